What follows belongs to an exercise in optimizing a design on an open flow for small area; a production flow would make more cautious choices. RTL that was checked went through simulation tests only; none was proved equivalent to the original. Order is by start time. A run may have started before the one above it ended, and the first run may already hold edits. Some runs may be left out. An edit can pass the tests and still lose a function that they never use. Function not checked in runs 3, 4 and 15: the RTL went through the layout flow alone. The flow treats the clock pin as an ideal source, which a real chip does not have.

## config.mk

```make
export PLATFORM = sky130hd
export DESIGN_NAME = simon
export DESIGN_NICKNAME = simon
export VERILOG_FILES = /design/flow/design.v
export SDC_FILE = /design/flow/constraint.sdc
export NUM_CORES = 4
export LEC_CHECK = 0
export CAP_MARGIN = 20
export CORE_MARGIN = 2
export CORE_UTILIZATION = 40
export PLACE_DENSITY = 0.6
export SLEW_MARGIN = 20
```

## design.v

```verilog
module simon(
    input wire clk,
    input wire rst,
    input wire [3:0] btn,     
    input wire start,
    input wire difficulty,  
    output reg [3:0] led,     
    output reg [11:0] rgb,    
    output reg hsync,         
    output reg vsync,         
    output reg [6:0] score,    
    output reg [3:0] an        
);
    parameter H_DISPLAY = 640;
    parameter H_FRONT = 16;
    parameter H_SYNC = 96;
    parameter H_BACK = 48;
    parameter V_DISPLAY = 480;
    parameter V_FRONT = 10;
    parameter V_SYNC = 2;
    parameter V_BACK = 33;
    parameter TOTAL_COLS = H_DISPLAY + H_FRONT + H_SYNC + H_BACK;
    parameter TOTAL_ROWS = V_DISPLAY + V_FRONT + V_SYNC + V_BACK;
    parameter SLOW_DELAY_ON = 27'd5000;
    parameter SLOW_DELAY_OFF = 27'd6000;
    parameter FAST_DELAY_ON = 27'd2000;
    parameter FAST_DELAY_OFF = 27'd2500;
    parameter BLINK_BIT = 10;  
    localparam IDLE = 3'b000;
    localparam SHOW = 3'b001;
    localparam WAIT = 3'b010;
    localparam INPUT = 3'b011;
    localparam WIN = 3'b100;
    localparam LOSE = 3'b101;
    reg [2:0] state;
    reg [3:0] seq_mem [15:0];
    reg [4:0] current_length;
    reg [4:0] current_pos;
    reg [26:0] counter;
    reg [9:0] h_count;
    reg [9:0] v_count;
    reg [3:0] btn_prev;
    reg [3:0] btn_valid;
    reg [1:0] clk_div;
    reg [26:0] delay_counter;  
    reg [16:0] refresh_counter;
    wire [1:0] display_select;
    reg [3:0] digit_value;   
    assign display_select = refresh_counter[16:15];
    always @(posedge clk or posedge rst) begin
        if (rst) begin
            clk_div <= 0;
            refresh_counter <= 0;
        end else begin
            clk_div <= clk_div + 1;
            refresh_counter <= refresh_counter + 1;
        end
    end
    always @(posedge clk or posedge rst) begin
        if (rst) begin
            btn_prev <= 0;
            btn_valid <= 0;
        end else begin
            btn_prev <= btn;
            btn_valid <= (btn & ~btn_prev);
        end
    end
    always @(posedge clk or posedge rst) begin
        if (rst) begin
            h_count <= 0;
            v_count <= 0;
        end else if (clk_div == 0) begin
            if (h_count == TOTAL_COLS - 1) begin
                h_count <= 0;
                if (v_count == TOTAL_ROWS - 1)
                    v_count <= 0;
                else
                    v_count <= v_count + 1;
            end else
                h_count <= h_count + 1;
        end
    end
    always @* begin
        hsync = ~((h_count >= (H_DISPLAY + H_FRONT)) && 
                  (h_count < (H_DISPLAY + H_FRONT + H_SYNC)));
        vsync = ~((v_count >= (V_DISPLAY + V_FRONT)) && 
                  (v_count < (V_DISPLAY + V_FRONT + V_SYNC)));
    end
    always @* begin
        case(display_select)
            2'b00: begin
                an = 4'b1110;   
                case(digit_value)
                    4'h0: score = 7'b1000000;  
                    4'h1: score = 7'b1111001;  
                    4'h2: score = 7'b0100100;  
                    4'h3: score = 7'b0110000;  
                    4'h4: score = 7'b0011001;  
                    4'h5: score = 7'b0010010;  
                    4'h6: score = 7'b0000010;  
                    4'h7: score = 7'b1111000;  
                    4'h8: score = 7'b0000000;  
                    4'h9: score = 7'b0010000;  
                    default: score = 7'b1111111;  
                endcase
            end
            default: begin
                an = 4'b1111;   
                score = 7'b1111111;  
            end
        endcase
    end
    reg [15:0] lfsr;
    always @(posedge clk) begin
        if (rst)
            lfsr <= 16'hFFFF;
        else
            lfsr <= {lfsr[14:0], lfsr[15] ^ lfsr[14] ^ lfsr[12] ^ lfsr[3]};
    end
    always @(posedge clk or posedge rst) begin
        if (rst) begin
            state <= IDLE;
            current_length <= 0;
            current_pos <= 0;
            digit_value <= 0;
            led <= 4'b0000;
            counter <= 0;
            delay_counter <= 0;
        end else begin
            case (state)
                IDLE: begin
                    led <= 4'b0000;
                    if (start) begin
                        state <= SHOW;
                        seq_mem[0] <= lfsr[1:0];
                        current_length <= 1;
                        current_pos <= 0;
                        counter <= 0;
                        digit_value <= 0;
                    end
                end
                SHOW: begin
                    if (difficulty) begin
                        if (delay_counter < SLOW_DELAY_ON) begin
                            led <= (4'b0001 << seq_mem[current_pos]);  
                            delay_counter <= delay_counter + 1;
                        end else if (delay_counter < SLOW_DELAY_OFF) begin
                            led <= 4'b0000;  
                            delay_counter <= delay_counter + 1;
                        end else begin
                            delay_counter <= 0;
                            if (current_pos == current_length - 1) begin
                                state <= INPUT;
                                current_pos <= 0;
                                led <= 4'b0000;
                            end else begin
                                current_pos <= current_pos + 1;
                            end
                        end
                    end else begin
                        if (delay_counter < FAST_DELAY_ON) begin
                            led <= (4'b0001 << seq_mem[current_pos]);  
                            delay_counter <= delay_counter + 1;
                        end else if (delay_counter < FAST_DELAY_OFF) begin
                            led <= 4'b0000;  
                            delay_counter <= delay_counter + 1;
                        end else begin
                            delay_counter <= 0;
                            if (current_pos == current_length - 1) begin
                                state <= INPUT;
                                current_pos <= 0;
                                led <= 4'b0000;
                            end else begin
                                current_pos <= current_pos + 1;
                            end
                        end
                    end
                end
                INPUT: begin
                    led <= btn;
                    if (|btn_valid) begin
                        if (btn_valid == (4'b0001 << seq_mem[current_pos])) begin
                            if (current_pos == current_length - 1) begin
                                if ((difficulty && current_length == 5) || (!difficulty && current_length == 4)) begin
                                    digit_value <= digit_value + 1;
                                    state <= WIN;
                                end else begin
                                    state <= SHOW;
                                    seq_mem[current_length] <= (lfsr[1:0] == 2'b11) ? 2'b10 : {1'b0, lfsr[0]};
                                    current_length <= current_length + 1;
                                    current_pos <= 0;
                                    if (digit_value < 9)  
                                        digit_value <= digit_value + 1;
                                    counter <= 0;
                                end
                            end else begin
                                current_pos <= current_pos + 1;
                            end
                        end else begin
                            state <= LOSE;
                        end
                    end
                end
                WIN: begin
                    led <= 4'b1111;
                    if (start) begin
                        state <= IDLE;
                    end
                end
                LOSE: begin
                    led <= 4'b0000;
                    counter <= counter + 1;
                    if (start) begin
                        state <= IDLE;
                    end
                end
            endcase
        end
    end
    always @* begin
        if (h_count < H_DISPLAY && v_count < V_DISPLAY) begin
            case (state)
                IDLE: rgb = 12'h333;
                SHOW, INPUT: begin
                    case (led)
                        4'b0001: rgb = 12'h00F; 
                        4'b0010: rgb = 12'hFF0; 
                        4'b0100: rgb = 12'hF0F; 
                        4'b1000: rgb = 12'h0F0; 
                        default: rgb = 12'h444;
                    endcase
                end
                WIN: rgb = 12'hF00;
                LOSE: rgb = (counter[BLINK_BIT]) ? 12'h00F : 12'h333;
                default: rgb = 12'h333;
            endcase
        end else
            rgb = 12'h000;
    end
endmodule
```

## run.sh

```bash
#!/bin/bash
# synth_recipe.tcl (not shown) runs the flow's synth.tcl, then flattens the netlist and writes it again
# the make line also repeats each setting of config.mk as NAME=value (left out here)
make -C /OpenROAD-flow-scripts/flow DESIGN_CONFIG=/design/flow/config.mk WORK_HOME=/design/flow/orfs CLKGATE_MAP_FILE= SYNTH_SCRIPT=/design/flow/synth_recipe.tcl finish
```

## constraint.sdc

```tcl
create_clock -name core_clock -period 10.0 [get_ports {clk}]
set_input_delay 2.0000 -clock core_clock [delete_from_list [all_inputs] [get_ports {clk}]]
set_output_delay 2.0000 -clock core_clock [all_outputs]
set_load 0.01 [all_outputs]
```

==> metrics.md, run 1 <==
| Metric | Value |
|---|---|
| Die ar. | 21500 sq um |
| Dpl hpwl | 13.2 mm |
| Synth area leaders | dfrtp_1, edfxtp_1, dfxtp_1 |
| WL final | 18.9 mm |
| Setup repair after global routing missed its margin | false |
| Fraction of layout cells with a size suffix above 1 | 7.98% |
| Global route overflow | 0 |
| Hold crit path type | register to register |
| Area share of the leading cell type in the synthesized netlist | 32.7% |
| Vias in the first global route | 5848 |
| Area Overhead vs Synth | 13.8% |
| Die height | 147 um |
| Critical path arrival | 2.93 ns |
| Post-synth ARST share | 68.8% |
| Global Route Usage Sum | 18.4% |
| Skew-Pair Late Insertion Delay | 0.43 ns |
| Type of element launching the critical path | register |
| PortBufs | 33 |
| Post-synth EDFFs | 32 |
| Crit Path Max Fanout | 23 |
| Final period utilization | 49.3% |
| Kind of critical path | register to output pin |
| DR WL/cell | 16.9 um |
| Multi-input logic area | 3880 sq um |
| Status | complete, no violations |
| Synth cell types | 77 |
| Detail Route Antenna Nets | 0 |
| Via Count | 6153 |
| Yosys reg bits | 154 |
| CTS root buffer | clkbuf_16 |
| Sequential element share of the synthesized area | 48.4% |
| Hold Path Depth | 1 |
| Fin. Hold Viols | 0 |
| Most common cell in the netlist | dfrtp_1 |
| Worst Skew | 0.0109 ns |
| F_max | 203 MHz |
| Slew @ Worst Pin | 0.932 ns |
| Largest net degree at the start of global routing | 69 |
| RD Place Congestion | 0.837 |
| Gate Count Post-Synth | 824 |
| Final setup viols | 0 |
| CTS Buf Count | 17 |
| Hold Path Sink | btn_valid[2]$_DFF_PP0_ |
| I/O pins | 37 |
| Crit end category | output pin |
| Synth area leader | dfrtp_1 |
| Synth warn | 2 |
| Top FF cell, synth | dfrtp_1 |
| Reg-to-reg endpoint | counter[8]$_DFFE_PP0P_ |
| Setup TNS | 0 ns |
| DIE WIDTH | 147 um |
| CTS tree | yes |
| Layout Nets | 869 |
| DRC viols | 0 |
| Min-delay src | btn_prev[2]$_DFF_PP0_ |
| Worst r2r src | state[1]$_DFFE_PP0P_ |
| Initial antenna violation count | 0 |
| Worst reg-to-reg path cell count | 7 |
| Reg area | 3930 sq um |
| Post-CTS Resized | 0 |
| Post-CTS setup buffers | 0 |
| Post-synth top cells | dfrtp_1, nand2_1, nor2_1 |
| Reg clk slew, reported paths | 0.07 ns |
| Headroom to the max-slew limit | 37.8% |
| Max Cap Viol | 0 |
| Synth Area per Inst | 9.86 sq um |
| # diodes | 0 |
| Vias per cell | 5.48 |
| Synth Cell Area | 8120 sq um |
| Initial Util | 40.4% |
| Clock net sink count | 154 |
| Drt first pass iters | 5 |
| R2R Setup Slk | 6.56 ns |
| Wire length of the first global-routing pass | 31.4 mm |
| Filler instances | 1908 |
| Row cnt | 52 |
| Initial drt markers | 404 |
| Max Root-Sink Buffers | 2 |
| Req. time, crit path | 8.00 ns |
| Tmin final | 4.93 ns |
| Hold Buf Count CTS | 0 |
| Final Max Tran Viols | 0 |
| H-tree lvl count | 4 |
| CORE AREA | 20100 sq um |
cell families (layout without fill, tap and decap cells):
logic type	after synthesis	in the layout	synth area share [%]
AOI/OAI and AO/OA	179	179	15.2
xor gates and xnor gates	56	56	6.04
adders and majority gates	22	22	3.39
buffers and inverters	75	101	3.91
DFF	154	154	48.4
muxes	13	13	1.65
other	1	3	0.0462
and+or+nand+nor	324	324	21.3
worst max path at each step:
stage          cells past startpoint                    endpoint  slack, ns                  from
2_1_floorplan                      4     seq_mem[4][0]$_DFFE_PP_       4.57                   rst
3_3_place_gp                       7  digit_value[2]$_DFFE_PP0P_       5.54            difficulty
6_report                           3                      rgb[0]       5.07  state[1]$_DFFE_PP0P_
5_1_grt                            5                      rgb[2]       4.93  state[1]$_DFFE_PP0P_
4_1_cts                            5                     rgb[10]       5.10  state[2]$_DFFE_PP0P_
3_5_place_dp                       7  digit_value[2]$_DFFE_PP0P_       5.49            difficulty
sequential cells by signal, summed over array words and instances, names as in the netlist:
signal / count
counter: 11
current_pos: 5
led: 4
btn_valid: 4
btn_prev: 4
clk_div: 2
refresh_counter: 17
digit_value: 4
delay_counter: 27
v_count: 10
current_length: 5
lfsr: 16
seq_mem: 32
state: 3
h_count: 10
metrics by stage:
stage               setup WS, ns  instances  utilization (%)  area [sq um]  hold WS [ns]
floorplan                   4.57        826                -          8130         0.378
global placement            5.54       1090             42.9          8630         0.378
detailed placement          5.49       1090             42.9          8630         0.384
CTS                         5.10       1122             46.0          9240         0.399
global route                4.93       1122             46.0          9240         0.409
finish                      5.07       1122             46.0          9240         0.399
critical path: stages, from the launching register on:
cell             delay (ns)
dfrtp_1                0.84
nor2b_1                0.28
a221oi_1               0.72
clkdlybuf4s50_1        0.67
metal layers:
metal  GRT usage, %  wire length (um)
met5              0                 0
met4           6.12               285
met1           26.2              8960
met2           28.2              8830
met3           3.91               827
cell type report:
type / count / share of cell area, %
multi-input cells: 597 / 42.0
well taps: 270 / 3.66
inverters: 34 / 1.41
clock inverters: 12 / 1.64
flip-flops and latches: 154 / 42.6
repair buffers: 35 / 3.74
clock buffers: 20 / 4.96
layout by cell type (no fill, tap or decap), types with 18 or more instances in the layout:
cell               n
xnor2_1           35
edfxtp_1          32
and2_1            18
clkbuf_16         18
a21oi_1           31
and3_1            26
xor2_1            21
clkdlybuf4s50_1   33
nand2_1           67
nor2_1            55
inv_1             31
nand3_1           36
nor3_1            19
dfrtp_1          106
ha_1              22
o21ai_0           44
Power of run 1 is not shown: the default activity estimate is doubtful for this run.
==> run 2, diff against run 1 <==
==> design.v (replaced) <==
module simon(
    input wire clk,
    input wire rst,
    input wire [3:0] btn,
    input wire start,
    input wire difficulty,  
    output reg [3:0] led,
    output reg [11:0] rgb,
    output reg hsync,
    output reg vsync,
    output reg [6:0] score,    
    output reg [3:0] an        
);
    localparam IDLE  = 3'b000;
    localparam SHOW  = 3'b001;
    localparam INPUT = 3'b011;
    localparam WIN   = 3'b100;
    localparam LOSE  = 3'b101;
    localparam L_OFF  = 2'd0;   
    localparam L_SEQ  = 2'd1;   
    localparam L_BTN  = 2'd2;   
    localparam L_ALL  = 2'd3;   
    reg [16:0] tb;
    reg [4:0]  h_hi;
    reg [9:0]  v_count;
    wire tb_wrap7 = &tb[6:0];
    always @(posedge clk or posedge rst) begin
        if (rst) begin
            tb <= 17'd3;
            h_hi <= 0;
            v_count <= 0;
        end else begin
            tb <= tb + 1'b1;
            if (tb_wrap7) begin
                if (h_hi == 5'd24) begin
                    h_hi <= 0;
                    if (v_count == 10'd524)
                        v_count <= 0;
                    else
                        v_count <= v_count + 1'b1;
                end else
                    h_hi <= h_hi + 1'b1;
            end
        end
    end
    wire h_vis = (h_hi < 5'd20);
    wire v_vis = (v_count < 10'd480);
    always @* begin
        hsync = ~((h_hi == 5'd20 && tb[6]) || h_hi == 5'd21 || h_hi == 5'd22 ||
                  (h_hi == 5'd23 && !tb[6]));
        vsync = ~(v_count[9:1] == 9'd245);
    end
    wire tb_low = (tb[14:2] == 13'd0) && (tb[1:0] != 2'b11);
    wire ds0 = ~tb[16] & (tb[15] ~^ tb_low);
    reg [15:0] lfsr;
    always @(posedge clk) begin
        if (rst)
            lfsr <= 16'hFFFF;
        else
            lfsr <= {lfsr[14:0], lfsr[15] ^ lfsr[14] ^ lfsr[12] ^ lfsr[3]};
    end
    reg [2:0]  state;
    reg [2:0]  digit;       
    reg [1:0]  lsrc;
    reg [2:0]  pos;
    reg [12:0] cnt;         
    reg [3:0]  btn_prev;
    reg [3:0]  btn_valid;
    reg [1:0]  seq0, seq1, seq2, seq3, seq4;
    reg [1:0] cur;
    always @* begin
        case (pos)
            3'd0: cur = seq0;
            3'd1: cur = seq1;
            3'd2: cur = seq2;
            3'd3: cur = seq3;
            default: cur = seq4;
        endcase
    end
    wire [3:0] cur_oh = 4'b0001 << cur;
    wire last  = (pos == digit);
    wire final_round = difficulty ? (digit == 3'd4) : (digit == 3'd3);
    wire led_on = difficulty ? (cnt < 13'd5000) : (cnt < 13'd2000);
    wire step   = difficulty ? (cnt == 13'd6000) : (cnt == 13'd2500);
    wire hit    = (btn_valid == cur_oh);
    wire [1:0] newval = {lfsr[1] & lfsr[0], ~lfsr[1] & lfsr[0]};
    wire s_idle  = (state == IDLE);
    wire s_show  = (state == SHOW);
    wire s_input = (state == INPUT);
    wire s_win   = (state == WIN);
    wire s_lose  = (state == LOSE);
    always @(posedge clk or posedge rst) begin
        if (rst) begin
            state <= IDLE;
            digit <= 0;
            lsrc <= L_OFF;
        end else begin
            lsrc <= L_OFF;
            case (state)
                IDLE: begin
                    if (start) begin
                        state <= SHOW;
                        digit <= 0;
                    end
                end
                SHOW: begin
                    if (!step) begin
                        if (led_on) lsrc <= L_SEQ;
                    end else if (last)
                        state <= INPUT;
                end
                INPUT: begin
                    lsrc <= L_BTN;
                    if (|btn_valid) begin
                        if (hit) begin
                            if (last) begin
                                digit <= digit + 1'b1;
                                state <= final_round ? WIN : SHOW;
                            end
                        end else
                            state <= LOSE;
                    end
                end
                WIN: begin
                    lsrc <= L_ALL;
                    if (start) state <= IDLE;
                end
                LOSE: begin
                    if (start) state <= IDLE;
                end
                default: state <= IDLE;
            endcase
        end
    end
    wire advance = (s_show & step) | (s_input & (|btn_valid) & hit);
    always @(posedge clk) begin
        btn_prev <= btn;
        btn_valid <= btn & ~btn_prev;
        if ((s_show & ~step) | s_lose)
            cnt <= cnt + 1'b1;
        else
            cnt <= 0;
        if (s_idle)
            pos <= 0;
        else if (advance)
            pos <= last ? 3'd0 : pos + 1'b1;
        if (s_idle & start)
            seq0 <= lfsr[1:0];
        if (s_input & (|btn_valid) & hit & last) begin
            case (digit)
                3'd0: seq1 <= newval;
                3'd1: seq2 <= newval;
                3'd2: seq3 <= newval;
                default: seq4 <= newval;
            endcase
        end
    end
    always @* begin
        case (lsrc)
            L_OFF: led = 4'b0000;
            L_SEQ: led = cur_oh;
            L_BTN: led = btn_prev;
            default: led = 4'b1111;
        endcase
    end
    always @* begin
        an = {3'b111, ~ds0};
        if (ds0) begin
            case (digit)
                3'd0: score = 7'b1000000;
                3'd1: score = 7'b1111001;
                3'd2: score = 7'b0100100;
                3'd3: score = 7'b0110000;
                3'd4: score = 7'b0011001;
                3'd5: score = 7'b0010010;
                3'd6: score = 7'b0000010;
                default: score = 7'b1111000;
            endcase
        end else
            score = 7'b1111111;
    end
    always @* begin
        if (h_vis && v_vis) begin
            case (state)
                SHOW, INPUT: begin
                    case (led)
                        4'b0001: rgb = 12'h00F;
                        4'b0010: rgb = 12'hFF0;
                        4'b0100: rgb = 12'hF0F;
                        4'b1000: rgb = 12'h0F0;
                        default: rgb = 12'h444;
                    endcase
                end
                WIN: rgb = 12'hF00;
                LOSE: rgb = cnt[10] ? 12'h00F : 12'h333;
                default: rgb = 12'h333;
            endcase
        end else
            rgb = 12'h000;
    end
endmodule
==> metrics.md, run 2 <==
| Metric | Value |
|---|---|
| Initial Util | 40.6% (+0.20 points) |
| Kind of critical path | register to output pin |
| Hold Buf Count CTS | 0 (unchanged) |
| Slew @ Worst Pin | 0.854 ns (-0.0777 ns) |
| Area Overhead vs Synth | 15.8% |
| Top FF cell, synth | dfxtp_1 |
| Wire length of the first global-routing pass | 16.0 mm (-49%) |
| Die height | 111 um (-24%) |
| Synth cell types | 56 (-27%) |
| Synth Area per Inst | 9.23 sq um (-6.4%) |
| Post-synth EDFFs | 10 (-69%) |
| Skew-Pair Late Insertion Delay | 0.34 ns (-0.09 ns) |
| DR WL/cell | 13.8 um (-18%) |
| Global route overflow | 0 (unchanged) |
| CORE AREA | 11300 sq um (-44%) |
| Global Route Usage Sum | 15.6% (-2.8 points) |
| F_max | 185 MHz (-8.7%) |
| CTS tree | yes |
| Clock net sink count | 90 (-42%) |
| Min-delay src | lfsr[7]$_SDFF_PP1_ |
| Dpl hpwl | 6.90 mm (-48%) |
| Top reg by flops | tb |
| Via Count | 3547 (-42%) |
| Sequential element share of the synthesized area | 45.8% (-2.6 points) |
| # diodes | 0 (unchanged) |
| Initial drt markers | 226 (-44%) |
| H-tree lvl count | 3 (-1) |
| Reg-to-reg endpoint | seq2[0]$_DFFE_PP_ |
| Layout Nets | 550 (-37%) |
| Vias in the first global route | 3379 (-42%) |
| R2R Setup Slk | 6.54 ns (-0.02 ns) |
| Post-CTS Resized | 0 (unchanged) |
| Crit end category | output pin |
| Setup repair after global routing missed its margin | false |
| Fraction of layout cells with a size suffix above 1 | 8.71% (+0.73 points) |
| Row cnt | 39 (-25%) |
| Biggest regs | tb x17, lfsr x16, cnt x13 |
| Reg clk slew, reported paths | 0.07 ns (about the same) |
| Max Cap Viol | 0 (unchanged) |
| Setup TNS | 0 ns (unchanged) |
| Hold Path Depth | 1 (unchanged) |
| Post-CTS setup buffers | 0 (unchanged) |
| Initial antenna violation count | 0 (unchanged) |
| Commonest cells after routing, fill and taps aside | nand2_1, nor2_1, dfxtp_1 |
| CTS root buffer | clkbuf_16 |
| Post-synth ARST share | 44.4% (-24 points) |
| Final period utilization | 54.0% (+4.7 points) |
| Fin. Hold Viols | 0 (unchanged) |
| Worst reg-to-reg path cell count | 9 (+2) |
| Type of element launching the critical path | register |
| Final setup viols | 0 (unchanged) |
| Reg area | 2100 sq um (-47%) |
| Multi-input logic area | 2310 sq um (-41%) |
| Max Root-Sink Buffers | 2 (unchanged) |
| RD Place Congestion | 0.809 (-3.4%) |
| DRC viols | 0 (unchanged) |
| Drt first pass iters | 5 (unchanged) |
| Synth area leaders | dfrtp_1, dfxtp_1, edfxtp_1 |
| Req. time, crit path | 8.00 ns (about the same) |
| Hold crit path type | register to register |
| Vias per cell | 5.29 (-3.6%) |
| Final Max Tran Viols | 0 (unchanged) |
| Hold Path Sink | lfsr[8]$_SDFF_PP1_ |
| Gate Count Post-Synth | 498 (-40%) |
| Yosys reg bits | 90 (-42%) |
| Synth area leader | dfrtp_1 |
| Detail Route Antenna Nets | 0 (unchanged) |
| Crit Path Max Fanout | 8 (-65%) |
| Tmin final | 5.40 ns (+0.469 ns) |
| Die ar. | 12400 sq um (-42%) |
| Filler instances | 1068 (-44%) |
| Headroom to the max-slew limit | 42.5% (+4.8 points) |
| Most common cell in the netlist | nand2_1 |
| Synth Cell Area | 4600 sq um (-43%) |
| Worst Skew | 0.00717 ns (-0.00368 ns) |
| DIE WIDTH | 111 um (-24%) |
| Area share of the leading cell type in the synthesized netlist | 20.7% (-12 points) |
| Status | complete, no violations |
| CTS Buf Count | 9 (-8) |
| Max reg flops | 17 (-47%) |
| Synth warn | 1 (-1) |
| Critical path arrival | 3.40 ns (+0.47 ns) |
| I/O pins | 37 (unchanged) |
| WL final | 9.29 mm (-51%) |
| Largest net degree at the start of global routing | 41 (-41%) |
| Most common cell after layout, fill and taps aside | nand2_1 |
| Worst r2r src | pos[0]$_SDFFE_PN0P_ |
| PortBufs | 33 (unchanged) |
| Post-synth top cells | nand2_1, nor2_1, dfxtp_1 |
[run 2: cell count changes after synthesis, sizes merged, moves of 9 or more]
cell    change
dfrtp      -68
and3       -24
dfxtp      +24
edfxtp     -22
a21oi      -19
nand2      -17
o21ai      -17
and2       -16
nand3      -16
nor3       -12
inv        -11
clkbuf     -10
buf         -9
[run 2: worst max-delay path, stage by stage, from the launching register on]
cell             delay [ns]
dfxtp_1                0.45
inv_1                  0.10
ha_1                   0.23
a222oi_1               0.32
o21ai_0                0.12
mux2i_1                0.52
xnor2_1                0.15
o22ai_1                0.28
o21ai_0                0.12
a21oi_1                0.20
clkdlybuf4s50_1        0.57
[run 2: how the worst max path moves through the flow]
stage,slack (ns),to,cells past startpoint,start
global route,4.22,rgb[8],10,pos[0]$_SDFFE_PN0P_
detailed placement,4.95,rgb[8],10,pos[0]$_SDFFE_PN0P_
CTS,4.57,rgb[8],10,pos[0]$_SDFFE_PN0P_
finish,4.60,rgb[8],10,pos[0]$_SDFFE_PN0P_
floorplan,5.61,rgb[5],9,pos[0]$_SDFFE_PN0P_
global placement,5.03,rgb[8],10,pos[0]$_SDFFE_PN0P_
[run 2: metal layers]
layer / up-vias / global-route usage [%] / part of all wire (%)
met5: - / 0 / 0
met4: 0 / 4.86 / 1.1
met3: 8 / 3.50 / 2.3
met2: 58 / 27.6 / 52
met1: 1704 / 19.0 / 45
li1: 1777 / - / -
[run 2: cell families (layout without fill, tap and decap cells)]
logic type | after synthesis | count (layout) | synth area share [%]
AO/OA/AOI/OAI | 79 | 79 | 10.8
XOR/XNOR | 42 | 42 | 8.00
adder cells (fa/ha/maj) | 19 | 19 | 5.17
buffers and inverters | 45 | 73 | 4.22
flip-flops | 90 | 90 | 45.8
multiplexers | 10 | 10 | 2.59
other | 1 | 3 | 0.0816
AND/OR/NAND/NOR | 212 | 212 | 23.4
[run 2: cell type report]
| cell class | instances | share of cell area (%) |
|---|---|---|
| clock buffer | 9 | 4.23 |
| inverter | 23 | 1.62 |
| tap | 143 | 3.36 |
| clock inverter | 7 | 1.55 |
| sequential | 90 | 39.5 |
| multi-input combinational | 365 | 43.3 |
| timing repair buffer | 34 | 6.35 |
[run 2: metrics by stage]
step           instances  worst slack (ns)  area, sq um  util [%]  hold WS [ns]
2_1_floorplan        500              5.61         4600         -         0.389
3_3_place_gp         655              5.03         5010      44.3         0.395
3_5_place_dp         655              4.95         5010      44.3         0.397
4_1_cts              671              4.57         5320      47.0         0.412
5_1_grt              671              4.22         5320      47.0         0.426
6_report             671              4.60         5320      47.0         0.405
Power of run 2 is not shown: the default activity estimate is doubtful for this run.
==> run 3, diff against run 2 <==
--- a/design.v
+++ b/design.v
@@ -53,10 +53,12 @@
     wire tb_low = (tb[14:2] == 13'd0) && (tb[1:0] != 2'b11);
     wire ds0 = ~tb[16] & (tb[15] ~^ tb_low);
-    reg [15:0] lfsr;
+    reg [15:0] lfsr_q;
+    wire [15:0] lfsr = lfsr_q ^ 16'hAAAA;
+    wire [15:0] lfsr_n = {lfsr[14:0], lfsr[15] ^ lfsr[14] ^ lfsr[12] ^ lfsr[3]};
     always @(posedge clk) begin
         if (rst)
-            lfsr <= 16'hFFFF;
+            lfsr_q <= 16'hFFFF ^ 16'hAAAA;
         else
-            lfsr <= {lfsr[14:0], lfsr[15] ^ lfsr[14] ^ lfsr[12] ^ lfsr[3]};
+            lfsr_q <= lfsr_n ^ 16'hAAAA;
     end
     reg [2:0]  state;
@@ -81,6 +83,9 @@
     wire last  = (pos == digit);
     wire final_round = difficulty ? (digit == 3'd4) : (digit == 3'd3);
-    wire led_on = difficulty ? (cnt < 13'd5000) : (cnt < 13'd2000);
-    wire step   = difficulty ? (cnt == 13'd6000) : (cnt == 13'd2500);
+    wire off_f = cnt[11] | (&cnt[10:6] & (cnt[5] | cnt[4]));
+    wire off_s = cnt[12] & (cnt[11] | cnt[10] | (&cnt[9:7] & (|cnt[6:3])));
+    wire led_on = ~(difficulty ? off_s : off_f);
+    wire step   = difficulty ? (cnt[12] & cnt[10] & cnt[9] & cnt[8] & cnt[6] & cnt[5] & cnt[4])
+                             : (cnt[11] & cnt[8] & cnt[7] & cnt[6] & cnt[2]);
     wire hit    = (btn_valid == cur_oh);
     wire [1:0] newval = {lfsr[1] & lfsr[0], ~lfsr[1] & lfsr[0]};
==> metrics.md, run 3 <==
| Metric | Value |
|---|---|
| Status | complete, no violations |
| Fraction of layout cells with a size suffix above 1 | 5.10% (-3.6 points) |
| Final period utilization | 51.9% (-2.2 points) |
| Detail Route Antenna Nets | 0 (unchanged) |
| Synth Cell Area | 4590 sq um (about the same) |
| Post-synth EDFFs | 10 (unchanged) |
| Vias per cell | 5.18 (-2.1%) |
| Initial drt markers | 122 (-46%) |
| Clock net sink count | 90 (unchanged) |
| Crit path cell chain | inv_1 -> ha_1 -> or3_1 -> a211o_1 -> o21ai_2 -> xnor2_1 -> nand3b_1 -> a31oi_1 -> clkdlybuf4s50_1 |
| F_max | 193 MHz (+4.2%) |
| Max Cap Viol | 0 (unchanged) |
| Synth cell types | 61 (+8.9%) |
| Critical path arrival | 3.19 ns (-0.21 ns) |
| Post-CTS Resized | 0 (unchanged) |
| H-tree lvl count | 3 (unchanged) |
| Die height | 111 um (about the same) |
| Worst Skew | 0.00940 ns (+0.00223 ns) |
| Req. time, crit path | 8.00 ns (about the same) |
| Drt first pass iters | 4 (-1) |
| Via Count | 3478 (-1.9%) |
| CORE AREA | 11300 sq um (unchanged) |
| Die ar. | 12400 sq um (about the same) |
| PortBufs | 33 (unchanged) |
| DR WL/cell | 13.7 um (-1.4%) |
| Setup repair after global routing missed its margin | false |
| Post-CTS setup buffers | 0 (unchanged) |
| Initial Util | 40.6% (about the same) |
| Commonest cells after routing, fill and taps aside | nand2_1, nor2_1, dfxtp_1 |
| Multi-input logic area | 2320 sq um (+0.49%) |
| Final Max Tran Viols | 0 (unchanged) |
| RD Place Congestion | 0.868 (+7.3%) |
| Reg clk slew, reported paths | 0.06 ns (about the same) |
| Crit Path Max Fanout | 8 (unchanged) |
| WL final | 9.18 mm (-1.2%) |
| Synth warn | 1 (unchanged) |
| Setup TNS | 0 ns (unchanged) |
| Biggest regs | tb x17, lfsr_q x16, cnt x13 |
| CTS tree | yes |
| Dpl hpwl | 6.64 mm (-3.8%) |
| Gate Count Post-Synth | 495 (-0.60%) |
| Largest net degree at the start of global routing | 44 (+7.3%) |
| Vias in the first global route | 3323 (-1.7%) |
| Top reg by flops | tb |
| Post-synth ARST share | 44.4% (unchanged) |
| Max Root-Sink Buffers | 2 (unchanged) |
| Row cnt | 39 (unchanged) |
| Final setup viols | 0 (unchanged) |
| Post-synth top cells | nand2_1, nor2_1, dfxtp_1 |
| Top FF cell, synth | dfxtp_1 |
| Kind of critical path | register to output pin |
| Reg area | 2100 sq um (unchanged) |
| Sequential element share of the synthesized area | 45.8% (about the same) |
| # diodes | 0 (unchanged) |
| Layout Nets | 550 (unchanged) |
| Global Route Usage Sum | 15.7% (+0.051 points) |
| Headroom to the max-slew limit | 47.7% (+5.2 points) |
| Most common cell after layout, fill and taps aside | nand2_1 |
| Critical Path Slowest Stage Cell | clkdlybuf4s50_1 |
| Hold Buf Count CTS | 0 (unchanged) |
| Filler instances | 1075 (+0.66%) |
| CTS root buffer | clkbuf_16 |
| Hold crit path type | register to register |
| Wire length of the first global-routing pass | 15.7 mm (-1.9%) |
| I/O pins | 37 (unchanged) |
| Tmin final | 5.19 ns (-0.215 ns) |
| Global route overflow | 0 (unchanged) |
| Skew-Pair Late Insertion Delay | 0.35 ns (about the same) |
| Area share of the leading cell type in the synthesized netlist | 20.7% (about the same) |
| Synth area leaders | dfrtp_1, dfxtp_1, edfxtp_1 |
| Synth area leader | dfrtp_1 |
| Type of element launching the critical path | register |
| Synth Area per Inst | 9.28 sq um (+0.52%) |
| Fin. Hold Viols | 0 (unchanged) |
| DRC viols | 0 (unchanged) |
| Most common cell in the netlist | nand2_1 |
| Crit end category | output pin |
| Slowest stage delay, CP | 0.58 ns (about the same) |
| Area Overhead vs Synth | 16.1% |
| Initial antenna violation count | 0 (unchanged) |
| DIE WIDTH | 111 um (about the same) |
| Slew @ Worst Pin | 0.777 ns (-0.0770 ns) |
| CTS Buf Count | 9 (unchanged) |
| Yosys reg bits | 90 (unchanged) |
| Max reg flops | 17 (unchanged) |
==> run 3: per-layer routing <==
metal  global-route usage, %  wire, um  part of all wire [%]  vias up
met1                    20.1      4400                    48     1645
met2                    25.1      4340                    47       44
li1                        -         -                     -     1775
met5                       0         0                     0        -
met3                    3.66       245                   2.7       14
met4                    7.24       192                   2.1        0
==> run 3: final cells by class <==
| type | count | share of cell area [%] |
|---|---|---|
| clock inverter | 3 | 0.868 |
| clock buffer | 13 | 4.88 |
| inverter | 23 | 1.62 |
| sequential | 90 | 39.5 |
| timing repair buffer | 34 | 6.34 |
| multi-input combinational | 366 | 43.5 |
| tap | 143 | 3.36 |
==> run 3: cells by family after synthesis <==
family	synth area share [%]
fa+ha+maj	4.90
simple gates	23.0
xor+xnor	8.01
flops	45.8
buf+inv	3.90
other cells	0.0816
compound gates	11.4
mux	2.81
==> run 3: per-stage QoR <==
| step | cells | hold slack, ns | utilization, % | setup WS, ns | area (sq um) |
|---|---|---|---|---|---|
| global route | 672 | 0.379 | 47.1 | 4.55 | 5330 |
| floorplan | 497 | 0.343 | - | 5.65 | 4600 |
| detailed placement | 656 | 0.348 | 44.4 | 5.17 | 5020 |
| CTS | 672 | 0.365 | 47.1 | 4.78 | 5330 |
| finish | 672 | 0.362 | 47.1 | 4.81 | 5330 |
| global placement | 656 | 0.345 | 44.4 | 5.26 | 5020 |
==> run 3: worst paths after layout <==
path	from	end	slack, ns	cells after the start
worst max-delay path	pos[0]$_SDFFE_PN0P_	rgb[9]	4.81	9
worst min-delay path	lfsr_q[7]$_SDFF_PP0_	lfsr_q[8]$_SDFF_PP1_	0.36	1
worst max register to register	pos[0]$_SDFFE_PN0P_	seq4[0]$_DFFE_PP_	7.19	8
worst min register to register	lfsr_q[7]$_SDFF_PP0_	lfsr_q[8]$_SDFF_PP1_	0.36	1
max in group asynchronous	rst	tb[0]$_DFF_PP1_	7.11	3
min in group asynchronous	rst	h_hi[1]$_DFFE_PP0P_	2.12	2
==> run 3: worst max-delay path, delay by kind of cell, from the launching register on <==
| family | cells | cell delay, ns |
|---|---|---|
| flops | 1 | 0.42 |
| fa+ha+maj | 1 | 0.24 |
| compound gates | 3 | 0.76 |
| xor+xnor | 1 | 0.17 |
| buf+inv | 2 | 0.69 |
| simple gates | 2 | 0.55 |
Power of run 3 is not shown: the default activity estimate is doubtful for this run.
==> run 4, diff against run 3 <==
--- a/config.mk
+++ b/config.mk
@@ -9,4 +9,5 @@
 export CORE_MARGIN = 2
 export CORE_UTILIZATION = 40
+export CTS_BUF_LIST = sky130_fd_sc_hd__clkbuf_8
 export PLACE_DENSITY = 0.6
 export SLEW_MARGIN = 20
==> metrics.md, run 4 <==
| Metric | Value |
|---|---|
| Status | complete, no violations |
| Global Route Usage Sum | 15.6% (-0.12 points) |
| Crit path cell chain | inv_1 -> ha_1 -> or3_1 -> a211o_1 -> o21ai_2 -> xnor2_1 -> nand3b_1 -> a31oi_1 -> clkdlybuf4s50_1 |
| Setup repair after global routing missed its margin | false |
| Post-synth EDFFs | 10 (unchanged) |
| Synth Area per Inst | 9.28 sq um (unchanged) |
| H-tree lvl count | 3 (unchanged) |
| CTS Buf Count | 9 (unchanged) |
| # diodes | 0 (unchanged) |
| Final Max Tran Viols | 0 (unchanged) |
| Vias in the first global route | 3310 (-0.39%) |
| DR WL/cell | 13.6 um (-0.56%) |
| Most common cell after layout, fill and taps aside | nand2_1 |
| Area Overhead vs Synth | 13.9% |
| Slew @ Worst Pin | 0.768 ns (-0.00936 ns) |
| Largest net degree at the start of global routing | 44 (unchanged) |
| Synth Cell Area | 4590 sq um (unchanged) |
| Skew-Pair Late Insertion Delay | 0.38 ns (+0.03 ns) |
| Synth area leader | dfrtp_1 |
| Final period utilization | 52.4% (+0.51 points) |
| Critical path arrival | 3.24 ns (+0.05 ns) |
| Top FF cell, synth | dfxtp_1 |
| Drt first pass iters | 4 (unchanged) |
| Hold Buf Count CTS | 0 (unchanged) |
| Filler instances | 1085 (+0.93%) |
| Critical Path Slowest Stage Cell | clkdlybuf4s50_1 |
| Area share of the leading cell type in the synthesized netlist | 20.7% (unchanged) |
| Global route overflow | 0 (unchanged) |
| Post-synth ARST share | 44.4% (unchanged) |
| Synth cell types | 61 (unchanged) |
| Final setup viols | 0 (unchanged) |
| Max Cap Viol | 0 (unchanged) |
| Detail Route Antenna Nets | 0 (unchanged) |
| Post-CTS Resized | 0 (unchanged) |
| Via Count | 3466 (-0.35%) |
| Multi-input logic area | 2320 sq um (unchanged) |
| Wire length of the first global-routing pass | 15.6 mm (-0.83%) |
| Most common cell in the netlist | nand2_1 |
| Initial Util | 40.6% (unchanged) |
| CTS root buffer | clkbuf_8 |
| Die height | 111 um (unchanged) |
| Crit end category | output pin |
| DRC viols | 0 (unchanged) |
| Clock net sink count | 90 (unchanged) |
| WL final | 9.13 mm (-0.56%) |
| Layout Nets | 550 (unchanged) |
| Synth area leaders | dfrtp_1, dfxtp_1, edfxtp_1 |
| I/O pins | 37 (unchanged) |
| Row cnt | 39 (unchanged) |
| Sequential element share of the synthesized area | 45.8% (unchanged) |
| Type of element launching the critical path | register |
| Initial antenna violation count | 0 (unchanged) |
| Worst Skew | 0.00982 ns (+0.000416 ns) |
| Gate Count Post-Synth | 495 (unchanged) |
| Fraction of layout cells with a size suffix above 1 | 5.10% (unchanged) |
| Headroom to the max-slew limit | 48.4% (+0.63 points) |
| Commonest cells after routing, fill and taps aside | nand2_1, nor2_1, dfxtp_1 |
| Hold crit path type | register to register |
| Synth warn | 1 (unchanged) |
| Crit Path Max Fanout | 8 (unchanged) |
| CORE AREA | 11300 sq um (unchanged) |
| Post-CTS setup buffers | 0 (unchanged) |
| Reg area | 2100 sq um (unchanged) |
| Yosys reg bits | 90 (unchanged) |
| Die ar. | 12400 sq um (unchanged) |
| Max Root-Sink Buffers | 2 (unchanged) |
| Post-synth top cells | nand2_1, nor2_1, dfxtp_1 |
| PortBufs | 33 (unchanged) |
| Top reg by flops | tb |
| Slowest stage delay, CP | 0.58 ns (about the same) |
| DIE WIDTH | 111 um (unchanged) |
| Tmin final | 5.24 ns (+0.0513 ns) |
| Max reg flops | 17 (unchanged) |
| Req. time, crit path | 8.00 ns (about the same) |
| Fin. Hold Viols | 0 (unchanged) |
| Reg clk slew, reported paths | 0.09 ns (+0.03 ns) |
| Biggest regs | tb x17, lfsr_q x16, cnt x13 |
| F_max | 191 MHz (-0.98%) |
| Initial drt markers | 114 (-6.6%) |
| RD Place Congestion | 0.868 (unchanged) |
| CTS tree | yes |
| Dpl hpwl | 6.64 mm (unchanged) |
| Vias per cell | 5.16 (-0.35%) |
| Setup TNS | 0 ns (unchanged) |
| Kind of critical path | register to output pin |
==> run 4: cells by family after synthesis <==
kind of cell    Yosys count  synth area share [%]
buf+inv                  41                  3.90
compound gates           74                  11.4
xor+xnor                 42                  8.01
simple gates            217                  23.0
mux                      12                  2.81
flops                    90                  45.8
other cells               1                0.0816
fa+ha+maj                18                  4.90
==> run 4: through the flow <==
stage | setup WS (ns) | cells | utilization [%] | cell area (sq um) | hold WS (ns)
after global placement | 5.26 | 656 | 44.4 | 5020 | 0.345
after CTS | 4.73 | 672 | 46.2 | 5230 | 0.369
after floorplan | 5.65 | 497 | - | 4600 | 0.343
final | 4.76 | 672 | 46.2 | 5230 | 0.365
after global routing | 4.51 | 672 | 46.2 | 5230 | 0.386
after detailed placement | 5.17 | 656 | 44.4 | 5020 | 0.348
==> run 4: path summary, 6_finish.rpt <==
kind,startpoint,cells past startpoint,slack (ns),to
max in group asynchronous,rst,3,7.15,tb[0]$_DFF_PP1_
worst min register to register,lfsr_q[9]$_SDFF_PP0_,1,0.37,lfsr_q[10]$_SDFF_PP1_
worst max-delay path,pos[0]$_SDFFE_PN0P_,9,4.76,rgb[9]
worst max register to register,pos[0]$_SDFFE_PN0P_,8,7.18,seq4[0]$_DFFE_PP_
min in group asynchronous,rst,2,2.08,h_hi[1]$_DFFE_PP0P_
worst min-delay path,lfsr_q[9]$_SDFF_PP0_,1,0.37,lfsr_q[10]$_SDFF_PP1_
==> run 4: area by class of cell <==
cell class	count	area share [%]
clock inverters	5	1.03
repair buffers	34	6.46
well taps	143	3.42
flip-flops and latches	90	40.2
multi-input cells	366	44.3
clock buffers	11	2.89
inverters	23	1.65
==> run 4: per-layer routing <==
layer,share of wire (%),global-route usage [%]
met1,47,19.9
met2,48,25.0
met3,2.9,3.17
met4,2.2,7.98
met5,0,0
==> run 4: worst max-delay path: cells and delay by family, from the launching register on <==
kind | cells | cell delay [ns]
adders and majority gates | 1 | 0.25
and+or+nand+nor | 2 | 0.55
buffers and inverters | 2 | 0.69
DFF | 1 | 0.43
AOI/OAI and AO/OA | 3 | 0.77
xor gates and xnor gates | 1 | 0.17
Power of run 4 is not shown: the default activity estimate is doubtful for this run.
==> run 5, diff against run 4 <==
==> design.v (replaced) <==
module simon(
    input wire clk,
    input wire rst,
    input wire [3:0] btn,
    input wire start,
    input wire difficulty,  
    output reg [3:0] led,
    output reg [11:0] rgb,
    output reg hsync,
    output reg vsync,
    output reg [6:0] score,    
    output reg [3:0] an        
);
    localparam IDLE  = 3'b000;
    localparam SHOW  = 3'b001;
    localparam INPUT = 3'b011;
    localparam WIN   = 3'b100;
    localparam LOSE  = 3'b101;
    localparam L_OFF = 2'd0;    
    localparam L_SEQ = 2'd1;    
    localparam L_BTN = 2'd2;    
    localparam L_ALL = 2'd3;    
    localparam J0 = 3'b000, J1 = 3'b001, J2 = 3'b011, J3 = 3'b111, J4 = 3'b110, J5 = 3'b100;
    reg [16:0] tb;
    reg [4:0]  h_hi;
    reg [9:0]  v_count;
    reg [17:0] tc;
    reg [16:0] tb_n;
    reg [5:0]  hc;
    reg [4:0]  h_n;
    reg [10:0] vc;
    reg [9:0]  v_n;
    integer i;
    wire h_end = h_hi[4] & h_hi[3];                  
    wire v_end = v_count[9] & v_count[3] & v_count[2];  
    always @* begin
        tc[0] = 1'b1;
        for (i = 0; i < 17; i = i + 1) begin
            tb_n[i] = tb[i] ^ tc[i];
            tc[i+1] = tc[i] & tb[i];
        end
        hc[0] = tc[7];
        for (i = 0; i < 5; i = i + 1) begin
            h_n[i] = (h_hi[i] ^ hc[i]) & ~(tc[7] & h_end);
            hc[i+1] = hc[i] & h_hi[i];
        end
        vc[0] = tc[7] & h_end;
        for (i = 0; i < 10; i = i + 1) begin
            v_n[i] = (v_count[i] ^ vc[i]) & ~(vc[0] & v_end);
            vc[i+1] = vc[i] & v_count[i];
        end
    end
    always @(posedge clk or posedge rst) begin
        if (rst) begin
            tb <= 17'd3;
            h_hi <= 0;
            v_count <= 0;
        end else begin
            tb <= tb_n;
            h_hi <= h_n;
            v_count <= v_n;
        end
    end
    wire h_vis = ~(h_hi[4] & (h_hi[3] | h_hi[2]));
    wire v_vis = ~(v_count[9] | (&v_count[8:5]));
    always @* begin
        hsync = ~(h_hi[4] & ~h_hi[3] & h_hi[2] &
                  ((h_hi[1] ^ h_hi[0]) | (~h_hi[1] & tb[6]) | (h_hi[1] & ~tb[6])));
        vsync = ~(v_count[9:1] == 9'd245);
    end
    wire tb_low = ~(|tb[14:2]) & ~(tb[1] & tb[0]);
    wire ds0 = ~tb[16] & (tb[15] ~^ tb_low);
    reg [15:0] lfsr_q;
    wire [15:0] lfsr = lfsr_q ^ 16'hAAAA;
    wire [15:0] lfsr_n = {lfsr[14:0], lfsr[15] ^ lfsr[14] ^ lfsr[12] ^ lfsr[3]};
    always @(posedge clk) begin
        if (rst)
            lfsr_q <= 16'hFFFF ^ 16'hAAAA;
        else
            lfsr_q <= lfsr_n ^ 16'hAAAA;
    end
    reg [2:0]  state;
    reg [2:0]  e;
    reg [1:0]  lsrc;
    reg [2:0]  q;
    reg [12:0] cnt;         
    reg [3:0]  btn_prev;
    reg [3:0]  btn_valid;
    reg [1:0]  s0, s1, s2, s3, s4;
    reg [1:0] cur;
    always @* begin
        case (1'b1)
            (~q[2] & ~q[0]): cur = s0;
            (q[0] & ~q[1]):  cur = s1;
            (q[1] & ~q[2]):  cur = s2;
            (q[2] & q[0]):   cur = s3;
            default:         cur = s4;
        endcase
    end
    wire [3:0] cur_oh = 4'b0001 << cur;
    wire last  = q[2] & ~q[0];                        
    wire final_round = difficulty ? (~e[2] & ~e[0])   
                                  : (e[0] & ~e[1]);   
    wire off_f = cnt[11] | (&cnt[10:6] & (cnt[5] | cnt[4]));
    wire off_s = cnt[12] & (cnt[11] | cnt[10] | (&cnt[9:7] & (|cnt[6:3])));
    wire led_on = ~(difficulty ? off_s : off_f);
    wire step   = difficulty ? (cnt[12] & cnt[10] & cnt[9] & cnt[8] & cnt[6] & cnt[5] & cnt[4])
                             : (cnt[11] & cnt[8] & cnt[7] & cnt[6] & cnt[2]);
    wire any = |btn_valid;
    wire hit = (btn_valid == cur_oh);
    wire [1:0] newval = {lfsr[1] & lfsr[0], ~lfsr[1] & lfsr[0]};
    wire s_idle  = (state == IDLE);
    wire s_show  = (state == SHOW);
    wire s_input = (state == INPUT);
    wire s_lose  = (state == LOSE);
    wire go      = s_idle & start;
    wire show_adv = s_show & step;
    wire in_adv  = s_input & any & hit;
    wire success = in_adv & last;                     
    wire [2:0] e_n = go ? J4 : (success ? {~e[0], e[2:1]} : e);
    always @(posedge clk or posedge rst) begin
        if (rst) begin
            state <= IDLE;
            e <= J4;
            lsrc <= L_OFF;
        end else begin
            e <= e_n;
            lsrc <= L_OFF;
            case (state)
                IDLE: begin
                    if (start) state <= SHOW;
                end
                SHOW: begin
                    if (!step) begin
                        if (led_on) lsrc <= L_SEQ;
                    end else if (last)
                        state <= INPUT;
                end
                INPUT: begin
                    lsrc <= L_BTN;
                    if (any) begin
                        if (hit) begin
                            if (last) state <= final_round ? WIN : SHOW;
                        end else
                            state <= LOSE;
                    end
                end
                WIN: begin
                    lsrc <= L_ALL;
                    if (start) state <= IDLE;
                end
                LOSE: begin
                    if (start) state <= IDLE;
                end
                default: state <= IDLE;
            endcase
        end
    end
    reg [13:0] cc;
    reg [12:0] cnt_n;
    wire cnt_run = (s_show & ~step) | s_lose;
    always @* begin
        cc[0] = 1'b1;
        for (i = 0; i < 13; i = i + 1) begin
            cnt_n[i] = (cnt[i] ^ cc[i]) & cnt_run;
            cc[i+1] = cc[i] & cnt[i];
        end
    end
    always @(posedge clk) begin
        btn_prev <= btn;
        btn_valid <= btn & ~btn_prev;
        cnt <= cnt_n;
        if (s_idle | ((show_adv | in_adv) & last))
            q <= e_n;
        else if (show_adv | in_adv)
            q <= {q[1:0], ~q[2]};
        if (go | success) begin
            s0 <= s1;
            s1 <= s2;
            s2 <= s3;
            s3 <= s4;
            s4 <= s_idle ? lfsr[1:0] : newval;
        end
    end
    always @* begin
        case (lsrc)
            L_OFF: led = 4'b0000;
            L_SEQ: led = cur_oh;
            L_BTN: led = btn_prev;
            default: led = 4'b1111;
        endcase
    end
    always @* begin
        an = {3'b111, ~ds0};
        if (ds0) begin
            case (e)
                J4: score = 7'b1000000;  
                J3: score = 7'b1111001;  
                J2: score = 7'b0100100;  
                J1: score = 7'b0110000;  
                J0: score = 7'b0011001;  
                default: score = 7'b0010010;  
            endcase
        end else
            score = 7'b1111111;
    end
    always @* begin
        if (h_vis && v_vis) begin
            case (state)
                SHOW, INPUT: begin
                    case (led)
                        4'b0001: rgb = 12'h00F;
                        4'b0010: rgb = 12'hFF0;
                        4'b0100: rgb = 12'hF0F;
                        4'b1000: rgb = 12'h0F0;
                        default: rgb = 12'h444;
                    endcase
                end
                WIN: rgb = 12'hF00;
                LOSE: rgb = cnt[10] ? 12'h00F : 12'h333;
                default: rgb = 12'h333;
            endcase
        end else
            rgb = 12'h000;
    end
endmodule
==> metrics.md, run 5 <==
| Metric | Value |
|---|---|
| Tmin final | 4.88 ns (-0.355 ns) |
| Synth Area per Inst | 10.6 sq um (+14%) |
| Setup WS pre-CTS | 5.47 ns (+0.302 ns) |
| Max Root-Sink Buffers | 2 (unchanged) |
| Hold Path Sink | lfsr_q[8]$_SDFF_PP1_ |
| RD Place Congestion | 0.815 (-6.1%) |
| Hold crit path type | register to register |
| Clock net sink count | 90 (unchanged) |
| Initial Util | 40.8% (+0.26 points) |
| Hold Path Depth | 1 (unchanged) |
| Area Overhead vs Synth | 14.6% |
| PortBufs | 33 (unchanged) |
| Post-synth top cells | nor2_1, ha_1, dfxtp_1 |
| Yosys reg bits | 90 (unchanged) |
| Headroom to the max-slew limit | 54.0% (+5.6 points) |
| Initial drt markers | 140 (+23%) |
| Filler instances | 952 (-12%) |
| Post-CTS setup buffers | 0 (unchanged) |
| CTS Buf Count | 9 (unchanged) |
| Crit end category | output pin |
| Die ar. | 11300 sq um (-8.3%) |
| CTS root buffer | clkbuf_8 |
| Post-DP Area | 4610 sq um (-8.2%) |
| Setup repair after global routing missed its margin | false |
| CTS tree | yes |
| Setup ws final | 5.12 ns (+0.355 ns) |
| Most common cell after layout, fill and taps aside | nor2_1 |
| I/O pins | 37 (unchanged) |
| Dpl hpwl | 5.50 mm (-17%) |
| DRC viols | 0 (unchanged) |
| DIE WIDTH | 106 um (-4.3%) |
| Synth warn | 1 (unchanged) |
| Most common cell in the netlist | nor2_1 |
| Reg clk slew, reported paths | 0.08 ns (about the same) |
| WL final | 7.59 mm (-17%) |
| Hold Buf Count CTS | 0 (unchanged) |
| Synth Cell Area | 4200 sq um (-8.6%) |
| H-tree lvl count | 3 (unchanged) |
| Drt first pass iters | 4 (unchanged) |
| Vias in the first global route | 2776 (-16%) |
| Max Cap Viol | 0 (unchanged) |
| Critical path arrival | 2.88 ns (-0.36 ns) |
| Worst r2r src | tb[0]$_DFF_PP1_ |
| DR WL/cell | 13.4 um (-1.1%) |
| Final setup viols | 0 (unchanged) |
| Fraction of layout cells with a size suffix above 1 | 6.53% (+1.4 points) |
| Req. time, crit path | 8.00 ns (about the same) |
| Row cnt | 37 (-5.1%) |
| Final period utilization | 48.8% (-3.5 points) |
| Area share of the leading cell type in the synthesized netlist | 21.5% (+0.76 points) |
| R2R Setup Slk | 6.23 ns (-0.95 ns) |
| Synth cell types | 58 (-4.9%) |
| Skew-Pair Late Insertion Delay | 0.35 ns (-0.03 ns) |
| Final Max Tran Viols | 0 (unchanged) |
| Sequential element share of the synthesized area | 50.9% (+5.1 points) |
| Via Count | 2866 (-17%) |
| Initial antenna violation count | 0 (unchanged) |
| Gate Count Post-Synth | 396 (-20%) |
| Setup TNS | 0 ns (unchanged) |
| Worst hold slack | 0.367 ns (+0.00121 ns) |
| Die height | 106 um (-4.3%) |
| Reg-to-reg endpoint | v_count[8]$_DFF_PP0_ |
| Wire length of the first global-routing pass | 13.1 mm (-16%) |
| Crit Path Max Fanout | 7 (-1) |
| Max reg flops | 17 (unchanged) |
| # diodes | 0 (unchanged) |
| Fin. Hold Viols | 0 (unchanged) |
| Slew @ Worst Pin | 0.687 ns (-0.0810 ns) |
| F_max | 205 MHz (+7.3%) |
| Kind of critical path | register to output pin |
| Design Area, Final | 4810 sq um (-8.0%) |
| Type of element launching the critical path | register |
| Global route overflow | 0 (unchanged) |
| Top reg by flops | tb |
| Post-CTS Resized | 0 (unchanged) |
| Layout Nets | 472 (-14%) |
| Biggest regs | tb x17, lfsr_q x16, cnt x13 |
| Worst reg-to-reg path cell count | 18 (+10) |
| Synth area leaders | dfrtp_1, dfxtp_1, ha_1 |
| CORE AREA | 10300 sq um (-9.2%) |
| Post-synth ARST share | 44.4% (unchanged) |
| Top FF cell, synth | dfxtp_1 |
| Detail Route Antenna Nets | 0 (unchanged) |
| Worst Skew | 0.0111 ns (+0.00127 ns) |
| Status | complete, no violations |
| Post-synth EDFFs | 13 (+3) |
| Commonest cells after routing, fill and taps aside | nor2_1, ha_1, dfxtp_1 |
| Synth area leader | dfrtp_1 |
| Largest net degree at the start of global routing | 46 (+4.5%) |
| Min-delay src | lfsr_q[7]$_SDFF_PP0_ |
| Global Route Usage Sum | 14.8% (-0.78 points) |
| Vias per cell | 5.07 (-1.7%) |
## run 5: cell types whose count changed in the layout (fill, tap and decap cells not counted), moves of 9 or more
cell,delta
and2_1,+12
and3_1,-9
ha_1,+21
inv_1,-13
nand2_1,-33
nand3_1,-14
nor2_1,-9
nor2b_1,+13
o21ai_0,-11
xnor2_1,-21
xor2_1,-10
## run 5: kinds of logic (layout without fill, tap and decap cells)
| kind of cell | count (synthesis) | count (layout) | synth area share (%) |
|---|---|---|---|
| compound gates | 63 | 63 | 10.9 |
| xor+xnor | 11 | 11 | 2.30 |
| fa+ha+maj | 39 | 39 | 11.6 |
| buf+inv | 27 | 58 | 3.22 |
| flops | 90 | 90 | 50.9 |
| mux | 7 | 7 | 1.82 |
| other cells | 1 | 3 | 0.0894 |
| simple gates | 158 | 158 | 19.2 |
## run 5: worst max-delay path by stage
stage / cells past startpoint / slack (ns) / from / end
2_1_floorplan: 8 / 5.96 / q[2]$_DFFE_PP_ / rgb[1]
3_3_place_gp: 7 / 5.53 / q[2]$_DFFE_PP_ / rgb[1]
3_5_place_dp: 7 / 5.47 / q[2]$_DFFE_PP_ / rgb[0]
4_1_cts: 7 / 5.07 / q[2]$_DFFE_PP_ / rgb[0]
5_1_grt: 7 / 4.81 / q[2]$_DFFE_PP_ / rgb[1]
6_report: 7 / 5.12 / q[2]$_DFFE_PP_ / rgb[0]
## run 5: area by class of cell
class | count | area, sq um | area share (%)
clock inverters | 6 | 76.3 | 1.59
multi-input cells | 281 | 1930 | 40.2
clock buffers | 9 | 124 | 2.57
well taps | 136 | 170 | 3.54
flip-flops and latches | 90 | 2140 | 44.4
inverters | 9 | 33.8 | 0.702
repair buffers | 34 | 338 | 7.02
## run 5: per-layer routing
metal	share of wire [%]	GRT usage [%]
met1	50	19.6
met2	45	23.0
met3	4.4	3.74
met4	0.98	6.22
met5	0	0
## run 5: through the flow
stage          util, %  cells
2_1_floorplan        -    398
3_3_place_gp      44.9    550
3_5_place_dp      44.9    550
4_1_cts           46.8    565
5_1_grt           46.8    565
6_report          46.8    565
## run 5: critical path: stages (launching register included)
cell and delay, ns:
edfxtp_1 0.51, mux2i_1 0.23, a21oi_1 0.13, or2_2 0.36, nor3_1 0.28, nor2_1 0.12
a211oi_1 0.31, clkdlybuf4s50_1 0.59
Power of run 5 is not shown: the default activity estimate is doubtful for this run.
==> run 6, diff against run 5 <==
==> flow/run.sh (new file) <==
#!/bin/bash
export BUFFER_PORTS_ARGS="-buffer_cell sky130_fd_sc_hd__buf_1"
bash standard.sh > standard.log 2>&1
==> standard.sh (new file) <==
#!/bin/bash
# synth_recipe.tcl (not shown) runs the flow's synth.tcl, then flattens the netlist and writes it again
# the make line also repeats each setting of config.mk as NAME=value (left out here)
make -C /OpenROAD-flow-scripts/flow DESIGN_CONFIG=/design/flow/config.mk WORK_HOME=/design/flow/orfs CLKGATE_MAP_FILE= SYNTH_SCRIPT=/design/flow/synth_recipe.tcl "${@:-finish}"
removed: run.sh
==> metrics.md, run 6 <==
| Metric | Value |
|---|---|
| Synth area leader | dfrtp_1 |
| Req. time, crit path | 8.00 ns (about the same) |
| PortBufs | 33 (unchanged) |
| Top reg by flops | tb |
| Synth area leaders | dfrtp_1, dfxtp_1, ha_1 |
| Setup repair after global routing missed its margin | false |
| Setup WS pre-CTS | 5.92 ns (+0.446 ns) |
| Synth Cell Area | 4200 sq um (unchanged) |
| Vias in the first global route | 2770 (-0.22%) |
| Worst Skew | 0.00878 ns (-0.00231 ns) |
| Post-CTS Resized | 0 (unchanged) |
| Crit end category | output pin |
| Type of element launching the critical path | register |
| RD Place Congestion | 0.841 (+3.3%) |
| Multi-input logic area | 1930 sq um (unchanged) |
| Hold Path Depth | 1 (unchanged) |
| Commonest cells after routing, fill and taps aside | nor2_1, ha_1, dfxtp_1 |
| Worst reg-to-reg path cell count | 18 (unchanged) |
| Hold Buf Count CTS | 0 (unchanged) |
| Tmin final | 4.52 ns (-0.366 ns) |
| Initial drt markers | 185 (+32%) |
| Initial Util | 40.8% (unchanged) |
| Synth Area per Inst | 10.6 sq um (unchanged) |
| DIE WIDTH | 106 um (unchanged) |
| Gate Count Post-Synth | 396 (unchanged) |
| Area Overhead vs Synth | 9.51% |
| Setup ws final | 5.48 ns (+0.366 ns) |
| Metal2 WL | 3.34 mm (-1.1%) |
| Detail Route Antenna Nets | 0 (unchanged) |
| H-tree lvl count | 3 (unchanged) |
| Sequential element share of the synthesized area | 50.9% (unchanged) |
| Skew-Pair Late Insertion Delay | 0.36 ns (about the same) |
| I/O pins | 37 (unchanged) |
| Global route overflow | 0 (unchanged) |
| CORE AREA | 10300 sq um (unchanged) |
| Max Root-Sink Buffers | 2 (unchanged) |
| Global Route Usage Sum | 14.5% (-0.29 points) |
| Dpl hpwl | 5.53 mm (+0.57%) |
| Max Cap Viol | 0 (unchanged) |
| Biggest regs | tb x17, lfsr_q x16, cnt x13 |
| CTS tree | yes |
| Setup TNS | 0 ns (unchanged) |
| DR WL/cell | 13.4 um (about the same) |
| Filler instances | 1003 (+5.4%) |
| # diodes | 0 (unchanged) |
| Max reg flops | 17 (unchanged) |
| Kind of critical path | register to output pin |
| Post-synth top cells | nor2_1, ha_1, dfxtp_1 |
| Via Count | 2834 (-1.1%) |
| Hold crit path type | register to register |
| Min-delay src | lfsr_q[9]$_SDFF_PP0_ |
| Layout Nets | 472 (unchanged) |
| Slew @ Worst Pin | 0.698 ns (+0.0119 ns) |
| Row cnt | 37 (unchanged) |
| Most common cell in the netlist | nor2_1 |
| Clock net sink count | 90 (unchanged) |
| CTS Buf Count | 9 (unchanged) |
| Top sig layer | met4 |
| Wire length of the first global-routing pass | 13.0 mm (-0.84%) |
| Worst r2r src | tb[0]$_DFF_PP1_ |
| WL final | 7.61 mm (+0.24%) |
| Post-CTS setup buffers | 0 (unchanged) |
| Drt first pass iters | 4 (unchanged) |
| F_max | 221 MHz (+8.1%) |
| Met1 Wirelength | 3.65 mm (-4.1%) |
| Final setup viols | 0 (unchanged) |
| Critical path arrival | 2.52 ns (-0.36 ns) |
| Final period utilization | 45.2% (-3.7 points) |
| CTS root buffer | clkbuf_8 |
| Hold Path Sink | lfsr_q[10]$_SDFF_PP1_ |
| Initial antenna violation count | 0 (unchanged) |
| Post-synth EDFFs | 13 (unchanged) |
| R2R Setup Slk | 6.21 ns (-0.02 ns) |
| Largest net degree at the start of global routing | 44 (-4.3%) |
| Fin. Hold Viols | 0 (unchanged) |
| Top FF cell, synth | dfxtp_1 |
| Final Max Tran Viols | 0 (unchanged) |
| Synth cell types | 58 (unchanged) |
| Die ar. | 11300 sq um (unchanged) |
| Met3 WL | 502 um (+51%) |
| Crit Path Max Fanout | 7 (unchanged) |
| Area share of the leading cell type in the synthesized netlist | 21.5% (unchanged) |
| Most common cell after layout, fill and taps aside | nor2_1 |
| Fraction of layout cells with a size suffix above 1 | 7.44% (+0.92 points) |
| Status | complete, no violations |
| Headroom to the max-slew limit | 53.2% (-0.80 points) |
| Vias per cell | 5.01 (-1.3%) |
| Post-synth ARST share | 44.4% (unchanged) |
| Synth warn | 1 (unchanged) |
| Reg-to-reg endpoint | v_count[8]$_DFF_PP0_ |
| DRC viols | 0 (unchanged) |
| Reg area | 2140 sq um (unchanged) |
| Reg clk slew, reported paths | 0.10 ns (+0.02 ns) |
| Die height | 106 um (unchanged) |
| Yosys reg bits | 90 (unchanged) |
## run 6: changes by cell type in the layout (fill, tap and decap cells not counted)
cell,previous run,this run
inv_6,0,4
clkdlybuf4s50_1,33,0
bufinv_16,2,0
inv_1,11,8
clkinv_8,0,1
inv_8,0,1
buf_1,0,33
## run 6: layout make-up
class	instances	area share, %
clock buffers	9	2.70
inverters	9	0.735
multi-input cells	281	42.0
clock inverters	7	1.47
flip-flops and latches	90	46.5
well taps	136	3.70
repair buffers	34	2.86
## run 6: critical path: stages (launching register included)
cell and delay, ns:
edfxtp_1 0.54, mux2i_1 0.22, a21oi_1 0.13, or2_2 0.36, nor3_1 0.31, nor2_1 0.12, a211oi_1 0.30, buf_1 0.19
## run 6: cell families after synthesis
| group | after synthesis | share of synthesized area, % |
|---|---|---|
| xor+xnor | 11 | 2.30 |
| simple gates | 158 | 19.2 |
| compound gates | 63 | 10.9 |
| other cells | 1 | 0.0894 |
| buf+inv | 27 | 3.22 |
| fa+ha+maj | 39 | 11.6 |
| mux | 7 | 1.82 |
| flops | 90 | 50.9 |
## run 6: worst max-delay path by stage
stage,startpoint,slack (ns),to,cells past startpoint
2_1_floorplan,q[2]$_DFFE_PP_,5.96,rgb[1],8
3_3_place_gp,q[2]$_DFFE_PP_,5.95,rgb[1],7
3_5_place_dp,q[2]$_DFFE_PP_,5.92,rgb[1],7
4_1_cts,q[2]$_DFFE_PP_,5.51,rgb[1],7
5_1_grt,q[2]$_DFFE_PP_,5.31,rgb[1],7
6_report,q[2]$_DFFE_PP_,5.48,rgb[1],7
## run 6: metrics by stage
step                      std cells  cell area (sq um)  hold WS, ns  utilization (%)
after floorplan                 398               4200        0.343                -
after global placement          550               4400        0.344             42.9
after detailed placement        550               4400        0.352             42.9
after CTS                       566               4600        0.378             44.7
after global routing            566               4600        0.399             44.7
final                           566               4600        0.376             44.7
## run 6: layer usage
layer	up-vias	global-route usage, %
met3	7	4.90
met2	62	22.3
met4	0	5.29
met1	1331	19.0
met5	-	0
li1	1434	-
Power of run 6 is not shown: the default activity estimate is doubtful for this run.
==> run 7, diff against run 6 <==
==> flow/run.sh (replaced) <==
#!/bin/bash
# The standard layout, with two changes:
#  - the port buffers are the smallest buffer cell (buf_1);
#  - before repair_design, every combinational cell is set to its
#    smallest-area drive strength (flow/downsize.tcl).
export BUFFER_PORTS_ARGS="-buffer_cell sky130_fd_sc_hd__buf_1"
export PRE_RESIZE_TCL="$(pwd)/flow/downsize.tcl"
bash standard.sh > standard.log 2>&1
==> flow/downsize.tcl (new file) <==
# Before repair_design: give every combinational cell the smallest-area cell
# of the same function (same name, other drive strength). repair_design that
# follows fixes any slew or capacitance violation this makes.
set dont_use [split $::env(DONT_USE_CELLS)]
set n 0
set saved 0.0
foreach inst [get_cells *] {
  set m [get_property $inst ref_name]
  if {![regexp {^(sky130_fd_sc_hd__[a-z0-9]+)_([0-9]+)$} $m -> base drv]} { continue }
  if {[regexp {__(df|edf|sdf|dl|clk|tap|conb|fill|decap|buf_|probe)} $m]} { continue }
  set cur [get_lib_cells $m]
  set best $m
  set best_area [get_property $cur area]
  foreach d {0 1 2 3 4 6 8 12 16} {
    set c ${base}_$d
    if {$c eq $m || [lsearch -exact $dont_use $c] >= 0} { continue }
    set lc [get_lib_cells -quiet $c]
    if {$lc eq ""} { continue }
    set a [get_property $lc area]
    if {$a < $best_area - 1e-6} { set best $c; set best_area $a }
  }
  if {$best ne $m} {
    set saved [expr {$saved + [get_property $cur area] - $best_area}]
    replace_cell $inst [get_lib_cells $best]
    incr n
  }
}
puts "downsize: replaced $n cells, saved $saved um2"
==> metrics.md, run 7 <==
| Metric | Value |
|---|---|
| Status | complete, no violations |
| Synth area leaders | dfrtp_1, dfxtp_1, ha_1 |
| Post-synth EDFFs | 13 (unchanged) |
| Max Cap Viol | 0 (unchanged) |
| Post-CTS Resized | 0 (unchanged) |
| Global route overflow | 0 (unchanged) |
| Reg clk slew, reported paths | 0.09 ns (about the same) |
| Initial antenna violation count | 0 (unchanged) |
| Die ar. | 11300 sq um (unchanged) |
| Top FF cell, synth | dfxtp_1 |
| Yosys reg bits | 90 (unchanged) |
| PortBufs | 33 (unchanged) |
| Setup TNS | 0 ns (unchanged) |
| Design Area, Final | 4540 sq um (-1.1%) |
| Initial Util | 40.8% (unchanged) |
| Largest net degree at the start of global routing | 44 (unchanged) |
| Max Root-Sink Buffers | 2 (unchanged) |
| # diodes | 0 (unchanged) |
| Crit Path Max Fanout | 7 (unchanged) |
| Req. time, crit path | 8.00 ns (about the same) |
| CORE AREA | 10300 sq um (unchanged) |
| DRC viols | 0 (unchanged) |
| Headroom to the max-slew limit | 50.3% (-2.8 points) |
| Row cnt | 37 (unchanged) |
| Worst reg-to-reg path cell count | 18 (unchanged) |
| DR WL/cell | 13.3 um (-0.72%) |
| Final Max Tran Viols | 0 (unchanged) |
| Clock net sink count | 90 (unchanged) |
| Layout Utilization | 44.2% (-0.50 points) |
| Synth warn | 1 (unchanged) |
| Crit end category | output pin |
| Fraction of layout cells with a size suffix above 1 | 5.58% (-1.9 points) |
| Final period utilization | 45.0% (-0.24 points) |
| F_max | 222 MHz (+0.53%) |
| Die height | 106 um (unchanged) |
| Hold Buf Count CTS | 0 (unchanged) |
| Final setup viols | 0 (unchanged) |
| Top reg by flops | tb |
| Gate Count Post-Synth | 396 (unchanged) |
| Critical path arrival | 2.50 ns (-0.02 ns) |
| Hold crit path type | register to register |
| Area share of the leading cell type in the synthesized netlist | 21.5% (unchanged) |
| Type of element launching the critical path | register |
| Tmin final | 4.50 ns (-0.0240 ns) |
| Fin. Hold Viols | 0 (unchanged) |
| Initial drt markers | 143 (-23%) |
| Dpl hpwl | 5.48 mm (-1.0%) |
| CTS root buffer | clkbuf_8 |
| Slew @ Worst Pin | 0.742 ns (+0.0436 ns) |
| Wire length of the first global-routing pass | 13.0 mm (-0.32%) |
| CTS Buf Count | 9 (unchanged) |
| H-tree lvl count | 3 (unchanged) |
| Global Route Usage Sum | 14.5% (-0.041 points) |
| Sequential element share of the synthesized area | 50.9% (unchanged) |
| DIE WIDTH | 106 um (unchanged) |
| Post-DP Area | 4350 sq um (-1.3%) |
| Commonest cells after routing, fill and taps aside | nor2_1, ha_1, dfxtp_1 |
| Synth Cell Area | 4200 sq um (unchanged) |
| Synth Area per Inst | 10.6 sq um (unchanged) |
| RD Place Congestion | 0.841 (unchanged) |
| Vias in the first global route | 2765 (-0.18%) |
| Worst Skew | 0.00896 ns (+0.000181 ns) |
| CTS tree | yes |
| I/O pins | 37 (unchanged) |
| Synth cell types | 58 (unchanged) |
| Most common cell after layout, fill and taps aside | nor2_1 |
| Layout Nets | 472 (unchanged) |
| Skew-Pair Late Insertion Delay | 0.36 ns (about the same) |
| Via Count | 2864 (+1.1%) |
| Area Overhead vs Synth | 8.29% |
| Detail Route Antenna Nets | 0 (unchanged) |
| Kind of critical path | register to output pin |
| Max reg flops | 17 (unchanged) |
| Drt first pass iters | 4 (unchanged) |
| Post-synth top cells | nor2_1, ha_1, dfxtp_1 |
| Hold Path Depth | 1 (unchanged) |
| Biggest regs | tb x17, lfsr_q x16, cnt x13 |
| Synth area leader | dfrtp_1 |
| Most common cell in the netlist | nor2_1 |
| Setup repair after global routing missed its margin | false |
| Post-synth ARST share | 44.4% (unchanged) |
| WL final | 7.55 mm (-0.72%) |
| Post-CTS setup buffers | 0 (unchanged) |
| Vias per cell | 5.06 (+1.1%) |
run 7: cell types whose count changed in the layout (fill, tap and decap cells not counted), moves of 2 or more:
cell	before	now
a21oi_1	11	13
inv_6	4	2
clkinv_4	0	2
a21oi_2	2	0
run 7: final timing paths:
| kind | start | to | slack [ns] |
|---|---|---|---|
| hold / removal | lfsr_q[11]$_SDFF_PP0_ | lfsr_q[12]$_SDFF_PP1_ | 0.37 |
| max in group asynchronous | rst | tb[1]$_DFF_PP1_ | 7.58 |
| setup / recovery | q[2]$_DFFE_PP_ | rgb[0] | 5.50 |
| min in group asynchronous | rst | v_count[6]$_DFF_PP0_ | 2.03 |
| hold reg to reg | lfsr_q[11]$_SDFF_PP0_ | lfsr_q[12]$_SDFF_PP1_ | 0.37 |
| setup reg to reg | tb[0]$_DFF_PP1_ | v_count[8]$_DFF_PP0_ | 6.20 |
run 7: metrics by stage:
stage               std cells  setup slack (ns)  hold slack [ns]
finish                    566              5.50            0.374
CTS                       566              5.51            0.379
floorplan                 398              5.96            0.343
global route              566              5.29            0.395
detailed placement        550              5.91            0.356
global placement          550              5.95            0.344
run 7: cell families (layout without fill, tap and decap cells):
logic type	count (synthesis)	after routing	synth area share, %
flops	90	90	50.9
xor+xnor	11	11	2.30
simple gates	158	158	19.2
compound gates	63	63	10.9
buf+inv	27	59	3.22
fa+ha+maj	39	39	11.6
mux	7	7	1.82
other cells	1	3	0.0894
run 7: layout make-up:
type | instances | area (sq um)
clock buffers | 9 | 124
clock inverters | 7 | 75.1
fillers | 1004 | 5730
inverters | 9 | 33.8
multi-input cells | 281 | 1870
flip-flops and latches | 90 | 2140
well taps | 136 | 170
repair buffers | 34 | 131
run 7: per-layer routing:
metal  track usage (%)  part of all wire, %
met1              19.1                   48
met2              22.3                   44
met5                 0                    0
met3              4.17                  6.1
met4              5.84                  1.8
run 7: worst max-delay path: stages (launching register included):
cell and delay (ns):
edfxtp_1 0.53, mux2i_1 0.22, a21oi_1 0.13, or2_2 0.35, nor3_1 0.30, nor2_1 0.11, a211oi_1 0.31, buf_1 0.19
Power of run 7 is not shown: the default activity estimate is doubtful for this run.
==> run 8, diff against run 7 <==
==> flow/run.sh (replaced) <==
#!/bin/bash
# The standard layout, with three changes:
#  - the port buffers are the smallest buffer cell (buf_1);
#  - before repair_design, every combinational cell is set to its
#    smallest-area drive strength (flow/downsize.tcl);
#  - clock tree synthesis adds no dummy loads.
export BUFFER_PORTS_ARGS="-buffer_cell sky130_fd_sc_hd__buf_1"
export PRE_RESIZE_TCL="$(pwd)/flow/downsize.tcl"
export CTS_ARGS="-sink_clustering_enable -repair_clock_nets -buf_list sky130_fd_sc_hd__clkbuf_8 -dont_use_dummy_load"
bash standard.sh > standard.log 2>&1
==> metrics.md, run 8 <==
| Metric | Value |
|---|---|
| Area Overhead vs Synth | 6.50% |
| Reg-to-reg endpoint | v_count[8]$_DFF_PP0_ |
| Worst Skew | 0.0273 ns (+0.0183 ns) |
| Setup repair after global routing missed its margin | false |
| Multi-input logic area | 1870 sq um (unchanged) |
| Synth area leader | dfrtp_1 |
| WL final | 7.45 mm (-1.4%) |
| Via Count | 2831 (-1.2%) |
| # diodes | 0 (unchanged) |
| Drt first pass iters | 4 (unchanged) |
| Crit Path Max Fanout | 7 (unchanged) |
| Detail Route Antenna Nets | 0 (unchanged) |
| H-tree lvl count | 3 (unchanged) |
| Hold crit path type | register to register |
| Most common cell after layout, fill and taps aside | nor2_1 |
| Tmin final | 4.45 ns (-0.0441 ns) |
| DR WL/cell | 13.3 um (-0.14%) |
| Slew @ Worst Pin | 0.742 ns (-0.000492 ns) |
| Reg clk slew, reported paths | 0.09 ns (about the same) |
| Yosys reg bits | 90 (unchanged) |
| Initial drt markers | 151 (+5.6%) |
| Skew-Pair Late Insertion Delay | 0.34 ns (-0.02 ns) |
| Filler instances | 1007 (+0.30%) |
| Fin. Hold Viols | 0 (unchanged) |
| Final setup viols | 0 (unchanged) |
| Hold Path Depth | 1 (unchanged) |
| Biggest regs | tb x17, lfsr_q x16, cnt x13 |
| Stages on worst setup path | 7 (unchanged) |
| Worst r2r src | tb[0]$_DFF_PP1_ |
| Fraction of layout cells with a size suffix above 1 | 4.02% (-1.6 points) |
| Max Cap Viol | 0 (unchanged) |
| CORE AREA | 10300 sq um (unchanged) |
| Type of element launching the critical path | register |
| Worst hold slack | 0.374 ns (+0.000180 ns) |
| Die height | 106 um (unchanged) |
| Crit path cell chain | mux2i_1 -> a21oi_1 -> or2_2 -> nor3_1 -> nor2_1 -> a211oi_1 -> buf_1 |
| R2R Setup Slk | 6.20 ns (about the same) |
| Post-CTS Resized | 0 (unchanged) |
| Most common cell in the netlist | nor2_1 |
| Kind of critical path | register to output pin |
| Synth warn | 1 (unchanged) |
| Vias in the first global route | 2736 (-1.0%) |
| Die ar. | 11300 sq um (unchanged) |
| CTS tree | yes |
| RD Place Congestion | 0.841 (unchanged) |
| Post-synth EDFFs | 13 (unchanged) |
| DRC viols | 0 (unchanged) |
| Vias per cell | 5.06 (about the same) |
| Buffer and inverter count on the worst path | 1 (unchanged) |
| Post-synth top cells | nor2_1, ha_1, dfxtp_1 |
| Dpl hpwl | 5.48 mm (unchanged) |
| DIE WIDTH | 106 um (unchanged) |
| Slowest stage delay, CP | 0.52 ns (about the same) |
| Initial antenna violation count | 0 (unchanged) |
| Area share of the leading cell type in the synthesized netlist | 21.5% (unchanged) |
| Global Route Usage Sum | 14.2% (-0.23 points) |
| Worst reg-to-reg path cell count | 18 (unchanged) |
| Crit end category | output pin |
| Synth Area per Inst | 10.6 sq um (unchanged) |
| CTS root buffer | clkbuf_8 |
| Layout Nets | 472 (unchanged) |
| Global route overflow | 0 (unchanged) |
| Headroom to the max-slew limit | 50.3% (about the same) |
| Synth Cell Area | 4200 sq um (unchanged) |
| CTS Buf Count | 9 (unchanged) |
| Critical path arrival | 2.45 ns (-0.05 ns) |
| Clock net sink count | 90 (unchanged) |
| Commonest cells after routing, fill and taps aside | nor2_1, ha_1, dfxtp_1 |
| Hold Buf Count CTS | 0 (unchanged) |
| PortBufs | 33 (unchanged) |
| Status | complete, no violations |
| Row cnt | 37 (unchanged) |
| Final Max Tran Viols | 0 (unchanged) |
| I/O pins | 37 (unchanged) |
| F_max | 225 MHz (+0.99%) |
| Final period utilization | 44.5% (-0.44 points) |
| Cell family with most CP delay | simple AND/OR/NAND/NOR gates |
| Gate Count Post-Synth | 396 (unchanged) |
| Max reg flops | 17 (unchanged) |
| Wire length of the first global-routing pass | 12.9 mm (-0.95%) |
| Crit path to | rgb[0] |
| Post-synth ARST share | 44.4% (unchanged) |
| Req. time, crit path | 8.00 ns (about the same) |
| Critical Path Start | q[2]$_DFFE_PP_ |
| Synth cell types | 58 (unchanged) |
| Reg area | 2140 sq um (unchanged) |
| Top reg by flops | tb |
| Sequential element share of the synthesized area | 50.9% (unchanged) |
| Largest net degree at the start of global routing | 44 (unchanged) |
| Setup TNS | 0 ns (unchanged) |
| Critical Path Slowest Stage Cell | edfxtp_1 |
| Initial Util | 40.8% (unchanged) |
| Top FF cell, synth | dfxtp_1 |
| Max Root-Sink Buffers | 2 (unchanged) |
| Post-CTS setup buffers | 0 (unchanged) |
| Synth area leaders | dfrtp_1, dfxtp_1, ha_1 |
## run 8: cell counts after synthesis
Identical to the previous run, type by type.
## run 8: metrics by stage
step / utilization, % / instances / instance area, sq um / worst slack (ns)
after global placement: 42.9 / 550 / 4400 / 5.95
after CTS: 43.5 / 559 / 4470 / 5.55
after global routing: 43.5 / 559 / 4470 / 5.32
final: 43.5 / 559 / 4470 / 5.55
after floorplan: - / 398 / 4200 / 5.96
after detailed placement: 42.3 / 550 / 4350 / 5.91
## run 8: kinds of logic after synthesis
family	share of synthesized area, %
AND/OR/NAND/NOR	19.2
flip-flops	50.9
AO/OA/AOI/OAI	10.9
adder cells (fa/ha/maj)	11.6
buffers and inverters	3.22
XOR/XNOR	2.30
multiplexers	1.82
other	0.0894
## run 8: metal layers
metal	wire, um	vias up	GRT usage [%]
li1	-	1428	-
met1	3600	1317	18.9
met2	3270	78	22.1
met3	482	8	4.35
met4	97	0	4.73
met5	0	-	0
## run 8: layout make-up
cell class | count | share of cell area (%)
sequential | 90 | 47.8
tap | 136 | 3.81
multi-input combinational | 281 | 41.9
timing repair buffer | 34 | 2.94
clock buffer | 9 | 2.77
inverter | 9 | 0.756
## run 8: worst min-delay path by stage
stage | startpoint | to | slack [ns]
after global routing | lfsr_q[8]$_SDFF_PP1_ | lfsr_q[9]$_SDFF_PP0_ | 0.39
after global placement | lfsr_q[11]$_SDFF_PP0_ | lfsr_q[12]$_SDFF_PP1_ | 0.34
after floorplan | lfsr_q[9]$_SDFF_PP0_ | lfsr_q[10]$_SDFF_PP1_ | 0.34
after detailed placement | lfsr_q[9]$_SDFF_PP0_ | lfsr_q[10]$_SDFF_PP1_ | 0.36
after CTS | lfsr_q[13]$_SDFF_PP0_ | lfsr_q[14]$_SDFF_PP1_ | 0.38
final | lfsr_q[11]$_SDFF_PP0_ | lfsr_q[12]$_SDFF_PP1_ | 0.37
Power of run 8 is not shown: the default activity estimate is doubtful for this run.
==> run 9, diff against run 8 <==
--- a/design.v
+++ b/design.v
@@ -15,6 +15,6 @@
     localparam SHOW  = 3'b001;
     localparam INPUT = 3'b011;
-    localparam WIN   = 3'b100;
-    localparam LOSE  = 3'b101;
+    localparam WIN   = 3'b010;
+    localparam LOSE  = 3'b100;
     localparam L_OFF = 2'd0;    
     localparam L_SEQ = 2'd1;    
@@ -110,8 +110,9 @@
     wire hit = (btn_valid == cur_oh);
     wire [1:0] newval = {lfsr[1] & lfsr[0], ~lfsr[1] & lfsr[0]};
-    wire s_idle  = (state == IDLE);
-    wire s_show  = (state == SHOW);
-    wire s_input = (state == INPUT);
-    wire s_lose  = (state == LOSE);
+    wire s_idle  = ~state[0] & ~state[1] & ~state[2];
+    wire s_show  = state[0] & ~state[1];
+    wire s_input = state[0] & state[1];
+    wire s_win   = ~state[0] & state[1];
+    wire s_lose  = state[2];
     wire go      = s_idle & start;
     wire show_adv = s_show & step;
@@ -171,8 +172,8 @@
         btn_valid <= btn & ~btn_prev;
         cnt <= cnt_n;
-        if (s_idle | ((show_adv | in_adv) & last))
-            q <= e_n;
+        if (s_idle)
+            q <= J4;
         else if (show_adv | in_adv)
-            q <= {q[1:0], ~q[2]};
+            q <= last ? (s_input ? {~e[0], e[2:1]} : e) : {q[1:0], ~q[2]};
         if (go | success) begin
             s0 <= s1;
@@ -205,22 +206,25 @@
             score = 7'b1111111;
     end
-    always @* begin
-        if (h_vis && v_vis) begin
-            case (state)
-                SHOW, INPUT: begin
-                    case (led)
-                        4'b0001: rgb = 12'h00F;
-                        4'b0010: rgb = 12'hFF0;
-                        4'b0100: rgb = 12'hF0F;
-                        4'b1000: rgb = 12'h0F0;
-                        default: rgb = 12'h444;
-                    endcase
-                end
-                WIN: rgb = 12'hF00;
-                LOSE: rgb = cnt[10] ? 12'h00F : 12'h333;
-                default: rgb = 12'h333;
-            endcase
-        end else
-            rgb = 12'h000;
+    wire vis = h_vis & v_vis;
+    wire l_seq = ~lsrc[1] & lsrc[0];
+    wire l_btn = lsrc[1] & ~lsrc[0];
+    wire b_oh = (btn_prev == 4'b0001) | (btn_prev == 4'b0010) |
+                (btn_prev == 4'b0100) | (btn_prev == 4'b1000);
+    wire si = state[0];
+    wire blink = cnt[10];
+    wire r_on = (l_seq & (cur[0] ^ cur[1])) | (l_btn & b_oh & (btn_prev[1] | btn_prev[2]));
+    wire g_on = (l_seq & cur[0]) | (l_btn & b_oh & (btn_prev[1] | btn_prev[3]));
+    wire b_on = (l_seq & ~cur[0]) | (l_btn & b_oh & (btn_prev[0] | btn_prev[2]));
+    wire led4 = si & ~(l_seq | (l_btn & b_oh));            
+    wire dim3 = s_idle | (s_lose & ~blink);                
+    wire rf = vis & ((si & r_on) | s_win);
+    wire gf = vis & si & g_on;
+    wire bf = vis & ((si & b_on) | (s_lose & blink));
+    wire c4 = vis & led4;
+    wire c3 = vis & dim3;
+    always @* begin
+        rgb[11] = rf; rgb[10] = rf | c4; rgb[9] = rf | c3; rgb[8] = rf | c3;
+        rgb[7]  = gf; rgb[6]  = gf | c4; rgb[5] = gf | c3; rgb[4] = gf | c3;
+        rgb[3]  = bf; rgb[2]  = bf | c4; rgb[1] = bf | c3; rgb[0] = bf | c3;
     end
 endmodule
==> metrics.md, run 9 <==
| Metric | Value |
|---|---|
| DIE WIDTH | 106 um (-0.57%) |
| Reg-to-reg endpoint | v_count[9]$_DFF_PP0_ |
| Global Route Usage Sum | 14.0% (-0.20 points) |
| Global route overflow | 0 (unchanged) |
| Max Root-Sink Buffers | 2 (unchanged) |
| # diodes | 0 (unchanged) |
| Worst reg-to-reg path cell count | 19 (+1) |
| Worst r2r src | tb[0]$_DFF_PP1_ |
| Crit Path Max Fanout | 9 (+2) |
| I/O pins | 37 (unchanged) |
| Setup TNS | 0 ns (unchanged) |
| Yosys reg bits | 90 (unchanged) |
| Area Overhead vs Synth | 6.25% |
| Crit end category | output pin |
| DR WL/cell | 13.2 um (-0.70%) |
| Hold crit path type | register to register |
| Hold Path Depth | 1 (unchanged) |
| Synth cell types | 57 (-1.7%) |
| Final Max Tran Viols | 0 (unchanged) |
| Via Count | 2700 (-4.6%) |
| CTS tree | yes |
| F_max | 220 MHz (-1.9%) |
| CTS Buf Count | 9 (unchanged) |
| Fin. Hold Viols | 0 (unchanged) |
| Biggest regs | tb x17, lfsr_q x16, cnt x13 |
| Sequential element share of the synthesized area | 50.8% (-0.11 points) |
| Synth area leader | dfrtp_1 |
| WL final | 7.12 mm (-4.4%) |
| Slew @ Worst Pin | 0.960 ns (+0.218 ns) |
| Critical path arrival | 2.54 ns (+0.09 ns) |
| Detail Route Antenna Nets | 0 (unchanged) |
| R2R Setup Slk | 6.22 ns (+0.02 ns) |
| Fraction of layout cells with a size suffix above 1 | 4.73% (+0.71 points) |
| RD Place Congestion | 0.884 (+5.0%) |
| CTS root buffer | clkbuf_8 |
| Top reg by flops | tb |
| Post-CTS Resized | 0 (unchanged) |
| Drt first pass iters | 4 (unchanged) |
| Initial drt markers | 104 (-31%) |
| Worst Skew | 0.0272 ns (-0.0000857 ns) |
| Final period utilization | 45.4% (+0.87 points) |
| Synth Cell Area | 4150 sq um (-1.2%) |
| Max Cap Viol | 0 (unchanged) |
| CORE AREA | 10200 sq um (-0.90%) |
| Post-synth ARST share | 44.4% (unchanged) |
| Most common cell after layout, fill and taps aside | ha_1 |
| Post-synth EDFFs | 10 (-3) |
| Wire length of the first global-routing pass | 12.4 mm (-3.3%) |
| Filler instances | 995 (-1.2%) |
| DRC viols | 0 (unchanged) |
| Headroom to the max-slew limit | 35.4% (-15 points) |
| Min-delay src | lfsr_q[9]$_SDFF_PP0_ |
| Largest net degree at the start of global routing | 44 (unchanged) |
| Area share of the leading cell type in the synthesized netlist | 21.7% (+0.26 points) |
| Vias in the first global route | 2688 (-1.8%) |
| Row cnt | 37 (unchanged) |
| Dpl hpwl | 5.06 mm (-7.7%) |
| Skew-Pair Late Insertion Delay | 0.36 ns (+0.02 ns) |
| Die height | 106 um (-0.57%) |
| Gate Count Post-Synth | 379 (-4.3%) |
| Status | complete, no violations |
| Final setup viols | 0 (unchanged) |
| Synth warn | 1 (unchanged) |
| Commonest cells after routing, fill and taps aside | ha_1, dfxtp_1, dfrtp_1 |
| Setup repair after global routing missed its margin | false |
| Tmin final | 4.54 ns (+0.0869 ns) |
| PortBufs | 33 (unchanged) |
| Clock net sink count | 90 (unchanged) |
| Synth area leaders | dfrtp_1, dfxtp_1, ha_1 |
| Top FF cell, synth | dfxtp_1 |
| Synth Area per Inst | 10.9 sq um (+3.2%) |
| Layout Nets | 455 (-3.6%) |
| H-tree lvl count | 3 (unchanged) |
| Max reg flops | 17 (unchanged) |
| Vias per cell | 5.02 (-0.90%) |
| Hold Path Sink | lfsr_q[10]$_SDFF_PP1_ |
| Reg clk slew, reported paths | 0.08 ns (about the same) |
| Die ar. | 11200 sq um (-1.1%) |
| Initial Util | 40.7% (-0.12 points) |
| Post-CTS setup buffers | 0 (unchanged) |
| Most common cell in the netlist | ha_1 |
| Kind of critical path | register to output pin |
| Req. time, crit path | 8.00 ns (about the same) |
| Post-synth top cells | ha_1, dfxtp_1, dfrtp_1 |
| Hold Buf Count CTS | 0 (unchanged) |
| Type of element launching the critical path | register |
| Initial antenna violation count | 0 (unchanged) |
-- run 9: changes by cell type after synthesis, sizes merged, moves of 4 or more --
| cell | previous run | this run |
|---|---|---|
| and2 | 17 | 5 |
| nor3b | 0 | 4 |
| nand2b | 6 | 2 |
| nor2b | 21 | 29 |
| mux2i | 5 | 10 |
| a211oi | 7 | 1 |
| nor2 | 42 | 35 |
| o21ai | 19 | 7 |
| ha | 39 | 43 |
-- run 9: worst max path at each step --
| stage | slack (ns) | from | depth (start not counted) | end |
|---|---|---|---|---|
| 2_1_floorplan | 6.14 | q[2]$_SDFFE_PP1P_ | 11 | rgb[9] |
| 3_3_place_gp | 6.02 | q[2]$_SDFFE_PP1P_ | 10 | rgb[10] |
| 3_5_place_dp | 5.90 | q[2]$_SDFFE_PP1P_ | 10 | rgb[10] |
| 4_1_cts | 5.49 | q[2]$_SDFFE_PP1P_ | 10 | rgb[10] |
| 5_1_grt | 5.17 | q[2]$_SDFFE_PP1P_ | 10 | rgb[10] |
| 6_report | 5.46 | q[2]$_SDFFE_PP1P_ | 10 | rgb[10] |
-- run 9: metrics by stage --
stage / hold WS [ns] / worst slack (ns) / util [%] / instance area (sq um) / instances
global placement: 0.346 / 6.02 / 42.3 / 4310 / 529
floorplan: 0.343 / 6.14 / - / 4150 / 381
finish: 0.353 / 5.46 / 43.3 / 4410 / 538
CTS: 0.363 / 5.49 / 43.3 / 4410 / 538
global route: 0.360 / 5.17 / 43.3 / 4410 / 538
detailed placement: 0.352 / 5.90 / 42.0 / 4280 / 529
-- run 9: per-layer routing --
metal | GRT usage (%) | part of all wire (%) | vias to the layer above
li1 | - | - | 1349
met1 | 18.6 | 49 | 1272
met2 | 20.6 | 43 | 63
met3 | 3.90 | 4.7 | 16
met4 | 7.89 | 3.0 | 0
met5 | 0 | 0 | -
-- run 9: cell type report --
cell class | count | area [sq um] | area share [%]
flip-flops and latches | 90 | 2110 | 47.8
multi-input cells | 260 | 1840 | 41.7
inverters | 9 | 33.8 | 0.767
repair buffers | 34 | 131 | 2.98
well taps | 136 | 170 | 3.86
clock buffers | 9 | 124 | 2.81
-- run 9: cell families (layout without fill, tap and decap cells) --
family / count (synthesis) / after routing / share of synthesized area, %
buf+inv: 31 / 52 / 4.28
fa+ha+maj: 43 / 43 / 13.0
other cells: 1 / 3 / 0.0904
mux: 11 / 11 / 2.69
compound gates: 42 / 42 / 7.27
xor+xnor: 15 / 15 / 3.17
simple gates: 146 / 146 / 18.7
flops: 90 / 90 / 50.8
-- run 9: critical path, cell delays in order, from the launching register on --
cell	delay (ns)
dfxtp_1	0.54
mux2i_1	0.25
a21oi_1	0.09
a21o_1	0.25
inv_1	0.10
ha_1	0.23
nand2_1	0.07
o311ai_0	0.15
o211ai_1	0.20
o21ai_0	0.15
buf_1	0.15
Power of run 9 is not shown: the default activity estimate is doubtful for this run.
==> run 10, diff against run 9 <==
==> flow/run.sh (replaced) <==
#!/bin/bash
# The standard layout, with these changes:
#  - the port buffers are the smallest buffer cell (buf_1);
#  - before repair_design, every combinational cell is set to its
#    smallest-area drive strength (flow/downsize.tcl);
#  - the clock tree is built by flow/clocktree.tcl before CTS (a clkbuf_2
#    root and six clkbuf_8 leaves, one per cluster of 15 flip-flops);
#    CTS then finds nothing left to do and adds no dummy loads.
export BUFFER_PORTS_ARGS="-buffer_cell sky130_fd_sc_hd__buf_1"
export PRE_RESIZE_TCL="$(pwd)/flow/downsize.tcl"
export PRE_CTS_TCL="$(pwd)/flow/clocktree.tcl"
export CTS_ARGS="-sink_clustering_enable -repair_clock_nets -buf_list sky130_fd_sc_hd__clkbuf_8 -dont_use_dummy_load"
bash standard.sh > standard.log 2>&1
==> flow/clocktree.tcl (new file) <==
# Clock tree built by hand before CTS: the flip-flops are split into 6
# equal clusters by position (k-means with a size cap), each driven by a
# clkbuf_8 at its centre; one clkbuf_2 drives the 6 from the clock port.
# manual clock tree: K leaf buffers, each driving a cluster of flops (k-means on x)
proc build_clock_tree {k cell} {
  set ::leaf_locs {}
  set pins [get_pins -hierarchical */CLK]
  set pts {}
  foreach p $pins {
    set inst [[sta::sta_to_db_pin $p] getInst]
    set loc [$inst getLocation]
    lappend pts [list [lindex $loc 0] [lindex $loc 1] [get_full_name $p]]
  }
  # k-means
  set n [llength $pts]
  set sorted [lsort -real -index 0 $pts]
  set cents {}
  for {set i 0} {$i < $k} {incr i} {
    set q [lindex $sorted [expr {int(($i + 0.5) * $n / $k)}]]
    lappend cents [list [lindex $q 0] [lindex $q 1]]
  }
  for {set it 0} {$it < 30} {incr it} {
    set groups [lrepeat $k {}]
    set cap [expr {($n + $k - 1) / $k}]
    set pairs {}
    set pi 0
    foreach q $pts {
      for {set i 0} {$i < $k} {incr i} {
        set c [lindex $cents $i]
        lappend pairs [list [expr {abs([lindex $q 0]-[lindex $c 0]) + abs([lindex $q 1]-[lindex $c 1])}] $pi $i]
      }
      incr pi
    }
    set done [lrepeat $n 0]
    set cnt [lrepeat $k 0]
    foreach pr [lsort -real -index 0 $pairs] {
      lassign $pr d p i
      if {[lindex $done $p] || [lindex $cnt $i] >= $cap} { continue }
      lset done $p 1
      lset cnt $i [expr {[lindex $cnt $i] + 1}]
      lset groups $i [concat [lindex $groups $i] [list [lindex $pts $p]]]
    }
    set cents {}
    foreach g $groups {
      set sx 0; set sy 0
      foreach q $g { set sx [expr {$sx + [lindex $q 0]}]; set sy [expr {$sy + [lindex $q 1]}] }
      set m [llength $g]; if {$m == 0} { set m 1 }
      lappend cents [list [expr {$sx / $m}] [expr {$sy / $m}]]
    }
  }
  set dbu [[ord::get_db_block] getDbUnitsPerMicron]
  for {set i 0} {$i < $k} {incr i} {
    set g [lindex $groups $i]
    set lp {}
    foreach q $g { lappend lp [get_pins [lindex $q 2]] }
    set c [lindex $cents $i]
    puts "cluster $i: [llength $g] sinks"
    lappend ::leaf_locs $c
    insert_buffer -buffer_cell $cell -net clk -load_pins $lp -location [list [expr {[lindex $c 0]/double($dbu)}] [expr {[lindex $c 1]/double($dbu)}]] -buffer_name clkleaf_$i -net_name clknet_leaf_$i
  }
}
proc build_clock_tree2 {k cell root} {
  build_clock_tree $k $cell
  # root buffer between the clock port and the leaf buffers, at their centre
  set dbu [[ord::get_db_block] getDbUnitsPerMicron]
  set sx 0; set sy 0
  foreach loc $::leaf_locs {
    set sx [expr {$sx + [lindex $loc 0]}]; set sy [expr {$sy + [lindex $loc 1]}]
  }
  insert_buffer -buffer_cell $root -net clk -location [list [expr {$sx/$k/double($dbu)}] [expr {$sy/$k/double($dbu)}]] -buffer_name clkroot -net_name clknet_root
}

build_clock_tree2 6 sky130_fd_sc_hd__clkbuf_8 sky130_fd_sc_hd__clkbuf_2
==> metrics.md, run 10 <==
| Metric | Value |
|---|---|
| Synth area leader | dfrtp_1 |
| Final setup viols | 0 (unchanged) |
| Synth warn | 1 (unchanged) |
| Post-synth EDFFs | 10 (unchanged) |
| Sequential element share of the synthesized area | 50.8% (unchanged) |
| Crit path to | rgb[10] |
| Final period utilization | 46.9% (+1.6 points) |
| Status | complete, no violations |
| Area share of the leading cell type in the synthesized netlist | 21.7% (unchanged) |
| Dpl hpwl | 5.06 mm (unchanged) |
| Post-synth ARST share | 44.4% (unchanged) |
| Max Cap Viol | 0 (unchanged) |
| Initial antenna violation count | 0 (unchanged) |
| Worst reg-to-reg path cell count | 19 (unchanged) |
| Tmin final | 4.69 ns (+0.155 ns) |
| Top reg by flops | tb |
| Fraction of layout cells with a size suffix above 1 | 4.25% (-0.48 points) |
| Headroom to the max-slew limit | 35.5% (+0.059 points) |
| Initial Util | 40.7% (unchanged) |
| R2R Setup Slk | 6.24 ns (+0.02 ns) |
| Via Count | 2666 (-1.3%) |
| Die height | 106 um (unchanged) |
| Area Overhead vs Synth | 5.37% |
| Max reg flops | 17 (unchanged) |
| Global Route Usage Sum | 12.9% (-1.1 points) |
| Final Max Tran Viols | 0 (unchanged) |
| Hold crit path type | register to register |
| Skew-Pair Late Insertion Delay | 0.50 ns (+0.14 ns) |
| Kind of critical path | register to output pin |
| Synth area leaders | dfrtp_1, dfxtp_1, ha_1 |
| F_max | 213 MHz (-3.3%) |
| DR WL/cell | 13.2 um (-0.57%) |
| Drt first pass iters | 4 (unchanged) |
| Post-CTS Resized | 0 (unchanged) |
| Initial drt markers | 116 (+12%) |
| Vias in the first global route | 2662 (-0.97%) |
| RD Place Congestion | 0.884 (unchanged) |
| Crit Path Max Fanout | 9 (unchanged) |
| Synth cell types | 57 (unchanged) |
| PortBufs | 33 (unchanged) |
| Critical path arrival | 2.69 ns (+0.15 ns) |
| Largest net degree at the start of global routing | 44 (unchanged) |
| I/O pins | 37 (unchanged) |
| Row cnt | 37 (unchanged) |
| Setup TNS | 0 ns (unchanged) |
| Crit path cell chain | mux2i_1 -> a21oi_1 -> a21o_1 -> inv_1 -> ha_1 -> nand2_1 -> o311ai_0 -> o211ai_1 -> o21ai_0 -> buf_1 |
| Req. time, crit path | 8.00 ns (about the same) |
| Layout Utilization | 42.9% (-0.36 points) |
| Most common cell in the netlist | ha_1 |
| Worst Skew | 0.0174 ns (-0.00987 ns) |
| Detail Route Antenna Nets | 0 (unchanged) |
| DIE WIDTH | 106 um (unchanged) |
| Slowest stage delay, CP | 0.55 ns (about the same) |
| Synth Area per Inst | 10.9 sq um (unchanged) |
| DRC viols | 0 (unchanged) |
| Critical Path Start | q[2]$_SDFFE_PP1P_ |
| Top FF cell, synth | dfxtp_1 |
| Critical Path Slowest Stage Cell | dfxtp_1 |
| Most common cell after layout, fill and taps aside | ha_1 |
| Type of element launching the critical path | register |
| Biggest regs | tb x17, lfsr_q x16, cnt x13 |
| Layout Nets | 453 (-0.44%) |
| Gate Count Post-Synth | 379 (unchanged) |
| Wire length of the first global-routing pass | 12.4 mm (-0.67%) |
| WL final | 7.05 mm (-0.94%) |
| Slew @ Worst Pin | 0.967 ns (+0.00796 ns) |
| Synth Cell Area | 4150 sq um (unchanged) |
| Commonest cells after routing, fill and taps aside | ha_1, dfxtp_1, dfrtp_1 |
| Worst r2r src | tb[0]$_DFF_PP1_ |
| Stages on worst setup path | 10 (unchanged) |
| Crit end category | output pin |
| Reg clk slew, reported paths | 0.10 ns (+0.02 ns) |
| Post-CTS setup buffers | 0 (unchanged) |
| Vias per cell | 4.97 (-0.89%) |
| Fin. Hold Viols | 0 (unchanged) |
| Buffer and inverter count on the worst path | 2 (unchanged) |
| Die ar. | 11200 sq um (unchanged) |
| CORE AREA | 10200 sq um (unchanged) |
| # diodes | 0 (unchanged) |
| Setup repair after global routing missed its margin | false |
| Yosys reg bits | 90 (unchanged) |
| Post-synth top cells | ha_1, dfxtp_1, dfrtp_1 |
| Cell family with most CP delay | compound AO/OA/AOI/OAI gates |
| Hold Buf Count CTS | 0 (unchanged) |
| Global route overflow | 0 (unchanged) |
| Reg-to-reg endpoint | v_count[9]$_DFF_PP0_ |
run 10: cell count changes in the layout (fill, tap and decap cells not counted), sizes merged:
cell    delta
clkbuf     -2
run 10: worst min-delay path by stage:
stage / start / end / slack (ns) / cells past startpoint
after global routing: lfsr_q[13]$_SDFF_PP0_ / lfsr_q[14]$_SDFF_PP1_ / 0.39 / 1
after detailed placement: lfsr_q[11]$_SDFF_PP0_ / lfsr_q[12]$_SDFF_PP1_ / 0.35 / 1
final: lfsr_q[7]$_SDFF_PP0_ / lfsr_q[8]$_SDFF_PP1_ / 0.37 / 1
after global placement: lfsr_q[11]$_SDFF_PP0_ / lfsr_q[12]$_SDFF_PP1_ / 0.35 / 1
after CTS: lfsr_q[11]$_SDFF_PP0_ / lfsr_q[12]$_SDFF_PP1_ / 0.35 / 1
after floorplan: lfsr_q[9]$_SDFF_PP0_ / lfsr_q[10]$_SDFF_PP1_ / 0.34 / 1
run 10: cell families (layout without fill, tap and decap cells):
group	count (synthesis)	count (layout)	share of synthesized area (%)
AND/OR/NAND/NOR	146	146	18.7
flip-flops	90	90	50.8
adder cells (fa/ha/maj)	43	43	13.0
AO/OA/AOI/OAI	42	42	7.27
buffers and inverters	31	50	4.28
XOR/XNOR	15	15	3.17
multiplexers	11	11	2.69
other	1	3	0.0904
run 10: worst register-to-register path, cell delays in order, from the launching register on:
cell and delay [ns]:
dfstp_2 0.38, ha_1 0.21, ha_1 0.19, ha_1 0.17, ha_1 0.18, ha_1 0.17, ha_1 0.21, nand3_1 0.19
inv_1 0.09, ha_1 0.19, ha_1 0.18, ha_1 0.18, ha_1 0.18, ha_1 0.18, ha_1 0.18, ha_1 0.18
ha_1 0.18, ha_1 0.20, xnor2_1 0.14, nor2_1 0.06
run 10: final cells by class, without the clock buffers:
cell class	instances	area [sq um]
Fill cell	1002	5820
Timing Repair Buffer	34	131
Tap cell	136	170
Sequential cell	90	2110
Multi-Input combinational cell	260	1840
Inverter	9	33.8
run 10: metal layers:
| metal | vias up | track usage, % | routed length, um |
|---|---|---|---|
| met5 | - | 0 | 0 |
| met2 | 63 | 20.9 | 3090 |
| met1 | 1247 | 18.2 | 3430 |
| li1 | 1343 | - | - |
| met3 | 13 | 1.92 | 376 |
| met4 | 0 | 3.01 | 161 |
run 10: stage by stage:
| step | hold slack, ns | std cells | area [sq um] | setup WS (ns) |
|---|---|---|---|---|
| floorplan | 0.343 | 381 | 4150 | 6.14 |
| global placement | 0.346 | 529 | 4310 | 6.02 |
| detailed placement | 0.352 | 529 | 4280 | 5.90 |
| CTS | 0.352 | 536 | 4370 | 5.89 |
| global route | 0.387 | 536 | 4370 | 4.99 |
| finish | 0.367 | 536 | 4370 | 5.31 |
Power of run 10 is not shown: the default activity estimate is doubtful for this run.
==> run 11, diff against run 10 <==
--- a/config.mk
+++ b/config.mk
@@ -8,6 +8,6 @@
 export CAP_MARGIN = 20
 export CORE_MARGIN = 2
-export CORE_UTILIZATION = 40
+export CORE_UTILIZATION = 60
 export CTS_BUF_LIST = sky130_fd_sc_hd__clkbuf_8
-export PLACE_DENSITY = 0.6
+export PLACE_DENSITY = 0.75
 export SLEW_MARGIN = 20
==> metrics.md, run 11 <==
| Metric | Value |
|---|---|
| Status | complete, no violations |
| PortBufs | 33 (unchanged) |
| WL final | 6.62 mm (-6.1%) |
| I/O pins | 37 (unchanged) |
| Type of element launching the critical path | register |
| Synth Area per Inst | 10.9 sq um (unchanged) |
| Global route overflow | 0 (unchanged) |
| Hold crit path type | register to register |
| Row cnt | 30 (-19%) |
| # diodes | 0 (unchanged) |
| Crit end category | output pin |
| Synth warn | 1 (unchanged) |
| CORE AREA | 6760 sq um (-34%) |
| Hold Buf Count CTS | 0 (unchanged) |
| R2R Setup Slk | 6.26 ns (+0.02 ns) |
| Top FF cell, synth | dfxtp_1 |
| Wire length of the first global-routing pass | 11.4 mm (-8.1%) |
| Dpl hpwl | 4.95 mm (-2.1%) |
| F_max | 220 MHz (+3.4%) |
| Synth area leader | dfrtp_1 |
| Fin. Hold Viols | 0 (unchanged) |
| Max Cap Viol | 0 (unchanged) |
| Synth Cell Area | 4150 sq um (unchanged) |
| DR WL/cell | 13.8 um (+4.9%) |
| Area Overhead vs Synth | 3.68% |
| Final setup viols | 0 (unchanged) |
| Critical Path Start | q[2]$_SDFFE_PP1P_ |
| Design Area, Final | 4300 sq um (-1.6%) |
| Placed Cells | 473 (-11%) |
| Vias in the first global route | 2546 (-4.4%) |
| Die ar. | 7590 sq um (-32%) |
| Met3 usage | 1.42% (-0.50 points) |
| Slew @ Worst Pin | 0.934 ns (-0.0332 ns) |
| Layout Utilization | 63.6% (+21 points) |
| Most common cell in the netlist | ha_1 |
| Synth area leaders | dfrtp_1, dfxtp_1, ha_1 |
| Headroom to the max-slew limit | 37.1% (+1.6 points) |
| Final period utilization | 45.4% (-1.5 points) |
| Filler instances | 561 (-44%) |
| Post-CTS setup buffers | 0 (unchanged) |
| Worst Skew | 0.0188 ns (+0.00145 ns) |
| Kind of critical path | register to output pin |
| Tmin final | 4.54 ns (-0.155 ns) |
| Layout Nets | 453 (unchanged) |
| Post-CTS Resized | 0 (unchanged) |
| Initial Util | 61.4% (+21 points) |
| Initial antenna violation count | 0 (unchanged) |
| Post-synth top cells | ha_1, dfxtp_1, dfrtp_1 |
| Busiest grt layer | met2 |
| Die height | 87.1 um (-18%) |
| Setup TNS | 0 ns (unchanged) |
| Drt first pass iters | 4 (unchanged) |
| Max reg flops | 17 (unchanged) |
| Biggest regs | tb x17, lfsr_q x16, cnt x13 |
| Setup repair after global routing missed its margin | false |
| Detail Route Antenna Nets | 0 (unchanged) |
| Largest net degree at the start of global routing | 45 (+2.3%) |
| Gate Count Post-Synth | 379 (unchanged) |
| Sequential element share of the synthesized area | 50.8% (unchanged) |
| Crit Path Max Fanout | 9 (unchanged) |
| Synth cell types | 57 (unchanged) |
| Post-synth ARST share | 44.4% (unchanged) |
| Vias per cell | 5.62 (+13%) |
| Fraction of layout cells with a size suffix above 1 | 4.25% (unchanged) |
| Reg clk slew, reported paths | 0.09 ns (about the same) |
| Via Count | 2699 (+1.2%) |
| Crit path to | rgb[10] |
| DRC viols | 0 (unchanged) |
| Met2 usage | 30.3% (+9.4 points) |
| Commonest cells after routing, fill and taps aside | ha_1, dfxtp_1, dfrtp_1 |
| Most common cell after layout, fill and taps aside | ha_1 |
| Final Max Tran Viols | 0 (unchanged) |
| Layout Cells excl Fill | 480 (-10%) |
| Req. time, crit path | 8.00 ns (about the same) |
| Yosys reg bits | 90 (unchanged) |
| Reg-to-reg endpoint | v_count[9]$_DFF_PP0_ |
| Critical path arrival | 2.54 ns (-0.15 ns) |
| Global Route met1 Usage | 25.5% (+7.2 points) |
| Post-synth EDFFs | 10 (unchanged) |
| Post-DP Area | 4210 sq um (-1.6%) |
| Worst reg-to-reg path cell count | 19 (unchanged) |
| Worst r2r src | tb[0]$_DFF_PP1_ |
| Initial drt markers | 91 (-22%) |
| Top reg by flops | tb |
| Area share of the leading cell type in the synthesized netlist | 21.7% (unchanged) |
| DIE WIDTH | 87.1 um (-18%) |
| Hold Path Depth | 1 (unchanged) |
| Skew-Pair Late Insertion Delay | 0.50 ns (about the same) |
| RD Place Congestion | 0.905 (+2.5%) |
| Global Route Usage Sum | 17.9% (+5.0 points) |
run 11: cell counts after synthesis:
Identical to the previous run, type by type.
run 11: worst min-delay path by stage:
stage                               start                     to  slack [ns]
detailed placement  lfsr_q[13]$_SDFF_PP0_  lfsr_q[14]$_SDFF_PP1_        0.35
CTS                 lfsr_q[13]$_SDFF_PP0_  lfsr_q[14]$_SDFF_PP1_        0.35
global placement    lfsr_q[11]$_SDFF_PP0_  lfsr_q[12]$_SDFF_PP1_        0.34
global route         lfsr_q[7]$_SDFF_PP0_   lfsr_q[8]$_SDFF_PP1_        0.39
floorplan            lfsr_q[9]$_SDFF_PP0_  lfsr_q[10]$_SDFF_PP1_        0.34
finish              lfsr_q[11]$_SDFF_PP0_  lfsr_q[12]$_SDFF_PP1_        0.37
run 11: kinds of logic (layout without fill, tap and decap cells):
group / after synthesis / count (layout) / synth area share, %
DFF: 90 / 90 / 50.8
AOI/OAI and AO/OA: 42 / 42 / 7.27
adders and majority gates: 43 / 43 / 13.0
buffers and inverters: 31 / 50 / 4.28
and+or+nand+nor: 146 / 146 / 18.7
xor gates and xnor gates: 15 / 15 / 3.17
muxes: 11 / 11 / 2.69
other: 1 / 3 / 0.0904
run 11: final cells by class, without the clock buffers:
class	count	area, sq um	area share [%]
Sequential cell	90	2110	49.0
Timing Repair Buffer	34	131	3.06
Inverter	9	33.8	0.786
Tap cell	80	100	2.33
Multi-Input combinational cell	260	1840	42.8
run 11: per-stage QoR:
step / hold WS (ns) / setup WS, ns
floorplan: 0.343 / 6.14
global placement: 0.344 / 6.03
detailed placement: 0.354 / 5.96
CTS: 0.354 / 5.95
global route: 0.388 / 5.20
finish: 0.373 / 5.46
run 11: critical path: stages (launching register included):
cell      delay (ns)
dfxtp_1         0.54
mux2i_1         0.23
a21oi_1         0.09
a21o_1          0.25
inv_1           0.09
ha_1            0.23
nand2_1         0.06
o311ai_0        0.12
o211ai_1        0.18
o21ai_0         0.13
buf_1           0.14
run 11: metal layers:
metal | wire (um) | vias to the layer above
met5 | 0 | -
met4 | 136 | 0
met3 | 233 | 13
met2 | 3070 | 48
met1 | 3190 | 1293
li1 | - | 1345
Power of run 11 is not shown: the default activity estimate is doubtful for this run.
==> run 12, diff against run 11 <==
--- a/design.v
+++ b/design.v
@@ -88,14 +88,7 @@
     reg [3:0]  btn_valid;
     reg [1:0]  s0, s1, s2, s3, s4;
-    reg [1:0] cur;
-    always @* begin
-        case (1'b1)
-            (~q[2] & ~q[0]): cur = s0;
-            (q[0] & ~q[1]):  cur = s1;
-            (q[1] & ~q[2]):  cur = s2;
-            (q[2] & q[0]):   cur = s3;
-            default:         cur = s4;
-        endcase
-    end
+    wire [1:0] cur = ({2{~q[2] & ~q[0]}} & s0) | ({2{q[0] & ~q[1]}} & s1) |
+                     ({2{q[1] & ~q[2]}} & s2) | ({2{q[2] & q[0]}} & s3) |
+                     ({2{q[2] & ~q[0]}} & s4);
     wire [3:0] cur_oh = 4'b0001 << cur;
     wire last  = q[2] & ~q[0];                        
@@ -194,15 +187,12 @@
     always @* begin
         an = {3'b111, ~ds0};
-        if (ds0) begin
-            case (e)
-                J4: score = 7'b1000000;  
-                J3: score = 7'b1111001;  
-                J2: score = 7'b0100100;  
-                J1: score = 7'b0110000;  
-                J0: score = 7'b0011001;  
-                default: score = 7'b0010010;  
-            endcase
-        end else
-            score = 7'b1111111;
+        score[6] = e[2] & e[1];
+        score[5] = e[0];
+        score[4] = ~e[1] | (e[2] & e[0]);
+        score[3] = (e[2] & e[0]) | ~(e[2] | e[1] | e[0]);
+        score[2] = ~e[2] & e[1];
+        score[1] = e[2] & ~e[1];
+        score[0] = score[3];
+        score = score | {7{~ds0}};
     end
     wire vis = h_vis & v_vis;
--- a/config.mk
+++ b/config.mk
@@ -8,6 +8,6 @@
 export CAP_MARGIN = 20
 export CORE_MARGIN = 2
-export CORE_UTILIZATION = 60
+export CORE_UTILIZATION = 40
 export CTS_BUF_LIST = sky130_fd_sc_hd__clkbuf_8
-export PLACE_DENSITY = 0.75
+export PLACE_DENSITY = 0.6
 export SLEW_MARGIN = 20
==> metrics.md, run 12 <==
| Metric | Value |
|---|---|
| Post-synth top cells | ha_1, nor2_1, dfxtp_1 |
| Post-DP Area | 4290 sq um (+1.9%) |
| Die ar. | 11200 sq um (+47%) |
| Fin. Hold Viols | 0 (unchanged) |
| Post-CTS setup buffers | 0 (unchanged) |
| Most common cell after layout, fill and taps aside | ha_1 |
| Commonest cells after routing, fill and taps aside | ha_1, nor2_1, dfxtp_1 |
| Largest family of logic cells by synthesized area | simple AND/OR/NAND/NOR gates |
| Layout Nets | 463 (+2.2%) |
| Drt first pass iters | 5 (+1) |
| Vias per cell | 4.95 (-12%) |
| Filler instances | 1010 (+80%) |
| Biggest regs | tb x17, lfsr_q x16, cnt x13 |
| Max Cap Viol | 0 (unchanged) |
| Reg clk slew, reported paths | 0.11 ns (+0.02 ns) |
| Initial Util | 40.7% (-21 points) |
| Compound-Gate Fraction of Synth Area | 7.91% (+0.63 points) |
| Global Route Usage Sum | 12.7% (-5.2 points) |
| Type of element launching the critical path | register |
| Detail Route Antenna Nets | 0 (unchanged) |
| Stages on worst setup path | 9 (-1) |
| R2R Setup Slk | 6.21 ns (-0.05 ns) |
| I/O pins | 37 (unchanged) |
| Area Overhead vs Synth | 5.79% |
| Tmin final | 4.69 ns (+0.157 ns) |
| Synth Area per Inst | 10.7 sq um (-2.3%) |
| Dpl hpwl | 5.03 mm (+1.6%) |
| Yosys reg bits | 90 (unchanged) |
| Worst Skew | 0.0126 ns (-0.00619 ns) |
| Hold crit path type | register to register |
| Final Max Tran Viols | 0 (unchanged) |
| Worst reg-to-reg path cell count | 18 (-1) |
| Hold Buf Count CTS | 0 (unchanged) |
| Via Count | 2702 (+0.11%) |
| Skew-Pair Late Insertion Delay | 0.52 ns (+0.02 ns) |
| Post-CTS Resized | 0 (unchanged) |
| Post-Synth Adder-Cell Area | 13.0% (unchanged) |
| Kind of critical path | register to output pin |
| Setup repair after global routing missed its margin | false |
| Slew @ Worst Pin | 0.998 ns (+0.0634 ns) |
| Critical Path Slowest Stage Cell | dfxtp_1 |
| Initial antenna violation count | 0 (unchanged) |
| DIE WIDTH | 106 um (+21%) |
| WL final | 6.94 mm (+4.8%) |
| Initial drt markers | 130 (+43%) |
| Req. time, crit path | 8.00 ns (about the same) |
| Synth Cell Area | 4150 sq um (unchanged) |
| Post-synth ARST share | 44.4% (unchanged) |
| RD Place Congestion | 0.767 (-15%) |
| Crit Path Max Fanout | 10 (+1) |
| # diodes | 0 (unchanged) |
| PortBufs | 33 (unchanged) |
| Synth area leaders | dfrtp_1, dfxtp_1, ha_1 |
| Headroom to the max-slew limit | 33.5% (-3.7 points) |
| Critical path arrival | 2.69 ns (+0.15 ns) |
| Hold Path Depth | 1 (unchanged) |
| Fraction of layout cells with a size suffix above 1 | 3.41% (-0.84 points) |
| Buffer and inverter count on the worst path | 2 (unchanged) |
| F_max | 213 MHz (-3.3%) |
| Top reg by flops | tb |
| Slowest stage delay, CP | 0.54 ns (about the same) |
| Cell mode on critical path | o21ai_0 |
| Wire length of the first global-routing pass | 12.2 mm (+7.6%) |
| Crit path cell chain | mux2i_1 -> nor2_1 -> a221o_1 -> inv_1 -> ha_1 -> o21ai_0 -> o221ai_1 -> o21ai_0 -> buf_1 |
| Top FF cell, synth | dfxtp_1 |
| Simple-gate share of the synthesized area | 18.6% (-0.091 points) |
| Most common cell in the netlist | ha_1 |
| Final setup viols | 0 (unchanged) |
| Sequential element share of the synthesized area | 50.8% (unchanged) |
| Die height | 106 um (+21%) |
| Post-synth EDFFs | 10 (unchanged) |
| Area share of the leading cell type in the synthesized netlist | 21.7% (unchanged) |
| Vias in the first global route | 2657 (+4.4%) |
| Global route overflow | 0 (unchanged) |
| Largest net degree at the start of global routing | 46 (+2.2%) |
| Crit end category | output pin |
| Synth cell types | 53 (-7.0%) |
| Cell family with most CP delay | compound AO/OA/AOI/OAI gates |
| CORE AREA | 10200 sq um (+51%) |
| Synth area leader | dfrtp_1 |
| Setup TNS | 0 ns (unchanged) |
| Row cnt | 37 (+23%) |
| Design Area, Final | 4390 sq um (+2.0%) |
| Max reg flops | 17 (unchanged) |
| Mux cell area share after synthesis | 2.29% (-0.39 points) |
| XOR/XNOR share of the synthesized area | 3.17% (unchanged) |
| Gate Count Post-Synth | 388 (+2.4%) |
| Status | complete, no violations |
| Synth warn | 1 (unchanged) |
| DR WL/cell | 12.7 um (-7.9%) |
| Final period utilization | 46.9% (+1.6 points) |
| DRC viols | 0 (unchanged) |
run 12: area by class of cell, without the clock buffers:
type	instances	area (sq um)	share of cell area [%]
inverter	12	45.0	1.03
multi-input combinational	266	1840	41.9
sequential	90	2110	48.0
tap	136	170	3.88
timing repair buffer	35	139	3.17
run 12: final timing paths:
kind	startpoint	endpoint
max in group asynchronous	rst	tb[1]$_DFF_PP1_
min in group asynchronous	rst	lsrc[1]$_DFF_PP0_
max reg2reg	tb[0]$_DFF_PP1_	v_count[8]$_DFF_PP0_
min	lfsr_q[7]$_SDFF_PP0_	lfsr_q[8]$_SDFF_PP1_
min reg2reg	lfsr_q[7]$_SDFF_PP0_	lfsr_q[8]$_SDFF_PP1_
max	q[2]$_SDFFE_PP1P_	rgb[10]
run 12: routing by layer:
layer	GRT usage [%]	up-vias	routed length (um)
met5	0	-	0
met4	1.50	0	82
met3	1.48	7	283
met2	22.3	49	3250
met1	17.3	1281	3320
li1	-	1365	-
run 12: worst reg2reg max path, delay by kind of cell, from the launching register on:
kind                       cells  cell delay [ns]
adders and majority gates     15             2.89
DFF                            1             0.38
buffers and inverters          1             0.09
and+or+nand+nor                2             0.33
run 12: logic make-up after synthesis:
group                      after synthesis
DFF                                     90
muxes                                    9
AOI/OAI and AO/OA                       49
other                                    1
adders and majority gates               43
xor gates and xnor gates                15
and+or+nand+nor                        147
buffers and inverters                   34
run 12: metrics by stage:
stage | instances | hold slack (ns) | utilization [%] | setup WS [ns]
3_5_place_dp | 539 | 0.349 | 42.1 | 5.89
2_1_floorplan | 390 | 0.343 | - | 6.08
5_1_grt | 546 | 0.396 | 43.1 | 5.03
4_1_cts | 546 | 0.354 | 43.0 | 5.87
6_report | 546 | 0.371 | 43.1 | 5.31
3_3_place_gp | 539 | 0.346 | 42.6 | 5.91
Power of run 12 is not shown: the default activity estimate is doubtful for this run.
==> run 13, diff against run 12 <==
--- a/design.v
+++ b/design.v
@@ -88,7 +88,14 @@
     reg [3:0]  btn_valid;
     reg [1:0]  s0, s1, s2, s3, s4;
-    wire [1:0] cur = ({2{~q[2] & ~q[0]}} & s0) | ({2{q[0] & ~q[1]}} & s1) |
-                     ({2{q[1] & ~q[2]}} & s2) | ({2{q[2] & q[0]}} & s3) |
-                     ({2{q[2] & ~q[0]}} & s4);
+    reg [1:0] cur;
+    always @* begin
+        case (1'b1)
+            (~q[2] & ~q[0]): cur = s0;
+            (q[0] & ~q[1]):  cur = s1;
+            (q[1] & ~q[2]):  cur = s2;
+            (q[2] & q[0]):   cur = s3;
+            default:         cur = s4;
+        endcase
+    end
     wire [3:0] cur_oh = 4'b0001 << cur;
     wire last  = q[2] & ~q[0];                        
@@ -187,12 +194,15 @@
     always @* begin
         an = {3'b111, ~ds0};
-        score[6] = e[2] & e[1];
-        score[5] = e[0];
-        score[4] = ~e[1] | (e[2] & e[0]);
-        score[3] = (e[2] & e[0]) | ~(e[2] | e[1] | e[0]);
-        score[2] = ~e[2] & e[1];
-        score[1] = e[2] & ~e[1];
-        score[0] = score[3];
-        score = score | {7{~ds0}};
+        if (ds0) begin
+            case (e)
+                J4: score = 7'b1000000;  
+                J3: score = 7'b1111001;  
+                J2: score = 7'b0100100;  
+                J1: score = 7'b0110000;  
+                J0: score = 7'b0011001;  
+                default: score = 7'b0010010;  
+            endcase
+        end else
+            score = 7'b1111111;
     end
     wire vis = h_vis & v_vis;
--- a/flow/run.sh
+++ b/flow/run.sh
@@ -1,4 +1,7 @@
 #!/bin/bash
 # The standard layout, with these changes:
+#  - after the standard synthesis, flow/reopt.sh re-optimises the
+#    combinational logic with ABC for area; every register instance of the
+#    standard synthesis is kept as it is (name and cell);
 #  - the port buffers are the smallest buffer cell (buf_1);
 #  - before repair_design, every combinational cell is set to its
@@ -7,7 +10,16 @@
 #    root and six clkbuf_8 leaves, one per cluster of 15 flip-flops);
 #    CTS then finds nothing left to do and adds no dummy loads.
+# Each tool's output goes to a log file in this folder.
+set -euo pipefail
+export DEEPSYN_J=${DEEPSYN_J:-500}
 export BUFFER_PORTS_ARGS="-buffer_cell sky130_fd_sc_hd__buf_1"
 export PRE_RESIZE_TCL="$(pwd)/flow/downsize.tcl"
 export PRE_CTS_TCL="$(pwd)/flow/clocktree.tcl"
 export CTS_ARGS="-sink_clustering_enable -repair_clock_nets -buf_list sky130_fd_sc_hd__clkbuf_8 -dont_use_dummy_load"
+bash standard.sh synth > standard_synth.log 2>&1
+R=$(pwd)/orfs/results/$FLOW_PLATFORM/simon/base
+cp -p "$R/1_2_yosys.v" 1_2_yosys_standard.v
+bash flow/reopt.sh 1_2_yosys_standard.v reopt.v > reopt_sh.log 2>&1
+cp reopt.v "$R/1_2_yosys.v"
+rm -f "$R/1_synth.odb"
 bash standard.sh > standard.log 2>&1
==> flow/dont_use.txt (new file) <==
sky130_fd_sc_hd__probe_p_8 sky130_fd_sc_hd__probec_p_8 sky130_fd_sc_hd__lpflow_bleeder_1 sky130_fd_sc_hd__lpflow_clkbufkapwr_1 sky130_fd_sc_hd__lpflow_clkbufkapwr_16 sky130_fd_sc_hd__lpflow_clkbufkapwr_2 sky130_fd_sc_hd__lpflow_clkbufkapwr_4 sky130_fd_sc_hd__lpflow_clkbufkapwr_8 sky130_fd_sc_hd__lpflow_clkinvkapwr_1 sky130_fd_sc_hd__lpflow_clkinvkapwr_16 sky130_fd_sc_hd__lpflow_clkinvkapwr_2 sky130_fd_sc_hd__lpflow_clkinvkapwr_4 sky130_fd_sc_hd__lpflow_clkinvkapwr_8 sky130_fd_sc_hd__lpflow_decapkapwr_12 sky130_fd_sc_hd__lpflow_decapkapwr_3 sky130_fd_sc_hd__lpflow_decapkapwr_4 sky130_fd_sc_hd__lpflow_decapkapwr_6 sky130_fd_sc_hd__lpflow_decapkapwr_8 sky130_fd_sc_hd__lpflow_inputiso0n_1 sky130_fd_sc_hd__lpflow_inputiso0p_1 sky130_fd_sc_hd__lpflow_inputiso1n_1 sky130_fd_sc_hd__lpflow_inputiso1p_1 sky130_fd_sc_hd__lpflow_inputisolatch_1 sky130_fd_sc_hd__lpflow_isobufsrc_1 sky130_fd_sc_hd__lpflow_isobufsrc_16 sky130_fd_sc_hd__lpflow_isobufsrc_2 sky130_fd_sc_hd__lpflow_isobufsrc_4 sky130_fd_sc_hd__lpflow_isobufsrc_8 sky130_fd_sc_hd__lpflow_isobufsrckapwr_16 sky130_fd_sc_hd__lpflow_lsbuf_lh_hl_isowell_tap_1 sky130_fd_sc_hd__lpflow_lsbuf_lh_hl_isowell_tap_2 
==> flow/gen_models.py (new file) <==
# Writes Verilog models (assign statements) of the combinational cells of a
# Liberty file, so that Yosys can flatten a mapped netlist into plain logic.
# Sequential cells are left out: they stay as black boxes from the Liberty.
import re, sys
lib = open(sys.argv[1]).read()
out = []
starts = [m.start() for m in re.finditer(r'\n\s*cell \("?\w+"?\)', lib)] + [len(lib)]
for a, b in zip(starts, starts[1:]):
    body = lib[a:b]
    name = re.search(r'cell \("?(\w+)"?\)', body).group(1)
    if re.search(r'\b(ff|latch|statetable)\s*\(', body):
        continue
    ins, outs = [], []
    for pb in re.split(r'\n\s*pin \(', body)[1:]:
        pn = re.match(r'"?(\w+)"?\)', pb).group(1)
        d = re.search(r'direction\s*:\s*"?(\w+)"?', pb)
        if not d:
            continue
        f = re.search(r'\bfunction\s*:\s*"([^"]*)"', pb)
        if d.group(1) == 'input':
            ins.append(pn)
        elif d.group(1) == 'output':
            outs.append((pn, f.group(1) if f else None))
    if not outs or any(f is None for _, f in outs):
        continue
    def conv(f):
        f = f.replace('!', '~').replace('*', '&').replace('+', '|')
        f = re.sub(r'(\w)\s+(?=[\w~(])', r'\1 & ', f)
        f = re.sub(r'\)\s+(?=[\w~(])', ') & ', f)
        return f
    s = 'module %s(%s);\n' % (name, ', '.join(ins + [o for o, _ in outs]))
    s += ''.join('  input %s;\n' % i for i in ins)
    s += ''.join('  output %s;\n  assign %s = %s;\n' % (o, o, conv(f)) for o, f in outs)
    out.append(s + 'endmodule\n')
open(sys.argv[2], 'w').write(''.join(out))
==> flow/reopt.sh (new file) <==
#!/bin/bash
# Re-optimises the combinational logic of the standard synthesis netlist with
# ABC (area-oriented), leaving every register instance as it is.
#   reopt.sh IN.v OUT.v
set -euo pipefail
IN=$1; OUT=$2
HERE=$(cd "$(dirname "$0")" && pwd)
LIB=$FLOW_HOME/platforms/sky130hd/lib/sky130_fd_sc_hd__tt_025C_1v80.lib
YOSYS=$(command -v yosys || echo "$FLOW_HOME/../tools/install/yosys/bin/yosys")
python3 "$HERE/gen_models.py" "$LIB" comb_models.v
DU=""
for c in $(cat "$HERE/dont_use.txt"); do DU="$DU -dont_use $c"; done
cat > reopt.ys <<EOY
read_verilog comb_models.v
read_liberty -lib -ignore_redef $LIB
read_verilog $IN
hierarchy -top $FLOW_TOP
tee -o reopt_before.txt stat -liberty $LIB
flatten
opt_clean -purge
techmap
opt -fast
abc -liberty $LIB $DU -script +strash;&get,-n;&deepsyn,-J,$DEEPSYN_J;&dch,-f;&nf,-R,1000;&put
opt_clean -purge
hilomap -singleton -hicell sky130_fd_sc_hd__conb_1 HI -locell sky130_fd_sc_hd__conb_1 LO
opt_clean -purge
tee -o reopt_after.txt stat -liberty $LIB
write_verilog -noattr -noexpr -nohex -nodec $OUT
EOY
"$YOSYS" -l reopt.log -s reopt.ys > /dev/null
==> metrics.md, run 13 <==
| Metric | Value |
|---|---|
| Detail Route Antenna Nets | 0 (unchanged) |
| Drt first pass iters | 5 (unchanged) |
| Initial Util | 41.6% (+0.85 points) |
| Gate Count Post-Synth | 371 (-4.4%) |
| Setup repair after global routing missed its margin | false |
| Type of element launching the critical path | register |
| CORE AREA | 8760 sq um (-14%) |
| Biggest regs | tb x17, lfsr_q x16, cnt x13 |
| Fin. Hold Viols | 0 (unchanged) |
| Crit Path Max Fanout | 9 (-1) |
| Crit end category | output pin |
| Die height | 99.4 um (-6.0%) |
| Headroom to the max-slew limit | 61.6% (+28 points) |
| Req. time, crit path | 8.00 ns (about the same) |
| Commonest cells after routing, fill and taps aside | nor2_1, dfxtp_1, dfrtp_1 |
| Crit path cell chain | nand2_1 -> o21ai_0 -> clkinv_1 -> o21ai_0 -> o21ai_0 -> o32ai_1 -> nand2b_1 -> buf_1 |
| Wire length of the first global-routing pass | 12.8 mm (+4.5%) |
| Initial antenna violation count | 0 (unchanged) |
| Area Overhead vs Synth | 10.1% |
| RD Place Congestion | 0.855 (+12%) |
| I/O pins | 37 (unchanged) |
| Final Max Tran Viols | 0 (unchanged) |
| Hold Buf Count CTS | 0 (unchanged) |
| Dpl hpwl | 5.13 mm (+1.9%) |
| Slew @ Worst Pin | 0.575 ns (-0.422 ns) |
| Layout Nets | 425 (-8.2%) |
| Layout Utilization | 45.8% (+2.7 points) |
| Post-CTS setup buffers | 0 (unchanged) |
| Global route overflow | 0 (unchanged) |
| Die ar. | 9890 sq um (-12%) |
| Tmin final | 4.77 ns (+0.0771 ns) |
| Critical path arrival | 2.77 ns (+0.08 ns) |
| WL final | 7.19 mm (+3.6%) |
| Synth Cell Area | 3640 sq um (-12%) |
| F_max | 210 MHz (-1.6%) |
| Vias per cell | 5.24 (+5.9%) |
| Fraction of layout cells with a size suffix above 1 | 3.13% (-0.28 points) |
| Top reg by flops | tb |
| Cell mode on critical path | o21ai_0 |
| Status | complete, no violations |
| DR WL/cell | 13.7 um (+8.1%) |
| Initial drt markers | 112 (-14%) |
| Hold crit path type | register to register |
| Setup TNS | 0 ns (unchanged) |
| # diodes | 0 (unchanged) |
| DIE WIDTH | 99.4 um (-6.0%) |
| Synth Area per Inst | 9.82 sq um (-8.1%) |
| Final period utilization | 47.7% (+0.77 points) |
| Most common cell after layout, fill and taps aside | nor2_1 |
| Buffer and inverter count on the worst path | 2 (unchanged) |
| Reg clk slew, reported paths | 0.09 ns (-0.02 ns) |
| Skew-Pair Late Insertion Delay | 0.53 ns (about the same) |
| Via Count | 2741 (+1.4%) |
| Slowest stage delay, CP | 0.52 ns (-0.02 ns) |
| Worst hold slack | 0.378 ns (+0.00735 ns) |
| Critical Path Slowest Stage Cell | dfxtp_1 |
| Cell family with most CP delay | compound AO/OA/AOI/OAI gates |
| Post-CTS Resized | 0 (unchanged) |
| Kind of critical path | register to output pin |
| Synth warn | 1 (unchanged) |
| Max reg flops | 17 (unchanged) |
| Worst Skew | 0.0319 ns (+0.0193 ns) |
| Largest net degree at the start of global routing | 48 (+4.3%) |
| Vias in the first global route | 2709 (+2.0%) |
| Final setup viols | 0 (unchanged) |
| Max Cap Viol | 0 (unchanged) |
| PortBufs | 33 (unchanged) |
| Row cnt | 34 (-8.1%) |
| DRC viols | 0 (unchanged) |
| Global Route Usage Sum | 15.2% (+2.5 points) |
run 13: layer usage:
layer  global-route usage (%)  part of all wire (%)
met4                     4.00                   3.1
met2                     24.7                    44
met3                     2.11                   5.4
met1                     21.4                    48
met5                        0                     0
run 13: final timing paths:
| kind | start | end | slack (ns) | cells past startpoint |
|---|---|---|---|---|
| min reg2reg | lfsr_q[13]$_SDFF_PP0_ | lfsr_q[14]$_SDFF_PP1_ | 0.38 | 1 |
| min | lfsr_q[13]$_SDFF_PP0_ | lfsr_q[14]$_SDFF_PP1_ | 0.38 | 1 |
| max reg2reg | q[0]$_SDFFE_PP0P_ | s3[0]$_DFFE_PP_ | 6.88 | 10 |
| min in group asynchronous | rst | lsrc[0]$_DFF_PP0_ | 1.74 | 3 |
| max in group asynchronous | rst | h_hi[0]$_DFF_PP0_ | 7.84 | 3 |
| max | q[2]$_SDFFE_PP1P_ | rgb[8] | 5.23 | 8 |
run 13: area by class of cell, without the clock buffers:
| type | count | area (sq um) |
|---|---|---|
| flip-flops and latches | 90 | 2110 |
| well taps | 108 | 135 |
| inverters | 15 | 56.3 |
| multi-input cells | 268 | 1490 |
| repair buffers | 35 | 139 |
| fillers | 860 | 4750 |
run 13: metrics by stage:
step	std cells	setup WS (ns)	instance area, sq um
floorplan	373	5.85	3650
global route	523	4.81	4010
global placement	516	5.91	3920
CTS	523	5.73	4010
detailed placement	516	5.75	3920
finish	523	5.23	4010
Power of run 13 is not shown: the default activity estimate is doubtful for this run.
==> run 14, diff against run 13 <==
--- a/flow/run.sh
+++ b/flow/run.sh
@@ -8,5 +8,5 @@
 #    smallest-area drive strength (flow/downsize.tcl);
 #  - the clock tree is built by flow/clocktree.tcl before CTS (a clkbuf_2
-#    root and six clkbuf_8 leaves, one per cluster of 15 flip-flops);
+#    root and seven clkbuf_8 leaves, one per cluster of about 13 flip-flops);
 #    CTS then finds nothing left to do and adds no dummy loads.
 # Each tool's output goes to a log file in this folder.
--- a/flow/clocktree.tcl
+++ b/flow/clocktree.tcl
@@ -1,5 +1,5 @@
-# Clock tree built by hand before CTS: the flip-flops are split into 6
+# Clock tree built by hand before CTS: the flip-flops are split into 7
 # equal clusters by position (k-means with a size cap), each driven by a
-# clkbuf_8 at its centre; one clkbuf_2 drives the 6 from the clock port.
+# clkbuf_8 at its centre; one clkbuf_2 drives the 7 from the clock port.
 # manual clock tree: K leaf buffers, each driving a cluster of flops (k-means on x)
 proc build_clock_tree {k cell} {
@@ -71,3 +71,3 @@
 }
 
-build_clock_tree2 6 sky130_fd_sc_hd__clkbuf_8 sky130_fd_sc_hd__clkbuf_2
+build_clock_tree2 7 sky130_fd_sc_hd__clkbuf_8 sky130_fd_sc_hd__clkbuf_2
==> metrics.md, run 14 <==
| Metric | Value |
|---|---|
| Initial antenna violation count | 0 (unchanged) |
| Max Cap Viol | 0 (unchanged) |
| Setup TNS | 0 ns (unchanged) |
| Met2 usage | 25.2% (+0.47 points) |
| Fin. Hold Viols | 0 (unchanged) |
| Top reg by flops | tb |
| Most common cell after layout, fill and taps aside | nor2_1 |
| Area Overhead vs Synth | 10.5% |
| Crit path to | rgb[8] |
| Worst reg-to-reg path cell count | 10 (unchanged) |
| RD Place Congestion | 0.855 (unchanged) |
| DIE WIDTH | 99.4 um (unchanged) |
| Slowest stage delay, CP | 0.52 ns (about the same) |
| Crit Path Max Fanout | 9 (unchanged) |
| Final period utilization | 48.2% (+0.44 points) |
| Worst r2r src | q[0]$_SDFFE_PP0P_ |
| Vias in the first global route | 2718 (+0.33%) |
| Crit end category | output pin |
| Initial drt markers | 100 (-11%) |
| Post-CTS setup buffers | 0 (unchanged) |
| Hold Buf Count CTS | 0 (unchanged) |
| DR WL/cell | 13.7 um (-0.62%) |
| Dpl hpwl | 5.13 mm (unchanged) |
| Via Count | 2761 (+0.73%) |
| Detail Route Antenna Nets | 0 (unchanged) |
| Global route overflow | 0 (unchanged) |
| Busiest grt layer | met2 |
| Commonest cells after routing, fill and taps aside | nor2_1, dfxtp_1, dfrtp_1 |
| Synth Cell Area | 3640 sq um (unchanged) |
| Global Route Usage Sum | 15.1% (-0.075 points) |
| Gate Count Post-Synth | 371 (unchanged) |
| Worst Skew | 0.0133 ns (-0.0186 ns) |
| Req. time, crit path | 8.00 ns (about the same) |
| Biggest regs | tb x17, lfsr_q x16, cnt x13 |
| Reg-to-reg endpoint | s0[1]$_DFFE_PP_ |
| Setup repair after global routing missed its margin | false |
| Stages on worst setup path | 8 (unchanged) |
| Row cnt | 34 (unchanged) |
| PortBufs | 33 (unchanged) |
| Buffer and inverter count on the worst path | 2 (unchanged) |
| Cell family with most CP delay | compound AO/OA/AOI/OAI gates |
| Skew-Pair Late Insertion Delay | 0.53 ns (about the same) |
| Hold crit path type | register to register |
| Headroom to the max-slew limit | 61.9% (+0.25 points) |
| I/O pins | 37 (unchanged) |
| Cell mode on critical path | o21ai_0 |
| Initial Util | 41.6% (unchanged) |
| Status | complete, no violations |
| Die ar. | 9890 sq um (unchanged) |
| Synth Area per Inst | 9.82 sq um (unchanged) |
| Tmin final | 4.82 ns (+0.0442 ns) |
| Reg clk slew, reported paths | 0.09 ns (about the same) |
| Slew @ Worst Pin | 0.572 ns (-0.00380 ns) |
| Drt first pass iters | 4 (-1) |
| CORE AREA | 8760 sq um (unchanged) |
| WL final | 7.16 mm (-0.43%) |
| Largest net degree at the start of global routing | 48 (unchanged) |
| # diodes | 0 (unchanged) |
| Type of element launching the critical path | register |
| R2R Setup Slk | 6.88 ns (about the same) |
| Critical Path Slowest Stage Cell | dfxtp_1 |
| Synth warn | 1 (unchanged) |
| Critical Path Start | q[2]$_SDFFE_PP1P_ |
| Crit path cell chain | nand2_1 -> o21ai_0 -> clkinv_1 -> o21ai_0 -> o21ai_0 -> o32ai_1 -> nand2b_1 -> buf_1 |
| Wire length of the first global-routing pass | 12.7 mm (-0.16%) |
| Vias per cell | 5.27 (+0.54%) |
| Final Max Tran Viols | 0 (unchanged) |
| F_max | 208 MHz (-0.92%) |
| Kind of critical path | register to output pin |
| Global Route met1 Usage | 21.2% (-0.23 points) |
| Post-CTS Resized | 0 (unchanged) |
| Final setup viols | 0 (unchanged) |
| Critical path arrival | 2.82 ns (+0.05 ns) |
| Max reg flops | 17 (unchanged) |
| DRC viols | 0 (unchanged) |
| Layout Nets | 426 (+0.24%) |
| Met3 usage | 1.90% (-0.21 points) |
| Fraction of layout cells with a size suffix above 1 | 3.37% (+0.23 points) |
| Die height | 99.4 um (unchanged) |
run 14: worst min-delay path by stage:
stage	start	to	slack, ns	cells after the start
floorplan	lfsr_q[9]$_SDFF_PP0_	lfsr_q[10]$_SDFF_PP1_	0.35	1
global placement	lfsr_q[13]$_SDFF_PP0_	lfsr_q[14]$_SDFF_PP1_	0.35	1
detailed placement	lfsr_q[9]$_SDFF_PP0_	lfsr_q[10]$_SDFF_PP1_	0.36	1
CTS	lfsr_q[13]$_SDFF_PP0_	lfsr_q[14]$_SDFF_PP1_	0.36	1
global route	lfsr_q[13]$_SDFF_PP0_	lfsr_q[14]$_SDFF_PP1_	0.38	1
finish	lfsr_q[13]$_SDFF_PP0_	lfsr_q[14]$_SDFF_PP1_	0.38	1
run 14: final cells by class, without the clock buffers:
| type | count | area [sq um] |
|---|---|---|
| inverter | 15 | 56.3 |
| timing repair buffer | 35 | 139 |
| tap | 108 | 135 |
| sequential | 90 | 2110 |
| multi-input combinational | 268 | 1490 |
| fill | 855 | 4740 |
run 14: per-stage QoR:
stage,utilization [%],hold slack (ns),worst slack [ns],cells,area (sq um)
2_1_floorplan,-,0.352,5.85,373,3650
3_3_place_gp,44.8,0.353,5.91,516,3920
3_5_place_dp,44.8,0.357,5.75,516,3920
4_1_cts,45.9,0.358,5.73,524,4030
5_1_grt,45.9,0.384,4.78,524,4030
6_report,45.9,0.376,5.18,524,4030
run 14: per-layer routing:
layer	wire length (um)	share of wire, %
met1	3350	47
met4	159	2.2
met3	391	5.5
met2	3250	45
met5	0	0
Power of run 14 is not shown: the default activity estimate is doubtful for this run.
==> run 15, diff against run 14 <==
--- a/design.v
+++ b/design.v
@@ -42,10 +42,10 @@
         hc[0] = tc[7];
         for (i = 0; i < 5; i = i + 1) begin
-            h_n[i] = (h_hi[i] ^ hc[i]) & ~(tc[7] & h_end);
+            h_n[i] = (h_hi[i] ^ hc[i]) & ~(tc[7] & h_end & (i == 0 || i == 3 || i == 4));
             hc[i+1] = hc[i] & h_hi[i];
         end
         vc[0] = tc[7] & h_end;
         for (i = 0; i < 10; i = i + 1) begin
-            v_n[i] = (v_count[i] ^ vc[i]) & ~(vc[0] & v_end);
+            v_n[i] = (v_count[i] ^ vc[i]) & ~(vc[0] & v_end & (i == 0 || i == 2 || i == 3 || i == 9));
             vc[i+1] = vc[i] & v_count[i];
         end
@@ -88,14 +88,7 @@
     reg [3:0]  btn_valid;
     reg [1:0]  s0, s1, s2, s3, s4;
-    reg [1:0] cur;
-    always @* begin
-        case (1'b1)
-            (~q[2] & ~q[0]): cur = s0;
-            (q[0] & ~q[1]):  cur = s1;
-            (q[1] & ~q[2]):  cur = s2;
-            (q[2] & q[0]):   cur = s3;
-            default:         cur = s4;
-        endcase
-    end
+    wire [1:0] cur = ({2{~q[2] & ~q[0]}} & s0) | ({2{q[0] & ~q[1]}} & s1) |
+                     ({2{q[1] & ~q[2]}} & s2) | ({2{q[2] & q[0]}} & s3) |
+                     ({2{q[2] & ~q[0]}} & s4);
     wire [3:0] cur_oh = 4'b0001 << cur;
     wire last  = q[2] & ~q[0];                        
@@ -194,15 +187,12 @@
     always @* begin
         an = {3'b111, ~ds0};
-        if (ds0) begin
-            case (e)
-                J4: score = 7'b1000000;  
-                J3: score = 7'b1111001;  
-                J2: score = 7'b0100100;  
-                J1: score = 7'b0110000;  
-                J0: score = 7'b0011001;  
-                default: score = 7'b0010010;  
-            endcase
-        end else
-            score = 7'b1111111;
+        score[6] = e[2] & e[1];
+        score[5] = e[0];
+        score[4] = ~e[1] | (e[2] & e[0]);
+        score[3] = (e[2] & e[0]) | ~(e[2] | e[1] | e[0]);
+        score[2] = ~e[2] & e[1];
+        score[1] = e[2] & ~e[1];
+        score[0] = score[3];
+        score = score | {7{~ds0}};
     end
     wire vis = h_vis & v_vis;
==> metrics.md, run 15 <==
| Metric | Value |
|---|---|
| Crit Path Max Fanout | 7 (-2) |
| Skew-Pair Late Insertion Delay | 0.52 ns (about the same) |
| Multi-input logic area | 1510 sq um (+1.6%) |
| Reg clk slew, reported paths | 0.09 ns (about the same) |
| Reg area | 2110 sq um (unchanged) |
| Tmin final | 4.85 ns (+0.0368 ns) |
| Max Cap Viol | 0 (unchanged) |
| DIE WIDTH | 99.7 um (+0.26%) |
| Filler instances | 863 (+0.94%) |
| Max reg flops | 17 (unchanged) |
| Initial Util | 41.6% (about the same) |
| Biggest regs | tb x17, lfsr_q x16, cnt x13 |
| Final period utilization | 48.5% (+0.37 points) |
| DRC viols | 0 (unchanged) |
| Placed Cells | 515 (-0.19%) |
| Commonest cells after routing, fill and taps aside | nor2_1, dfxtp_1, dfrtp_1 |
| Worst Skew | 0.00929 ns (-0.00399 ns) |
| Setup TNS | 0 ns (unchanged) |
| Synth warn | 1 (unchanged) |
| Status | complete, no violations |
| Detail Route Antenna Nets | 0 (unchanged) |
| Headroom to the max-slew limit | 35.8% (-26 points) |
| Synth Area per Inst | 9.87 sq um (+0.55%) |
| Layout Cells excl Fill | 523 (-0.19%) |
| Layout Utilization | 45.9% (-0.080 points) |
| Die ar. | 9940 sq um (+0.52%) |
| Global route overflow | 0 (unchanged) |
| PortBufs | 33 (unchanged) |
| Via Count | 2725 (-1.3%) |
| Hold crit path type | register to register |
| Synth Cell Area | 3660 sq um (+0.55%) |
| Crit path cell chain | clkinv_1 -> a22oi_1 -> o21ai_0 -> a21oi_1 -> nor2_1 -> nor2_1 -> a221oi_1 -> or3b_1 -> nand2_1 -> buf_1 |
| DR WL/cell | 12.9 um (-5.5%) |
| Crit end category | output pin |
| Cell mode on critical path | nor2_1 |
| F_max | 206 MHz (-0.76%) |
| Die height | 99.7 um (+0.26%) |
| Req. time, crit path | 8.00 ns (about the same) |
| Area Overhead vs Synth | 10.2% |
| Cell family with most CP delay | compound AO/OA/AOI/OAI gates |
| Buffer and inverter count on the worst path | 2 (unchanged) |
| Slew @ Worst Pin | 0.963 ns (+0.391 ns) |
| Drt first pass iters | 4 (unchanged) |
| Setup repair after global routing missed its margin | false |
| Initial antenna violation count | 0 (unchanged) |
| Hold Path Depth | 1 (unchanged) |
| Initial drt markers | 115 (+15%) |
| Slowest stage delay, CP | 0.44 ns (-0.08 ns) |
| Gate Count Post-Synth | 371 (unchanged) |
| R2R Setup Slk | 6.59 ns (-0.29 ns) |
| Row cnt | 34 (unchanged) |
| Kind of critical path | register to output pin |
| Worst reg-to-reg path cell count | 11 (+1) |
| # diodes | 0 (unchanged) |
| Worst r2r src | q[0]$_SDFFE_PP0P_ |
| Hold Path Sink | lfsr_q[6]$_SDFF_PP1_ |
| Fraction of layout cells with a size suffix above 1 | 3.13% (-0.23 points) |
| Post-CTS setup buffers | 0 (unchanged) |
| WL final | 6.75 mm (-5.7%) |
| Critical path arrival | 2.85 ns (+0.03 ns) |
| Final Max Tran Viols | 0 (unchanged) |
| Largest net degree at the start of global routing | 42 (-13%) |
| I/O pins | 37 (unchanged) |
| Vias in the first global route | 2541 (-6.5%) |
| Type of element launching the critical path | register |
| Post-CTS Resized | 0 (unchanged) |
| Most common cell after layout, fill and taps aside | nor2_1 |
| Reg-to-reg endpoint | s3[1]$_DFFE_PP_ |
| Min-delay src | lfsr_q[5]$_SDFF_PP0_ |
| Dpl hpwl | 4.82 mm (-5.9%) |
| Final setup viols | 0 (unchanged) |
| Hold Buf Count CTS | 0 (unchanged) |
| Vias per cell | 5.21 (-1.1%) |
| Wire length of the first global-routing pass | 11.8 mm (-7.3%) |
| Top reg by flops | tb |
| Layout Nets | 425 (-0.23%) |
| CORE AREA | 8810 sq um (+0.49%) |
| Global Route Usage Sum | 13.9% (-1.2 points) |
| RD Place Congestion | 0.783 (-8.5%) |
| Critical Path Slowest Stage Cell | a21oi_1 |
| Fin. Hold Viols | 0 (unchanged) |
==> run 15: changes by cell type in the layout (fill, tap and decap cells not counted), sizes merged, moves of 4 or more <==
cell and delta:
a22oi +4, nand3 -8, nor2 +12, nor3 -5, o21a -5
==> run 15: final cells by class, without the clock buffers <==
type                       count  share of cell area, %
timing repair buffer          34                   3.25
inverter                      14                   1.30
tap                          108                   3.35
multi-input combinational    269                   37.4
sequential                    90                   52.2
==> run 15: layer usage <==
metal / up-vias / global-route usage, % / routed length (um)
met5: - / 0 / 0
met4: 0 / 1.58 / 100
met3: 7 / 1.76 / 244
met2: 30 / 23.6 / 3080
met1: 1287 / 19.6 / 3320
li1: 1401 / - / -
==> run 15: through the flow <==
step	hold WS [ns]	setup slack, ns	area [sq um]
after floorplan	0.352	6.05	3670
after global placement	0.353	5.80	3940
after detailed placement	0.357	5.71	3940
after CTS	0.357	5.71	4040
after global routing	0.385	4.74	4040
final	0.375	5.15	4040
==> run 15: worst max-delay path by stage <==
| stage | from | endpoint | slack [ns] | depth (start not counted) |
|---|---|---|---|---|
| 4_1_cts | q[0]$_SDFFE_PP0P_ | rgb[9] | 5.71 | 10 |
| 2_1_floorplan | q[0]$_SDFFE_PP0P_ | rgb[8] | 6.05 | 9 |
| 5_1_grt | q[2]$_SDFFE_PP1P_ | rgb[9] | 4.74 | 10 |
| 3_3_place_gp | q[0]$_SDFFE_PP0P_ | rgb[8] | 5.80 | 10 |
| 6_report | q[0]$_SDFFE_PP0P_ | rgb[9] | 5.15 | 10 |
| 3_5_place_dp | q[0]$_SDFFE_PP0P_ | rgb[9] | 5.71 | 10 |
Power of run 15 is not shown: the default activity estimate is doubtful for this run.
==> run 16, diff against run 15 <==
--- a/design.v
+++ b/design.v
@@ -42,10 +42,10 @@
         hc[0] = tc[7];
         for (i = 0; i < 5; i = i + 1) begin
-            h_n[i] = (h_hi[i] ^ hc[i]) & ~(tc[7] & h_end & (i == 0 || i == 3 || i == 4));
+            h_n[i] = (h_hi[i] ^ hc[i]) & ~(tc[7] & h_end);
             hc[i+1] = hc[i] & h_hi[i];
         end
         vc[0] = tc[7] & h_end;
         for (i = 0; i < 10; i = i + 1) begin
-            v_n[i] = (v_count[i] ^ vc[i]) & ~(vc[0] & v_end & (i == 0 || i == 2 || i == 3 || i == 9));
+            v_n[i] = (v_count[i] ^ vc[i]) & ~(vc[0] & v_end);
             vc[i+1] = vc[i] & v_count[i];
         end
--- a/flow/reopt.sh
+++ b/flow/reopt.sh
@@ -21,5 +21,5 @@
 techmap
 opt -fast
-abc -liberty $LIB $DU -script +strash;&get,-n;&deepsyn,-J,$DEEPSYN_J;&dch,-f;&nf,-R,1000;&put
+abc -liberty $LIB $DU -script +strash;&get,-n;&deepsyn,-J,$DEEPSYN_J;&dch,-f;&nf,-R,1000;&put;strash;&get,-n;&dch,-f;&nf,-R,1000;&put
 opt_clean -purge
 hilomap -singleton -hicell sky130_fd_sc_hd__conb_1 HI -locell sky130_fd_sc_hd__conb_1 LO
==> metrics.md, run 16 <==
| Metric | Value |
|---|---|
| Status | complete, no violations |
| Req. time, crit path | 8.00 ns (about the same) |
| Type of element launching the critical path | register |
| I/O pins | 37 (unchanged) |
| Row cnt | 34 (unchanged) |
| Global Route Usage Sum | 13.6% (-0.28 points) |
| Headroom to the max-slew limit | 55.6% (+20 points) |
| WL final | 6.77 mm (+0.30%) |
| Kind of critical path | register to output pin |
| Worst Skew | 0.0108 ns (+0.00147 ns) |
| Stages on worst setup path | 9 (-1) |
| Commonest cells after routing, fill and taps aside | nor2_1, dfxtp_1, dfrtp_1 |
| Synth Cell Area | 3630 sq um (-0.89%) |
| Min-delay src | lfsr_q[10]$_SDFF_PP1_ |
| Vias in the first global route | 2474 (-2.6%) |
| Fraction of layout cells with a size suffix above 1 | 3.38% (+0.25 points) |
| Area Overhead vs Synth | 10.4% |
| F_max | 214 MHz (+3.8%) |
| Final setup viols | 0 (unchanged) |
| Wire length of the first global-routing pass | 11.5 mm (-2.4%) |
| Reg area | 2110 sq um (unchanged) |
| Top reg by flops | tb |
| Gate Count Post-Synth | 370 (-0.27%) |
| Post-CTS Resized | 0 (unchanged) |
| Crit path cell chain | nor2b_1 -> a21oi_1 -> nand2b_1 -> o21ai_0 -> nor2_1 -> nor2_1 -> a21oi_1 -> nand2_1 -> buf_1 |
| Drt first pass iters | 4 (unchanged) |
| Initial Util | 41.4% (-0.17 points) |
| Die ar. | 9850 sq um (-0.85%) |
| Setup TNS | 0 ns (unchanged) |
| Synth Area per Inst | 9.81 sq um (-0.62%) |
| Fin. Hold Viols | 0 (unchanged) |
| Hold Path Sink | lfsr_q[11]$_SDFF_PP0_ |
| PortBufs | 33 (unchanged) |
| Vias per cell | 5.20 (-0.25%) |
| Dpl hpwl | 4.77 mm (-1.0%) |
| Cell family with most CP delay | simple AND/OR/NAND/NOR gates |
| Worst reg-to-reg path cell count | 10 (-1) |
| Max reg flops | 17 (unchanged) |
| Hold crit path type | register to register |
| Initial drt markers | 88 (-23%) |
| Max Cap Viol | 0 (unchanged) |
| Skew-Pair Late Insertion Delay | 0.53 ns (about the same) |
| Tmin final | 4.67 ns (-0.179 ns) |
| Synth warn | 1 (unchanged) |
| DIE WIDTH | 99.3 um (-0.43%) |
| Worst r2r src | tb[0]$_DFF_PP1_ |
| Crit Path Max Fanout | 8 (+1) |
| Multi-input logic area | 1480 sq um (-2.2%) |
| Die height | 99.3 um (-0.43%) |
| Critical path arrival | 2.67 ns (-0.18 ns) |
| Hold Path Depth | 1 (unchanged) |
| Via Count | 2713 (-0.44%) |
| Post-DP Area | 3900 sq um (-0.83%) |
| DR WL/cell | 13.0 um (+0.49%) |
| Initial antenna violation count | 0 (unchanged) |
| Design Area, Final | 4010 sq um (-0.71%) |
| Detail Route Antenna Nets | 0 (unchanged) |
| Reg-to-reg endpoint | v_count[5]$_DFF_PP0_ |
| Most common cell after layout, fill and taps aside | nor2_1 |
| RD Place Congestion | 0.872 (+11%) |
| Biggest regs | tb x17, lfsr_q x16, cnt x13 |
| DRC viols | 0 (unchanged) |
| Reg clk slew, reported paths | 0.09 ns (about the same) |
| CORE AREA | 8760 sq um (-0.48%) |
| R2R Setup Slk | 6.67 ns (+0.08 ns) |
| Buffer and inverter count on the worst path | 1 (-1) |
| Final Max Tran Viols | 0 (unchanged) |
| Setup repair after global routing missed its margin | false |
| Final period utilization | 46.7% (-1.8 points) |
| # diodes | 0 (unchanged) |
| Worst hold slack | 0.366 ns (-0.00951 ns) |
| Global route overflow | 0 (unchanged) |
| Slowest stage delay, CP | 0.46 ns (+0.02 ns) |
| Largest net degree at the start of global routing | 32 (-24%) |
| Post-CTS setup buffers | 0 (unchanged) |
| Slew @ Worst Pin | 0.661 ns (-0.302 ns) |
| Critical Path Slowest Stage Cell | dfxtp_1 |
| Layout Nets | 424 (-0.24%) |
| Filler instances | 834 (-3.4%) |
| Crit end category | output pin |
| Hold Buf Count CTS | 0 (unchanged) |
-- run 16: area by class of cell, without the clock buffers --
type,count,share of cell area [%]
sequential,90,52.6
multi-input combinational,267,36.9
timing repair buffer,34,3.28
inverter,15,1.40
tap,108,3.37
-- run 16: worst max path at each step --
| stage | start | end |
|---|---|---|
| 2_1_floorplan | q[2]$_SDFFE_PP1P_ | rgb[8] |
| 3_3_place_gp | q[0]$_SDFFE_PP0P_ | rgb[8] |
| 3_5_place_dp | q[0]$_SDFFE_PP0P_ | rgb[8] |
| 4_1_cts | q[0]$_SDFFE_PP0P_ | rgb[8] |
| 5_1_grt | q[0]$_SDFFE_PP0P_ | rgb[8] |
| 6_report | q[2]$_SDFFE_PP1P_ | rgb[9] |
-- run 16: worst register-to-register path, delay by kind of cell, from the launching register on --
kind	cells	cell delay, ns
AOI/OAI and AO/OA	1	0.20
and+or+nand+nor	9	2.46
DFF	1	0.57
-- run 16: layer usage --
layer | vias to the layer above | part of all wire [%] | track usage, %
li1 | 1402 | - | -
met1 | 1247 | 48 | 19.8
met2 | 53 | 45 | 22.2
met3 | 11 | 4.3 | 1.34
met4 | 0 | 2.3 | 2.63
met5 | - | 0 | 0
-- run 16: through the flow --
step                cells  setup WS (ns)  util [%]
finish                522           5.33      45.7
global route          522           5.08      45.7
CTS                   522           5.93      45.7
detailed placement    514           5.93      44.5
global placement      514           6.05      44.5
floorplan             372           6.14         -
Power of run 16 is not shown: the default activity estimate is doubtful for this run.
==> run 17, diff against run 16 <==
--- a/flow/run.sh
+++ b/flow/run.sh
@@ -2,5 +2,6 @@
 # The standard layout, with these changes:
 #  - after the standard synthesis, flow/reopt.sh re-optimises the
-#    combinational logic with ABC for area; every register instance of the
+#    combinational logic with ABC for area (best of four &deepsyn seeds);
+#    every register instance of the
 #    standard synthesis is kept as it is (name and cell);
 #  - the port buffers are the smallest buffer cell (buf_1);
==> flow/reopt.sh (replaced) <==
#!/bin/bash
set -euo pipefail
IN=$(readlink -f "$1"); OUT=$2
HERE=$(cd "$(dirname "$0")" && pwd)
LIB=$FLOW_HOME/platforms/sky130hd/lib/sky130_fd_sc_hd__tt_025C_1v80.lib
YOSYS=$(command -v yosys || echo "$FLOW_HOME/../tools/install/yosys/bin/yosys")
python3 "$HERE/gen_models.py" "$LIB" comb_models.v
DU=""
for c in $(cat "$HERE/dont_use.txt"); do DU="$DU -dont_use $c"; done
for S in 0 1 2 3; do
  mkdir -p reopt_s$S
  cat > reopt_s$S/reopt.ys <<EOY
read_verilog ../comb_models.v
read_liberty -lib -ignore_redef $LIB
read_verilog $IN
hierarchy -top $FLOW_TOP
tee -o reopt_before.txt stat -liberty $LIB
flatten
opt_clean -purge
techmap
opt -fast
abc -liberty $LIB $DU -script +strash;&get,-n;&deepsyn,-J,$DEEPSYN_J,-S,$S;&dch,-f;&nf,-R,1000;&put;strash;&get,-n;&dch,-f;&nf,-R,1000;&put
opt_clean -purge
hilomap -singleton -hicell sky130_fd_sc_hd__conb_1 HI -locell sky130_fd_sc_hd__conb_1 LO
opt_clean -purge
tee -o reopt_after.txt stat -liberty $LIB
write_verilog -noattr -noexpr -nohex -nodec out.v
EOY
  (cd reopt_s$S && "$YOSYS" -l ../reopt_s$S.log -s reopt.ys > /dev/null) &
done
wait
BEST=""; BEST_A=""
for S in 0 1 2 3; do
  A=$(grep -o "Chip area for module '.$FLOW_TOP': [0-9.]*" reopt_s$S/reopt_after.txt | awk '{print $NF}' || true)
  echo "seed $S: area $A"
  if [[ -n "$A" ]] && { [[ -z "$BEST_A" ]] || awk "BEGIN{exit !($A < $BEST_A)}"; }; then BEST=$S; BEST_A=$A; fi
done
echo "best: seed $BEST, area $BEST_A"
cp reopt_s$BEST/out.v "$OUT"
==> metrics.md, run 17 <==
| Metric | Value |
|---|---|
| I/O pins | 37 (unchanged) |
| Final Max Tran Viols | 0 (unchanged) |
| Die height | 98.9 um (-0.33%) |
| Cell family with most CP delay | compound AO/OA/AOI/OAI gates |
| Met3 usage | 1.21% (-0.13 points) |
| Req. time, crit path | 8.00 ns (about the same) |
| Design Area, Final | 3980 sq um (-0.72%) |
| Via Count | 2763 (+1.8%) |
| RD Place Congestion | 0.821 (-5.9%) |
| Vias in the first global route | 2671 (+8.0%) |
| Largest net degree at the start of global routing | 40 (+25%) |
| Filler instances | 829 (-0.60%) |
| Layout Nets | 418 (-1.4%) |
| Wire length of the first global-routing pass | 12.2 mm (+5.8%) |
| Dpl hpwl | 4.95 mm (+3.7%) |
| CORE AREA | 8720 sq um (-0.49%) |
| Global Route Usage Sum | 14.5% (+0.88 points) |
| Busiest grt layer | met2 |
| Final period utilization | 46.9% (+0.14 points) |
| Setup TNS | 0 ns (unchanged) |
| F_max | 213 MHz (-0.31%) |
| Tmin final | 4.69 ns (+0.0143 ns) |
| Post-CTS Resized | 0 (unchanged) |
| Crit end category | output pin |
| Worst Skew | 0.00912 ns (-0.00163 ns) |
| Kind of critical path | register to output pin |
| Slew @ Worst Pin | 0.991 ns (+0.331 ns) |
| Synth Area per Inst | 9.90 sq um (+0.95%) |
| Post-CTS setup buffers | 0 (unchanged) |
| DR WL/cell | 13.5 um (+4.4%) |
| Headroom to the max-slew limit | 33.9% (-22 points) |
| Detail Route Antenna Nets | 0 (unchanged) |
| Synth warn | 1 (unchanged) |
| PortBufs | 33 (unchanged) |
| Vias per cell | 5.35 (+3.0%) |
| DIE WIDTH | 98.9 um (-0.33%) |
| Crit Path Max Fanout | 7 (-1) |
| Biggest regs | tb x17, lfsr_q x16, cnt x13 |
| Max reg flops | 17 (unchanged) |
| Status | complete, no violations |
| Top reg by flops | tb |
| Post-DP Area | 3880 sq um (-0.64%) |
| Reg clk slew, reported paths | 0.09 ns (about the same) |
| # diodes | 0 (unchanged) |
| Met2 usage | 23.1% (+0.88 points) |
| Layout Utilization | 45.6% (-0.11 points) |
| Global Route met1 Usage | 21.7% (+1.9 points) |
| Skew-Pair Late Insertion Delay | 0.54 ns (about the same) |
| Buffer and inverter count on the worst path | 2 (+1) |
| Fraction of layout cells with a size suffix above 1 | 3.19% (-0.20 points) |
| Critical Path Slowest Stage Cell | dfxtp_1 |
| Worst hold slack | 0.372 ns (+0.00677 ns) |
| Commonest cells after routing, fill and taps aside | nor2_1, dfxtp_1, dfrtp_1 |
| Slowest stage delay, CP | 0.38 ns (-0.08 ns) |
| Critical path arrival | 2.69 ns (+0.02 ns) |
| Fin. Hold Viols | 0 (unchanged) |
| WL final | 6.99 mm (+3.2%) |
| Hold Buf Count CTS | 0 (unchanged) |
| Initial drt markers | 116 (+32%) |
| Initial antenna violation count | 0 (unchanged) |
| Max Cap Viol | 0 (unchanged) |
| Setup repair after global routing missed its margin | false |
| Most common cell after layout, fill and taps aside | nor2_1 |
| Crit path cell chain | clkinv_1 -> a22oi_1 -> o221ai_1 -> nand2b_1 -> or2_0 -> a31oi_1 -> o21ai_0 -> nand2_1 -> buf_1 |
| Row cnt | 34 (unchanged) |
| Initial Util | 41.3% (-0.085 points) |
| Final setup viols | 0 (unchanged) |
| Drt first pass iters | 4 (unchanged) |
| Die ar. | 9790 sq um (-0.66%) |
| Area Overhead vs Synth | 10.4% (about the same) |
| DRC viols | 0 (unchanged) |
| Gate Count Post-Synth | 364 (-1.6%) |
| Hold crit path type | register to register |
| Global route overflow | 0 (unchanged) |
| Type of element launching the critical path | register |
| Synth Cell Area | 3600 sq um (-0.69%) |
-- run 17: final timing paths --
check	startpoint	endpoint	slack, ns	depth (start not counted)
setup / recovery	q[0]$_SDFFE_PP0P_	rgb[9]	5.31	9
hold / removal	lfsr_q[9]$_SDFF_PP0_	lfsr_q[10]$_SDFF_PP1_	0.37	1
setup reg to reg	tb[0]$_DFF_PP1_	v_count[8]$_DFF_PP0_	6.72	10
hold reg to reg	lfsr_q[9]$_SDFF_PP0_	lfsr_q[10]$_SDFF_PP1_	0.37	1
max in group asynchronous	rst	e[2]$_DFFE_PP1P_	7.71	3
min in group asynchronous	rst	lsrc[0]$_DFF_PP0_	1.53	2
-- run 17: cell type report, without the clock buffers --
type	instances	area (sq um)	area share, %
repair buffers	34	131	3.30
inverters	16	60.1	1.51
multi-input cells	260	1450	36.3
flip-flops and latches	90	2110	52.9
well taps	108	135	3.40
-- run 17: per-layer routing --
layer	vias up	share of wire [%]	routed length [um]
met4	0	2.3	163
met2	56	44	3080
met1	1305	50	3470
met5	-	0	0
met3	14	3.9	275
li1	1388	-	-
-- run 17: per-stage QoR --
stage          instances  setup WS [ns]
2_1_floorplan        366           6.23
3_3_place_gp         508           5.95
3_5_place_dp         508           5.87
4_1_cts              516           5.89
5_1_grt              516           5.04
6_report             516           5.31
-- run 17: worst reg2reg max path, cell delays in order, from the launching register on --
cell      delay, ns
dfstp_2        0.57
and3_1         0.21
and2_0         0.27
and4_1         0.41
and3_1         0.40
and3_1         0.27
and3_1         0.21
and2_0         0.32
and3_1         0.27
a21oi_1        0.09
a211oi_1       0.16
Power of run 17 is not shown: the default activity estimate is doubtful for this run.

## static timing again, ports no longer ideal
Ports are ideal in the flow. The routed layouts listed here were re-timed in OpenROAD.
Step 1 (the two cells are an assumption about what drives the block):
set clk [get_ports {clk}]
set_driving_cell -lib_cell sky130_fd_sc_hd__clkbuf_16 $clk
set_driving_cell -lib_cell sky130_fd_sc_hd__buf_2 [delete_from_list [all_inputs] $clk]
Step 2 also shifts input and output timing later by t, the mid clock arrival at the registers, as if the neighbouring blocks saw the same clock.
Three values: ideal ports, drivers, drivers and shift; two values: the first two.
run | t (ns) | setup slack, ns | worst hold slack (ns) | clock arrival spread, ns | worst register clock-pin slew, ns
run 1 | 0.474 | 5.066 / 5.019 / 5.460 | 0.399 / 0.399 / 0.399 | 0.011 / 0.011 | 0.07 / 0.07
run 2 | 0.375 | 4.596 / 4.560 / 4.935 | 0.405 / 0.405 / 0.405 | 0.008 / 0.008 | 0.07 / 0.07
run 3 | 0.384 | 4.812 / 4.772 / 5.156 | 0.362 / 0.362 / 0.362 | 0.010 / 0.009 | 0.07 / 0.07
run 4 | 0.408 | 4.760 / 4.725 / 5.134 | 0.365 / 0.365 / 0.365 | 0.011 / 0.011 | 0.09 / 0.09
run 5 | 0.377 | 5.115 / 5.084 / 5.461 | 0.367 / 0.367 / 0.367 | 0.011 / 0.012 | 0.09 / 0.09
run 6 | 0.388 | 5.481 / 5.449 / 5.837 | 0.376 / 0.376 / 0.376 | 0.012 / 0.012 | 0.10 / 0.10
run 7 | 0.384 | 5.505 / 5.473 / 5.857 | 0.374 / 0.374 / 0.374 | 0.009 / 0.009 | 0.09 / 0.09
run 8 | 0.361 | 5.549 / 5.519 / 5.880 | 0.374 / 0.374 / 0.374 | 0.028 / 0.028 | 0.09 / 0.09
run 9 | 0.375 | 5.462 / 5.430 / 5.805 | 0.353 / 0.353 / 0.353 | 0.028 / 0.028 | 0.09 / 0.09
run 10 | 0.517 | 5.307 / 5.281 / 5.798 | 0.367 / 0.367 / 0.367 | 0.017 / 0.018 | 0.11 / 0.11
run 11 | 0.514 | 5.462 / 5.437 / 5.951 | 0.373 / 0.373 / 0.373 | 0.020 / 0.020 | 0.11 / 0.11
run 12 | 0.540 | 5.305 / 5.280 / 5.821 | 0.371 / 0.371 / 0.371 | 0.017 / 0.017 | 0.11 / 0.11
run 13 | 0.536 | 5.228 / 5.203 / 5.739 | 0.378 / 0.378 / 0.378 | 0.032 / 0.032 | 0.12 / 0.12
run 14 | 0.552 | 5.184 / 5.159 / 5.710 | 0.376 / 0.376 / 0.376 | 0.015 / 0.015 | 0.09 / 0.09
run 15 | 0.546 | 5.147 / 5.120 / 5.666 | 0.375 / 0.375 / 0.375 | 0.010 / 0.009 | 0.09 / 0.09
run 16 | 0.550 | 5.326 / 5.299 / 5.849 | 0.366 / 0.365 / 0.365 | 0.011 / 0.011 | 0.09 / 0.09
run 17 | 0.562 | 5.311 / 5.284 / 5.847 | 0.372 / 0.372 / 0.372 | 0.009 / 0.009 | 0.09 / 0.09
After both steps every run listed still meets setup and hold.
